From an optimization exercise on the open Yosys and OpenROAD flow, aimed at small area; shortcuts taken in it are not production practice. At most, simulation tests tie the RTL to the original design; equivalence was not proved. Runs are listed by start time; runs that overlapped did not see each other's results, and the first one shown may already differ from the original design. Some runs may be left out. An edit can pass the tests and still lose a function that they never use. Function not checked in runs 4 to 6, 14, 15 and 21 to 24: the RTL went through the layout flow alone. In runs 7 to 10 and 12 to 25 the design's own scripts or RTL, not TritonCTS, make the clock network. The clock input has no modelled driver; a real chip could not lean on it and would need a root buffer or a full tree. No activity file was given, so power comes from the tool's default toggle rates.

$ cat run.sh
#!/bin/bash
# synth_recipe.tcl (not shown) runs the flow's synth.tcl, then flattens the netlist and writes it again
# the make line also repeats each setting of config.mk as NAME=value (left out here)
make -C /OpenROAD-flow-scripts/flow DESIGN_CONFIG=/design/flow/config.mk WORK_HOME=/design/flow/orfs CLKGATE_MAP_FILE= SYNTH_SCRIPT=/design/flow/synth_recipe.tcl finish
$ cat config.mk
export PLATFORM = sky130hd
export DESIGN_NAME = top
export DESIGN_NICKNAME = top
export VERILOG_FILES = /design/flow/design.v
export SDC_FILE = /design/flow/constraint.sdc
export NUM_CORES = 4
export LEC_CHECK = 0
export CAP_MARGIN = 20
export CORE_MARGIN = 2
export CORE_UTILIZATION = 40
export SLEW_MARGIN = 20
$ cat constraint.sdc
create_clock -name core_clock -period 10.0 [get_ports {clk}]
set_input_delay 2.0000 -clock core_clock [delete_from_list [all_inputs] [get_ports {clk}]]
set_output_delay 2.0000 -clock core_clock [all_outputs]
set_load 0.01 [all_outputs]
$ cat design.v
`timescale 1ns / 1ps
module readinput(
    input clk, rst,
    input [15:0] SW,
    output wire [3:0] car_nb,
    output wire enter, exit
    );
    reg [3:0] car_nb_in;
    reg diff2;
    reg [15:0] present;
    reg [15:0] past;
    reg enter_in, exit_in;
    wire diff;
    always @(posedge clk) begin 
        if(!rst) begin
            present <=0;
            past<=0;
        end
        else begin
            present <= SW;
            past <= present;  
            end    
    end
    assign diff = (past==present)? 0:1;  
    always @(posedge clk) begin
        if(!rst) diff2<=0;
        else diff2<=diff;
    end
    always @(posedge clk) begin
        if(!rst) begin
            exit_in<=1'b0;
            enter_in<=1'b0;
        end
        else if(diff2) begin
            if(present[car_nb_in]) begin
                 enter_in<=1'b1;
                 exit_in<=1'b0;
            end
            else begin
                exit_in<=1'b1;
                enter_in<=1'b0;
            end 
        end   
        else begin
            exit_in<=1'b0;
            enter_in<=1'b0;
        end
    end
    always@(posedge clk) begin
        if(!rst) begin 
        car_nb_in <=0;
        end
        else if(diff) begin
            case(past^present)
                16'b0000000000000001: car_nb_in <= 'b0000;  
                16'b0000000000000010: car_nb_in <= 'b0001;
                16'b0000000000000100: car_nb_in <= 'b0010;
                16'b0000000000001000: car_nb_in <= 'b0011;
                16'b0000000000010000: car_nb_in <= 'b0100;
                16'b0000000000100000: car_nb_in <= 'b0101;
                16'b0000000001000000: car_nb_in <= 'b0110;
                16'b0000000010000000: car_nb_in <= 'b0111;
                16'b0000000100000000: car_nb_in <= 'b1000;
                16'b0000001000000000: car_nb_in <= 'b1001;        
                16'b0000010000000000: car_nb_in <= 'b1010;
                16'b0000100000000000: car_nb_in <= 'b1011;        
                16'b0001000000000000: car_nb_in <= 'b1100;
                16'b0010000000000000: car_nb_in <= 'b1101;
                16'b0100000000000000: car_nb_in <= 'b1110;
                16'b1000000000000000: car_nb_in <= 'b1111;
                default: car_nb_in <='b0000;
            endcase
      end
      end
assign car_nb = car_nb_in; 
assign enter = enter_in;
assign exit = exit_in;
endmodule
`timescale 1ns / 1ps
module parking_controller(
    input clk, rst, exit, enter, pw_correct, pwdone,
    input [15:0] SW,
    input [3:0] car_nb, output wire [2:0] TriLED1,
    output wire [15:0] LED, 
    output wire [1:0] segstate, output wire pwstart,  
    output wire full
    );
    reg [3:0] parked_car;  
    reg [15:0] LED_in;
    reg [1:0] segstate_in;
    reg pwstart_in;
    parameter [2:0] s0 =3'b000, s1=3'b001, s2=3'b010, s3=3'b011, s4=3'b100, s5=3'b101;
    parameter [1:0] seg_full=2'b00, seg_enter=2'b01, seg_error=2'b10, seg_off=3'b11;
    reg [1:0] preState, nextState;
always @ (posedge clk) begin  
        if (!rst)  
           begin preState <= s0; 
                 LED_in <=16'b0;
           end 
        else begin 
        preState <= nextState; 
        if (preState == s2) begin  LED_in[car_nb] <= 1'b1; end
        else if (preState == s3) begin  LED_in[car_nb] <= 1'b0; end 
        else begin  LED_in <= LED_in; end 
        end     
    end
    always @(posedge clk) begin
        if (!rst) segstate_in <= seg_off;
        else begin 
            if(full & !(preState==s3)) segstate_in <= seg_full;
            else if(enter|(preState==s3)) segstate_in <= seg_off;
            else if(pw_correct && pwdone) segstate_in <= seg_enter;
            else if(!pw_correct && pwdone) segstate_in <= seg_error;
        else segstate_in<=segstate_in; end 
    end
    always @(*) begin          
             if (!rst) begin             
             pwstart_in = 1'b0;
             nextState=s0;
             end 
             else begin 
             case(preState)
                s0:  begin 
                     pwstart_in = 0;
                     if(exit) nextState=s3;
                     else if(enter & !full) nextState=s1;
                     else nextState=s0;
                     end
                s1: begin
                    if(!pwdone) nextState = s1;  
                    else if(pwdone & pw_correct) nextState = s2;  
                    else nextState = s0;
                    pwstart_in = 1'b1;
                    end
                s2: begin   
                    nextState = s0;
                    pwstart_in = 1'b0;  
                    end
                 s3: begin 
                     nextState = s0;  
                     pwstart_in = 1'b0;
                    end    
                default:  begin
                          nextState = s0; 
                          pwstart_in = 1'b0; 
                          end
            endcase  
            end             
         end
         assign full = (LED == 16'b1111_1111_1111_1111)? 1'b1:1'b0; 
         assign LED = LED_in; 
         assign segstate = segstate_in; 
         assign pwstart = pwstart_in;
         assign TriLED1[1] = (pwstart)? 1:0; assign TriLED1[0] = 0; assign TriLED1[2] = 0;
endmodule
`timescale 1ns / 1ps
module pwread(
    input clk, BTNL, BTNR, BTNU, BTND, BTNC, 
    output wire [2:0] pwinput,
    output wire pw_entered, output wire [2:0] TriLED2
);
    assign pwinput = (BTNL)? 3'b001: (BTNR)? 3'b010: (BTNU)? 3'b011: (BTND)? 3'b100: (BTNC)? 3'b101: 3'b000;
    assign pw_entered = (pwinput != 3'b000)? 1: 0; 
    assign TriLED2[0] = (pw_entered == 1'b1)? 1: 0; assign TriLED2[1] = 0; assign TriLED2[2] = 0;
endmodule 
`timescale 1ns / 1ps
`timescale 1ns/1ps
module pwcheck(
    input rst, clk, pwstart, pw_entered, 
    input [2:0] pwinput,
    output wire pw_correct, pwdone
    );
reg [3:0] ps, ns;  
reg pw_correct_in, pwdone_in;
parameter [3:0] 
            S0 = 4'b0000, S1 = 4'b0001, S2 = 4'b0010, S3= 4'b0011, S4 = 4'b0100, 
            S5 = 4'b0101, S6 = 4'b0110, S7 = 4'b0111, S8 = 4'b1000, 
            E9 = 4'b1001, E10 = 4'b1010, E11 = 4'b1011, E12 = 4'b1100, E13 = 4'b1101, E14 = 4'b1110, E15 = 4'b1111;
parameter [2:0]
		    left = 3'b001, right = 3'b010, up= 3'b011, down = 3'b100, center = 3'b101;  
always @(posedge clk) begin
    if (!rst) begin ps <= S0; end
    else begin ps <= ns; end 
end
always @(*) begin
    if (!rst) begin ns = S0; pw_correct_in = 0; pwdone_in = 0; end
    else if (rst & pwstart) begin
        case (ps)
            S0: begin if (pw_entered != 1) ns = S0;
                      else ns = S1; 
                      pw_correct_in = 0; pwdone_in = 0; 
                end
            S1: begin if ((pw_entered == 1) & (pwinput == left)) ns = S2;
                      else if ((pw_entered == 1) & (pwinput != left)) ns = E9; 
                      else ns = S1;  
                      pw_correct_in = 0; pwdone_in = 0;
                end
            S2: begin if (pw_entered == 1) ns = S2;
                      else ns = S3;         
                      pw_correct_in = 0; pwdone_in = 0; 
                end
            S3: begin if ((pw_entered == 1) & (pwinput == right)) ns = S4;
                      else if ((pw_entered == 1) & (pwinput != right)) ns = E11; 
                      else ns = S3;
                      pw_correct_in = 0; pwdone_in = 0;
                end          
            S4: begin if (pw_entered == 1) ns = S4;
                       else ns = S5; 
                       pw_correct_in = 0; pwdone_in = 0;         
                end          
            S5: begin if ((pw_entered == 1) & (pwinput == up)) ns = S6;
                      else if ((pw_entered == 1) & (pwinput != up)) ns = E13;
                      else ns = S5; 
                      pw_correct_in = 0; pwdone_in = 0;
                end   
            S6: begin if (pw_entered == 1) ns = S6;
                      else ns = S7;            
                      pw_correct_in = 0; pwdone_in = 0; 
                end                    
            S7: begin if ((pw_entered == 1) & (pwinput == center)) ns = S8;
                      else if ((pw_entered == 1) & (pwinput != center)) ns = E15; 
                      else ns = S7;
                      pw_correct_in = 0; pwdone_in = 0;
                end    
            S8: begin if (pw_entered == 1) ns = S8;  
                      else ns = S0;
                      pw_correct_in = 1; pwdone_in = 1;
                end
            E9: begin if (pw_entered == 1) ns = E9; 
                      else ns = E10;       
                      pw_correct_in = 0; pwdone_in = 0;
                end    
            E10: begin if (pw_entered == 1) ns = E11;  
                      else ns = E10;     
                      pw_correct_in = 0; pwdone_in = 0;       
                end    
            E11: begin if (pw_entered == 1) ns = E11;  
                      else ns = E12;     
                      pw_correct_in = 0; pwdone_in = 0;   
                end                                         
            E12: begin if (pw_entered == 1) ns = E13;  
                      else ns = E12;     
                pw_correct_in = 0; pwdone_in = 0;     
                end         
            E13: begin if (pw_entered == 1) ns = E13;  
                          else ns = E14;     
                 pw_correct_in = 0; pwdone_in = 0;  
                end              
            E14: begin if (pw_entered == 1) ns = E15;  
                          else ns = E14;     
                 pw_correct_in = 0; pwdone_in = 0;    
                end       
            E15: begin if (pw_entered == 1) ns = E15;  
                      else ns = S0;     
                 pw_correct_in = 0; pwdone_in = 1;     
                end         
            default: begin ns = S0; pw_correct_in = 0; pwdone_in = 0; end
            endcase
            end
      else begin ns = S0; pw_correct_in = 0; pwdone_in = 0; end 
end 
assign pw_correct = pw_correct_in; 
assign pwdone = pwdone_in;
endmodule
`timescale 1ns / 1ps
module sevensegment(
    input clk, rst,
    input [1:0] segstate,
    output reg [7:0] digit,
    output reg [6:0] seg
    );
reg [55:0] seg1;  
reg [31:0] count;  
reg clk_10000;
always @(posedge clk)begin   
   if (!rst) begin
       count <= 32'd0;
       clk_10000 <= 0;
   end
   else begin
       if(count=='d10000) begin
            count<=32'd0;
            clk_10000<=~clk_10000;
        end
        else begin
        count<=count+1;
        end
    end
end
always@(posedge clk) begin  
   if(!rst) begin
      digit <= 8'b11111110;
   end
   else if(count=='d10000 && !clk_10000) begin
       digit <= {digit[6:0], digit[7]};
   end
end
always@(segstate) begin
   case(segstate)
        2'b00: seg1 = 56'b1111111_1111111_1111111_1111111_0111000_1000001_1110001_1110001;  
        2'b01: seg1 = 56'b1111111_1111111_1111111_0110000_1101010_1110000_0110000_1111010;  
        2'b10: seg1 = 56'b1111111_1111111_1111111_0110000_1111010_1111010_1100010_1111010;  
        2'b11: seg1 = 56'b1111111_1111111_1111111_1111111_1111111_1111111_1111111_1111111;  
      default : seg1 = 56'b0000000_0000000_0000000_0000000_0000000_0000000_0000000_0000000;
    endcase
end
always @(digit or seg1) begin
    case(digit)
        8'b11111110: seg = seg1[6:0];
        8'b11111101: seg = seg1[13:7];
        8'b11111011: seg = seg1[20:14];
        8'b11110111: seg = seg1[27:21];
        8'b11101111: seg = seg1[34:28];
        8'b11011111: seg = seg1[41:35];
        8'b10111111: seg = seg1[48:42];
        8'b01111111: seg = seg1[55:49];
        default : seg = 7'b0;
    endcase
end
endmodule
`timescale 1ns / 1ps
module top(
clk, 
rst, 
BTNL, 
BTNR,
BTNU,
BTND,
BTNC,
SW, 
LED, TriLED1, TriLED2,
seg,
digit
);
input clk;  
input rst;
input BTNL, BTNR, BTNU, BTND, BTNC;
input [15:0] SW;
output [15:0] LED;  
output [6:0] seg;
output [7:0] digit;
output [2:0] TriLED1, TriLED2;
wire enter, exit, full, pw_correct, pwdone, pw_entered, pwstart;
wire [3:0] enter_car_nb, exit_car_nb, car_nb; 
wire [2:0] pwinput; 
wire [1:0] segstate;
readinput RI(clk, rst, SW, car_nb, enter, exit);      
parking_controller PC(clk, rst, exit, enter, pw_correct, pwdone, SW, car_nb, TriLED1, LED, segstate, pwstart, full);
pwread PWR(clk, BTNL, BTNR, BTNU, BTND, BTNC, pwinput, pw_entered, TriLED2);          
pwcheck PWC(rst, clk, pwstart, pw_entered, pwinput, pw_correct, pwdone);   
sevensegment SS(clk, rst, segstate, digit, seg);       
endmodule
==> results of run 1 <==
==> worst max-delay path, cell delays in order <==
cell             delay, ns
clkdlybuf4s50_1       0.42
nor4_1                0.54
nand2b_1              0.28
clkdlybuf4s50_1       0.55
==> final cells by class <==
class,instances,area [sq um]
multi-input cells,453,2989
well taps,176,220.2
clock buffers,12,266.5
fillers,1249,6869
repair buffers,56,553.0
inverters,21,78.83
flip-flops and latches,104,2082
clock inverters,4,26.28
==> synthesized netlist by cell type (3+ instances only) <==
| library cell | n |
|---|---|
| mux2i_1 | 20 |
| nand2_1 | 55 |
| a21oi_1 | 20 |
| nand4_1 | 11 |
| buf_2 | 6 |
| nand3_1 | 27 |
| nand3b_1 | 5 |
| mux4_2 | 5 |
| a211oi_1 | 4 |
| inv_1 | 21 |
| o21a_1 | 4 |
| a221oi_1 | 3 |
| o211ai_1 | 5 |
| and2_1 | 35 |
| nor4_1 | 11 |
| nor2b_1 | 3 |
| xnor2_1 | 44 |
| o21ai_0 | 17 |
| buf_4 | 6 |
| and4_1 | 8 |
| nor3b_1 | 6 |
| a311oi_1 | 5 |
| nand2b_1 | 7 |
| nor3_1 | 23 |
| xor2_1 | 16 |
| ha_1 | 10 |
| nor2_1 | 61 |
| clkbuf_1 | 20 |
| dfxtp_1 | 104 |
| and3_1 | 5 |
| nand4b_1 | 3 |
==> report_power, final <==
part,switching [mW],internal (mW)
clock,0.151,0.189
combinational,0.0348,0.0315
sequential,0.00950,0.423
total,0.196,0.644
==> metal layers <==
metal  vias up  GRT usage, %  part of all wire [%]
met5         -             0                     0
met4         0         5.878                   1.7
li1       2183             -                     -
met3        17         2.874                   3.3
met2        63         26.54                    47
met1      2054         20.68                    48
==> cells by family (layout without fill, tap and decap cells) <==
group	Yosys count	after routing	share of synthesized area, %
AO/OA/AOI/OAI	76	76	9.519
AND/OR/NAND/NOR	275	275	27.80
flip-flops	104	104	39.30
XOR/XNOR	60	60	9.920
buffers and inverters	54	93	4.535
adder cells (fa/ha/maj)	12	12	2.740
other	1	4	0.07079
multiplexers	26	26	6.117
==> per-stage QoR <==
step	setup slack, ns	hold slack (ns)
floorplan	5.149	0.4148
global placement	4.273	0.4263
detailed placement	4.229	0.4322
CTS	4.215	0.4472
global route	4.076	0.4718
finish	4.218	0.4438
==> path summary, 6_finish.rpt <==
check | slack (ns) | to
min | 0.44 | RI.exit_in
max | 4.22 | TriLED2[0]
max reg2reg | 7.70 | SS.count[6]
min reg2reg | 0.44 | RI.exit_in
==> run notes, run 1 <==
- Status: complete, no violations
- Min-delay src: RI.diff2
- Starting Density: 40.49%
- Worst r2r src: SS.count[0]
- H-tree depth: 3
- Setup crit start kind: input port
- TritonRoute pass-1 iters: 4
- Tightest Pin Transition: 0.8568 ns
- 1st-iter DRT viols: 293
- Commonest non-fill, non-tap cell in the layout: dfxtp_1
- CTS Buf Count: 9
- Synth Register Bits: ~100
- Post-Synthesis Cells: 608
- # hold bufs at CTS: 0
- Cell area after layout: around 6200 sq um
- Row cnt: 42
- Ys Warns: 4
- Clock root cell: clkbuf_16
- Antenna Nets Post-Route: 0
- CTS Buffer Depth: 2
- CP arrival: 3.78 ns
- Post-cts resize count: 0
- Final setup fails: 0
- Die width: 119.1 um
- CTS clk-pin slew, worst paths: about 0.06 ns
- Slew Limit Fails: 0
- Post-layout util: 47.50%
- Crit share post-route: just under 60%
- Crit path kind: input port to output port
- Pwr/cell area: 135.0 nW/um^2
- Maximum vdd drop: ~0.000092 V
- Hold Path Class: flop to flop
- Hold Violations, Final: 0
- CTS tree: yes
- CP Capture Type: output port
- First-pass GRT wire length: 18.77 mm
- Vias per Instance: approximately 5.2
- Finished Layout Cells: 826
- Req. time, crit path: 8.00 ns
- Tot GR Track Use: 15.96%
- GPL Wtd Cong: about 0.80
- DP Area: around 6000 sq um
- GRT overflow: 0
- Leak Pwr: 2.244 nW
- Worst-path maximum fanout: 7
- Most frequent cells in the layout: dfxtp_1 (104), nor2_1 (61), nand2_1 (55)
- Sequential area share after synthesis: around two fifths
- Placed Instances: 810
- Hold path depth: 2
- Async set-reset flop share out of synthesis: 0%
- WL per Instance: around 13 um
- Initial antenna violation count: 0
- Worst Clk Skew: between 0.008 and 0.009 ns
- Synth top area share: 39.30%
- Antenna Cells: 0
- Clock sinks: 104
- RSZ-0062 raised after global routing: false
- Largest net degree at the start of global routing: 63
- Final HPWL DP: ~8 mm
- # port buffers: 55
- Setup TNS: 0 ns
- Fraction of layout cells with a size suffix above 1: about 4.9%
- Vias in the first global route: between 4,000 and 5,000
- Min Tclk post-route: 5.782 ns
- Clk Latency, worst-skew pair: 0.35 ns
- Vias: 4,317
- Post-synth EDFFs: 0
- Mapped Area: 5298 sq um
- Final net count: 678
- Die area: ~14,000 sq um
- I/O pins: 60
- R2R cell count: 7
- Core box area: 13,090 sq um
- Crit path from: BTNU
- DRC violations left: 0
- Synth top area cells: dfxtp_1 (39%), xnor2_1 (7.3%), nor2_1 (4.3%)
- Yosys cell types: 60
- Max Cap Violations: 0
- Layout area overhead: 17.34%
- Top_reg_cell synth: dfxtp_1
- Slew headroom: 41.40%
- Post-synth top area cell: dfxtp_1
- Syn avg cell area: 8.713 sq um
- Fmax: between 0.15 and 0.2 GHz
- Wirelength, routed: 11.03 mm
- Overall Power: approximately 840 uW
- Chip height: approximately 120 um
- Post-CTS Setup Repair Bufs: 0
==> run 2, diff against run 1 <==
==> design.v (replaced) <==
module readinput(
    input clk, rst,
    input [15:0] SW,
    output reg [3:0] car_nb,
    output reg enter, exit
    );
    reg [15:0] present;
    reg diffr, diff2;
    reg [3:0] code;
    wire [15:0] d = SW ^ present;
    reg [3:0] enc;
    integer i;
    always @(*) begin
        enc = 4'd0;
        for (i = 0; i < 16; i = i + 1)
            if (d == (16'd1 << i)) enc = i;
    end
    always @(posedge clk) begin
        code <= enc;
        if (!rst) begin
            present <= 16'd0;
            diffr <= 1'b0;
            diff2 <= 1'b0;
            enter <= 1'b0;
            exit <= 1'b0;
            car_nb <= 4'd0;
        end else begin
            present <= SW;
            diffr <= |d;
            diff2 <= diffr;
            enter <= diff2 & present[car_nb];
            exit <= diff2 & ~present[car_nb];
            if (diffr) car_nb <= code;
        end
    end
endmodule
module parking_controller(
    input clk, rst, exit, enter, pw_correct, pwdone,
    input [3:0] car_nb,
    output wire [2:0] TriLED1,
    output reg [15:0] LED,
    output reg [1:0] segstate,
    output wire pwstart
    );
    reg we, v;
    wire full = &LED;
    assign pwstart = rst & ~we & v;
    assign TriLED1 = {1'b0, pwstart, 1'b0};
    always @(posedge clk) begin
        if (!rst) begin
            we <= 1'b0;
            v <= 1'b0;
            LED <= 16'd0;
            segstate <= 2'b11;
        end else begin
            if (we) LED[car_nb] <= v;
            case ({we, v})
                2'b00: begin we <= exit; v <= ~exit & enter & ~full; end
                2'b01: begin we <= pwdone & pw_correct; v <= ~pwdone | pw_correct; end
                default: begin we <= 1'b0; v <= 1'b0; end
            endcase
            if (full & ~(we & ~v)) segstate <= 2'b00;
            else if (enter | (we & ~v)) segstate <= 2'b11;
            else if (pwdone) segstate <= pw_correct ? 2'b01 : 2'b10;
        end
    end
endmodule
module pwread(
    input BTNL, BTNR, BTNU, BTND, BTNC,
    output wire pw_entered,
    output wire [2:0] TriLED2
    );
    assign pw_entered = BTNL | BTNR | BTNU | BTND | BTNC;
    assign TriLED2 = {2'b00, pw_entered};
endmodule
module pwcheck(
    input rst, clk, pwstart,
    input BTNL, BTNR, BTNU, BTND, BTNC,
    output wire pw_correct, pwdone
    );
    reg err, h;
    reg [1:0] k;
    wire e = BTNL | BTNR | BTNU | BTND | BTNC;
    wire nl = ~BTNL, nr = nl & ~BTNR, nu = nr & ~BTNU;
    reg match;
    always @(*) begin
        case (k)
            2'd0: match = BTNL;
            2'd1: match = nl & BTNR;
            2'd2: match = nr & BTNU;
            default: match = nu & ~BTND & BTNC;
        endcase
    end
    wire last = k == 2'd3;
    wire idle = err & ~h & (k == 2'd0);
    assign pwdone = pwstart & h & last;
    assign pw_correct = pwdone & ~err;
    always @(posedge clk) begin
        if (!pwstart) begin
            err <= 1'b1;
            h <= 1'b0;
            k <= 2'd0;
        end else begin
            h <= e & (h | ~idle);
            if (h & ~e) k <= k + 2'd1;
            if (h) err <= err | (~e & last);
            else if (idle) err <= ~e;
            else err <= err | (e & ~match);
        end
    end
endmodule
module sevensegment(
    input clk, rst,
    input [1:0] segstate,
    output wire [7:0] digit,
    output reg [6:0] seg
    );
    reg [13:0] count;
    reg tgl;
    reg [2:0] idx;
    wire tc = count[13] & count[10] & count[9] & count[8] & count[4];
    always @(posedge clk) begin
        if (!rst | tc) count <= 14'd0;
        else count <= count + 14'd1;
        if (!rst) begin
            tgl <= 1'b0;
            idx <= 3'd0;
        end else begin
            tgl <= tgl ^ tc;
            if (tc & ~tgl) idx <= idx + 3'd1;
        end
    end
    assign digit = ~(8'd1 << idx);
    always @(*) begin
        case ({segstate, idx})
            5'b00_000: seg = 7'b1110001;
            5'b00_001: seg = 7'b1110001;
            5'b00_010: seg = 7'b1000001;
            5'b00_011: seg = 7'b0111000;
            5'b01_000: seg = 7'b1111010;
            5'b01_001: seg = 7'b0110000;
            5'b01_010: seg = 7'b1110000;
            5'b01_011: seg = 7'b1101010;
            5'b01_100: seg = 7'b0110000;
            5'b10_000: seg = 7'b1111010;
            5'b10_001: seg = 7'b1100010;
            5'b10_010: seg = 7'b1111010;
            5'b10_011: seg = 7'b1111010;
            5'b10_100: seg = 7'b0110000;
            default: seg = 7'b1111111;
        endcase
    end
endmodule
module top(
    clk, rst, BTNL, BTNR, BTNU, BTND, BTNC, SW,
    LED, TriLED1, TriLED2, seg, digit
    );
    input clk;
    input rst;
    input BTNL, BTNR, BTNU, BTND, BTNC;
    input [15:0] SW;
    output [15:0] LED;
    output [6:0] seg;
    output [7:0] digit;
    output [2:0] TriLED1, TriLED2;
    wire enter, exit, pw_correct, pwdone, pw_entered, pwstart;
    wire [3:0] car_nb;
    wire [1:0] segstate;
    readinput RI(.clk(clk), .rst(rst), .SW(SW), .car_nb(car_nb), .enter(enter), .exit(exit));
    parking_controller PC(.clk(clk), .rst(rst), .exit(exit), .enter(enter),
        .pw_correct(pw_correct), .pwdone(pwdone), .car_nb(car_nb), .TriLED1(TriLED1),
        .LED(LED), .segstate(segstate), .pwstart(pwstart));
    pwread PWR(.BTNL(BTNL), .BTNR(BTNR), .BTNU(BTNU), .BTND(BTND), .BTNC(BTNC),
        .pw_entered(pw_entered), .TriLED2(TriLED2));
    pwcheck PWC(.rst(rst), .clk(clk), .pwstart(pwstart), .BTNL(BTNL), .BTNR(BTNR),
        .BTNU(BTNU), .BTND(BTND), .BTNC(BTNC), .pw_correct(pw_correct), .pwdone(pwdone));
    sevensegment SS(.clk(clk), .rst(rst), .segstate(segstate), .digit(digit), .seg(seg));
endmodule
==> run 2 against run 1 <==
Against the previous run: still clean on timing, DRC and antenna; combinational power is 6.3% lower; wire length decreased by 28%; power fell by 28%; fmax shrank 0.29%; register-to-register slack worse by 0.22 ns; clock power decreased by 26%; highest routed layer unchanged.
==> run notes, run 2 <==
- GRT overflow: 0 (unchanged)
- TritonRoute pass-1 iters: 4 (unchanged)
- Ys Warns: 4 (unchanged)
- Most frequent cells in the layout: dfxtp_1 (70), clkdlybuf4s50_1 (55), nand2_1 (47) (was dfxtp_1 (104), nor2_1 (61), nand2_1 (55))
- Hold Path End: RI.exit (was RI.exit_in)
- Layout area overhead: 21.78% (was 17.34%)
- Slew headroom: 34.79% (was 41.40%)
- Hold Violations, Final: 0 (unchanged)
- Worst Clk Skew: 0.008647 ns (was 0.008453 ns)
- Max Cap Violations: 0 (unchanged)
- Synth top area cells: dfxtp_1 (36%), ha_1 (6.2%), nand2_1 (4.6%) (was dfxtp_1 (39%), xnor2_1 (7.3%), nor2_1 (4.3%))
- CTS clk-pin slew, worst paths: 0.07 ns (was 0.06 ns)
- # port buffers: 55 (unchanged)
- Tightest Pin Transition: 0.9692 ns (was 0.8568 ns)
- Core box area: 9284 sq um (was 13,090 sq um)
- Wirelength, routed: 7.918 mm (was 11.03 mm)
- Hold Path Class: flop to flop (unchanged)
- Req. time, crit path: 8.00 ns (about the same)
- Largest regs: PC.LED (16), RI.present (16), SS.count (14)
- First-pass GRT wire length: 13.52 mm (was 18.77 mm)
- Clock root cell: clkbuf_8 (was clkbuf_16)
- Post-cts resize count: 0 (unchanged)
- RSZ-0062 raised after global routing: false (unchanged)
- Clk Latency, worst-skew pair: 0.34 ns (was 0.35 ns)
- Synth Register Bits: 70 (was 104)
- Crit path kind: input port to output port (unchanged)
- CP arrival: 3.80 ns (was 3.78 ns)
- Sequential area share after synthesis: 36.29% (was 39.30%)
- Fraction of layout cells with a size suffix above 1: 7.010% (was 4.923%)
- Sequential cell area: 1401 sq um (was 2082 sq um)
- Die area: 10,460 sq um (was 14,180 sq um)
- Pwr/cell area: 128.8 nW/um^2 (was 135.0 nW/um^2)
- Async set-reset flop share out of synthesis: 0% (unchanged)
- R2r setup slk: 7.48 ns (was 7.70 ns)
- Fillers: 907 (was 1,249)
- Yosys cell types: 57 (was 60)
- Worst r2r src: RI.car_nb[0] (was SS.count[0])
- I/O pins: 60 (unchanged)
- Min Tclk post-route: 5.798 ns (was 5.782 ns)
- Most common cell in the netlist: dfxtp_1 (unchanged)
- Overall Power: 605.8 uW (was 839.3 uW)
- Crit share post-route: 57.98% (was 57.82%)
- 1st-iter DRT viols: 156 (was 293)
- Post-synth EDFFs: 0 (unchanged)
- Post-synth top area cell: dfxtp_1 (unchanged)
- Vias per Instance: 5.166 (was 5.226)
- Final setup fails: 0 (unchanged)
- Antenna Cells: 0 (unchanged)
- Maximum vdd drop: 0.00006731 V (was 0.00009194 V)
- CTS tree: yes (unchanged)
- GPL Wtd Cong: 0.8435 (was 0.7962)
- Setup TNS: 0 ns (unchanged)
- Leak Pwr: 1.730 nW (was 2.244 nW)
- Post-CTS Setup Repair Bufs: 0 (unchanged)
- Syn avg cell area: 8.917 sq um (was 8.713 sq um)
- Min-delay src: RI.diff2 (unchanged)
- Synth top area share: 36.29% (was 39.30%)
- Final HPWL DP: 5.790 mm (was 7.870 mm)
- CTS Buf Count: 9 (unchanged)
- Setup crit start kind: input port (unchanged)
- Status: complete, no violations (unchanged)
- Worst-path maximum fanout: 51 (was 7)
- Commonest non-fill, non-tap cell in the layout: dfxtp_1 (unchanged)
- H-tree depth: 3 (unchanged)
- Clock sinks: 70 (was 104)
- Final net count: 522 (was 678)
- Post-layout util: 50.65% (was 47.50%)
- Commonest cells post-synth: dfxtp_1 (70), nand2_1 (47), inv_1 (27) (was dfxtp_1 (104), nor2_1 (61), nand2_1 (55))
- Hold path depth: 2 (unchanged)
- Mapped Area: 3861 sq um (was 5298 sq um)
- Post-Synthesis Cells: 433 (was 608)
- WL per Instance: 12.90 um (was 13.36 um)
- Fmax: 0.1725 GHz (was 0.1730 GHz)
- Tot GR Track Use: 16.10% (was 15.96%)
- Largest net degree at the start of global routing: 52 (was 63)
- Slew Limit Fails: 0 (unchanged)
- Top_reg_cell synth: dfxtp_1 (unchanged)
- Chip height: 102.3 um (was 119.1 um)
- R2R cell count: 7 (unchanged)
- Initial antenna violation count: 0 (unchanged)
- # hold bufs at CTS: 0 (unchanged)
- Row cnt: 35 (was 42)
- Multi-input gate area: 2255 sq um (was 2989 sq um)
- Die width: 102.3 um (was 119.1 um)
- Vias: 3,172 (was 4,317)
- Worst R2R End: PC.LED[5] (was SS.count[6])
- CP Capture Type: output port (unchanged)
- CTS Buffer Depth: 2 (unchanged)
- Antenna Nets Post-Route: 0 (unchanged)
- DRC violations left: 0 (unchanged)
- Vias in the first global route: 3,006 (was 4,113)
- Starting Density: 41.59% (was 40.49%)
## run 2: cell types whose count changed after synthesis, sizes merged, moves of 8 or more
cell   delta
nor2b    +12
nor3     -12
nor4      -9
xnor2    -21
a21oi     -8
a32o      +9
nand2     -8
nor2     -41
mux2i     -8
dfxtp    -34
and2     -16
and4      -8
ha        +9
## run 2: worst max-delay path: stages
cell             delay [ns]
clkdlybuf4s50_1        0.46
buf_4                  0.39
nand3b_1               0.23
inv_1                  0.14
clkdlybuf4s50_1        0.54
## run 2: through the flow
| step | hold WS (ns) | instances | setup slack (ns) | area (sq um) |
|---|---|---|---|---|
| floorplan | 0.4267 | 436 | 5.201 | 3872 |
| CTS | 0.4600 | 614 | 4.168 | 4702 |
| global placement | 0.4453 | 598 | 4.244 | 4481 |
| global route | 0.4867 | 614 | 4.057 | 4702 |
| detailed placement | 0.4491 | 598 | 4.178 | 4481 |
| finish | 0.4559 | 614 | 4.202 | 4702 |
## run 2: layout make-up
type	instances	share of cell area (%)
multi-input cells	315	47.95
flip-flops and latches	70	29.80
repair buffers	56	11.87
well taps	129	3.433
clock buffers	9	2.634
inverters	28	2.235
clock inverters	7	2.076
## run 2: worst max-delay path by stage
stage	endpoint	startpoint
finish	TriLED1[1]	rst
CTS	TriLED1[1]	rst
global placement	TriLED1[1]	rst
detailed placement	TriLED1[1]	rst
global route	TriLED1[1]	rst
floorplan	TriLED2[0]	BTNR
## run 2: report_power, final
| part | total (mW) | internal (mW) | switching [mW] |
|---|---|---|---|
| Sequential | 0.291 | 0.284 | 0.00655 |
| Combinational | 0.0621 | 0.0305 | 0.0316 |
| Clock | 0.253 | 0.141 | 0.112 |
| Total | 0.606 | 0.456 | 0.150 |
## run 2: cells by family (layout without fill, tap and decap cells)
kind of cell / after synthesis / in the layout / share of synthesized area [%]
XOR/XNOR: 39 / 39 / 10.50
adder cells (fa/ha/maj): 19 / 19 / 6.157
other: 1 / 4 / 0.09712
multiplexers: 18 / 18 / 6.319
AND/OR/NAND/NOR: 169 / 169 / 22.94
flip-flops: 70 / 70 / 36.29
buffers and inverters: 51 / 100 / 5.606
AO/OA/AOI/OAI: 66 / 66 / 12.09
## run 2: metal layers
layer	global-route usage, %	wire length [um]	up-vias
met5	0	0	-
met2	27.68	3719	68
li1	-	-	1592
met1	20.31	3821	1502
met3	2.873	280	10
met4	5.641	95	0
==> run 3, diff against run 2 <==
--- a/design.v
+++ b/design.v
@@ -2,21 +2,20 @@
     input clk, rst,
     input [15:0] SW,
     output reg [3:0] car_nb,
+    output wire [15:0] sel,
     output reg enter, exit
     );
     reg [15:0] present;
     reg diffr, diff2;
     reg [3:0] code;
     wire [15:0] d = SW ^ present;
-    reg [3:0] enc;
-    integer i;
-    always @(*) begin
-        enc = 4'd0;
-        for (i = 0; i < 16; i = i + 1)
-            if (d == (16'd1 << i)) enc = i;
-    end
+    wire [3:0] hi = {|(d & 16'hff00), |(d & 16'hf0f0), |(d & 16'hcccc), |(d & 16'haaaa)};
+    wire [3:0] lo = {|(d & 16'h00ff), |(d & 16'h0f0f), |(d & 16'h3333), |(d & 16'h5555)};
+    wire multi = |(hi & lo);
+    assign sel = 16'd1 << car_nb;
+    wire b = |(sel & present);
     always @(posedge clk) begin
-        code <= enc;
+        code <= multi ? 4'd0 : hi;
         if (!rst) begin
             present <= 16'd0;
             diffr <= 1'b0;
@@ -26,17 +25,17 @@
             car_nb <= 4'd0;
         end else begin
             present <= SW;
-            diffr <= |d;
+            diffr <= hi[0] | lo[0];
             diff2 <= diffr;
-            enter <= diff2 & present[car_nb];
-            exit <= diff2 & ~present[car_nb];
+            enter <= diff2 & b;
+            exit <= diff2 & ~b;
             if (diffr) car_nb <= code;
         end
     end
 endmodule
 module parking_controller(
     input clk, rst, exit, enter, pw_correct, pwdone,
-    input [3:0] car_nb,
+    input [15:0] sel,
     output wire [2:0] TriLED1,
     output reg [15:0] LED,
     output reg [1:0] segstate,
@@ -46,6 +45,7 @@
     wire full = &LED;
     assign pwstart = rst & ~we & v;
     assign TriLED1 = {1'b0, pwstart, 1'b0};
+    integer i;
     always @(posedge clk) begin
         if (!rst) begin
             we <= 1'b0;
@@ -53,7 +53,8 @@
             LED <= 16'd0;
             segstate <= 2'b11;
         end else begin
-            if (we) LED[car_nb] <= v;
+            for (i = 0; i < 16; i = i + 1)
+                if (we & sel[i]) LED[i] <= v;
             case ({we, v})
                 2'b00: begin we <= exit; v <= ~exit & enter & ~full; end
                 2'b01: begin we <= pwdone & pw_correct; v <= ~pwdone | pw_correct; end
@@ -115,13 +116,14 @@
     output wire [7:0] digit,
     output reg [6:0] seg
     );
-    reg [13:0] count;
+    localparam [13:0] SEED = 14'd8100, TERM = 14'd11967, TMASK = 14'b10101010111111;
+    reg [13:0] lfsr;
     reg tgl;
     reg [2:0] idx;
-    wire tc = count[13] & count[10] & count[9] & count[8] & count[4];
+    wire tc = ((lfsr ^ TERM) & TMASK) == 14'd0;
     always @(posedge clk) begin
-        if (!rst | tc) count <= 14'd0;
-        else count <= count + 14'd1;
+        if (!rst | tc) lfsr <= SEED;
+        else lfsr <= {lfsr[12:0], ~(lfsr[13] ^ lfsr[12])};
         if (!rst) begin
             tgl <= 1'b0;
             idx <= 3'd0;
@@ -165,10 +167,11 @@
     output [2:0] TriLED1, TriLED2;
     wire enter, exit, pw_correct, pwdone, pw_entered, pwstart;
     wire [3:0] car_nb;
+    wire [15:0] sel;
     wire [1:0] segstate;
-    readinput RI(.clk(clk), .rst(rst), .SW(SW), .car_nb(car_nb), .enter(enter), .exit(exit));
+    readinput RI(.clk(clk), .rst(rst), .SW(SW), .car_nb(car_nb), .sel(sel), .enter(enter), .exit(exit));
     parking_controller PC(.clk(clk), .rst(rst), .exit(exit), .enter(enter),
-        .pw_correct(pw_correct), .pwdone(pwdone), .car_nb(car_nb), .TriLED1(TriLED1),
+        .pw_correct(pw_correct), .pwdone(pwdone), .sel(sel), .TriLED1(TriLED1),
         .LED(LED), .segstate(segstate), .pwstart(pwstart));
     pwread PWR(.BTNL(BTNL), .BTNR(BTNR), .BTNU(BTNU), .BTND(BTND), .BTNC(BTNC),
         .pw_entered(pw_entered), .TriLED2(TriLED2));
==> flow/run.sh (new file) <==
#!/bin/bash
set -euo pipefail
bash standard.sh \
  "BUFFER_PORTS_ARGS=-buffer_cell sky130_fd_sc_hd__buf_1" \
  "CTS_ARGS=-sink_clustering_enable -repair_clock_nets -dont_use_dummy_load -buf_list sky130_fd_sc_hd__clkbuf_4 -root_buf sky130_fd_sc_hd__clkbuf_4 -sink_clustering_size 30 -sink_clustering_max_diameter 100" \
  finish > standard.log 2>&1
==> standard.sh (new file) <==
#!/bin/bash
# synth_recipe.tcl (not shown) runs the flow's synth.tcl, then flattens the netlist and writes it again
# the make line also repeats each setting of config.mk as NAME=value (left out here)
make -C /OpenROAD-flow-scripts/flow DESIGN_CONFIG=/design/flow/config.mk WORK_HOME=/design/flow/orfs CLKGATE_MAP_FILE= SYNTH_SCRIPT=/design/flow/synth_recipe.tcl "${@:-finish}"
removed: run.sh
==> run 3 against run 2 <==
Against the previous run: combinational power is 42% lower; synthesized cell count is 14% lower; cell count is 15% lower; register-to-register slack better by 0.60 ns; sequential power hardly changed; still clean on timing, DRC and antenna; largest power group unchanged; flip-flop and latch count stayed put; non-clock buffer count stayed put; first-iteration DRC count is 7.1% higher; synthesized area is 11% lower; fmax is 16% higher; highest routed layer unchanged; clock skew is 0.013 ns higher.
==> run notes, run 3 <==
- Status: complete, no violations (unchanged)
- Yosys cell types: 50 (was 57)
- Mapped Area: 3420 sq um (was 3861 sq um)
- TritonRoute pass-1 iters: 4 (unchanged)
- CP arrival: 3.00 ns (was 3.80 ns)
- Clock sinks: 70 (unchanged)
- CTS Buf Count: 9 (unchanged)
- Hold Violations, Final: 0 (unchanged)
- Min-delay src: SS.lfsr[8] (was RI.diff2)
- H-tree depth: 3 (unchanged)
- GRT overflow: 0 (unchanged)
- Slew headroom: 51.37% (was 34.79%)
- Hold Path Class: flop to flop (unchanged)
- Starting Density: 41.41% (was 41.59%)
- Commonest non-fill, non-tap cell in the layout: dfxtp_1 (unchanged)
- Vias in the first global route: 2,344 (was 3,006)
- Crit share post-route: 49.99% (was 57.98%)
- Top_reg_cell synth: dfxtp_1 (unchanged)
- Die width: 96.46 um (was 102.3 um)
- CP Capture Type: output port (unchanged)
- Final HPWL DP: 4.772 mm (was 5.790 mm)
- Req. time, crit path: 8.00 ns (about the same)
- CTS Buffer Depth: 2 (unchanged)
- Post-CTS Setup Repair Bufs: 0 (unchanged)
- Clk Latency, worst-skew pair: 0.38 ns (was 0.34 ns)
- Overall Power: 451.4 uW (was 605.8 uW)
- Async set-reset flop share out of synthesis: 0% (unchanged)
- Synth top area cells: dfxtp_1 (41%), ha_1 (5.1%), mux2i_1 (5.0%) (was dfxtp_1 (36%), ha_1 (6.2%), nand2_1 (4.6%))
- # hold bufs at CTS: 0 (unchanged)
- Max Cap Violations: 0 (unchanged)
- Worst-path maximum fanout: 53 (was 51)
- GRT met2 Usage: 22.86% (was 27.68%)
- RSZ-0062 raised after global routing: false (unchanged)
- Met3 Use GR: 2.793% (was 2.873%)
- Fraction of layout cells with a size suffix above 1: 4.296% (was 7.010%)
- Synth Register Bits: 70 (unchanged)
- DRC violations left: 0 (unchanged)
- Fmax: 0.2000 GHz (was 0.1725 GHz)
- Post-cts resize count: 0 (unchanged)
- Slew Limit Fails: 0 (unchanged)
- Layout area overhead: 9.038% (was 21.78%)
- Antenna Cells: 0 (unchanged)
- Setup crit start kind: input port (unchanged)
- Tot GR Track Use: 14.97% (was 16.10%)
- Tightest Pin Transition: 0.7228 ns (was 0.9692 ns)
- Maximum vdd drop: 0.00005075 V (was 0.00006731 V)
- Final net count: 458 (was 522)
- Antenna Nets Post-Route: 0 (unchanged)
- Worst Clk Skew: 0.02118 ns (was 0.008647 ns)
- I/O pins: 60 (unchanged)
- 1st-iter DRT viols: 167 (was 156)
- Most common cell in the netlist: dfxtp_1 (unchanged)
- Syn avg cell area: 9.143 sq um (was 8.917 sq um)
- Largest regs: PC.LED (16), RI.present (16), SS.lfsr (14) (was PC.LED (16), RI.present (16), SS.count (14))
- Fillers: 844 (was 907)
- Largest net degree at the start of global routing: 54 (was 52)
- Met1 GRT Util: 20.57% (was 20.31%)
- WL per Instance: 12.56 um (was 12.90 um)
- Die area: 9305 sq um (was 10,460 sq um)
- Initial antenna violation count: 0 (unchanged)
- Most frequent cells in the layout: dfxtp_1 (70), buf_1 (55), nand2_1 (35) (was dfxtp_1 (70), clkdlybuf4s50_1 (55), nand2_1 (47))
- CTS tree: yes (unchanged)
- Vias per Instance: 5.074 (was 5.166)
- Leak Pwr: 1.336 nW (was 1.730 nW)
- Pwr/cell area: 121.1 nW/um^2 (was 128.8 nW/um^2)
- First-pass GRT wire length: 10.82 mm (was 13.52 mm)
- Crit path kind: input port to output port (unchanged)
- Min Tclk post-route: 4.999 ns (was 5.798 ns)
- Gr busiest metal: met2 (unchanged)
- Final setup fails: 0 (unchanged)
- Setup TNS: 0 ns (unchanged)
- Row cnt: 33 (was 35)
- Synth top area share: 40.98% (was 36.29%)
- Crit path from: rst (unchanged)
- Worst r2r src: RI.car_nb[1] (was RI.car_nb[0])
- Post-synth top area cell: dfxtp_1 (unchanged)
- Sequential area share after synthesis: 40.98% (was 36.29%)
- Chip height: 96.46 um (was 102.3 um)
- Clock root cell: clkbuf_4 (was clkbuf_8)
- Vias: 2,659 (was 3,172)
- GPL Wtd Cong: 0.7949 (was 0.8435)
- Ys Warns: 4 (unchanged)
- # port buffers: 55 (unchanged)
- Wirelength, routed: 6.579 mm (was 7.918 mm)
- Post-Synthesis Cells: 374 (was 433)
- CTS clk-pin slew, worst paths: 0.11 ns (was 0.07 ns)
- Commonest cells post-synth: dfxtp_1 (70), nand2_1 (35), and2_1 (24) (was dfxtp_1 (70), nand2_1 (47), inv_1 (27))
- Core box area: 8258 sq um (was 9284 sq um)
- Post-synth EDFFs: 0 (unchanged)
run 3: worst max-delay path: stages:
cell	delay (ns)
buf_1	0.07
buf_4	0.36
nand3b_1	0.27
inv_1	0.13
buf_1	0.15
run 3: cell families after synthesis:
| family | count (synthesis) | synth area share, % |
|---|---|---|
| xor gates and xnor gates | 19 | 4.866 |
| and+or+nand+nor | 160 | 27.37 |
| other | 1 | 0.1097 |
| adders and majority gates | 14 | 5.123 |
| DFF | 70 | 40.98 |
| buffers and inverters | 37 | 4.903 |
| AOI/OAI and AO/OA | 54 | 10.57 |
| muxes | 19 | 6.074 |
run 3: metrics by stage:
step	setup WS (ns)	instances	instance area [sq um]	utilization (%)	hold slack [ns]
final	5.001	524	3729	45.15	0.3947
after global placement	4.960	515	3661	44.33	0.3888
after floorplan	5.290	377	3431	-	0.3863
after global routing	4.792	524	3729	45.15	0.4364
after CTS	4.965	524	3729	45.15	0.4005
after detailed placement	4.959	515	3661	44.33	0.3928
run 3: worst paths after layout:
check	to	slack, ns	cells after the start
worst min register to register	SS.lfsr[9]	0.39	1
worst max-delay path	TriLED1[1]	5.00	5
worst min-delay path	SS.lfsr[9]	0.39	1
worst max register to register	RI.enter	8.08	4
run 3: area by class of cell:
cell class | count | area [sq um] | share of cell area [%]
multi-input combinational | 270 | 1862 | 49.93
sequential | 70 | 1401 | 37.58
timing repair buffer | 56 | 214.0 | 5.738
tap | 105 | 131.4 | 3.523
clock buffer | 9 | 67.56 | 1.812
inverter | 14 | 52.55 | 1.409
run 3: metal layers:
layer / up-vias / part of all wire (%)
li1: 1375 / -
met1: 1210 / 51
met2: 68 / 43
met3: 6 / 4.5
met4: 0 / 1.2
met5: - / 0
run 3: power by group:
part	internal, mW	total [mW]	leakage [nW]	switching, mW
registers	0.286	0.291	0.573	0.00518
clock network	0.0419	0.124	0.0414	0.0823
logic	0.0160	0.0361	0.721	0.0201
==> run 4, diff against run 3 <==
--- a/design.v
+++ b/design.v
@@ -5,7 +5,8 @@
     output wire [15:0] sel,
     output reg enter, exit
     );
-    reg [15:0] present;
+    reg [15:0] presentn;   
+    wire [15:0] present = ~presentn;
     reg diffr, diff2;
     reg [3:0] code;
     wire [15:0] d = SW ^ present;
@@ -16,20 +17,19 @@
     wire b = |(sel & present);
     always @(posedge clk) begin
         code <= multi ? 4'd0 : hi;
+        if (diffr) car_nb <= code;
         if (!rst) begin
-            present <= 16'd0;
+            presentn <= 16'hffff;
             diffr <= 1'b0;
             diff2 <= 1'b0;
             enter <= 1'b0;
             exit <= 1'b0;
-            car_nb <= 4'd0;
         end else begin
-            present <= SW;
+            presentn <= ~SW;
             diffr <= hi[0] | lo[0];
             diff2 <= diffr;
             enter <= diff2 & b;
             exit <= diff2 & ~b;
-            if (diffr) car_nb <= code;
         end
     end
 endmodule
==> flow/run.sh (replaced) <==
#!/bin/bash
# The standard layout (standard.sh) with:
#  - synthesis: the standard script, area-oriented ABC mapping, no half-adder cells
#  - port buffers: buf_1 instead of the default
#  - clock tree: clkbuf_4 only, no dummy loads
set -euo pipefail
F=$PWD/flow
export ABC_SCRIPT=$F/abc_area.script
bash standard.sh \
  "SYNTH_SCRIPT=$F/synth.tcl" \
  "ADDER_MAP_FILE=" \
  "BUFFER_PORTS_ARGS=-buffer_cell sky130_fd_sc_hd__buf_1" \
  "CTS_ARGS=-sink_clustering_enable -repair_clock_nets -dont_use_dummy_load -buf_list sky130_fd_sc_hd__clkbuf_4 -root_buf sky130_fd_sc_hd__clkbuf_4 -sink_clustering_size 30 -sink_clustering_max_diameter 100" \
  finish > standard.log 2>&1
==> flow/abc_area.script (new file) <==
&get -n
&st
&syn2
&dch
&nf -R 1000 -p -a
&put
topo
dnsize -c
==> flow/synth.tcl (new file) <==
# synth_recipe.tcl (the standard synthesis) with one change: the ABC pass
# that maps the logic runs the area-oriented script in ABC_SCRIPT.
proc synth {args} { yosys synth -nofsm -noshare {*}$args }
set f [open $::env(SCRIPTS_DIR)/synth.tcl]; set s [read $f]; close $f
set n [regsub {log_cmd abc \{\*\}\$abc_args} $s {log_cmd abc {*}[lreplace $abc_args 1 1 $::env(ABC_SCRIPT)]} s]
if { $n != 1 } { error "abc call not found in synth.tcl" }
uplevel #0 $s
# left out here: clear keep_hierarchy, flatten, clean up, hide names made inside functions, write 1_2_yosys.v
==> run 4 against run 3 <==
Against the previous run: largest cell class is now flip-flops and latches; critical endpoint is now TriLED2[0]; flip-flop and latch count unchanged; synthesized area down 14%; clock-buffer cell count unchanged.
==> run notes, run 4 <==
- Status: complete, no violations (unchanged)
- Post-synth top area cell: dfxtp_1 (unchanged)
- CTS Buffer Depth: 2 (unchanged)
- H-tree depth: 3 (unchanged)
- Leak Pwr: 1.170 nW (was 1.336 nW)
- 1st-iter DRT viols: 126 (was 167)
- Async set-reset flop share out of synthesis: 0% (unchanged)
- Post-cts resize count: 0 (unchanged)
- Die area: 8052 sq um (was 9305 sq um)
- Final net count: 423 (was 458)
- Maximum vdd drop: 0.00005350 V (was 0.00005075 V)
- Synth top area cells: dfxtp_1 (45%), nor2_1 (5.1%), nand2_1 (4.5%) (was dfxtp_1 (41%), ha_1 (5.1%), mux2i_1 (5.0%))
- # port buffers: 55 (unchanged)
- Top_reg_cell synth: dfxtp_1 (unchanged)
- Commonest cells post-synth: dfxtp_1 (66), nor2_1 (40), nand2_1 (35) (was dfxtp_1 (70), nand2_1 (35), and2_1 (24))
- Min-delay src: RI.code[1] (was SS.lfsr[8])
- Antenna Nets Post-Route: 0 (unchanged)
- DP Worst Slack: 4.808 ns (was 4.959 ns)
- Pwr/cell area: 135.3 nW/um^2 (was 121.1 nW/um^2)
- Syn avg cell area: 8.751 sq um (was 9.143 sq um)
- Row cnt: 31 (was 33)
- CTS clk-pin slew, worst paths: 0.06 ns (was 0.11 ns)
- Setup crit start kind: input port (unchanged)
- Fmax: 0.1924 GHz (was 0.2000 GHz)
- Vias: 2,521 (was 2,659)
- Synth top area share: 44.94% (was 40.98%)
- Antenna Cells: 0 (unchanged)
- Crit path kind: input port to output port (unchanged)
- Starting Density: 40.98% (was 41.41%)
- Slew Limit Fails: 0 (unchanged)
- GRT overflow: 0 (unchanged)
- Post-CTS Setup Repair Bufs: 0 (unchanged)
- RSZ-0062 raised after global routing: false (unchanged)
- Fillers: 736 (was 844)
- Worst-path maximum fanout: 5 (was 53)
- Layout area overhead: 12.68% (was 9.038%)
- Sequential area share after synthesis: 49.02% (was 40.98%)
- CP Capture Type: output port (unchanged)
- Crit share post-route: 51.98% (was 49.99%)
- GPL Wtd Cong: 0.8368 (was 0.7949)
- Mapped Area: 2940 sq um (was 3420 sq um)
- DRC violations left: 0 (unchanged)
- Post-Synthesis Cells: 336 (was 374)
- Final HPWL DP: 4.317 mm (was 4.772 mm)
- First-pass GRT wire length: 10.36 mm (was 10.82 mm)
- Worst Clk Skew: 0.04193 ns (was 0.02118 ns)
- Tightest Pin Transition: 0.4867 ns (was 0.7228 ns)
- Synth Register Bits: 70 (unchanged)
- Core box area: 7176 sq um (was 8258 sq um)
- Vias per Instance: 5.072 (was 5.074)
- Initial antenna violation count: 0 (unchanged)
- Wirelength, routed: 6.162 mm (was 6.579 mm)
- Max Cap Violations: 0 (unchanged)
- Hold Violations, Final: 0 (unchanged)
- Hold Path Class: flop to flop (unchanged)
- Most common cell in the netlist: dfxtp_1 (unchanged)
- Sequential cell area: 1441 sq um (was 1401 sq um)
- # hold bufs at CTS: 0 (unchanged)
- Multi-input gate area: 1439 sq um (was 1862 sq um)
- Clk Latency, worst-skew pair: 0.41 ns (was 0.38 ns)
- Yosys cell types: 41 (was 50)
- Slew headroom: 67.26% (was 51.37%)
- CTS Buf Count: 9 (unchanged)
- Commonest non-fill, non-tap cell in the layout: dfxtp_1 (unchanged)
- Die width: 89.74 um (was 96.46 um)
- Req. time, crit path: 8.00 ns (about the same)
- Largest regs: PC.LED (16), RI.presentn (16), SS.lfsr (14) (was PC.LED (16), RI.present (16), SS.lfsr (14))
- Post-synth EDFFs: 4 (was 0)
- Most frequent cells in the layout: dfxtp_1 (66), buf_1 (54), nor2_1 (40) (was dfxtp_1 (70), buf_1 (55), nand2_1 (35))
- TritonRoute pass-1 iters: 6 (was 4)
- Setup TNS: 0 ns (unchanged)
- Tot GR Track Use: 15.62% (was 14.97%)
- Clock sinks: 70 (unchanged)
- Clock root cell: clkbuf_4 (unchanged)
- CTS tree: yes (unchanged)
- Largest net degree at the start of global routing: 50 (was 54)
- Min Tclk post-route: 5.198 ns (was 4.999 ns)
- WL per Instance: 12.40 um (was 12.56 um)
- Final setup fails: 0 (unchanged)
- Crit path from: BTNL (was rst)
- Vias in the first global route: 2,327 (was 2,344)
- I/O pins: 60 (unchanged)
- Final WS setup: 4.802 ns (was 5.001 ns)
- CP arrival: 3.20 ns (was 3.00 ns)
- Worst r2r src: PC.we (was RI.car_nb[1])
- Ys Warns: 4 (unchanged)
- Fraction of layout cells with a size suffix above 1: 3.015% (was 4.296%)
- Chip height: 89.74 um (was 96.46 um)
==> run 4: area by class of cell <==
type                    instances  area share (%)
repair buffers                 56           6.495
flip-flops and latches         70           43.50
clock buffers                   9           2.039
multi-input cells             256           43.43
inverters                       7          0.7931
well taps                      99           3.739
==> run 4: worst paths after layout <==
| path | end | slack [ns] | cells past startpoint |
|---|---|---|---|
| max | TriLED2[0] | 4.80 | 5 |
| min reg2reg | RI.car_nb[1] | 0.40 | 0 |
| min | RI.car_nb[1] | 0.40 | 0 |
| max reg2reg | PC.segstate[1] | 8.14 | 7 |
==> run 4: layer usage <==
layer  vias up  track usage (%)  part of all wire, %
met3        15            3.269                  4.2
met2        64            24.62                   44
met5         -                0                    0
met1      1137            20.06                   49
li1       1305                -                    -
met4         0            8.590                  2.8
==> run 4: cells by family after synthesis <==
| logic type | count (synthesis) | synth area share [%] |
|---|---|---|
| simple gates | 165 | 28.60 |
| other cells | 1 | 0.1275 |
| buf+inv | 13 | 2.426 |
| flops | 70 | 49.02 |
| xor+xnor | 18 | 5.362 |
| mux | 1 | 0.7659 |
| compound gates | 68 | 13.70 |
==> run 4: where the power goes <==
part           internal (mW)  switching (mW)  total (mW)
Sequential             0.289         0.00579       0.295
Clock                 0.0418          0.0804       0.122
Combinational         0.0129          0.0187      0.0316
==> run 4: worst max-delay path: stages <==
cell and delay [ns]:
buf_1 0.10, or4_1 0.53, nor2_1 0.27, clkinv_1 0.14, buf_1 0.15
==> run 4: stage by stage <==
step | area, sq um | hold WS (ns) | util [%] | power [mW] | cells
6_report | 3313 | 0.4034 | 46.17 | 0.4484 | 497
3_5_place_dp | 3246 | 0.3887 | 45.23 | 0.3326 | 488
2_1_floorplan | 2952 | 0.3855 | - | 0.3205 | 339
5_1_grt | 3313 | 0.4181 | 46.17 | 0.4722 | 497
3_3_place_gp | 3246 | 0.3856 | 45.23 | 0.3320 | 488
4_1_cts | 3313 | 0.4048 | 46.17 | 0.4549 | 497
==> run 5, diff against run 4 <==
--- a/flow/run.sh
+++ b/flow/run.sh
@@ -10,5 +10,5 @@
   "SYNTH_SCRIPT=$F/synth.tcl" \
   "ADDER_MAP_FILE=" \
   "BUFFER_PORTS_ARGS=-buffer_cell sky130_fd_sc_hd__buf_1" \
-  "CTS_ARGS=-sink_clustering_enable -repair_clock_nets -dont_use_dummy_load -buf_list sky130_fd_sc_hd__clkbuf_4 -root_buf sky130_fd_sc_hd__clkbuf_4 -sink_clustering_size 30 -sink_clustering_max_diameter 100" \
+  "CTS_ARGS=-sink_clustering_enable -repair_clock_nets -dont_use_dummy_load -buf_list sky130_fd_sc_hd__clkbuf_8 -root_buf sky130_fd_sc_hd__clkbuf_8 -sink_clustering_size 80 -sink_clustering_max_diameter 500" \
   finish > standard.log 2>&1
==> run 5 against run 4 <==
Against the previous run: still clean; cell count is the same; power grew 9.7%; wire length shrank 0.31%; clock skew shrank 0.015 ns; register-to-register slack is essentially flat; critical path type unchanged; critical endpoint unchanged; largest power group unchanged.
==> run notes, run 5 <==
- WL per Instance: 12.36 um (was 12.40 um)
- Top_reg_cell synth: dfxtp_1 (unchanged)
- Crit path kind: input port to output port (unchanged)
- CTS Buffer Depth: 2 (unchanged)
- DRC violations left: 0 (unchanged)
- Die width: 89.74 um (unchanged)
- Hold Path Class: flop to flop (unchanged)
- Hold Violations, Final: 0 (unchanged)
- Post-synth top area cell: dfxtp_1 (unchanged)
- Combinational Power Share: 6.4% (was 7.0%)
- Commonest non-fill, non-tap cell in the layout: dfxtp_1 (unchanged)
- Most common cell in the netlist: dfxtp_1 (unchanged)
- CTS clk-pin slew, worst paths: 0.05 ns (was 0.06 ns)
- # port buffers: 55 (unchanged)
- Req. time, crit path: 8.00 ns (about the same)
- Status: complete, no violations (unchanged)
- Post-synth EDFFs: 4 (unchanged)
- Crit-path slowest cell: or4_1 (unchanged)
- Post-CTS Setup Repair Bufs: 0 (unchanged)
- CP arrival: 3.20 ns (about the same)
- Ys Warns: 4 (unchanged)
- GPL Wtd Cong: 0.8368 (unchanged)
- Worst path cell trace: buf_1 -> or4_1 -> nor2_1 -> clkinv_1 -> buf_1 (unchanged)
- Chip height: 89.74 um (unchanged)
- Crit share post-route: 51.97% (was 51.98%)
- Sequential area share after synthesis: 49.02% (unchanged)
- Row cnt: 31 (unchanged)
- Max Cap Violations: 0 (unchanged)
- Tot GR Track Use: 15.54% (was 15.62%)
- Cell area after layout: 3369 sq um (was 3313 sq um)
- DP Area: 3246 sq um (unchanged)
- Clk Latency, worst-skew pair: 0.34 ns (was 0.41 ns)
- Post-Synthesis Cells: 336 (unchanged)
- Final HPWL DP: 4.317 mm (unchanged)
- Pwr/cell area: 146.0 nW/um^2 (was 135.3 nW/um^2)
- GRT overflow: 0 (unchanged)
- # hold bufs at CTS: 0 (unchanged)
- CP Capture Type: output port (unchanged)
- Mapped Area: 2940 sq um (unchanged)
- Sw Share: 22.34% (was 23.39%)
- Post-cts resize count: 0 (unchanged)
- CP most frequent cell: buf_1 (unchanged)
- Core box area: 7176 sq um (unchanged)
- Most frequent cells in the layout: dfxtp_1 (66), buf_1 (54), nor2_1 (40) (unchanged)
- Leak Pwr: 1.194 nW (was 1.170 nW)
- Initial antenna violation count: 0 (unchanged)
- Wirelength, routed: 6.143 mm (was 6.162 mm)
- Syn avg cell area: 8.751 sq um (unchanged)
- Clock sinks: 70 (unchanged)
- Synth Register Bits: 70 (unchanged)
- Worst Clk Skew: 0.02725 ns (was 0.04193 ns)
- Fraction of layout cells with a size suffix above 1: 3.015% (unchanged)
- TritonRoute pass-1 iters: 7 (was 6)
- Vias in the first global route: 2,347 (was 2,327)
- Net Switching: 109.9 uW (was 104.9 uW)
- Maximum vdd drop: 0.00007003 V (was 0.00005350 V)
- Seq pwr share: 60.0% (was 65.7%)
- Hold path depth: 0 (unchanged)
- Yosys cell types: 41 (unchanged)
- Fmax: 0.1924 GHz (about the same)
- CTS tree: yes (unchanged)
- Largest stage delay on the critical path: 0.53 ns (about the same)
- Vias per Instance: 5.087 (was 5.072)
- Int Power: 382.1 uW (was 343.5 uW)
- Die area: 8052 sq um (unchanged)
- Largest regs: PC.LED (16), RI.presentn (16), SS.lfsr (14) (unchanged)
- Layout area overhead: 14.60% (was 12.68%)
- Async set-reset flop share out of synthesis: 0% (unchanged)
- Final net count: 423 (unchanged)
- Vias: 2,528 (was 2,521)
- Starting Density: 40.98% (unchanged)
- Commonest cells post-synth: dfxtp_1 (66), nor2_1 (40), nand2_1 (35) (unchanged)
- Clk pwr share: 33.6% (was 27.2%)
- RSZ-0062 raised after global routing: false (unchanged)
- Final setup fails: 0 (unchanged)
- H-tree depth: 3 (unchanged)
- Worst-path maximum fanout: 5 (unchanged)
- I/O pins: 60 (unchanged)
- R2R cell count: 5 (was 7)
- CTS Buf Count: 9 (unchanged)
- 1st-iter DRT viols: 175 (was 126)
- Slew Limit Fails: 0 (unchanged)
- Largest net degree at the start of global routing: 50 (unchanged)
- Antenna Nets Post-Route: 0 (unchanged)
- Antenna Cells: 0 (unchanged)
- Min Tclk post-route: 5.197 ns (was 5.198 ns)
- Setup crit start kind: input port (unchanged)
- Synth top area cells: dfxtp_1 (45%), nor2_1 (5.1%), nand2_1 (4.5%) (unchanged)
- Setup TNS: 0 ns (unchanged)
- Synth top area share: 44.94% (unchanged)
- Post-layout util: 46.96% (was 46.17%)
- First-pass GRT wire length: 10.43 mm (was 10.36 mm)
- Clock root cell: clkbuf_8 (was clkbuf_4)
==> run 5: stage by stage <==
stage / hold WS [ns] / setup slack, ns / instances / power [mW]
finish: 0.3992 / 4.803 / 497 / 0.4920
global route: 0.4127 / 4.684 / 497 / 0.5160
CTS: 0.4000 / 4.802 / 497 / 0.4990
detailed placement: 0.3887 / 4.808 / 488 / 0.3326
global placement: 0.3856 / 4.839 / 488 / 0.3320
floorplan: 0.3855 / 4.977 / 339 / 0.3205
==> run 5: area by class of cell <==
cell class	instances	area [sq um]
clock buffer	9	123.9
fill	736	3806
inverter	7	26.28
multi-input combinational	256	1439
sequential	70	1441
tap	99	123.9
timing repair buffer	56	215.2
==> run 5: metal layers <==
| metal | vias up | part of all wire, % | GRT usage, % | wire [um] |
|---|---|---|---|---|
| met2 | 60 | 45 | 24.94 | 2741 |
| met1 | 1152 | 49 | 20.22 | 2996 |
| met5 | - | 0 | 0 | 0 |
| li1 | 1301 | - | - | - |
| met4 | 0 | 2.7 | 7.821 | 164 |
| met3 | 15 | 3.9 | 2.766 | 241 |
==> run 5: worst paths after layout <==
kind / start / end / slack, ns
worst min register to register: RI.code[0] / RI.car_nb[0] / 0.40
worst min-delay path: RI.code[0] / RI.car_nb[0] / 0.40
worst max register to register: RI.presentn[3] / RI.code[2] / 8.15
worst max-delay path: BTNL / TriLED2[0] / 4.80
==> run 5: cells by family (layout without fill, tap and decap cells) <==
logic type	count (synthesis)	count (layout)	share of synthesized area, %
simple gates	165	165	28.60
flops	70	70	49.02
compound gates	68	68	13.70
xor+xnor	18	18	5.362
buf+inv	13	72	2.426
other cells	1	4	0.1275
mux	1	1	0.7659
==> run 5: critical path: cells and delay by family <==
kind	cells	cell delay [ns]
AND/OR/NAND/NOR	2	0.80
buffers and inverters	3	0.39
==> run 5: power groups by stage <==
stage	Combinational (mW)	Clock [mW]	Sequential [mW]
floorplan	0.0211	0	0.299
global placement	0.0310	0	0.301
detailed placement	0.0314	0	0.301
CTS	0.0316	0.172	0.295
global route	0.0354	0.185	0.296
finish	0.0315	0.166	0.295
==> run 6, diff against run 5 <==
--- a/flow/run.sh
+++ b/flow/run.sh
@@ -10,5 +10,5 @@
   "SYNTH_SCRIPT=$F/synth.tcl" \
   "ADDER_MAP_FILE=" \
   "BUFFER_PORTS_ARGS=-buffer_cell sky130_fd_sc_hd__buf_1" \
-  "CTS_ARGS=-sink_clustering_enable -repair_clock_nets -dont_use_dummy_load -buf_list sky130_fd_sc_hd__clkbuf_8 -root_buf sky130_fd_sc_hd__clkbuf_8 -sink_clustering_size 80 -sink_clustering_max_diameter 500" \
+  "CTS_ARGS=-repair_clock_nets -dont_use_dummy_load -buf_list sky130_fd_sc_hd__clkbuf_16 -root_buf sky130_fd_sc_hd__clkbuf_16" \
   finish > standard.log 2>&1
==> run 6 against run 5 <==
Against the previous run: register-to-register slack is essentially flat; worst hold slack got worse by 0.0016 ns; utilization is 1.4 points higher; wire length unchanged; combinational power is essentially flat; final area is 3.0% higher; synthesized area did not move; clock-buffer cell count stayed put; sequential power about the same; setup slack unchanged; synthesized cell count stayed put; highest routed layer unchanged.
==> run notes, run 6 <==
- DP Worst Slack: 4.808 ns (unchanged)
- Setup TNS: 0 ns (unchanged)
- Worst-path maximum fanout: 5 (unchanged)
- TritonRoute pass-1 iters: 4 (was 7)
- DRC violations left: 0 (unchanged)
- Layout area overhead: 18.04% (was 14.60%)
- Most common cell in the netlist: dfxtp_1 (unchanged)
- Clock sinks: 70 (unchanged)
- Fmax: 0.1924 GHz (unchanged)
- Pwr/cell area: 167.0 nW/um^2 (was 146.0 nW/um^2)
- Commonest non-fill, non-tap cell in the layout: dfxtp_1 (unchanged)
- Final HPWL DP: 4.317 mm (unchanged)
- Largest stage delay on the critical path: 0.53 ns (about the same)
- Clock root cell: clkbuf_16 (was clkbuf_8)
- Crit-path slowest cell: or4_1 (unchanged)
- Final setup fails: 0 (unchanged)
- Post-cts resize count: 0 (unchanged)
- Post-synth top area cell: dfxtp_1 (unchanged)
- Min-delay src: RI.code[1] (was RI.code[0])
- R2R cell count: 5 (unchanged)
- Maximum vdd drop: 0.00009222 V (was 0.00007003 V)
- 1st-iter DRT viols: 116 (was 175)
- Post-Synthesis Cells: 336 (unchanged)
- Synth top area cells: dfxtp_1 (45%), nor2_1 (5.1%), nand2_1 (4.5%) (unchanged)
- Vias per Instance: 5.085 (was 5.087)
- Final net count: 423 (unchanged)
- CTS Buf Count: 9 (unchanged)
- GRT overflow: 0 (unchanged)
- Min Tclk post-route: 5.197 ns (unchanged)
- Hold path depth: 0 (unchanged)
- Clk Latency, worst-skew pair: 0.33 ns (was 0.34 ns)
- I/O pins: 60 (unchanged)
- Chip height: 89.74 um (unchanged)
- Ys Warns: 4 (unchanged)
- Crit path kind: input port to output port (unchanged)
- Post-synth EDFFs: 4 (unchanged)
- Final WS setup: 4.803 ns (unchanged)
- Vias: 2,527 (was 2,528)
- Crit share post-route: 51.97% (unchanged)
- Sequential area share after synthesis: 49.02% (unchanged)
- Status: complete, no violations (unchanged)
- Wirelength, routed: 6.143 mm (unchanged)
- CTS Buffer Depth: 2 (unchanged)
- Async set-reset flop share out of synthesis: 0% (unchanged)
- Antenna Cells: 0 (unchanged)
- WL per Instance: 12.36 um (unchanged)
- Tot GR Track Use: 15.70% (was 15.54%)
- Worst R2R End: RI.code[2] (unchanged)
- Worst path cell trace: buf_1 -> or4_1 -> nor2_1 -> clkinv_1 -> buf_1 (unchanged)
- CP Capture Type: output port (unchanged)
- # port buffers: 55 (unchanged)
- Yosys cell types: 41 (unchanged)
- R2r setup slk: 8.15 ns (about the same)
- CTS tree: yes (unchanged)
- Initial antenna violation count: 0 (unchanged)
- CTS clk-pin slew, worst paths: 0.04 ns (was 0.05 ns)
- Req. time, crit path: 8.00 ns (about the same)
- Row cnt: 31 (unchanged)
- Largest net degree at the start of global routing: 50 (unchanged)
- Setup crit start kind: input port (unchanged)
- Fraction of layout cells with a size suffix above 1: 3.015% (unchanged)
- Most frequent cells in the layout: dfxtp_1 (66), buf_1 (54), nor2_1 (40) (unchanged)
- Commonest cells post-synth: dfxtp_1 (66), nor2_1 (40), nand2_1 (35) (unchanged)
- Slew Limit Fails: 0 (unchanged)
- Vias in the first global route: 2,354 (was 2,347)
- Hold Violations, Final: 0 (unchanged)
- # hold bufs at CTS: 0 (unchanged)
- Post-CTS Setup Repair Bufs: 0 (unchanged)
- Hold Path End: RI.car_nb[1] (was RI.car_nb[0])
- Max Cap Violations: 0 (unchanged)
- Worst Clk Skew: 0.01907 ns (was 0.02725 ns)
- Leak Pwr: 1.240 nW (was 1.194 nW)
- Top_reg_cell synth: dfxtp_1 (unchanged)
- CP arrival: 3.20 ns (about the same)
- RSZ-0062 raised after global routing: false (unchanged)
- First-pass GRT wire length: 10.44 mm (was 10.43 mm)
- CP most frequent cell: buf_1 (unchanged)
- Core box area: 7176 sq um (unchanged)
- Die area: 8052 sq um (unchanged)
- Synth Register Bits: 70 (unchanged)
- GPL Wtd Cong: 0.8368 (unchanged)
- Die width: 89.74 um (unchanged)
- Hold Path Class: flop to flop (unchanged)
- Antenna Nets Post-Route: 0 (unchanged)
- H-tree depth: 3 (unchanged)
- Syn avg cell area: 8.751 sq um (unchanged)
- Starting Density: 40.98% (unchanged)
- Synth top area share: 44.94% (unchanged)
- Worst r2r src: RI.presentn[3] (unchanged)
- Mapped Area: 2940 sq um (unchanged)
- Largest regs: PC.LED (16), RI.presentn (16), SS.lfsr (14) (unchanged)
==> run 6: cell counts after synthesis <==
No cell type changed its count.
==> run 6: metal layers <==
layer	share of wire (%)	track usage, %	vias up	wire length, um
li1	-	-	1306	-
met1	48	20.12	1141	2960
met2	45	25.00	68	2762
met4	2.4	8.590	0	148
met5	0	0	-	0
met3	4.4	3.101	12	272
==> run 6: cell families after synthesis <==
group                  count (synthesis)  synth area share [%]
AND/OR/NAND/NOR                      165                 28.60
buffers and inverters                 13                 2.426
AO/OA/AOI/OAI                         68                 13.70
multiplexers                           1                0.7659
XOR/XNOR                              18                 5.362
other                                  1                0.1275
flip-flops                            70                 49.02
==> run 6: worst max-delay path: cells and delay by family <==
family	cells	cell delay, ns
AND/OR/NAND/NOR	2	0.80
buffers and inverters	3	0.39
==> run 6: cell type report <==
class	count	area [sq um]
fill	722	3705
multi-input combinational	256	1439
clock buffer	9	225.2
timing repair buffer	56	215.2
tap	99	123.9
sequential	70	1441
inverter	7	26.28
==> run 6: worst max-delay path by stage <==
stage,slack [ns],depth (start not counted),endpoint,from
6_report,4.80,5,TriLED2[0],BTNL
5_1_grt,4.68,5,TriLED2[0],BTNL
4_1_cts,4.80,5,TriLED2[0],BTNL
3_5_place_dp,4.81,5,TriLED2[0],BTNL
3_3_place_gp,4.84,5,TriLED2[0],BTNL
2_1_floorplan,4.98,4,TriLED2[0],BTNR
==> run 6: power breakdown <==
group / leakage, nW / internal (mW) / switching, mW / total [mW]
registers: 0.584 / 0.290 / 0.00578 / 0.296
logic: 0.545 / 0.0129 / 0.0186 / 0.0315
clock network: 0.111 / 0.157 / 0.0959 / 0.253
==> run 6: through the flow <==
step | area [sq um] | instances | power, mW | hold slack (ns) | util, %
2_1_floorplan | 2952 | 339 | 0.3205 | 0.3855 | -
3_3_place_gp | 3246 | 488 | 0.3320 | 0.3856 | 45.23
3_5_place_dp | 3246 | 488 | 0.3326 | 0.3887 | 45.23
4_1_cts | 3471 | 497 | 0.5875 | 0.3981 | 48.37
5_1_grt | 3471 | 497 | 0.6061 | 0.4104 | 48.37
6_report | 3471 | 497 | 0.5797 | 0.3977 | 48.37
==> run 7, diff against run 6 <==
--- a/design.v
+++ b/design.v
@@ -34,34 +34,23 @@
     end
 endmodule
 module parking_controller(
-    input clk, rst, exit, enter, pw_correct, pwdone,
+    input clk, rst, enter, we, v, leave, pw_correct, pwdone,
     input [15:0] sel,
-    output wire [2:0] TriLED1,
+    output wire full,
     output reg [15:0] LED,
-    output reg [1:0] segstate,
-    output wire pwstart
+    output reg [1:0] segstate
     );
-    reg we, v;
-    wire full = &LED;
-    assign pwstart = rst & ~we & v;
-    assign TriLED1 = {1'b0, pwstart, 1'b0};
+    assign full = &LED;
     integer i;
     always @(posedge clk) begin
         if (!rst) begin
-            we <= 1'b0;
-            v <= 1'b0;
             LED <= 16'd0;
             segstate <= 2'b11;
         end else begin
             for (i = 0; i < 16; i = i + 1)
                 if (we & sel[i]) LED[i] <= v;
-            case ({we, v})
-                2'b00: begin we <= exit; v <= ~exit & enter & ~full; end
-                2'b01: begin we <= pwdone & pw_correct; v <= ~pwdone | pw_correct; end
-                default: begin we <= 1'b0; v <= 1'b0; end
-            endcase
-            if (full & ~(we & ~v)) segstate <= 2'b00;
-            else if (enter | (we & ~v)) segstate <= 2'b11;
+            if (full & ~leave) segstate <= 2'b00;
+            else if (enter | leave) segstate <= 2'b11;
             else if (pwdone) segstate <= pw_correct ? 2'b01 : 2'b10;
         end
     end
@@ -75,11 +64,11 @@
     assign TriLED2 = {2'b00, pw_entered};
 endmodule
 module pwcheck(
-    input rst, clk, pwstart,
+    input clk, rst, exit, enter, full,
     input BTNL, BTNR, BTNU, BTND, BTNC,
-    output wire pw_correct, pwdone
+    output wire we, v, leave, pwstart, pwdone, pw_correct
     );
-    reg err, h;
+    reg x, err, h;
     reg [1:0] k;
     wire e = BTNL | BTNR | BTNU | BTND | BTNC;
     wire nl = ~BTNL, nr = nl & ~BTNR, nu = nr & ~BTNU;
@@ -92,21 +81,31 @@
             default: match = nu & ~BTND & BTNC;
         endcase
     end
-    wire last = k == 2'd3;
+    wire last = h & (k == 2'd3);
     wire idle = err & ~h & (k == 2'd0);
-    assign pwdone = pwstart & h & last;
+    assign we = x & ~err;
+    assign v = h;
+    assign leave = x & ~err & ~h;
+    assign pwstart = rst & ~x;
+    assign pwdone = pwstart & last;
     assign pw_correct = pwdone & ~err;
     always @(posedge clk) begin
-        if (!pwstart) begin
-            err <= 1'b1;
+        if (!rst) begin
+            x <= 1'b1; err <= 1'b1; h <= 1'b0; k <= 2'd0;
+        end else if (x) begin
+            x <= ~(err & ~exit & enter & ~full);
+            err <= ~(err & exit);
             h <= 1'b0;
+            k <= 2'd0;
+        end else if (last) begin
+            x <= 1'b1;
+            h <= ~err;
             k <= 2'd0;
         end else begin
             h <= e & (h | ~idle);
             if (h & ~e) k <= k + 2'd1;
-            if (h) err <= err | (~e & last);
-            else if (idle) err <= ~e;
-            else err <= err | (e & ~match);
+            if (idle) err <= ~e;
+            else if (~h) err <= err | (e & ~match);
         end
     end
 endmodule
@@ -116,21 +115,16 @@
     output wire [7:0] digit,
     output reg [6:0] seg
     );
-    localparam [13:0] SEED = 14'd8100, TERM = 14'd11967, TMASK = 14'b10101010111111;
-    reg [13:0] lfsr;
-    reg tgl;
+    localparam [13:0] SEEDQ = 14'd13582, TERMQ = 14'd1045, TMASK = 14'b10101010111111;
+    reg [13:0] q;
+    reg t;
     reg [2:0] idx;
-    wire tc = ((lfsr ^ TERM) & TMASK) == 14'd0;
+    wire tc = ((q ^ TERMQ) & TMASK) == 14'd0;
     always @(posedge clk) begin
-        if (!rst | tc) lfsr <= SEED;
-        else lfsr <= {lfsr[12:0], ~(lfsr[13] ^ lfsr[12])};
-        if (!rst) begin
-            tgl <= 1'b0;
-            idx <= 3'd0;
-        end else begin
-            tgl <= tgl ^ tc;
-            if (tc & ~tgl) idx <= idx + 3'd1;
-        end
+        if (!rst | tc) q <= SEEDQ;
+        else q <= {~q[12:0], q[13] ^ q[12]};
+        if (!rst) {idx, t} <= 4'b0001;
+        else if (tc) {idx, t} <= {idx, t} + 4'd1;
     end
     assign digit = ~(8'd1 << idx);
     always @(*) begin
@@ -165,17 +159,18 @@
     output [6:0] seg;
     output [7:0] digit;
     output [2:0] TriLED1, TriLED2;
-    wire enter, exit, pw_correct, pwdone, pw_entered, pwstart;
+    wire enter, exit, full, pw_correct, pwdone, pw_entered, pwstart, we, v, leave;
     wire [3:0] car_nb;
     wire [15:0] sel;
     wire [1:0] segstate;
+    assign TriLED1 = {1'b0, pwstart, 1'b0};
     readinput RI(.clk(clk), .rst(rst), .SW(SW), .car_nb(car_nb), .sel(sel), .enter(enter), .exit(exit));
-    parking_controller PC(.clk(clk), .rst(rst), .exit(exit), .enter(enter),
-        .pw_correct(pw_correct), .pwdone(pwdone), .sel(sel), .TriLED1(TriLED1),
-        .LED(LED), .segstate(segstate), .pwstart(pwstart));
+    pwcheck PWC(.clk(clk), .rst(rst), .exit(exit), .enter(enter), .full(full),
+        .BTNL(BTNL), .BTNR(BTNR), .BTNU(BTNU), .BTND(BTND), .BTNC(BTNC),
+        .we(we), .v(v), .leave(leave), .pwstart(pwstart), .pwdone(pwdone), .pw_correct(pw_correct));
+    parking_controller PC(.clk(clk), .rst(rst), .enter(enter), .we(we), .v(v), .leave(leave),
+        .pw_correct(pw_correct), .pwdone(pwdone), .sel(sel), .full(full), .LED(LED), .segstate(segstate));
     pwread PWR(.BTNL(BTNL), .BTNR(BTNR), .BTNU(BTNU), .BTND(BTND), .BTNC(BTNC),
         .pw_entered(pw_entered), .TriLED2(TriLED2));
-    pwcheck PWC(.rst(rst), .clk(clk), .pwstart(pwstart), .BTNL(BTNL), .BTNR(BTNR),
-        .BTNU(BTNU), .BTND(BTND), .BTNC(BTNC), .pw_correct(pw_correct), .pwdone(pwdone));
     sevensegment SS(.clk(clk), .rst(rst), .segstate(segstate), .digit(digit), .seg(seg));
 endmodule
==> flow/run.sh (replaced) <==
#!/bin/bash
# The standard layout (standard.sh) with:
#  - synthesis: the standard script, area-oriented ABC mapping, no half-adder cells
#  - port buffers: buf_1 instead of the default
#  - clock: the clock port drives 4 clock buffers, each driving a group of registers (cts.tcl)
set -euo pipefail
F=$PWD/flow
export ABC_SCRIPT=$F/abc_area.script
export CLOCK_BUF_CELL=${CLOCK_BUF_CELL:-sky130_fd_sc_hd__clkbuf_8}
export CLOCK_GROUPS=${CLOCK_GROUPS:-4}
bash standard.sh \
  "SYNTH_SCRIPT=$F/synth.tcl" \
  "ADDER_MAP_FILE=" \
  "BUFFER_PORTS_ARGS=-buffer_cell sky130_fd_sc_hd__buf_1" \
  "PRE_CTS_TCL=$F/cts.tcl" \
  finish > standard.log 2>&1
==> flow/cts.tcl (new file) <==
rename clock_tree_synthesis _ctsorig_clock_tree_synthesis
proc clock_tree_synthesis {args} {
  set block [ord::get_db_block]
  set dbu [$block getDefUnits]
  set regs {}
  foreach inst [$block getInsts] {
    if { [[$inst getMaster] isSequential] } {
      set bb [$inst getBBox]
      lappend regs [list [expr {([$bb xMin] + [$bb xMax]) / 2}] \
                         [expr {([$bb yMin] + [$bb yMax]) / 2}] [$inst getName]]
    }
  }
  set groups [list [lsort -integer -index 0 $regs]]
  # split the largest group in two, along its wider side, until there are enough
  while { [llength $groups] < $::env(CLOCK_GROUPS) } {
    set groups [lsort -command {apply {{a b} {expr {[llength $b] - [llength $a]}}}} $groups]
    set g [lindex $groups 0]
    set xs [lsort -integer [lmap r $g {lindex $r 0}]]
    set ys [lsort -integer [lmap r $g {lindex $r 1}]]
    set idx [expr {([lindex $xs end] - [lindex $xs 0]) >= ([lindex $ys end] - [lindex $ys 0]) ? 0 : 1}]
    set g [lsort -integer -index $idx $g]
    set h [expr {[llength $g] / 2}]
    set groups [lreplace $groups 0 0 [lrange $g 0 [expr {$h - 1}]] [lrange $g $h end]]
  }
  set i 0
  foreach g $groups {
    set sx 0; set sy 0; set pins {}
    foreach r $g {
      set sx [expr {$sx + [lindex $r 0]}]
      set sy [expr {$sy + [lindex $r 1]}]
      lappend pins [get_pins [lindex $r 2]/CLK]
    }
    set x [expr {double($sx) / [llength $g] / $dbu}]
    set y [expr {double($sy) / [llength $g] / $dbu}]
    puts "clock buffer $i at $x $y for [llength $g] registers"
    insert_buffer -buffer_cell $::env(CLOCK_BUF_CELL) -net clk -load_pins $pins \
      -location [list $x $y] -buffer_name clkbuf_$i -net_name clknet_$i
    incr i
  }
  set_propagated_clock [all_clocks]
}
==> run 7 against run 6 <==
Against the previous run: still clean on timing, DRC and antenna; wire length fell by 2.2%; sequential power shrank 2%; register-to-register slack worse by 0.20 ns; final area fell by 5.8%; global-route usage fell by 0.67 points; critical path depth unchanged; die area fell by 1.0%; fmax increased by 5.9%; largest power group unchanged.
==> run notes, run 7 <==
- Status: complete, no violations (unchanged)
- Adder-cell share of the synthesized area: 0% (unchanged)
- Async set-reset flop share out of synthesis: 0% (unchanged)
- Most frequent cells in the layout: dfxtp_1 (65), buf_1 (55), nor2_1 (43) (was dfxtp_1 (66), buf_1 (54), nor2_1 (40))
- Setup crit start kind: input port (unchanged)
- GRT overflow: 0 (unchanged)
- Syn avg cell area: 8.581 sq um (was 8.751 sq um)
- R2R cell count: 6 (was 5)
- Worst R2R End: SS.idx[1] (was RI.code[2])
- Final WS setup: 5.091 ns (was 4.803 ns)
- Layout area overhead: 12.34% (was 18.04%)
- Vias: 2,466 (was 2,527)
- Post-layout util: 45.79% (was 48.37%)
- Die width: 89.28 um (was 89.74 um)
- Die area: 7971 sq um (was 8052 sq um)
- Vias in the first global route: 2,202 (was 2,354)
- Synth top area share: 44.73% (was 44.94%)
- Mux contribution to synthesized area: 0.7742% (was 0.7660%)
- Synth top area cells: dfxtp_1 (45%), nor2_1 (5.5%), nand2_1 (5.4%) (was dfxtp_1 (45%), nor2_1 (5.1%), nand2_1 (4.5%))
- Sequential cell area: 1421 sq um (was 1441 sq um)
- Worst-path maximum fanout: 48 (was 5)
- Final setup fails: 0 (unchanged)
- Maximum vdd drop: 0.00006706 V (was 0.00009222 V)
- Post-synth EDFFs: 4 (unchanged)
- Crit share post-route: 49.09% (was 51.97%)
- # port buffers: 55 (unchanged)
- Post-Synthesis Cells: 339 (was 336)
- DRC violations left: 0 (unchanged)
- Wirelength, routed: 6.006 mm (was 6.143 mm)
- Hold path depth: 1 (was 0)
- Post-cts resize count: 0 (unchanged)
- Most common cell in the netlist: dfxtp_1 (unchanged)
- Chip height: 89.28 um (was 89.74 um)
- WL per Instance: 12.13 um (was 12.36 um)
- Commonest cells post-synth: dfxtp_1 (65), nor2_1 (43), nand2_1 (42) (was dfxtp_1 (66), nor2_1 (40), nand2_1 (35))
- RSZ-0062 raised after global routing: false (unchanged)
- Starting Density: 40.76% (was 40.98%)
- Antenna Nets Post-Route: 0 (unchanged)
- Row cnt: 31 (unchanged)
- GPL Wtd Cong: 0.8921 (was 0.8368)
- Leak Pwr: 1.128 nW (was 1.240 nW)
- Hold Violations, Final: 0 (unchanged)
- Initial antenna violation count: 0 (unchanged)
- Fillers: 749 (was 722)
- Hold Path End: SS.q[11] (was RI.car_nb[1])
- Tightest Pin Transition: around 0.50 ns
- Slew headroom: 66.42%
- Synth Area in XOR/XNOR: 5.720% (was 5.362%)
- 1st-iter DRT viols: 150 (was 116)
- # hold bufs at CTS: 0 (unchanged)
- Post-CTS Setup Repair Bufs: 0 (unchanged)
- First-pass GRT wire length: 9.970 mm (was 10.44 mm)
- Yosys cell types: 40 (was 41)
- Min-delay src: SS.q[10] (was RI.code[1])
- Largest family of logic cells by synthesized area: simple AND/OR/NAND/NOR gates (unchanged)
- Core box area: 7137 sq um (was 7176 sq um)
- Worst Clk Skew: 0.007944 ns (was 0.01907 ns)
- Clk Latency, worst-skew pair: 0.16 ns (was 0.33 ns)
- CP arrival: 2.91 ns (was 3.20 ns)
- Largest regs: PC.LED (16), RI.presentn (16), SS.q (14) (was PC.LED (16), RI.presentn (16), SS.lfsr (14))
- Synth Register Bits: 69 (was 70)
- Req. time, crit path: 8.00 ns (about the same)
- Min Tclk post-route: 4.909 ns (was 5.197 ns)
- Largest net degree at the start of global routing: 49 (was 50)
- Commonest non-fill, non-tap cell in the layout: dfxtp_1 (unchanged)
- Final HPWL DP: 4.427 mm (was 4.317 mm)
- CTS clk-pin slew, worst paths: 0.10 ns (was 0.04 ns)
- DP Worst Slack: 5.081 ns (was 4.808 ns)
- Antenna Cells: 0 (unchanged)
- Pwr/cell area: 130.5 nW/um^2 (was 167.0 nW/um^2)
- Fraction of layout cells with a size suffix above 1: 1.515% (was 3.015%)
- Top_reg_cell synth: dfxtp_1 (unchanged)
- Sequential area share after synthesis: 48.86% (was 49.02%)
- Final net count: 421 (was 423)
- Synth Area in Simple Gates: 27.83% (was 28.60%)
- I/O pins: 60 (unchanged)
- Mapped Area: 2909 sq um (was 2940 sq um)
- Tot GR Track Use: 15.03% (was 15.70%)
- Post-synth top area cell: dfxtp_1 (unchanged)
- Max Cap Violations: 0 (unchanged)
- Hold Path Class: flop to flop (unchanged)
- Slew Limit Fails: 0 (unchanged)
- Multi-input gate area: 1424 sq um (was 1439 sq um)
- R2r setup slk: 7.95 ns (was 8.15 ns)
- Post-synthesis compound-gate area fraction: 14.11% (was 13.70%)
- TritonRoute pass-1 iters: 4 (unchanged)
- Ys Warns: 4 (unchanged)
- Setup TNS: 0 ns (unchanged)
- Worst r2r src: SS.q[5] (was RI.presentn[3])
- Fmax: 0.2037 GHz (was 0.1924 GHz)
- Vias per Instance: 4.982 (was 5.085)
- CP Capture Type: output port (unchanged)
- Crit path kind: input port to output port (unchanged)
## run 7: changes by cell type after synthesis, moves of 3 or more
cell      delta
and2_0       +3
nand2_1      +7
nor2_1       +3
or2_0        -8
nor2b_1      +4
o21ai_0      +3
nand3_1      -6
nand4b_1     +3
a21oi_1      +5
and3b_1      -3
xor2_1       +3
## run 7: power breakdown
part	switching, mW	internal [mW]
combinational	0.0185	0.0127
sequential	0.00628	0.285
clock	0.0668	0.0372
## run 7: worst max-delay path: stages
cell,delay (ns)
buf_1,0.06
buf_4,0.36
nand2b_1,0.18
clkinv_1,0.12
buf_1,0.16
## run 7: metal layers
layer	GRT usage, %	routed length (um)	vias to the layer above
met5	0	0	-
li1	-	-	1294
met1	21.66	2873	1093
met4	1.900	93	0
met3	1.385	336	7
met2	25.32	2702	72
## run 7: final cells by class, clock buffers not listed
class                   count  area share [%]
multi-input cells         259           43.57
flip-flops and latches     69           43.49
repair buffers             56           6.547
well taps                  99           3.790
inverters                   8          0.9188
## run 7: worst max path at each step
stage | startpoint | endpoint | slack (ns) | cells past startpoint
after CTS | rst | TriLED1[1] | 5.07 | 5
after detailed placement | rst | TriLED1[1] | 5.08 | 5
final | rst | TriLED1[1] | 5.09 | 5
after floorplan | BTNR | TriLED2[0] | 5.42 | 5
after global placement | rst | TriLED1[1] | 5.09 | 5
after global routing | rst | TriLED1[1] | 4.95 | 5
## run 7: kinds of logic after synthesis
kind of cell,after synthesis
simple gates,162
other cells,1
mux,1
flops,69
compound gates,73
xor+xnor,19
buf+inv,14
## run 7: through the flow
stage	cell area, sq um	hold slack, ns	power, mW	std cells
floorplan	2920	0.3527	0.3169	342
global placement	3213	0.3689	0.3285	491
detailed placement	3213	0.3702	0.3291	491
CTS	3268	0.3921	0.4321	495
global route	3268	0.4017	0.4499	495
finish	3268	0.3898	0.4265	495
==> run 8, diff against run 7 <==
==> flow/run.sh (replaced) <==
#!/bin/bash
# The standard layout (standard.sh) with:
#  - synthesis: the standard script, but the logic is mapped by the smallest
#    of several area-oriented ABC scripts (synth.tcl), and no half-adder cells
#  - port buffers: buf_1 instead of the default
#  - clock: the clock port drives a few clock buffers, each driving a group
#    of registers (cts.tcl)
set -euo pipefail
F=$PWD/flow
export ABC_SCRIPTS="$(ls $F/abc_*.script | tr '\n' ' ')"
export CLOCK_BUF_CELL=${CLOCK_BUF_CELL:-sky130_fd_sc_hd__clkbuf_8}
export CLOCK_GROUPS=${CLOCK_GROUPS:-4}
bash standard.sh \
  "SYNTH_SCRIPT=$F/synth.tcl" \
  "ADDER_MAP_FILE=" \
  "BUFFER_PORTS_ARGS=-buffer_cell sky130_fd_sc_hd__buf_1" \
  "PRE_CTS_TCL=$F/cts.tcl" \
  finish > standard.log 2>&1
==> flow/abc_a3.script (new file) <==
&get -n
&st
&syn2
&dch
&nf -R 1000 -p -a
&put
topo
dnsize -c
==> flow/abc_b7.script (new file) <==
strash
&get -n
&fraig -x
&put
scorr
dc2
dretime
strash
&get -n
&dch -f
&nf -R 1000 -p -a
&put
topo
dnsize -c
==> flow/abc_b8.script (new file) <==
&get -n
&st
&syn2
&dch
&nf -R 1000 -p -a
&put
amap
topo
dnsize -c
==> flow/abc_c2.script (new file) <==
strash
dch -f
amap -m
topo
dnsize -c
==> flow/abc_c3.script (new file) <==
&get -n
&st
&syn2
&dch
&put
amap
topo
dnsize -c
==> flow/abc_c5.script (new file) <==
strash
dc2
dch
amap
topo
dnsize -c
==> flow/abc_c6.script (new file) <==
&get -n
&st
&syn2
&dch
&nf -R 1000 -p -a
&put
mfs
amap
topo
dnsize -c
==> flow/abc_c8.script (new file) <==
&get -n
&st
&syn2
&dch
&nf -R 1000 -p -a
&put
strash
dch
amap
topo
dnsize -c
==> flow/synth.tcl (replaced) <==
# synth_recipe.tcl (the standard synthesis) with one change: the ABC pass that
# maps the logic is run with each area-oriented script in ABC_SCRIPTS (and
# the standard one), and the smallest result is kept. Registers are mapped
# before ABC, so they are the standard synthesis's.
proc synth {args} { yosys synth -nofsm -noshare {*}$args }

proc mapped_area {} {
  global lib_args
  set s [tee -q -s result.string stat {*}$lib_args]
  set area {}
  foreach line [split $s "\n"] {
    if { [regexp {Chip area for (top )?module '[^']*': ([0-9.]+)} $line -> _ a] } { set area $a }
  }
  return $area
}

proc best_abc {abc_args} {
  design -save pre_abc
  set best {}
  set best_area {}
  foreach script [concat [list [lindex $abc_args 1]] $::env(ABC_SCRIPTS)] {
    design -load pre_abc
    abc {*}[lreplace $abc_args 1 1 $script]
    opt_clean -purge
    set area [mapped_area]
    puts "ABC script $script: area $area"
    if { $area ne {} && ($best_area eq {} || $area < $best_area) } {
      set best $script
      set best_area $area
    }
  }
  puts "ABC script chosen: $best (area $best_area)"
  design -load pre_abc
  log_cmd abc {*}[lreplace $abc_args 1 1 $best]
}

set f [open $::env(SCRIPTS_DIR)/synth.tcl]; set s [read $f]; close $f
set n [regsub {log_cmd abc \{\*\}\$abc_args} $s {best_abc $abc_args} s]
if { $n != 1 } { error "abc call not found in synth.tcl" }
uplevel #0 $s
# left out here: clear keep_hierarchy, flatten, clean up, hide names made inside functions, write 1_2_yosys.v
removed: flow/abc_area.script
==> run 8 against run 7 <==
Against the previous run: still clean on timing, DRC and antenna; global-route usage grew 1.0 points; combinational power shrank 5%; cell count grew 2.8%; worst hold slack lost 0.0027 ns; utilization grew 1.1 points; final area shrank 1.9%; via count grew 5.3%; critical path type unchanged; largest cell class is now flip-flops and latches; largest power group unchanged.
==> run notes, run 8 <==
- Layout area overhead: 12.46% (was 12.34%)
- Post-synth EDFFs: 4 (unchanged)
- # hold bufs at CTS: 0 (unchanged)
- Wl on met1: 3.108 mm (was 2.873 mm)
- Worst path cell trace: buf_1 -> buf_4 -> clkinv_1 -> nor2_1 -> buf_1 (was buf_1 -> buf_4 -> nand2b_1 -> clkinv_1 -> buf_1)
- Pwr/cell area: 132.7 nW/um^2 (was 130.5 nW/um^2)
- Synth Register Bits: 69 (unchanged)
- Largest regs: PC.LED (16), RI.presentn (16), SS.q (14) (unchanged)
- Tot GR Track Use: 16.04% (was 15.03%)
- Clk Latency, worst-skew pair: 0.16 ns (about the same)
- Row cnt: 30 (was 31)
- Vias: 2,596 (was 2,466)
- Die width: 88.43 um (was 89.28 um)
- Finished Layout Cells: 509 (was 495)
- Final HPWL DP: 4.714 mm (was 4.427 mm)
- Die area: 7820 sq um (was 7971 sq um)
- Commonest non-fill, non-tap cell in the layout: nor2_1 (was dfxtp_1)
- Post-CTS Setup Repair Bufs: 0 (unchanged)
- Largest net degree at the start of global routing: 26 (was 49)
- Worst r2r src: RI.presentn[7] (was SS.q[5])
- Antenna Cells: 0 (unchanged)
- Top layer used by detailed routing: met4 (unchanged)
- Final net count: 438 (was 421)
- Hold path depth: 1 (unchanged)
- Starting Density: 41.74% (was 40.76%)
- Vias per Instance: 5.100 (was 4.982)
- Crit path kind: input port to output port (unchanged)
- Most frequent cells in the layout: nor2_1 (66), dfxtp_1 (65), nand2_1 (59) (was dfxtp_1 (65), buf_1 (55), nor2_1 (43))
- Leak Pwr: 1.076 nW (was 1.128 nW)
- Largest stage delay on the critical path: 0.56 ns (was 0.36 ns)
- Final setup fails: 0 (unchanged)
- WL per Instance: 12.16 um (was 12.13 um)
- I/O pins: 60 (unchanged)
- Placed Instances: 505 (was 491)
- Met2 wire len: 2.757 mm (was 2.702 mm)
- Antenna Nets Post-Route: 0 (unchanged)
- Crit share post-route: 56.30% (was 49.09%)
- # port buffers: 55 (unchanged)
- DRC violations left: 0 (unchanged)
- Synth top area cells: dfxtp_1 (46%), nor2_1 (8.7%), nand2_1 (7.8%) (was dfxtp_1 (45%), nor2_1 (5.5%), nand2_1 (5.4%))
- Status: complete, no violations (unchanged)
- Hold Path Class: flop to flop (unchanged)
- Max Cap Violations: 0 (unchanged)
- Wirelength, routed: 6.189 mm (was 6.006 mm)
- Chip height: 88.43 um (was 89.28 um)
- Min Tclk post-route: 5.630 ns (was 4.909 ns)
- Setup crit start kind: input port (unchanged)
- CP Capture Type: output port (unchanged)
- Worst R2R End: RI.code[3] (was SS.idx[1])
- Setup TNS: 0 ns (unchanged)
- Vias in the first global route: 2,318 (was 2,202)
- Req. time, crit path: 8.00 ns (about the same)
- Final WS setup: 4.370 ns (was 5.091 ns)
- Slew headroom: 58.40% (was 66.42%)
- Crit path to: TriLED1[1] (unchanged)
- Tightest Pin Transition: 0.6202 ns (was 0.5036 ns)
- Fraction of layout cells with a size suffix above 1: 1.211% (was 1.515%)
- Worst-path maximum fanout: 25 (was 48)
- R2R cell count: 8 (was 6)
- CTS clk-pin slew, worst paths: 0.10 ns (about the same)
- Maximum vdd drop: 0.00008321 V (was 0.00006706 V)
- CP arrival: 3.63 ns (was 2.91 ns)
- Sequential area share after synthesis: 49.85% (was 48.86%)
- Most common cell in the netlist: nor2_1 (was dfxtp_1)
- Mapped Area: 2851 sq um (was 2909 sq um)
- Overall Power: 425.4 uW (was 426.5 uW)
- Top_reg_cell synth: dfxtp_1 (unchanged)
- Post-synth top area cell: dfxtp_1 (unchanged)
- Post-cts resize count: 0 (unchanged)
- Initial antenna violation count: 0 (unchanged)
- Worst Clk Skew: 0.01134 ns (was 0.007944 ns)
- Crit path from: rst (unchanged)
- DR WL met3: 252 um (was 336 um)
- Async set-reset flop share out of synthesis: 0% (unchanged)
- Hold Violations, Final: 0 (unchanged)
- First-pass GRT wire length: 10.49 mm (was 9.970 mm)
- Fmax: 0.1776 GHz (was 0.2037 GHz)
- Cell area after layout: 3207 sq um (was 3268 sq um)
- TritonRoute pass-1 iters: 4 (unchanged)
- R2r setup slk: 7.91 ns (was 7.95 ns)
- Commonest cells post-synth: nor2_1 (66), dfxtp_1 (65), nand2_1 (59) (was dfxtp_1 (65), nor2_1 (43), nand2_1 (42))
- GPL Wtd Cong: 0.8355 (was 0.8921)
- CP most frequent cell: buf_1 (unchanged)
- Ys Warns: 4 (unchanged)
- Yosys cell types: 33 (was 40)
- GRT overflow: 0 (unchanged)
- DP Worst Slack: 4.326 ns (was 5.081 ns)
- RSZ-0062 raised after global routing: false (unchanged)
- Post-Synthesis Cells: 356 (was 339)
- Synth top area share: 45.63% (was 44.73%)
- Syn avg cell area: 8.010 sq um (was 8.581 sq um)
- 1st-iter DRT viols: 168 (was 150)
- DP Area: 3152 sq um (was 3213 sq um)
- Min-delay src: SS.q[10] (unchanged)
- Crit-path slowest cell: clkinv_1 (was buf_4)
- Slew Limit Fails: 0 (unchanged)
- Core box area: 6832 sq um (was 7137 sq um)
==> run 8: cell types whose count changed in the layout (fill, tap and decap cells not counted), sizes merged, moves of 8 or more <==
cell    change
nand2b     -15
xor2       -11
xnor2       -8
a21oi      -21
nor2b       -8
a211oi     +18
nand2      +17
nor2       +23
clkinv     +12
==> run 8: report_power, final <==
part	total (mW)	switching, mW	internal, mW
Combinational	0.0297	0.0195	0.0102
Sequential	0.291	0.00556	0.285
Clock	0.105	0.0679	0.0372
Total	0.425	0.0930	0.332
==> run 8: metal layers <==
metal / vias to the layer above / GRT usage, %
met4: 0 / 1.653
met1: 1170 / 23.89
li1: 1363 / -
met2: 57 / 26.79
met3: 6 / 0.7463
met5: - / 0
==> run 8: how the worst min path moves through the flow <==
stage	end	slack [ns]
2_1_floorplan	SS.q[8]	0.35
3_3_place_gp	SS.q[2]	0.36
3_5_place_dp	SS.q[1]	0.37
4_1_cts	SS.q[7]	0.39
5_1_grt	SS.q[9]	0.41
6_report	SS.q[11]	0.39
==> run 8: critical path, delay by kind of cell <==
kind,cells,cell delay (ns)
buffers and inverters,4,1.07
and+or+nand+nor,1,0.54
==> run 8: layout make-up, clock buffers not listed <==
type,instances,area (sq um)
inverters,20,75.07
multi-input cells,264,1321
well taps,96,120.1
flip-flops and latches,69,1421
fillers,712,3625
repair buffers,56,214.0
==> run 8: logic make-up (layout without fill, tap and decap cells) <==
kind of cell           count (synthesis)  after routing  share of synthesized area [%]
AND/OR/NAND/NOR                      185            185                          28.48
flip-flops                            69             69                          49.85
other                                  1              4                         0.1315
AO/OA/AOI/OAI                         75             75                          17.33
buffers and inverters                 26             80                          4.212
==> run 8: through the flow <==
step | hold slack (ns) | utilization (%)
2_1_floorplan | 0.3529 | -
3_3_place_gp | 0.3601 | 46.14
3_5_place_dp | 0.3655 | 46.14
4_1_cts | 0.3877 | 46.94
5_1_grt | 0.4051 | 46.94
6_report | 0.3871 | 46.94
==> run 9, diff against run 8 <==
--- a/design.v
+++ b/design.v
@@ -42,16 +42,16 @@
     );
     assign full = &LED;
     integer i;
+    always @(posedge clk)
+        for (i = 0; i < 16; i = i + 1)
+            if (~rst | (we & sel[i])) LED[i] <= v & rst;
     always @(posedge clk) begin
         if (!rst) begin
-            LED <= 16'd0;
-            segstate <= 2'b11;
+            segstate <= 2'b01;
         end else begin
-            for (i = 0; i < 16; i = i + 1)
-                if (we & sel[i]) LED[i] <= v;
             if (full & ~leave) segstate <= 2'b00;
-            else if (enter | leave) segstate <= 2'b11;
-            else if (pwdone) segstate <= pw_correct ? 2'b01 : 2'b10;
+            else if (enter | leave) segstate <= 2'b01;
+            else if (pwdone) segstate <= pw_correct ? 2'b10 : 2'b11;
         end
     end
 endmodule
@@ -133,16 +133,16 @@
             5'b00_001: seg = 7'b1110001;
             5'b00_010: seg = 7'b1000001;
             5'b00_011: seg = 7'b0111000;
-            5'b01_000: seg = 7'b1111010;
-            5'b01_001: seg = 7'b0110000;
-            5'b01_010: seg = 7'b1110000;
-            5'b01_011: seg = 7'b1101010;
-            5'b01_100: seg = 7'b0110000;
             5'b10_000: seg = 7'b1111010;
-            5'b10_001: seg = 7'b1100010;
-            5'b10_010: seg = 7'b1111010;
-            5'b10_011: seg = 7'b1111010;
+            5'b10_001: seg = 7'b0110000;
+            5'b10_010: seg = 7'b1110000;
+            5'b10_011: seg = 7'b1101010;
             5'b10_100: seg = 7'b0110000;
+            5'b11_000: seg = 7'b1111010;
+            5'b11_001: seg = 7'b1100010;
+            5'b11_010: seg = 7'b1111010;
+            5'b11_011: seg = 7'b1111010;
+            5'b11_100: seg = 7'b0110000;
             default: seg = 7'b1111111;
         endcase
     end
==> run 9 against run 8 <==
Against the previous run: fmax rose by 9.1%; still clean; highest routed layer unchanged; worst hold slack got worse by 0.0023 ns; die area fell by 1.9%; critical path type unchanged; power rose by 2.5%; cell count fell by 7.5%; sequential power rose by 4%; flip-flop and latch count did not move; sequential share of layout area rose by 5.9 points; wire length fell by 13%.
==> run notes, run 9 <==
- Commonest cells post-synth: nand2_1 (58), dfxtp_1 (49), nor2_1 (46) (was nor2_1 (66), dfxtp_1 (65), nand2_1 (59))
- Hold Violations, Final: 0 (unchanged)
- Hold Path Class: flop to flop (unchanged)
- Antenna Cells: 0 (unchanged)
- Worst R2R End: RI.exit (was RI.code[3])
- Post-synth EDFFs: 20 (was 4)
- Commonest non-fill, non-tap cell in the layout: nand2_1 (was nor2_1)
- Final WS setup: 4.841 ns (was 4.370 ns)
- 1st-iter DRT viols: 109 (was 168)
- WL per Instance: 11.43 um (was 12.16 um)
- GRT overflow: 0 (unchanged)
- Req. time, crit path: 8.00 ns (about the same)
- Min-delay src: SS.q[1] (was SS.q[10])
- I/O pins: 60 (unchanged)
- Die area: 7669 sq um (was 7820 sq um)
- Final HPWL DP: 4.194 mm (was 4.714 mm)
- Fmax: 0.1938 GHz (was 0.1776 GHz)
- RSZ-0062 raised after global routing: false (unchanged)
- Worst Clk Skew: 0.007187 ns (was 0.01134 ns)
- Sequential cell area: 1582 sq um (was 1421 sq um)
- Net Switching: 91.52 uW (was 92.97 uW)
- Placed Instances: 467 (was 505)
- Worst-path maximum fanout: 41 (was 25)
- First-pass GRT wire length: 8.825 mm (was 10.49 mm)
- Sw Share: 20.98% (was 21.85%)
- Worst path cell trace: buf_1 -> buf_4 -> clkinv_1 -> nor2_1 -> buf_1 (unchanged)
- Starting Density: 41.12% (was 41.74%)
- Max Cap Violations: 0 (unchanged)
- Die width: 87.58 um (was 88.43 um)
- TritonRoute pass-1 iters: 4 (unchanged)
- Post-CTS Setup Repair Bufs: 0 (unchanged)
- Setup TNS: 0 ns (unchanged)
- Hold path depth: 1 (unchanged)
- CTS clk-pin slew, worst paths: 0.10 ns (about the same)
- Yosys cell types: 28 (was 33)
- Hold Path End: SS.q[2] (was SS.q[11])
- CP most frequent cell: buf_1 (unchanged)
- Antenna Nets Post-Route: 0 (unchanged)
- CP arrival: 3.16 ns (was 3.63 ns)
- Slew Limit Fails: 0 (unchanged)
- Ys Warns: 4 (unchanged)
- Wirelength, routed: 5.384 mm (was 6.189 mm)
- Pwr/cell area: 138.5 nW/um^2 (was 132.7 nW/um^2)
- Largest stage delay on the critical path: 0.33 ns (was 0.56 ns)
- Final setup fails: 0 (unchanged)
- Clk pwr share: 23.5% (was 24.7%)
- Vias in the first global route: 2,035 (was 2,318)
- DP Worst Slack: 4.830 ns (was 4.326 ns)
- Async set-reset flop share out of synthesis: 0% (unchanged)
- Finished Layout Cells: 471 (was 509)
- Row cnt: 30 (unchanged)
- Layout area overhead: 12.72% (was 12.46%)
- Crit-path slowest cell: clkinv_1 (unchanged)
- Int Power: 344.6 uW (was 332.5 uW)
- Tot GR Track Use: 13.48% (was 16.04%)
- Crit share post-route: 51.59% (was 56.30%)
- Slew headroom: 48.30% (was 58.40%)
- Core box area: 6794 sq um (was 6832 sq um)
- # hold bufs at CTS: 0 (unchanged)
- Multi-input gate area: 1104 sq um (was 1321 sq um)
- Post-cts resize count: 0 (unchanged)
- Synth top area cells: dfxtp_1 (35%), edfxtp_1 (21%), nand2_1 (7.8%) (was dfxtp_1 (46%), nor2_1 (8.7%), nand2_1 (7.8%))
- R2r setup slk: 8.03 ns (was 7.91 ns)
- Largest regs: PC.LED (16), RI.presentn (16), SS.q (14) (unchanged)
- Vias per Instance: 4.964 (was 5.100)
- Chip height: 87.58 um (was 88.43 um)
- Hold slack: 0.3848 ns (was 0.3871 ns)
- DRC violations left: 0 (unchanged)
- Synth top area share: 35.11% (was 45.63%)
- Setup crit start kind: input port (unchanged)
- Worst r2r src: RI.car_nb[2] (was RI.presentn[7])
- Status: complete, no violations (unchanged)
- # port buffers: 55 (unchanged)
- Top_reg_cell synth: dfxtp_1 (unchanged)
- Fillers: 691 (was 712)
- Final net count: 400 (was 438)
- Post-Synthesis Cells: 318 (was 356)
- Initial antenna violation count: 0 (unchanged)
- Post-synth top area cell: dfxtp_1 (unchanged)
- Seq pwr share: 69.7% (was 68.3%)
- Maximum vdd drop: 0.00007367 V (was 0.00008321 V)
- Most frequent cells in the layout: nand2_1 (58), buf_1 (55), dfxtp_1 (49) (was nor2_1 (66), dfxtp_1 (65), nand2_1 (59))
- Min Tclk post-route: 5.159 ns (was 5.630 ns)
- DP Area: 3094 sq um (was 3152 sq um)
- Fraction of layout cells with a size suffix above 1: 1.333% (was 1.211%)
- R2R cell count: 6 (was 8)
- Largest net degree at the start of global routing: 42 (was 26)
- CP Capture Type: output port (unchanged)
- Most common cell in the netlist: nand2_1 (was nor2_1)
- Synth Register Bits: 69 (unchanged)
- Clk Latency, worst-skew pair: 0.16 ns (about the same)
- Tightest Pin Transition: 0.7726 ns (was 0.6202 ns)
- Sequential area share after synthesis: 56.61% (was 49.85%)
- Mapped Area: 2794 sq um (was 2851 sq um)
- Combinational Power Share: 6.9% (was 7.0%)
- Leak Pwr: 1.103 nW (was 1.076 nW)
- Syn avg cell area: 8.786 sq um (was 8.010 sq um)
- GPL Wtd Cong: 0.8088 (was 0.8355)
- Vias: 2,338 (was 2,596)
- Cell area after layout: 3149 sq um (was 3207 sq um)
- Crit path kind: input port to output port (unchanged)
run 9: cell types whose count changed in the layout (fill, tap and decap cells not counted), moves of 6 or more:
| cell | before | now |
|---|---|---|
| nor2_1 | 66 | 46 |
| dfxtp_1 | 65 | 49 |
| or4_1 | 1 | 11 |
| nor4_1 | 9 | 3 |
| a211oi_1 | 19 | 4 |
| o21ai_0 | 23 | 42 |
| nor3_1 | 18 | 12 |
| edfxtp_1 | 4 | 20 |
run 9: area by class of cell, clock buffers not listed:
class                   count  share of cell area (%)
inverters                  20                   2.384
multi-input cells         226                   35.04
repair buffers             56                   6.794
well taps                  96                   3.814
flip-flops and latches     69                   50.22
run 9: kinds of logic (layout without fill, tap and decap cells):
| kind of cell | after synthesis | after routing | share of synthesized area (%) |
|---|---|---|---|
| other | 1 | 4 | 0.1342 |
| AOI/OAI and AO/OA | 69 | 69 | 14.55 |
| buffers and inverters | 26 | 80 | 4.299 |
| DFF | 69 | 69 | 56.61 |
| and+or+nand+nor | 153 | 153 | 24.41 |
run 9: power groups by stage:
stage	logic (mW)	clock network, mW	registers [mW]
after global routing	0.0350	0.116	0.305
after global placement	0.0296	0	0.310
after CTS	0.0302	0.107	0.304
after detailed placement	0.0301	0	0.310
final	0.0300	0.102	0.304
after floorplan	0.0176	0	0.310
run 9: stage by stage:
stage | utilization [%] | power (mW)
2_1_floorplan | - | 0.3275
3_3_place_gp | 45.54 | 0.3396
3_5_place_dp | 45.54 | 0.3405
4_1_cts | 46.35 | 0.4408
5_1_grt | 46.35 | 0.4563
6_report | 46.35 | 0.4361
run 9: layer usage:
metal  part of all wire (%)  GRT usage, %  up-vias
li1                       -             -     1248
met1                     49         19.36     1039
met2                     46         23.35       46
met3                    3.5        0.7540        5
met4                    1.1         1.399        0
met5                      0             0        -
run 9: how the worst max path moves through the flow:
stage	from	end	slack (ns)	cells past startpoint
global placement	rst	TriLED1[1]	4.85	5
floorplan	BTNR	TriLED2[0]	5.05	3
finish	rst	TriLED1[1]	4.84	5
global route	rst	TriLED1[1]	4.65	5
CTS	rst	TriLED1[1]	4.82	5
detailed placement	rst	TriLED1[1]	4.83	5
run 9: worst max-delay path, delay by kind of cell:
family	cells	cell delay, ns
AND/OR/NAND/NOR	1	0.26
buffers and inverters	4	0.89
==> run 10, diff against run 9 <==
==> flow/abc_d1.script (new file) <==
&get -n
&st
&syn2
&dch -f
&nf -R 1000 -p -a
&put
strash
dch -f
amap
topo
dnsize -c
==> flow/abc_d2.script (new file) <==
&get -n
&st
&syn2
&dch
&nf -R 1000 -p -a
&put
strash
dch
amap -m
topo
dnsize -c
==> flow/abc_d3.script (new file) <==
&get -n
&st
&syn3
&dch
&nf -R 1000 -p -a
&put
strash
dch
amap
topo
dnsize -c
==> flow/abc_d4.script (new file) <==
&get -n
&st
&synch2
&dch
&nf -R 1000 -p -a
&put
strash
dch
amap
topo
dnsize -c
==> flow/abc_d5.script (new file) <==
strash
dc2
dch
amap
topo
dnsize -c
==> flow/abc_d6.script (new file) <==
strash
&get -n
&fraig -x
&put
scorr
dc2
strash
&get -n
&dch -f
&nf -R 1000 -p -a
&put
strash
dch
amap
topo
dnsize -c
==> flow/abc_d7.script (new file) <==
&get -n
&st
&syn2
&dch
&nf -R 1000 -p
&put
amap
topo
dnsize -c
==> flow/abc_d8.script (new file) <==
strash
dch
amap
strash
dch
amap
topo
dnsize -c
==> flow/abc_d9.script (new file) <==
&get -n
&st
&dc2
&dch
&nf -R 1000 -p -a
&put
amap
topo
dnsize -c
==> flow/abc_e1.script (new file) <==
strash
ifraig
dc2
dch -f
amap
topo
dnsize -c
==> flow/abc_e2.script (new file) <==
strash
drw
drf
dch
amap
topo
dnsize -c
==> flow/abc_e3.script (new file) <==
&get -n
&st
&syn2
&dch
&nf -R 1000 -p -a -C 32 -F 8 -A 8
&put
amap
topo
dnsize -c
==> run 10 against run 9 <==
Against the previous run: worst hold slack barely moved; die area shrank 0.34%; utilization is 0.19 points lower; setup slack got worse by 0.099 ns; wire length grew 1.1%; fmax shrank 1.9%; clock power is essentially flat.
==> run notes, run 10 <==
- Status: complete, no violations (unchanged)
- Post-synth top area cell: dfxtp_1 (unchanged)
- Placed Instances: 441 (was 467)
- Overall Power: 437.0 uW (was 436.1 uW)
- Most common cell in the netlist: nand2_1 (unchanged)
- Vias: 2,321 (was 2,338)
- Post-cts resize count: 0 (unchanged)
- Maximum vdd drop: 0.00008055 V (was 0.00007367 V)
- Tot GR Track Use: 13.75% (was 13.48%)
- Finished Layout Cells: 445 (was 471)
- CP most frequent cell: buf_1 (unchanged)
- Antenna Nets Post-Route: 0 (unchanged)
- Vias per Instance: 5.216 (was 4.964)
- Die width: 87.43 um (was 87.58 um)
- Wirelength, routed: 5.445 mm (was 5.384 mm)
- CP arrival: 3.26 ns (was 3.16 ns)
- Crit share post-route: 52.59% (was 51.59%)
- Vias in the first global route: 1,972 (was 2,035)
- DRC violations left: 0 (unchanged)
- Slew headroom: 48.35% (was 48.30%)
- Commonest cells post-synth: nand2_1 (60), dfxtp_1 (49), nor2_1 (39) (was nand2_1 (58), dfxtp_1 (49), nor2_1 (46))
- # hold bufs at CTS: 0 (unchanged)
- GRT overflow: 0 (unchanged)
- Largest stage delay on the critical path: 0.36 ns (was 0.33 ns)
- Die area: 7643 sq um (was 7669 sq um)
- Crit-path slowest cell: clkinv_1 (unchanged)
- Slew Limit Fails: 0 (unchanged)
- Post-CTS Setup Repair Bufs: 0 (unchanged)
- WL per Instance: 12.24 um (was 11.43 um)
- Final net count: 390 (was 400)
- Final setup fails: 0 (unchanged)
- Synth top area share: 35.24% (was 35.11%)
- CP Capture Type: output port (unchanged)
- Fraction of layout cells with a size suffix above 1: 1.370% (was 1.333%)
- Syn avg cell area: 9.039 sq um (was 8.786 sq um)
- Cell family with most CP delay: buffers and inverters (unchanged)
- Initial antenna violation count: 0 (unchanged)
- Min Tclk post-route: 5.259 ns (was 5.159 ns)
- I/O pins: 60 (unchanged)
- Commonest non-fill, non-tap cell in the layout: nand2_1 (unchanged)
- Setup crit start kind: input port (unchanged)
- Largest net degree at the start of global routing: 41 (was 42)
- RSZ-0062 raised after global routing: false (unchanged)
- Worst path cell trace: buf_1 -> buf_4 -> clkinv_1 -> nor2_1 -> buf_1 (unchanged)
- Mapped Area: 2784 sq um (was 2794 sq um)
- Max Cap Violations: 0 (unchanged)
- Tightest Pin Transition: 0.7719 ns (was 0.7726 ns)
- TritonRoute pass-1 iters: 4 (unchanged)
- First-pass GRT wire length: 8.942 mm (was 8.825 mm)
- Starting Density: 41.20% (was 41.12%)
- Crit path kind: input port to output port (unchanged)
- Largest regs: PC.LED (16), RI.presentn (16), SS.q (14) (unchanged)
- Post-layout util: 46.17% (was 46.35%)
- Setup TNS: 0 ns (unchanged)
- Post-synth EDFFs: 20 (unchanged)
- Worst Clk Skew: 0.006382 ns (was 0.007187 ns)
- Req. time, crit path: 8.00 ns (about the same)
- # port buffers: 55 (unchanged)
- Hold Violations, Final: 0 (unchanged)
- Layout area overhead: 12.04% (was 12.72%)
- Crit path buf inv count: 4 (unchanged)
- Final HPWL DP: 4.186 mm (was 4.194 mm)
- Hold slack: 0.3852 ns (was 0.3848 ns)
- Top_reg_cell synth: dfxtp_1 (unchanged)
- Ys Warns: 4 (unchanged)
- Core box area: 6756 sq um (was 6794 sq um)
- Fmax: 0.1902 GHz (was 0.1938 GHz)
- Synth top area cells: dfxtp_1 (35%), edfxtp_1 (22%), nand2_1 (8.1%) (was dfxtp_1 (35%), edfxtp_1 (21%), nand2_1 (7.8%))
- GPL Wtd Cong: 0.8503 (was 0.8088)
- Clk Latency, worst-skew pair: 0.16 ns (about the same)
- Row cnt: 30 (unchanged)
- Hold Path Class: flop to flop (unchanged)
- Leak Pwr: 1.106 nW (was 1.103 nW)
- Yosys cell types: 31 (was 28)
- 1st-iter DRT viols: 130 (was 109)
- Worst-path maximum fanout: 40 (was 41)
- Async set-reset flop share out of synthesis: 0% (unchanged)
- Post-Synthesis Cells: 308 (was 318)
- Sequential area share after synthesis: 56.81% (was 56.61%)
- Chip height: 87.43 um (was 87.58 um)
- Fillers: 657 (was 691)
- Most frequent cells in the layout: nand2_1 (60), buf_1 (55), dfxtp_1 (49) (was nand2_1 (58), buf_1 (55), dfxtp_1 (49))
- Antenna Cells: 0 (unchanged)
- Synth Register Bits: 69 (unchanged)
- Pwr/cell area: 140.1 nW/um^2 (was 138.5 nW/um^2)
- CTS clk-pin slew, worst paths: 0.09 ns (was 0.10 ns)
run 10: cell types whose count changed in the layout (fill, tap and decap cells not counted), sizes merged, moves of 4 or more:
cell	before	now
o21ai	42	37
nor2	46	39
a221oi	0	4
nor3	12	8
run 10: power by group:
| part | total [mW] | switching (mW) | internal, mW |
|---|---|---|---|
| Clock | 0.103 | 0.0657 | 0.0372 |
| Combinational | 0.0304 | 0.0197 | 0.0107 |
| Sequential | 0.304 | 0.00672 | 0.297 |
run 10: final timing paths:
kind,endpoint,startpoint,depth (start not counted),slack [ns]
worst max-delay path,TriLED1[1],rst,5,4.74
worst max register to register,RI.exit,RI.car_nb[2],6,8.01
worst min-delay path,SS.q[1],SS.q[0],1,0.39
worst min register to register,SS.q[1],SS.q[0],1,0.39
run 10: routing by layer:
metal  vias up  part of all wire (%)  global-route usage [%]
li1       1216                     -                       -
met3         6                   4.4                   1.043
met1      1046                    49                   19.94
met2        53                    45                   23.07
met4         0                   1.1                   1.818
met5         -                     0                       0
run 10: kinds of logic after synthesis:
| group | synth area share, % |
|---|---|
| AND/OR/NAND/NOR | 22.79 |
| AO/OA/AOI/OAI | 16.22 |
| flip-flops | 56.81 |
| other | 0.1347 |
| buffers and inverters | 4.045 |
run 10: layout make-up, clock buffers not listed:
| class | instances | area [sq um] | area share [%] |
|---|---|---|---|
| timing repair buffer | 56 | 214.0 | 6.859 |
| inverter | 18 | 67.56 | 2.166 |
| tap | 80 | 100.1 | 3.209 |
| sequential | 69 | 1582 | 50.70 |
| multi-input combinational | 218 | 1101 | 35.30 |
run 10: through the flow:
stage	area, sq um	worst slack, ns
2_1_floorplan	2795	5.043
3_3_place_gp	3064	4.761
3_5_place_dp	3064	4.729
4_1_cts	3119	4.722
5_1_grt	3119	4.585
6_report	3119	4.741
==> run 11, diff against run 10 <==
--- a/flow/run.sh
+++ b/flow/run.sh
@@ -8,8 +8,9 @@
 set -euo pipefail
 F=$PWD/flow
 export ABC_SCRIPTS="$(ls $F/abc_*.script | tr '\n' ' ')"
-export CLOCK_BUF_CELL=${CLOCK_BUF_CELL:-sky130_fd_sc_hd__clkbuf_8}
+export CLOCK_BUF_CELL=${CLOCK_BUF_CELL:-sky130_fd_sc_hd__clkbuf_4}
 export CLOCK_GROUPS=${CLOCK_GROUPS:-4}
+export CLOCK_ROOT_CELL=${CLOCK_ROOT_CELL:-sky130_fd_sc_hd__clkbuf_4}
 bash standard.sh \
   "SYNTH_SCRIPT=$F/synth.tcl" \
   "ADDER_MAP_FILE=" \
--- a/flow/cts.tcl
+++ b/flow/cts.tcl
@@ -37,5 +37,20 @@
       -location [list $x $y] -buffer_name clkbuf_$i -net_name clknet_$i
     incr i
   }
+  if { [info exists ::env(CLOCK_ROOT_CELL)] && $::env(CLOCK_ROOT_CELL) ne "" } {
+    # one root buffer, at the centre of the group buffers, drives them
+    set sx 0; set sy 0; set pins {}
+    for {set j 0} {$j < $i} {incr j} {
+      set bb [[[ord::get_db_block] findInst clkbuf_$j] getBBox]
+      set sx [expr {$sx + ([$bb xMin] + [$bb xMax]) / 2}]
+      set sy [expr {$sy + ([$bb yMin] + [$bb yMax]) / 2}]
+      lappend pins [get_pins clkbuf_$j/A]
+    }
+    set x [expr {double($sx) / $i / $dbu}]
+    set y [expr {double($sy) / $i / $dbu}]
+    puts "clock root buffer at $x $y"
+    insert_buffer -buffer_cell $::env(CLOCK_ROOT_CELL) -net clk -load_pins $pins \
+      -location [list $x $y] -buffer_name clkbuf_root -net_name clknet_root
+  }
   set_propagated_clock [all_clocks]
 }
==> run 11 against run 10 <==
Against the previous run: synthesized cell count stayed put; synthesized area did not move; the run now fails in clock tree synthesis.
==> run notes, run 11 <==
- Chip height: 87.43 um (unchanged)
- Mapped Area: 2784 sq um (unchanged)
- Top_reg_cell synth: dfxtp_1 (unchanged)
- GPL Wtd Cong: 0.8503 (unchanged)
- Post-synth top area cell: dfxtp_1 (unchanged)
- Final HPWL DP: 4.186 mm (unchanged)
- Post-synth EDFFs: 20 (unchanged)
- Synth Register Bits: 69 (unchanged)
- Sequential area share after synthesis: 56.81% (unchanged)
- Syn avg cell area: 9.039 sq um (unchanged)
- Synth top area cells: dfxtp_1 (35%), edfxtp_1 (22%), nand2_1 (8.1%) (unchanged)
- Most common cell in the netlist: nand2_1 (unchanged)
- Async set-reset flop share out of synthesis: 0% (unchanged)
- Error: Error: cts.tcl, 36 invalid command name "NULL"
- Post-Synthesis Cells: 308 (unchanged)
- Exit stage: clock tree synthesis
- Yosys cell types: 31 (unchanged)
- Ys Warns: 4 (unchanged)
- # port buffers: 55 (unchanged)
- I/O pins: 60 (unchanged)
- Die width: 87.43 um (unchanged)
- Commonest cells post-synth: nand2_1 (60), dfxtp_1 (49), nor2_1 (39) (unchanged)
- Synth top area share: 35.24% (unchanged)
- Status: stopped before the end (was complete, no violations)
- Starting Density: 41.20% (unchanged)
- Row cnt: 30 (unchanged)
-- run 11: cell counts after synthesis --
No cell type changed its count.
-- run 11: logic make-up after synthesis --
family                 synth area share [%]
buffers and inverters                 4.045
other                                0.1347
DFF                                   56.81
AOI/OAI and AO/OA                     16.22
and+or+nand+nor                       22.79
-- run 11: how the worst max path moves through the flow --
stage	from	to	slack (ns)
floorplan	BTNR	TriLED2[0]	5.04
global placement	rst	TriLED1[1]	4.76
detailed placement	rst	TriLED1[1]	4.73
-- run 11: power by group through the flow --
stage          Combinational, mW  Sequential (mW)  Clock [mW]
3_3_place_gp              0.0300            0.310           0
3_5_place_dp              0.0304            0.310           0
2_1_floorplan             0.0179            0.310           0
-- run 11: metrics by stage --
step	cells	power [mW]	cell area, sq um	utilization (%)	setup slack, ns
floorplan	311	0.3276	2795	-	5.043
global placement	441	0.3400	3064	45.35	4.761
detailed placement	441	0.3407	3064	45.35	4.729
==> run 12, diff against run 11 <==
==> flow/run.sh (replaced) <==
#!/bin/bash
# The standard layout (standard.sh) with:
#  - synthesis: the standard script, but the logic is mapped by the smallest
#    of several area-oriented ABC scripts (synth.tcl), and no half-adder cells
#  - port buffers: buf_1 instead of the default
#  - one tie cell drives all the constant outputs
#  - clock: the clock port drives a few clock buffers, each driving a group
#    of registers (cts.tcl)
set -euo pipefail
F=$PWD/flow
export ABC_SCRIPTS="$(ls $F/abc_*.script | tr '\n' ' ')"
export CLOCK_BUF_CELL=${CLOCK_BUF_CELL:-sky130_fd_sc_hd__clkbuf_8}
export CLOCK_GROUPS=${CLOCK_GROUPS:-4}
export CLOCK_ROOT_CELL=${CLOCK_ROOT_CELL:-}
bash standard.sh \
  "SYNTH_SCRIPT=$F/synth.tcl" \
  "ADDER_MAP_FILE=" \
  "BUFFER_PORTS_ARGS=-buffer_cell sky130_fd_sc_hd__buf_1" \
  "PRE_CTS_TCL=$F/cts.tcl" \
  "SKIP_REPAIR_TIE_FANOUT=1" \
  finish > standard.log 2>&1
--- a/flow/cts.tcl
+++ b/flow/cts.tcl
@@ -40,14 +40,14 @@
   if { [info exists ::env(CLOCK_ROOT_CELL)] && $::env(CLOCK_ROOT_CELL) ne "" } {
     # one root buffer, at the centre of the group buffers, drives them
     set sx 0; set sy 0; set pins {}
-    for {set j 0} {$j < $i} {incr j} {
-      set bb [[[ord::get_db_block] findInst clkbuf_$j] getBBox]
+    foreach it [[$block findNet clk] getITerms] {
+      set bb [[$it getInst] getBBox]
       set sx [expr {$sx + ([$bb xMin] + [$bb xMax]) / 2}]
       set sy [expr {$sy + ([$bb yMin] + [$bb yMax]) / 2}]
-      lappend pins [get_pins clkbuf_$j/A]
+      lappend pins [get_pins [[$it getInst] getName]/[[$it getMTerm] getName]]
     }
-    set x [expr {double($sx) / $i / $dbu}]
-    set y [expr {double($sy) / $i / $dbu}]
+    set x [expr {double($sx) / [llength $pins] / $dbu}]
+    set y [expr {double($sy) / [llength $pins] / $dbu}]
     puts "clock root buffer at $x $y"
     insert_buffer -buffer_cell $::env(CLOCK_ROOT_CELL) -net clk -load_pins $pins \
       -location [list $x $y] -buffer_name clkbuf_root -net_name clknet_root
==> run 12 against run 11 <==
Against the previous run: synthesized area did not move; now clean on timing, DRC and antenna; synthesized cell count is the same.
==> run notes, run 12 <==
- Die width: 87.43 um (unchanged)
- # port buffers: 55 (unchanged)
- Max Cap Violations: 0
- CP arrival: 3.27 ns
- Fraction of layout cells with a size suffix above 1: under 10%
- CP Capture Type: output port
- DP Area: 3053 sq um (was 3064 sq um)
- Overall Power: 441.0 uW
- Final WS setup: around 4.7 ns
- CP most frequent cell: buf_1
- DRC violations left: 0
- RSZ-0062 raised after global routing: false
- Vias in the first global route: 1,938
- Async set-reset flop share out of synthesis: 0% (unchanged)
- Yosys cell types: 31 (unchanged)
- Ys Warns: 4 (unchanged)
- TritonRoute pass-1 iters: 4
- Adder-cell share of the synthesized area: 0% (unchanged)
- Mapped Area: 2784 sq um (unchanged)
- Wirelength, routed: 5.673 mm
- Slew headroom: 47.08%
- Pwr/cell area: 141.9 nW/um^2
- Row cnt: 30 (unchanged)
- Largest stage delay on the critical path: about 0.36 ns
- Post-cts resize count: 0
- Synth top area cells: dfxtp_1 (35%), edfxtp_1 (22%), nand2_1 (8.1%) (unchanged)
- Largest family of logic cells by synthesized area: simple AND/OR/NAND/NOR gates (unchanged)
- Sequential area share after synthesis: 56.81% (unchanged)
- Synth Area in Simple Gates: 22.79% (unchanged)
- Crit share post-route: 52.70%
- Cell family with most CP delay: buffers and inverters
- Crit path buf inv count: 4
- Crit path kind: input port to output port
- Commonest cells post-synth: nand2_1 (60), dfxtp_1 (49), nor2_1 (39) (unchanged)
- Chip height: 87.43 um (unchanged)
- Tightest Pin Transition: 0.7909 ns
- Top_reg_cell synth: dfxtp_1 (unchanged)
- Synth Area in XOR/XNOR: 0% (unchanged)
- Commonest non-fill, non-tap cell in the layout: nand2_1
- Cell area after layout: 3108 sq um
- Post-synthesis compound-gate area fraction: 16.22% (unchanged)
- GPL Wtd Cong: 0.8559 (was 0.8503)
- GRT overflow: 0
- Gr busiest metal: met2
- Largest net degree at the start of global routing: 41
- Slew Limit Fails: 0
- Synth top area share: 35.24% (unchanged)
- Layout area overhead: 11.64%
- Vias: 2,365
- Post-synth EDFFs: 20 (unchanged)
- DP Worst Slack: 4.718 ns (was 4.729 ns)
- Status: complete, no violations (was stopped before the end)
- Min Tclk post-route: 5.270 ns
- Most common cell in the netlist: nand2_1 (unchanged)
- Crit-path slowest cell: clkinv_1
- Synth Register Bits: 69 (unchanged)
- Final setup fails: 0
- Syn avg cell area: 9.039 sq um (unchanged)
- Tot GR Track Use: between 10 and 15%
- Setup TNS: 0 ns
- Antenna Nets Post-Route: 0
- Hold Violations, Final: 0
- Hold Path Class: flop to flop
- Largest regs: PC.LED (16), RI.presentn (16), SS.q (14)
- Met3 Use GR: 1.422%
- Hold slack: around 0.38 ns
- GRT met2 Usage: between 20% and 30%
- Initial antenna violation count: 0
- Post-CTS Setup Repair Bufs: 0
- Worst-path maximum fanout: 40
- Maximum vdd drop: 0.00006651 V
- Final net count: 387
- Met1 GRT Util: 20.71%
- Starting Density: 41.20% (unchanged)
- WL per Instance: 12.83 um
- Fmax: 0.1898 GHz
- Die area: 7643 sq um
- Worst path cell trace: buf_1 -> buf_4 -> clkinv_1 -> nor2_1 -> buf_1
- Req. time, crit path: ~8.0 ns
- # hold bufs at CTS: 0
- Antenna Cells: 0
- Worst Clk Skew: 0.01375 ns
- Final HPWL DP: 4.266 mm (was 4.186 mm)
- 1st-iter DRT viols: roughly 120
- Mux contribution to synthesized area: 0% (unchanged)
- First-pass GRT wire length: 8.990 mm
- Setup crit start kind: input port
- Most frequent cells in the layout: nand2_1 (60), buf_1 (55), dfxtp_1 (49)
- Core box area: 6756 sq um
- CTS clk-pin slew, worst paths: 0.10 ns
- Clk Latency, worst-skew pair: 0.17 ns
- Vias per Instance: 5.351
- Post-Synthesis Cells: 308 (unchanged)
- I/O pins: 60 (unchanged)
- Leak Pwr: 1.096 nW
- Post-synth top area cell: dfxtp_1 (unchanged)
## run 12: cell counts after synthesis
Identical to the previous run, type by type.
## run 12: final cells by class, clock buffers not listed
cell class | instances | area, sq um
well taps | 80 | 100.1
inverters | 18 | 67.56
multi-input cells | 215 | 1090
repair buffers | 56 | 214.0
fillers | 688 | 3649
flip-flops and latches | 69 | 1582
## run 12: through the flow
step / cells / utilization [%]
2_1_floorplan: 308 / -
3_3_place_gp: 438 / 45.19
3_5_place_dp: 438 / 45.19
4_1_cts: 442 / 46.00
5_1_grt: 442 / 46.00
6_report: 442 / 46.00
## run 12: logic make-up after synthesis
family                 after synthesis
and+or+nand+nor                    142
AOI/OAI and AO/OA                   72
other                                1
DFF                                 69
buffers and inverters               24
## run 12: path summary, 6_finish.rpt
path | from | endpoint | slack (ns) | depth (start not counted)
min | SS.q[1] | SS.q[2] | 0.38 | 1
max | rst | TriLED1[1] | 4.73 | 5
max reg2reg | RI.car_nb[2] | RI.exit | 8.04 | 6
min reg2reg | SS.q[1] | SS.q[2] | 0.38 | 1
## run 12: power breakdown
| part | internal (mW) | total (mW) | switching, mW |
|---|---|---|---|
| registers | 0.297 | 0.304 | 0.00679 |
| clock network | 0.0373 | 0.106 | 0.0692 |
| logic | 0.0107 | 0.0308 | 0.0200 |
## run 12: metal layers
| layer | share of wire, % | routed length [um] | vias up |
|---|---|---|---|
| li1 | - | - | 1217 |
| met1 | 49 | 2779 | 1084 |
| met2 | 45 | 2564 | 60 |
| met3 | 4.8 | 273 | 4 |
| met4 | 0.99 | 56 | 0 |
| met5 | 0 | 0 | - |
==> run 13, diff against run 12 <==
--- a/config.mk
+++ b/config.mk
@@ -7,5 +7,6 @@
 export LEC_CHECK = 0
 export CAP_MARGIN = 20
 export CORE_MARGIN = 2
-export CORE_UTILIZATION = 40
+export CORE_UTILIZATION = 65
+export PLACE_DENSITY = 0.75
 export SLEW_MARGIN = 20
==> run 13 against run 12 <==
Against the previous run: highest routed layer unchanged; register-to-register slack is essentially flat; combinational power about the same; flip-flop and latch count is the same; fmax hardly changed; via count up 1.6%; still clean on timing, DRC and antenna; synthesized cell count unchanged.
==> run notes, run 13 <==
- Worst-path maximum fanout: 40 (unchanged)
- Wirelength, routed: 5.399 mm (was 5.673 mm)
- Hold Violations, Final: 0 (unchanged)
- Final net count: 387 (unchanged)
- RSZ-0062 raised after global routing: false (unchanged)
- Yosys cell types: 31 (unchanged)
- Worst Clk Skew: 0.007335 ns (was 0.01375 ns)
- TritonRoute pass-1 iters: 4 (unchanged)
- Post-synth top area cell: dfxtp_1 (unchanged)
- Starting Density: 68.61% (was 41.20%)
- Hold slack: 0.3868 ns (was 0.3831 ns)
- Maximum vdd drop: 0.0001445 V (was 0.00006651 V)
- # hold bufs at CTS: 0 (unchanged)
- CP most frequent cell: buf_1 (unchanged)
- Most frequent cells in the layout: nand2_1 (60), buf_1 (55), dfxtp_1 (49) (unchanged)
- Fillers: 307 (was 688)
- Worst path cell trace: buf_1 -> buf_4 -> clkinv_1 -> nor2_1 -> buf_1 (unchanged)
- Row cnt: 23 (was 30)
- Post-synth EDFFs: 20 (unchanged)
- Status: complete, no violations (unchanged)
- Synth top area cells: dfxtp_1 (35%), edfxtp_1 (22%), nand2_1 (8.1%) (unchanged)
- Antenna Cells: 0 (unchanged)
- Slew headroom: 49.18% (was 47.08%)
- Final setup fails: 0 (unchanged)
- Layout area overhead: 10.29% (was 11.64%)
- Largest net degree at the start of global routing: 41 (unchanged)
- DRC violations left: 0 (unchanged)
- Hold Path Class: flop to flop (unchanged)
- Die area: 4823 sq um (was 7643 sq um)
- Req. time, crit path: 8.00 ns (about the same)
- Core box area: 4058 sq um (was 6756 sq um)
- Final HPWL DP: 4.071 mm (was 4.266 mm)
- GPL Wtd Cong: 0.8634 (was 0.8559)
- Initial antenna violation count: 0 (unchanged)
- Syn avg cell area: 9.039 sq um (unchanged)
- Tightest Pin Transition: 0.7595 ns (was 0.7909 ns)
- Max Cap Violations: 0 (unchanged)
- Tot GR Track Use: 22.86% (was 14.03%)
- Post-CTS Setup Repair Bufs: 0 (unchanged)
- Crit share post-route: 52.65% (was 52.70%)
- Slew Limit Fails: 0 (unchanged)
- Setup TNS: 0 ns (unchanged)
- Cell family with most CP delay: buffers and inverters (unchanged)
- Crit path kind: input port to output port (unchanged)
- Synth Register Bits: 69 (unchanged)
- Top_reg_cell synth: dfxtp_1 (unchanged)
- First-pass GRT wire length: 9.528 mm (was 8.990 mm)
- WL per Instance: 13.10 um (was 12.83 um)
- Leak Pwr: 1.096 nW (unchanged)
- Crit path buf inv count: 4 (unchanged)
- Sequential area share after synthesis: 56.81% (unchanged)
- Antenna Nets Post-Route: 0 (unchanged)
- CP Capture Type: output port (unchanged)
- I/O pins: 60 (unchanged)
- Most common cell in the netlist: nand2_1 (unchanged)
- Post-Synthesis Cells: 308 (unchanged)
- Ys Warns: 4 (unchanged)
- Vias per Instance: 5.833 (was 5.351)
- Synth top area share: 35.24% (unchanged)
- Fraction of layout cells with a size suffix above 1: 1.381% (unchanged)
- Vias: 2,403 (was 2,365)
- Die width: 69.45 um (was 87.43 um)
- Vias in the first global route: 2,177 (was 1,938)
- CTS clk-pin slew, worst paths: 0.09 ns (was 0.10 ns)
- Pwr/cell area: 141.5 nW/um^2 (was 141.9 nW/um^2)
- # port buffers: 55 (unchanged)
- Largest regs: PC.LED (16), RI.presentn (16), SS.q (14) (unchanged)
- Largest stage delay on the critical path: 0.35 ns (was 0.36 ns)
- 1st-iter DRT viols: 297 (was 123)
- Clk Latency, worst-skew pair: 0.16 ns (was 0.17 ns)
- Chip height: 69.45 um (was 87.43 um)
- Mapped Area: 2784 sq um (unchanged)
- Fmax: 0.1899 GHz (was 0.1898 GHz)
- Overall Power: 434.4 uW (was 441.0 uW)
- GRT overflow: 0 (unchanged)
- Commonest cells post-synth: nand2_1 (60), dfxtp_1 (49), nor2_1 (39) (unchanged)
- Crit-path slowest cell: clkinv_1 (unchanged)
- Post-cts resize count: 0 (unchanged)
- CP arrival: 3.26 ns (was 3.27 ns)
- Commonest non-fill, non-tap cell in the layout: nand2_1 (unchanged)
- Async set-reset flop share out of synthesis: 0% (unchanged)
- Min Tclk post-route: 5.265 ns (was 5.270 ns)
- Setup crit start kind: input port (unchanged)
-- run 13: cell counts after synthesis --
No cell type changed its count.
-- run 13: power breakdown --
part / internal, mW / switching (mW)
sequential: 0.297 / 0.00681
clock: 0.0371 / 0.0628
combinational: 0.0107 / 0.0200
total: 0.345 / 0.0897
-- run 13: final timing paths --
check                                   from          to  slack (ns)  cells past startpoint
worst max-delay path                     rst  TriLED1[1]        4.74                      5
worst min-delay path                SS.q[10]    SS.q[11]        0.39                      1
worst max register to register  RI.car_nb[2]     RI.exit        8.03                      6
worst min register to register      SS.q[10]    SS.q[11]        0.39                      1
-- run 13: area by class of cell, clock buffers not listed --
type / count / area, sq um / share of cell area (%)
flip-flops and latches: 69 / 1582 / 51.51
multi-input cells: 215 / 1090 / 35.49
repair buffers: 56 / 214.0 / 6.968
inverters: 18 / 67.56 / 2.200
well taps: 50 / 62.56 / 2.037
-- run 13: cells by family after synthesis --
logic type / Yosys count / share of synthesized area, %
AND/OR/NAND/NOR: 142 / 22.79
AO/OA/AOI/OAI: 72 / 16.22
flip-flops: 69 / 56.81
buffers and inverters: 24 / 4.045
other: 1 / 0.1347
-- run 13: metal layers --
| layer | global-route usage (%) | wire length (um) | vias up |
|---|---|---|---|
| met4 | 4.357 | 72 | 0 |
| met3 | 1.890 | 284 | 6 |
| met5 | 0 | 0 | - |
| li1 | - | - | 1217 |
| met1 | 32.18 | 2374 | 1100 |
| met2 | 39.21 | 2668 | 80 |
-- run 13: through the flow --
step                util (%)  worst slack (ns)  area (sq um)  cells
floorplan                  -             5.043          2784    308
global placement       74.31             4.817          3015    408
detailed placement     74.31             4.760          3015    408
CTS                    75.67             4.763          3070    412
global route           75.67             4.602          3070    412
finish                 75.67             4.735          3070    412
==> run 14, diff against run 13 <==
--- a/design.v
+++ b/design.v
@@ -3,11 +3,13 @@
     input [15:0] SW,
     output reg [3:0] car_nb,
     output wire [15:0] sel,
-    output reg enter, exit
+    output wire enter, exit
     );
     reg [15:0] presentn;   
     wire [15:0] present = ~presentn;
-    reg diffr, diff2;
+    reg diffr, diff2, ev, bq;
+    assign enter = ev & bq;
+    assign exit = ev & ~bq;
     reg [3:0] code;
     wire [15:0] d = SW ^ present;
     wire [3:0] hi = {|(d & 16'hff00), |(d & 16'hf0f0), |(d & 16'hcccc), |(d & 16'haaaa)};
@@ -17,19 +19,18 @@
     wire b = |(sel & present);
     always @(posedge clk) begin
         code <= multi ? 4'd0 : hi;
+        bq <= b;
         if (diffr) car_nb <= code;
         if (!rst) begin
             presentn <= 16'hffff;
             diffr <= 1'b0;
             diff2 <= 1'b0;
-            enter <= 1'b0;
-            exit <= 1'b0;
+            ev <= 1'b0;
         end else begin
             presentn <= ~SW;
             diffr <= hi[0] | lo[0];
             diff2 <= diffr;
-            enter <= diff2 & b;
-            exit <= diff2 & ~b;
+            ev <= diff2;
         end
     end
 endmodule
--- a/config.mk
+++ b/config.mk
@@ -7,6 +7,5 @@
 export LEC_CHECK = 0
 export CAP_MARGIN = 20
 export CORE_MARGIN = 2
-export CORE_UTILIZATION = 65
-export PLACE_DENSITY = 0.75
+export CORE_UTILIZATION = 40
 export SLEW_MARGIN = 20
==> run 14 against run 13 <==
Against the previous run: cell count rose by 14%; sequential share of layout area fell by 1.5 points; flip-flop and latch count did not move; final area rose by 3.0%; clock skew rose by 0.0024 ns; setup slack improved by 0.075 ns; power rose by 1.0%.
==> run notes, run 14 <==
- Worst Clk Skew: 0.009739 ns (was 0.007335 ns)
- Antenna Cells: 0 (unchanged)
- Max Cap Violations: 0 (unchanged)
- Status: complete, no violations (unchanged)
- Req. time, crit path: 8.00 ns (about the same)
- R2R cell count: 8 (was 6)
- DRC violations left: 0 (unchanged)
- Async set-reset flop share out of synthesis: 0% (unchanged)
- Initial antenna violation count: 0 (unchanged)
- Sequential area share after synthesis: 56.10% (was 56.81%)
- Tightest Pin Transition: 0.8426 ns (was 0.7595 ns)
- Fraction of layout cells with a size suffix above 1: 1.340% (was 1.381%)
- I/O pins: 60 (unchanged)
- Chip height: 87.95 um (was 69.45 um)
- Overall Power: 438.9 uW (was 434.4 uW)
- CP arrival: 3.19 ns (was 3.26 ns)
- Post-CTS Setup Repair Bufs: 0 (unchanged)
- Synth Register Bits: 69 (unchanged)
- Synth top area cells: dfxtp_1 (35%), edfxtp_1 (21%), o21ai_0 (6.6%) (was dfxtp_1 (35%), edfxtp_1 (22%), nand2_1 (8.1%))
- Ys Warns: 4 (unchanged)
- Vias in the first global route: 2,080 (was 2,177)
- Hold path depth: 1 (unchanged)
- Crit path kind: input port to output port (unchanged)
- Post-synth EDFFs: 20 (unchanged)
- Vias: 2,389 (was 2,403)
- Yosys cell types: 36 (was 31)
- Wirelength, routed: 5.782 mm (was 5.399 mm)
- Min Tclk post-route: 5.190 ns (was 5.265 ns)
- CP Capture Type: output port (unchanged)
- # hold bufs at CTS: 0 (unchanged)
- Largest regs: PC.LED (16), RI.presentn (16), SS.q (14) (unchanged)
- Post-Synthesis Cells: 319 (was 308)
- Vias per Instance: 5.094 (was 5.833)
- CTS clk-pin slew, worst paths: 0.10 ns (was 0.09 ns)
- Min-delay src: SS.q[10] (unchanged)
- Fillers: 680 (was 307)
- Setup crit start kind: input port (unchanged)
- Core box area: 6794 sq um (was 4058 sq um)
- Largest net degree at the start of global routing: 41 (unchanged)
- Crit share post-route: 51.90% (was 52.65%)
- Fmax: 0.1927 GHz (was 0.1899 GHz)
- Hold Violations, Final: 0 (unchanged)
- Die width: 87.95 um (was 69.45 um)
- GPL Wtd Cong: 0.9195 (was 0.8634)
- # port buffers: 55 (unchanged)
- Post-cts resize count: 0 (unchanged)
- TritonRoute pass-1 iters: 6 (was 4)
- Commonest non-fill, non-tap cell in the layout: buf_1 (was nand2_1)
- Mapped Area: 2819 sq um (was 2784 sq um)
- Most frequent cells in the layout: buf_1 (55), dfxtp_1 (49), nand2_1 (49) (was nand2_1 (60), buf_1 (55), dfxtp_1 (49))
- Top_reg_cell synth: dfxtp_1 (unchanged)
- WL per Instance: 12.33 um (was 13.10 um)
- Starting Density: 41.49% (was 68.61%)
- Pwr/cell area: 138.8 nW/um^2 (was 141.5 nW/um^2)
- Hold Path End: SS.q[11] (unchanged)
- Commonest cells post-synth: dfxtp_1 (49), nand2_1 (49), nor2_1 (47) (was nand2_1 (60), dfxtp_1 (49), nor2_1 (39))
- Synth top area share: 34.80% (was 35.24%)
- Antenna Nets Post-Route: 0 (unchanged)
- Post-synth top area cell: dfxtp_1 (unchanged)
- Syn avg cell area: 8.837 sq um (was 9.039 sq um)
- Hold slack: 0.3871 ns (was 0.3868 ns)
- GRT overflow: 0 (unchanged)
- Worst r2r src: RI.presentn[3] (was RI.car_nb[2])
- First-pass GRT wire length: 9.197 mm (was 9.528 mm)
- Slew headroom: 43.62% (was 49.18%)
- Finished Layout Cells: 469 (was 412)
- Die area: 7735 sq um (was 4823 sq um)
- Worst-path maximum fanout: 40 (unchanged)
- 1st-iter DRT viols: 143 (was 297)
- Row cnt: 30 (was 23)
- Final setup fails: 0 (unchanged)
- R2r setup slk: 8.04 ns (was 8.03 ns)
- Placed Instances: 465 (was 408)
- Clk Latency, worst-skew pair: 0.16 ns (about the same)
- Hold Path Class: flop to flop (unchanged)
- Layout area overhead: 12.21% (was 10.29%)
- Final net count: 398 (was 387)
- Maximum vdd drop: 0.00007926 V (was 0.0001445 V)
- Slew Limit Fails: 0 (unchanged)
- Final HPWL DP: 4.403 mm (was 4.071 mm)
- RSZ-0062 raised after global routing: false (unchanged)
- Setup TNS: 0 ns (unchanged)
- Leak Pwr: 1.094 nW (was 1.096 nW)
- Worst R2R End: RI.code[1] (was RI.exit)
- Tot GR Track Use: 14.31% (was 22.86%)
==> run 14: cell types whose count changed in the layout (fill, tap and decap cells not counted), sizes merged, moves of 5 or more <==
| cell | previous run | this run |
|---|---|---|
| nand2 | 60 | 49 |
| or4 | 10 | 2 |
| a21oi | 3 | 8 |
| nor2 | 39 | 47 |
| nor4 | 3 | 8 |
| or2 | 1 | 7 |
==> run 14: cell families (layout without fill, tap and decap cells) <==
logic type,count (synthesis),after routing,share of synthesized area (%)
AO/OA/AOI/OAI,68,68,14.25
buffers and inverters,25,79,4.128
flip-flops,69,69,56.10
other,1,1,0.1330
AND/OR/NAND/NOR,156,156,25.39
==> run 14: report_power, final <==
group	internal [mW]	leakage (nW)	switching (mW)
logic	0.0114	0.453	0.0210
registers	0.297	0.612	0.00673
clock network	0.0372	0.0288	0.0656
total	0.346	1.09	0.0932
==> run 14: metal layers <==
layer  routed length [um]  track usage (%)
met1                 2778            20.24
met2                 2654            24.10
met3                  293            1.979
met4                   56            1.818
met5                    0                0
==> run 14: layout make-up, clock buffers not listed <==
cell class | count | area, sq um | area share, %
Sequential cell | 69 | 1582 | 50.00
Timing Repair Buffer | 56 | 214.0 | 6.764
Multi-Input combinational cell | 225 | 1121 | 35.44
Inverter | 19 | 71.32 | 2.255
Tap cell | 96 | 120.1 | 3.797
==> run 14: critical path, stage by stage <==
cell and delay [ns]:
buf_1 0.07, buf_4 0.34, clkinv_1 0.31, nor2_1 0.28
buf_1 0.18
==> run 14: how the worst max path moves through the flow <==
stage	start	endpoint	slack (ns)	cells after the start
after floorplan	BTNU	TriLED2[0]	5.03	4
after global placement	rst	TriLED1[1]	4.86	5
after global routing	rst	TriLED1[1]	4.67	5
final	rst	TriLED1[1]	4.81	5
after CTS	rst	TriLED1[1]	4.79	5
after detailed placement	rst	TriLED1[1]	4.80	5
==> run 14: stage by stage <==
step	setup slack (ns)	area, sq um	utilization [%]
floorplan	5.033	2819	-
global placement	4.861	3108	45.75
detailed placement	4.796	3108	45.75
CTS	4.789	3163	46.56
global route	4.666	3163	46.56
finish	4.810	3163	46.56
==> run 15, diff against run 14 <==
--- a/design.v
+++ b/design.v
@@ -69,46 +69,55 @@
     input BTNL, BTNR, BTNU, BTND, BTNC,
     output wire we, v, leave, pwstart, pwdone, pw_correct
     );
-    reg x, err, h;
-    reg [1:0] k;
+    localparam [4:0] POL = 5'b10100;
+    localparam [1:0] K0 = 2'd0, K1 = 2'd1, K2 = 2'd3, K3 = 2'd2;
+    reg [4:0] st;
+    wire [4:0] cur = st ^ POL;
+    wire x = cur[4], err = cur[3], h = cur[2];
+    wire [1:0] k = cur[1:0];
+    reg nx, nerr, nh; reg [1:0] nk;
     wire e = BTNL | BTNR | BTNU | BTND | BTNC;
     wire nl = ~BTNL, nr = nl & ~BTNR, nu = nr & ~BTNU;
     reg match;
     always @(*) begin
         case (k)
-            2'd0: match = BTNL;
-            2'd1: match = nl & BTNR;
-            2'd2: match = nr & BTNU;
+            K0: match = BTNL;
+            K1: match = nl & BTNR;
+            K2: match = nr & BTNU;
             default: match = nu & ~BTND & BTNC;
         endcase
     end
-    wire last = h & (k == 2'd3);
-    wire idle = err & ~h & (k == 2'd0);
+    wire last = h & (k == K3);
+    wire idle = err & ~h & (k == K0);
+    reg [1:0] kinc;
+    always @(*) case (k) K0: kinc = K1; K1: kinc = K2; K2: kinc = K3; default: kinc = K0; endcase
     assign we = x & ~err;
     assign v = h;
     assign leave = x & ~err & ~h;
     assign pwstart = rst & ~x;
     assign pwdone = pwstart & last;
     assign pw_correct = pwdone & ~err;
-    always @(posedge clk) begin
+    always @(*) begin
+        nx = x; nerr = err; nh = h; nk = k;
         if (!rst) begin
-            x <= 1'b1; err <= 1'b1; h <= 1'b0; k <= 2'd0;
+            nx = 1'b1; nerr = 1'b1; nh = 1'b0; nk = K0;
         end else if (x) begin
-            x <= ~(err & ~exit & enter & ~full);
-            err <= ~(err & exit);
-            h <= 1'b0;
-            k <= 2'd0;
+            nx = ~(err & ~exit & enter & ~full);
+            nerr = ~(err & exit);
+            nh = 1'b0;
+            nk = K0;
         end else if (last) begin
-            x <= 1'b1;
-            h <= ~err;
-            k <= 2'd0;
+            nx = 1'b1;
+            nh = ~err;
+            nk = K0;
         end else begin
-            h <= e & (h | ~idle);
-            if (h & ~e) k <= k + 2'd1;
-            if (idle) err <= ~e;
-            else if (~h) err <= err | (e & ~match);
+            nh = e & (h | ~idle);
+            if (h & ~e) nk = kinc;
+            if (idle) nerr = ~e;
+            else if (~h) nerr = err | (e & ~match);
         end
     end
+    always @(posedge clk) st <= {nx, nerr, nh, nk} ^ POL;
 endmodule
 module sevensegment(
     input clk, rst,
==> run 15 against run 14 <==
Against the previous run: largest cell class unchanged; worst hold slack got worse by 0.0040 ns; power grew 0.50%; sequential share of layout area is 0.059 points lower; fmax shrank 1.6%; flip-flop and latch count did not move; setup slack got worse by 0.082 ns; die area rose by 0.13%; synthesized cell count shrank 0.94%; via count shrank 1.1%.
==> run notes, run 15 <==
- Post-synth top area cell: dfxtp_1 (unchanged)
- Clk Latency, worst-skew pair: 0.16 ns (about the same)
- Maximum vdd drop: 0.00009374 V (was 0.00007926 V)
- Worst path cell trace: buf_1 -> buf_4 -> clkinv_1 -> nor2_1 -> buf_1 (unchanged)
- Crit share post-route: 52.72% (was 51.90%)
- Largest regs: PC.LED (16), RI.presentn (16), SS.q (14) (unchanged)
- Hold Path End: SS.q[2] (was SS.q[11])
- Slew Limit Fails: 0 (unchanged)
- 1st-iter DRT viols: 106 (was 143)
- Post-cts resize count: 0 (unchanged)
- Vias: 2,363 (was 2,389)
- Req. time, crit path: 8.00 ns (about the same)
- Sequential area share after synthesis: 56.03% (was 56.10%)
- Die width: 88.01 um (was 87.95 um)
- R2R cell count: 7 (was 8)
- Crit path from: rst (unchanged)
- DRC violations left: 0 (unchanged)
- CTS clk-pin slew, worst paths: 0.09 ns (was 0.10 ns)
- Largest net degree at the start of global routing: 38 (was 41)
- Largest family of logic cells by synthesized area: simple AND/OR/NAND/NOR gates (unchanged)
- Vias in the first global route: 2,083 (was 2,080)
- # port buffers: 55 (unchanged)
- GPL Wtd Cong: 0.8287 (was 0.9195)
- Commonest cells post-synth: nand2_1 (59), dfxtp_1 (49), nor2_1 (39) (was dfxtp_1 (49), nand2_1 (49), nor2_1 (47))
- Hold Violations, Final: 0 (unchanged)
- Adder-cell share of the synthesized area: 0% (unchanged)
- Final net count: 395 (was 398)
- Mux contribution to synthesized area: 0% (unchanged)
- Synth top area cells: dfxtp_1 (35%), edfxtp_1 (21%), nand2_1 (7.8%) (was dfxtp_1 (35%), edfxtp_1 (21%), o21ai_0 (6.6%))
- Fillers: 696 (was 680)
- Overall Power: 441.1 uW (was 438.9 uW)
- CP arrival: 3.27 ns (was 3.19 ns)
- R2r setup slk: 7.89 ns (was 8.04 ns)
- CP Capture Type: output port (unchanged)
- Row cnt: 30 (unchanged)
- I/O pins: 60 (unchanged)
- Ys Warns: 4 (unchanged)
- Hold Path Class: flop to flop (unchanged)
- Most frequent cells in the layout: nand2_1 (59), buf_1 (55), dfxtp_1 (49) (was buf_1 (55), dfxtp_1 (49), nand2_1 (49))
- Tot GR Track Use: 14.29% (was 14.31%)
- GRT overflow: 0 (unchanged)
- Min Tclk post-route: 5.272 ns (was 5.190 ns)
- Layout area overhead: 12.19% (was 12.21%)
- Setup TNS: 0 ns (unchanged)
- WL per Instance: 12.01 um (was 12.33 um)
- First-pass GRT wire length: 9.246 mm (was 9.197 mm)
- Top_reg_cell synth: dfxtp_1 (unchanged)
- Mapped Area: 2823 sq um (was 2819 sq um)
- Post-Synthesis Cells: 316 (was 319)
- Post-synth EDFFs: 20 (unchanged)
- Final setup fails: 0 (unchanged)
- Commonest non-fill, non-tap cell in the layout: nand2_1 (was buf_1)
- Vias per Instance: 5.071 (was 5.094)
- Pwr/cell area: 139.3 nW/um^2 (was 138.8 nW/um^2)
- Worst r2r src: RI.presentn[14] (was RI.presentn[3])
- Chip height: 88.01 um (was 87.95 um)
- Min-delay src: SS.q[1] (was SS.q[10])
- Hold path depth: 1 (unchanged)
- Tightest Pin Transition: 0.8060 ns (was 0.8426 ns)
- Crit path kind: input port to output port (unchanged)
- Wirelength, routed: 5.598 mm (was 5.782 mm)
- Starting Density: 41.55% (was 41.49%)
- TritonRoute pass-1 iters: 4 (was 6)
- Status: complete, no violations (unchanged)
- Post-CTS Setup Repair Bufs: 0 (unchanged)
- Final HPWL DP: 4.312 mm (was 4.403 mm)
- Synth top area share: 34.75% (was 34.80%)
- Initial antenna violation count: 0 (unchanged)
- Largest stage delay on the critical path: 0.37 ns (was 0.34 ns)
- Yosys cell types: 32 (was 36)
- Worst R2R End: RI.code[1] (unchanged)
- CP most frequent cell: buf_1 (unchanged)
- Antenna Nets Post-Route: 0 (unchanged)
- Post-synthesis compound-gate area fraction: 15.25% (was 14.25%)
- Fmax: 0.1897 GHz (was 0.1927 GHz)
- Most common cell in the netlist: nand2_1
- Slew headroom: 46.07% (was 43.62%)
- Die area: 7745 sq um (was 7735 sq um)
- Setup crit start kind: input port (unchanged)
- Max Cap Violations: 0 (unchanged)
- Fraction of layout cells with a size suffix above 1: 1.351% (was 1.340%)
- Synth Area in XOR/XNOR: 0% (unchanged)
- Antenna Cells: 0 (unchanged)
- Crit-path slowest cell: clkinv_1 (was buf_4)
- Syn avg cell area: 8.933 sq um (was 8.837 sq um)
- Leak Pwr: 1.085 nW (was 1.094 nW)
- Worst-path maximum fanout: 37 (was 40)
- # hold bufs at CTS: 0 (unchanged)
- Async set-reset flop share out of synthesis: 0% (unchanged)
- Synth Register Bits: 69 (unchanged)
- RSZ-0062 raised after global routing: false (unchanged)
- Core box area: 6794 sq um (unchanged)
- Synth Area in Simple Gates: 24.20% (was 25.39%)
- Worst Clk Skew: 0.01307 ns (was 0.009739 ns)
-- run 15: where the power goes --
group          switching (mW)  internal, mW  total, mW
Sequential            0.00651         0.297      0.304
Combinational          0.0207        0.0113     0.0320
Clock                  0.0682        0.0372      0.105
Total                  0.0954         0.346      0.441
-- run 15: logic make-up after synthesis --
group	after synthesis
buf+inv	27
other cells	1
compound gates	70
simple gates	149
flops	69
-- run 15: layout make-up, clock buffers not listed --
class / instances / area (sq um) / area share, %
Timing Repair Buffer: 56 / 214.0 / 6.756
Sequential cell: 69 / 1582 / 49.94
Multi-Input combinational cell: 220 / 1117 / 35.28
Tap cell: 96 / 120.1 / 3.793
Inverter: 21 / 78.83 / 2.489
-- run 15: worst max-delay path: cells and delay by family --
| kind | cells | cell delay, ns |
|---|---|---|
| and+or+nand+nor | 1 | 0.34 |
| buffers and inverters | 4 | 0.92 |
-- run 15: routing by layer --
layer	vias to the layer above	global-route usage [%]	part of all wire, %	routed length (um)
met5	-	0	0	0
met4	0	1.538	1.3	71
met3	5	0.9425	4.3	240
met2	55	24.86	45	2534
met1	1069	20.26	49	2752
li1	1234	-	-	-
-- run 15: worst max path at each step --
stage                     slack, ns  cells after the start         end
after floorplan                5.04                      4  TriLED2[0]
after global placement         4.74                      5  TriLED1[1]
after detailed placement       4.69                      5  TriLED1[1]
after CTS                      4.70                      5  TriLED1[1]
after global routing           4.57                      5  TriLED1[1]
final                          4.73                      5  TriLED1[1]
-- run 15: stage by stage --
| stage | instances | instance area (sq um) | utilization [%] | worst slack (ns) | hold slack [ns] |
|---|---|---|---|---|---|
| 2_1_floorplan | 316 | 2823 | - | 5.045 | 0.3529 |
| 5_1_grt | 466 | 3167 | 46.61 | 4.568 | 0.3939 |
| 4_1_cts | 466 | 3167 | 46.61 | 4.695 | 0.3875 |
| 6_report | 466 | 3167 | 46.61 | 4.728 | 0.3831 |
| 3_5_place_dp | 462 | 3112 | 45.80 | 4.689 | 0.3645 |
| 3_3_place_gp | 462 | 3112 | 45.80 | 4.743 | 0.3575 |
==> run 16, diff against run 15 <==
==> design.v: back to that of run 9 <==
==> flow/abc_m1.script (new file) <==
&get -n
&st
&deepsyn -T 10
&put
strash
dch
amap
topo
dnsize -c
==> flow/abc_m2.script (new file) <==
&get -n
&st
&deepsyn -T 10 -S 1
&put
strash
dch
amap
topo
dnsize -c
==> flow/abc_m3.script (new file) <==
&get -n
&st
&deepsyn -T 10 -S 3
&put
strash
dch -f
amap
topo
dnsize -c
==> flow/abc_m4.script (new file) <==
&get -n
&st
&deepsyn -T 10
&dch
&nf -R 1000 -p -a
&put
amap
topo
dnsize -c
==> flow/abc_m5.script (new file) <==
&get -n
&st
&deepsyn -T 10 -S 5
&put
strash
dch
amap
topo
dnsize -c
==> flow/abc_m6.script (new file) <==
&get -n
&st
&syn2
&deepsyn -T 10 -S 7
&put
strash
dch
amap
topo
dnsize -c
==> run 16 against run 15 <==
Against the previous run: combinational power shrank 5%; synthesized area decreased by 3.1%; global-route usage shrank 0.19 points; cell count down 5.4%; power fell by 0.51%; sequential power about the same; flip-flop and latch count unchanged; critical path type unchanged; critical path depth stayed put.
==> run notes, run 16 <==
- Status: complete, no violations (unchanged)
- Adder-cell share of the synthesized area: 0% (unchanged)
- Async set-reset flop share out of synthesis: 0% (unchanged)
- Synth Area in XOR/XNOR: 0% (unchanged)
- Crit path from: rst (unchanged)
- Leak Pwr: 1.082 nW (was 1.085 nW)
- Commonest cells post-synth: nand2_1 (54), nor2_1 (50), dfxtp_1 (49) (was nand2_1 (59), dfxtp_1 (49), nor2_1 (39))
- Row cnt: 30 (unchanged)
- Hold Violations, Final: 0 (unchanged)
- Gr busiest metal: met2 (unchanged)
- Most common cell in the netlist: nand2_1 (unchanged)
- Die area: 7515 sq um (was 7745 sq um)
- Clk Latency, worst-skew pair: 0.16 ns (about the same)
- RSZ-0062 raised after global routing: false (unchanged)
- Synth Register Bits: 69 (unchanged)
- Starting Density: 40.71% (was 41.55%)
- Synth Area in Simple Gates: 24.84% (was 24.20%)
- CP arrival: 3.29 ns (was 3.27 ns)
- Syn avg cell area: 8.909 sq um (was 8.933 sq um)
- Crit share post-route: 52.89% (was 52.72%)
- Worst r2r src: PWC.h (was RI.presentn[14])
- Met1 GRT Util: 19.21% (was 20.26%)
- Maximum vdd drop: 0.00006742 V (was 0.00009374 V)
- GRT met2 Usage: 25.10% (was 24.86%)
- Wirelength, routed: 5.393 mm (was 5.598 mm)
- Hold slack: 0.3844 ns (was 0.3831 ns)
- Final HPWL DP: 4.173 mm (was 4.312 mm)
- Layout area overhead: 11.85% (was 12.19%)
- Tot GR Track Use: 14.09% (was 14.29%)
- DP Area: 3004 sq um (was 3112 sq um)
- Setup crit start kind: input port (unchanged)
- Fmax: 0.1891 GHz (was 0.1897 GHz)
- Synth top area share: 35.86% (was 34.75%)
- Post-CTS Setup Repair Bufs: 0 (unchanged)
- DRC violations left: 0 (unchanged)
- Worst Clk Skew: 0.01094 ns (was 0.01307 ns)
- Crit path kind: input port to output port (unchanged)
- Final net count: 386 (was 395)
- Hold Path End: SS.q[2] (unchanged)
- Vias per Instance: 5.116 (was 5.071)
- Setup TNS: 0 ns (unchanged)
- TritonRoute pass-1 iters: 4 (unchanged)
- Chip height: 86.69 um (was 88.01 um)
- Antenna Cells: 0 (unchanged)
- Largest regs: PC.LED (16), RI.presentn (16), SS.q (14) (unchanged)
- Vias: 2,256 (was 2,363)
- GPL Wtd Cong: 0.8800 (was 0.8287)
- Slew Limit Fails: 0 (unchanged)
- Mapped Area: 2735 sq um (was 2823 sq um)
- Mux contribution to synthesized area: 0% (unchanged)
- Commonest non-fill, non-tap cell in the layout: buf_1 (was nand2_1)
- Worst-path maximum fanout: 38 (was 37)
- Post-synth EDFFs: 20 (unchanged)
- Placed Instances: 437 (was 462)
- CP Capture Type: output port (unchanged)
- Finished Layout Cells: 441 (was 466)
- First-pass GRT wire length: 8.921 mm (was 9.246 mm)
- Fillers: 676 (was 696)
- 1st-iter DRT viols: 68 (was 106)
- GRT overflow: 0 (unchanged)
- Hold Path Class: flop to flop (unchanged)
- Worst R2R End: PC.segstate[1] (was RI.code[1])
- Sequential cell area: 1582 sq um (unchanged)
- Met3 Use GR: 1.238% (was 0.9425%)
- Largest net degree at the start of global routing: 39 (was 38)
- Slew headroom: 41.41% (was 46.07%)
- # hold bufs at CTS: 0 (unchanged)
- R2r setup slk: 8.13 ns (was 7.89 ns)
- Initial antenna violation count: 0 (unchanged)
- Vias in the first global route: 2,003 (was 2,083)
- Pwr/cell area: 143.4 nW/um^2 (was 139.3 nW/um^2)
- Min-delay src: SS.q[1] (unchanged)
- Hold path depth: 1 (unchanged)
- R2R cell count: 4 (was 7)
- Die width: 86.69 um (was 88.01 um)
- Post-synthesis compound-gate area fraction: 12.81% (was 15.25%)
- Post-cts resize count: 0 (unchanged)
- Post-Synthesis Cells: 307 (was 316)
- Req. time, crit path: 8.00 ns (about the same)
- Ys Warns: 4 (unchanged)
- Tightest Pin Transition: 0.8756 ns (was 0.8060 ns)
- Largest family of logic cells by synthesized area: simple AND/OR/NAND/NOR gates (unchanged)
- Cell area after layout: 3059 sq um (was 3167 sq um)
- Antenna Nets Post-Route: 0 (unchanged)
- I/O pins: 60 (unchanged)
- Max Cap Violations: 0 (unchanged)
- # port buffers: 55 (unchanged)
- CTS clk-pin slew, worst paths: 0.10 ns (was 0.09 ns)
- Yosys cell types: 31 (was 32)
- Post-synth top area cell: dfxtp_1 (unchanged)
- WL per Instance: 12.23 um (was 12.01 um)
- Top_reg_cell synth: dfxtp_1 (unchanged)
- Fraction of layout cells with a size suffix above 1: 1.385% (was 1.351%)
- Synth top area cells: dfxtp_1 (36%), edfxtp_1 (22%), nand2_1 (7.4%) (was dfxtp_1 (35%), edfxtp_1 (21%), nand2_1 (7.8%))
- Sequential area share after synthesis: 57.82% (was 56.03%)
- Multi-input gate area: 1033 sq um (was 1117 sq um)
- Final setup fails: 0 (unchanged)
- Core box area: 6719 sq um (was 6794 sq um)
- Most frequent cells in the layout: buf_1 (55), nand2_1 (54), nor2_1 (50) (was nand2_1 (59), buf_1 (55), dfxtp_1 (49))
- Min Tclk post-route: 5.289 ns (was 5.272 ns)
-- run 16: cell count changes after synthesis, sizes merged, moves of 3 or more --
cell,change
nor2,+11
o221ai,-5
or3,-6
or2,-6
nand3,+6
nand2,-5
or4,+4
a21oi,-3
nand4,-4
-- run 16: worst max path at each step --
stage                  to  slack [ns]
2_1_floorplan  TriLED2[0]        4.96
3_3_place_gp   TriLED2[0]        4.81
3_5_place_dp   TriLED2[0]        4.73
4_1_cts        TriLED1[1]        4.73
5_1_grt        TriLED2[0]        4.57
6_report       TriLED1[1]        4.71
-- run 16: area by class of cell, clock buffers not listed --
cell class | instances | area share (%)
multi-input combinational | 212 | 33.78
timing repair buffer | 56 | 6.994
inverter | 20 | 2.454
tap | 80 | 3.272
sequential | 69 | 51.70
-- run 16: where the power goes --
part | internal (mW) | switching [mW] | total, mW
clock network | 0.0372 | 0.0681 | 0.105
registers | 0.297 | 0.00622 | 0.303
logic | 0.0106 | 0.0198 | 0.0304
-- run 16: cell families (layout without fill, tap and decap cells) --
kind of cell | Yosys count | in the layout
AND/OR/NAND/NOR | 151 | 151
flip-flops | 69 | 69
AO/OA/AOI/OAI | 60 | 60
buffers and inverters | 26 | 80
other | 1 | 1
-- run 16: critical path: stages --
cell      delay, ns
buf_1          0.07
buf_4          0.32
clkinv_1       0.36
nor2_1         0.34
buf_1          0.18
-- run 16: metal layers --
layer | routed length (um) | share of wire [%]
met1 | 2555 | 47
met2 | 2544 | 47
met3 | 232 | 4.3
met4 | 60 | 1.1
met5 | 0 | 0
-- run 16: stage by stage --
step           setup WS (ns)  util, %  total power, mW
2_1_floorplan          4.963        -           0.3270
3_3_place_gp           4.812    44.71           0.3391
3_5_place_dp           4.734    44.71           0.3400
4_1_cts                4.730    45.53           0.4430
5_1_grt                4.571    45.53           0.4568
6_report               4.711    45.53           0.4388
==> run 17, diff against run 16 <==
--- a/design.v
+++ b/design.v
@@ -42,13 +42,13 @@
     );
     assign full = &LED;
     integer i;
-    always @(posedge clk)
-        for (i = 0; i < 16; i = i + 1)
-            if (~rst | (we & sel[i])) LED[i] <= v & rst;
     always @(posedge clk) begin
         if (!rst) begin
+            LED <= 16'd0;
             segstate <= 2'b01;
         end else begin
+            for (i = 0; i < 16; i = i + 1)
+                if (we & sel[i]) LED[i] <= v;
             if (full & ~leave) segstate <= 2'b00;
             else if (enter | leave) segstate <= 2'b01;
             else if (pwdone) segstate <= pw_correct ? 2'b10 : 2'b11;
==> run 17 against run 16 <==
Against the previous run: still clean on timing, DRC and antenna; synthesized area down 0.32%; power down 3.2%; clock power about the same; highest routed layer unchanged.
==> run notes, run 17 <==
- Crit path kind: input port to output port (unchanged)
- Post-synth EDFFs: 4 (was 20)
- Fraction of layout cells with a size suffix above 1: 1.020% (was 1.385%)
- Combinational Power Share: 6.9% (about the same)
- Largest regs: PC.LED (16), RI.presentn (16), SS.q (14) (unchanged)
- First-pass GRT wire length: 10.10 mm (was 8.921 mm)
- CP most frequent cell: buf_1 (unchanged)
- Tot GR Track Use: 16.02% (was 14.09%)
- Req. time, crit path: 8.00 ns (about the same)
- Die width: 86.56 um (was 86.69 um)
- Post-synth top area cell: dfxtp_1 (unchanged)
- CP arrival: 3.90 ns (was 3.29 ns)
- Maximum vdd drop: 0.00009885 V (was 0.00006742 V)
- Pwr/cell area: 139.6 nW/um^2 (was 143.4 nW/um^2)
- Status: complete, no violations (unchanged)
- Worst-path maximum fanout: 22 (was 38)
- Tightest Pin Transition: 0.9081 ns (was 0.8756 ns)
- Commonest non-fill, non-tap cell in the layout: dfxtp_1 (was buf_1)
- Vias per Instance: 5.157 (was 5.116)
- Starting Density: 40.81% (was 40.71%)
- Layout area overhead: 11.61% (was 11.85%)
- Cell area after layout: 3043 sq um (was 3059 sq um)
- DP Area: 2988 sq um (was 3004 sq um)
- Post-cts resize count: 0 (unchanged)
- Hold Path Class: flop to flop (unchanged)
- Max Cap Violations: 0 (unchanged)
- Fmax: 0.1694 GHz (was 0.1891 GHz)
- Setup TNS: 0 ns (unchanged)
- WL per Instance: 12.64 um (was 12.23 um)
- Core box area: 6681 sq um (was 6719 sq um)
- Sequential cell area: 1421 sq um (was 1582 sq um)
- Net Switching: 93.16 uW (was 94.11 uW)
- GRT overflow: 0 (unchanged)
- Worst Clk Skew: 0.008090 ns (was 0.01094 ns)
- Synth top area cells: dfxtp_1 (48%), o21ai_0 (9.4%), nor2_1 (7.7%) (was dfxtp_1 (36%), edfxtp_1 (22%), nand2_1 (7.4%))
- Sw Share: 21.94% (was 21.44%)
- Seq pwr share: 68.2% (was 69.1%)
- Crit path buf inv count: 3 (was 4)
- Final HPWL DP: 4.633 mm (was 4.173 mm)
- Die area: 7493 sq um (was 7515 sq um)
- Async set-reset flop share out of synthesis: 0% (unchanged)
- Fillers: 722 (was 676)
- Final setup fails: 0 (unchanged)
- I/O pins: 60 (unchanged)
- Antenna Nets Post-Route: 0 (unchanged)
- Mapped Area: 2726 sq um (was 2735 sq um)
- Synth top area share: 47.73% (was 35.86%)
- CTS clk-pin slew, worst paths: 0.10 ns (about the same)
- Clk pwr share: 24.9% (was 24.0%)
- Clk Latency, worst-skew pair: 0.16 ns (about the same)
- CP Capture Type: output port (unchanged)
- Setup crit start kind: input port (unchanged)
- Final net count: 417 (was 386)
- Post-Synthesis Cells: 339 (was 307)
- Slew Limit Fails: 0 (unchanged)
- Largest net degree at the start of global routing: 23 (was 39)
- Int Power: 331.5 uW (was 344.7 uW)
- # port buffers: 55 (unchanged)
- Min Tclk post-route: 5.902 ns (was 5.289 ns)
- Largest stage delay on the critical path: 0.68 ns (was 0.36 ns)
- Yosys cell types: 34 (was 31)
- Vias: 2,434 (was 2,256)
- Crit-path slowest cell: clkinv_1 (unchanged)
- Slew headroom: 39.46% (was 41.41%)
- Hold Violations, Final: 0 (unchanged)
- DRC violations left: 0 (unchanged)
- Syn avg cell area: 8.042 sq um (was 8.909 sq um)
- Most frequent cells in the layout: dfxtp_1 (65), nor2_1 (56), buf_1 (55) (was buf_1 (55), nand2_1 (54), nor2_1 (50))
- # hold bufs at CTS: 0 (unchanged)
- Crit share post-route: 59.02% (was 52.89%)
- Post-CTS Setup Repair Bufs: 0 (unchanged)
- Ys Warns: 4 (unchanged)
- Vias in the first global route: 2,205 (was 2,003)
- Multi-input gate area: 1147 sq um (was 1033 sq um)
- TritonRoute pass-1 iters: 4 (unchanged)
- RSZ-0062 raised after global routing: false (unchanged)
- Cell family with most CP delay: buffers and inverters (unchanged)
- Sequential area share after synthesis: 52.13% (was 57.82%)
- Row cnt: 30 (unchanged)
- Synth Register Bits: 69 (unchanged)
- Leak Pwr: 1.068 nW (was 1.082 nW)
- Antenna Cells: 0 (unchanged)
- Commonest cells post-synth: dfxtp_1 (65), nor2_1 (56), nand2_1 (54) (was nand2_1 (54), nor2_1 (50), dfxtp_1 (49))
- Worst path cell trace: buf_1 -> clkinv_1 -> nor2_1 -> buf_1 (was buf_1 -> buf_4 -> clkinv_1 -> nor2_1 -> buf_1)
- Overall Power: 424.7 uW (was 438.8 uW)
- Wirelength, routed: 5.968 mm (was 5.393 mm)
- 1st-iter DRT viols: 64 (was 68)
- Most common cell in the netlist: dfxtp_1 (was nand2_1)
- GPL Wtd Cong: 0.8229 (was 0.8800)
- Top_reg_cell synth: dfxtp_1 (unchanged)
- Initial antenna violation count: 0 (unchanged)
- R2r setup slk: 8.08 ns (was 8.13 ns)
- Chip height: 86.56 um (was 86.69 um)
## run 17: changes by cell type in the layout (fill, tap and decap cells not counted), sizes merged, moves of 7 or more
cell    previous run  this run
clkinv            20        30
o21ai             36        51
dfxtp             49        65
edfxtp            20         4
or4                9         2
## run 17: path summary, 6_finish.rpt
kind,start,end,cells after the start
worst max-delay path,rst,TriLED1[1],4
worst min-delay path,SS.q[1],SS.q[2],1
worst max register to register,SS.q[7],SS.idx[2],6
worst min register to register,SS.q[1],SS.q[2],1
## run 17: layout make-up, clock buffers not listed
| type | instances | area share, % |
|---|---|---|
| Inverter | 30 | 3.701 |
| Multi-Input combinational cell | 234 | 37.71 |
| Sequential cell | 69 | 46.71 |
| Tap cell | 80 | 3.289 |
| Timing Repair Buffer | 55 | 6.785 |
## run 17: cells by family after synthesis
group / after synthesis / share of synthesized area, %
other: 1 / 0.1375
buffers and inverters: 36 / 5.782
AND/OR/NAND/NOR: 148 / 23.45
flip-flops: 69 / 52.13
AO/OA/AOI/OAI: 85 / 18.49
## run 17: per-layer routing
layer	vias up	GRT usage [%]	part of all wire, %
met4	0	1.847	1.4
met2	53	27.76	46
met5	-	0	0
li1	1278	-	-
met3	5	0.9524	4.2
met1	1098	22.77	48
## run 17: power by group through the flow
stage | Combinational (mW) | Clock (mW) | Sequential (mW)
final | 0.0292 | 0.106 | 0.290
after global routing | 0.0342 | 0.119 | 0.291
after CTS | 0.0294 | 0.110 | 0.290
after detailed placement | 0.0293 | 0 | 0.296
after global placement | 0.0287 | 0 | 0.296
after floorplan | 0.0194 | 0 | 0.294
## run 17: per-stage QoR
stage	cells	utilization [%]	setup slack (ns)	hold slack, ns
global route	472	45.54	3.770	0.4038
detailed placement	468	44.72	4.086	0.3635
floorplan	339	-	5.096	0.3529
finish	472	45.54	4.098	0.3852
global placement	468	44.72	4.121	0.3598
CTS	472	45.54	4.083	0.3876
==> run 18, diff against run 17 <==
==> flow/abc_m1.script (replaced) <==
&get -n
&st
&deepsyn -T 30
&put
strash
dch
amap
topo
dnsize -c
==> flow/abc_m2.script (replaced) <==
&get -n
&st
&deepsyn -T 30 -S 1
&put
strash
dch
amap
topo
dnsize -c
==> flow/abc_m3.script (replaced) <==
&get -n
&st
&deepsyn -T 30 -S 3
&put
strash
dch -f
amap
topo
dnsize -c
==> flow/abc_m4.script (replaced) <==
&get -n
&st
&deepsyn -T 30
&dch
&nf -R 1000 -p -a
&put
amap
topo
dnsize -c
==> flow/abc_m5.script (replaced) <==
&get -n
&st
&deepsyn -T 30 -S 5
&put
strash
dch
amap
topo
dnsize -c
==> flow/abc_m6.script (replaced) <==
&get -n
&st
&syn2
&deepsyn -T 30 -S 7
&put
strash
dch
amap
topo
dnsize -c
==> run 18 against run 17 <==
Against the previous run: register-to-register slack hardly changed; critical path type unchanged; die area is 0.39% higher; first-iteration DRC count is 81% higher; critical endpoint unchanged; largest cell class unchanged; synthesized cell count is 0.59% lower; still clean; via count is 0.29% lower.
==> run notes, run 18 <==
- Critical path depth: 5 (was 4)
- Slew headroom: 59.23% (was 39.46%)
- Crit path from: rst (unchanged)
- DRC violations left: 0 (unchanged)
- Setup crit start kind: input port (unchanged)
- Fraction of layout cells with a size suffix above 1: 1.279% (was 1.020%)
- # port buffers: 55 (unchanged)
- Crit-path slowest cell: clkinv_1 (unchanged)
- Most frequent cells in the layout: dfxtp_1 (65), buf_1 (55), nor2_1 (53), o21ai_0 (53), nand2_1 (47) (was dfxtp_1 (65), nor2_1 (56), buf_1 (55))
- Yosys cell types: 39 (was 34)
- Finished Layout Cells: 471 (was 472)
- Post-layout util: 45.57% (was 45.54%)
- R2r setup slk: 8.07 ns (was 8.08 ns)
- Worst R2R End: SS.idx[2] (unchanged)
- Tightest Pin Transition: 0.6060 ns (was 0.9081 ns)
- Overall Power: 425.8 uW (was 424.7 uW)
- Req. time, crit path: 8.00 ns (about the same)
- GPL Wtd Cong: 0.8279 (was 0.8229)
- Seq pwr share: 68.1% (was 68.2%)
- Post-Synthesis Cells: 337 (was 339)
- WL per Instance: 12.50 um (was 12.64 um)
- Vias in the first global route: 2,270 (was 2,205)
- Core box area: 6719 sq um (was 6681 sq um)
- Cell area after layout: 3062 sq um (was 3043 sq um)
- CTS clk-pin slew, worst paths: 0.10 ns (about the same)
- Sw Share: 21.90% (was 21.94%)
- Crit path buf inv count: 4 (was 3)
- Row cnt: 30 (unchanged)
- Crit path kind: input port to output port (unchanged)
- Starting Density: 40.74% (was 40.81%)
- Final net count: 416 (was 417)
- Chip height: 86.73 um (was 86.56 um)
- Synth top area cells: dfxtp_1 (48%), o21ai_0 (9.7%), nor2_1 (7.3%) (was dfxtp_1 (48%), o21ai_0 (9.4%), nor2_1 (7.7%))
- Vias: 2,427 (was 2,434)
- Commonest cells post-synth: dfxtp_1 (65), nor2_1 (53), o21ai_0 (53) (was dfxtp_1 (65), nor2_1 (56), nand2_1 (54))
- Worst Clk Skew: 0.009807 ns (was 0.008090 ns)
- 1st-iter DRT viols: 116 (was 64)
- Most common cell in the netlist: dfxtp_1 (unchanged)
- Post-CTS Setup Repair Bufs: 0 (unchanged)
- Net Switching: 93.24 uW (was 93.16 uW)
- Synth top area share: 47.53% (was 47.73%)
- Antenna Cells: 0 (unchanged)
- I/O pins: 60 (unchanged)
- Hold Violations, Final: 0 (unchanged)
- Worst r2r src: SS.q[7] (unchanged)
- Cell family with most CP delay: buffers and inverters (unchanged)
- Final HPWL DP: 4.614 mm (was 4.633 mm)
- Syn avg cell area: 8.124 sq um (was 8.042 sq um)
- Worst path cell trace: buf_1 -> buf_4 -> clkinv_1 -> nor2_1 -> buf_1 (was buf_1 -> clkinv_1 -> nor2_1 -> buf_1)
- Final WS setup: 4.768 ns (was 4.098 ns)
- Hold slack: 0.3868 ns (was 0.3852 ns)
- Mapped Area: 2738 sq um (was 2726 sq um)
- Post-synth EDFFs: 4 (unchanged)
- Die width: 86.73 um (was 86.56 um)
- CP arrival: 3.23 ns (was 3.90 ns)
- DP Worst Slack: 4.740 ns (was 4.086 ns)
- Placed Instances: 467 (was 468)
- Wirelength, routed: 5.886 mm (was 5.968 mm)
- R2R cell count: 6 (unchanged)
- Largest stage delay on the critical path: 0.41 ns (was 0.68 ns)
- Status: complete, no violations (unchanged)
- Min Tclk post-route: 5.232 ns (was 5.902 ns)
- Layout area overhead: 11.84% (was 11.61%)
- Largest regs: PC.LED (16), RI.presentn (16), SS.q (14) (unchanged)
- Max Cap Violations: 0 (unchanged)
- Largest net degree at the start of global routing: 25 (was 23)
- Worst-path maximum fanout: 24 (was 22)
- Leak Pwr: 1.066 nW (was 1.068 nW)
- Int Power: 332.6 uW (was 331.5 uW)
- Tot GR Track Use: 15.95% (was 16.02%)
- RSZ-0062 raised after global routing: false (unchanged)
- Antenna Nets Post-Route: 0 (unchanged)
- TritonRoute pass-1 iters: 4 (unchanged)
- Slew Limit Fails: 0 (unchanged)
- Maximum vdd drop: 0.00006666 V (was 0.00009885 V)
- Crit share post-route: 52.32% (was 59.02%)
- GRT overflow: 0 (unchanged)
- DP Area: 3007 sq um (was 2988 sq um)
- Clk Latency, worst-skew pair: 0.16 ns (about the same)
- Post-cts resize count: 0 (unchanged)
- Sequential area share after synthesis: 51.92% (was 52.13%)
- CP Capture Type: output port (unchanged)
- CP most frequent cell: buf_1 (unchanged)
- Async set-reset flop share out of synthesis: 0% (unchanged)
- Hold Path Class: flop to flop (unchanged)
- Final setup fails: 0 (unchanged)
- Commonest non-fill, non-tap cell in the layout: dfxtp_1 (unchanged)
- Ys Warns: 4 (unchanged)
- Clk pwr share: 24.6% (was 24.9%)
- Die area: 7522 sq um (was 7493 sq um)
- Combinational Power Share: 7.3% (was 6.9%)
- Post-synth top area cell: dfxtp_1 (unchanged)
- Top_reg_cell synth: dfxtp_1 (unchanged)
- Fmax: 0.1911 GHz (was 0.1694 GHz)
- Setup TNS: 0 ns (unchanged)
- Vias per Instance: 5.153 (was 5.157)
- # hold bufs at CTS: 0 (unchanged)
- Synth Register Bits: 69 (unchanged)
- Crit path to: TriLED1[1] (unchanged)
- Initial antenna violation count: 0 (unchanged)
- Pwr/cell area: 139.1 nW/um^2 (was 139.6 nW/um^2)
- First-pass GRT wire length: 10.16 mm (was 10.10 mm)
[run 18: logic make-up (layout without fill, tap and decap cells)]
family / Yosys count / in the layout / share of synthesized area (%)
AO/OA/AOI/OAI: 91 / 91 / 19.20
buffers and inverters: 34 / 88 / 5.484
flip-flops: 69 / 69 / 51.92
other: 1 / 1 / 0.1370
AND/OR/NAND/NOR: 142 / 142 / 23.26
[run 18: layout make-up, clock buffers not listed]
| type | count | area (sq um) |
|---|---|---|
| well taps | 80 | 100.1 |
| flip-flops and latches | 69 | 1421 |
| inverters | 28 | 105.1 |
| repair buffers | 56 | 214.0 |
| multi-input cells | 234 | 1166 |
| fillers | 690 | 3657 |
[run 18: routing by layer]
| layer | wire [um] | track usage (%) |
|---|---|---|
| met1 | 2928 | 23.14 |
| met2 | 2683 | 26.64 |
| met3 | 200 | 1.429 |
| met4 | 73 | 1.989 |
| met5 | 0 | 0 |
[run 18: power by group through the flow]
stage	clock network [mW]	registers (mW)	logic (mW)
after floorplan	0	0.295	0.0202
after global placement	0	0.297	0.0305
after detailed placement	0	0.297	0.0312
after CTS	0.108	0.290	0.0313
after global routing	0.122	0.291	0.0362
final	0.105	0.290	0.0312
[run 18: worst min-delay path by stage]
stage	from	to	slack, ns	cells after the start
6_report	SS.q[8]	SS.q[9]	0.39	1
5_1_grt	SS.q[6]	SS.q[7]	0.39	1
4_1_cts	SS.q[6]	SS.q[7]	0.39	1
3_5_place_dp	SS.q[2]	SS.q[3]	0.37	1
3_3_place_gp	SS.q[1]	SS.q[2]	0.36	1
2_1_floorplan	SS.q[1]	SS.q[2]	0.35	1
==> run 19, diff against run 18 <==
==> flow/abc_ja_100_0.script (new file) <==
&get -n
&st
&deepsyn -J 100 -S 0
&put
strash
dch
amap
topo
dnsize -c
==> flow/abc_ja_20_0.script (new file) <==
&get -n
&st
&deepsyn -J 20 -S 0
&put
strash
dch
amap
topo
dnsize -c
==> flow/abc_jn_100_5.script (new file) <==
&get -n
&st
&deepsyn -J 100 -S 5
&dch
&nf -R 1000 -p -a
&put
amap
topo
dnsize -c
==> flow/abc_jn_20_0.script (new file) <==
&get -n
&st
&deepsyn -J 20 -S 0
&dch
&nf -R 1000 -p -a
&put
amap
topo
dnsize -c
==> flow/abc_jn_20_1.script (new file) <==
&get -n
&st
&deepsyn -J 20 -S 1
&dch
&nf -R 1000 -p -a
&put
amap
topo
dnsize -c
==> flow/abc_jn_20_5.script (new file) <==
&get -n
&st
&deepsyn -J 20 -S 5
&dch
&nf -R 1000 -p -a
&put
amap
topo
dnsize -c
removed: flow/abc_m1.script
removed: flow/abc_m2.script
removed: flow/abc_m3.script
removed: flow/abc_m4.script
removed: flow/abc_m5.script
removed: flow/abc_m6.script
==> run 19 against run 18 <==
Against the previous run: flip-flop and latch count stayed put; first-iteration DRC count rose by 27%; largest power group unchanged; still clean on timing, DRC and antenna; power is 0.33% higher; synthesized area is 1.1% higher; clock skew about the same; wire length increased by 3.3%; synthesized cell count is 2.4% lower; register-to-register slack hardly changed.
==> run notes, run 19 <==
- Top_reg_cell synth: dfxtp_1 (unchanged)
- Hold Violations, Final: 0 (unchanged)
- Crit path from: BTNL (was rst)
- Antenna Nets Post-Route: 0 (unchanged)
- DRC violations left: 0 (unchanged)
- First-pass GRT wire length: 9.998 mm (was 10.16 mm)
- Row cnt: 30 (unchanged)
- Post-Synthesis Cells: 329 (was 337)
- Post-layout util: 45.74% (was 45.57%)
- Finished Layout Cells: 463 (was 471)
- # port buffers: 55 (unchanged)
- Largest net degree at the start of global routing: 28 (was 25)
- Setup crit start kind: input port (unchanged)
- R2R cell count: 7 (was 6)
- Commonest cells post-synth: dfxtp_1 (65), nor2_1 (53), o21ai_0 (39) (was dfxtp_1 (65), nor2_1 (53), o21ai_0 (53))
- Yosys cell types: 34 (was 39)
- Leak Pwr: 1.048 nW (was 1.066 nW)
- Maximum vdd drop: 0.0001125 V (was 0.00006666 V)
- Post-cts resize count: 0 (unchanged)
- Clk Latency, worst-skew pair: 0.16 ns (about the same)
- Tightest Pin Transition: 0.9284 ns (was 0.6060 ns)
- Max Cap Violations: 0 (unchanged)
- GPL Wtd Cong: 0.8184 (was 0.8279)
- Post-synth EDFFs: 4 (unchanged)
- CTS clk-pin slew, worst paths: 0.10 ns (about the same)
- Most frequent cells in the layout: dfxtp_1 (65), buf_1 (55), nor2_1 (53) (was dfxtp_1 (65), buf_1 (55), nor2_1 (53), o21ai_0 (53), nand2_1 (47))
- Worst Clk Skew: 0.009600 ns (was 0.009807 ns)
- Slew Limit Fails: 0 (unchanged)
- Vias per Instance: 5.324 (was 5.153)
- TritonRoute pass-1 iters: 4 (unchanged)
- Slew headroom: 37.23% (was 59.23%)
- CP arrival: 3.35 ns (was 3.23 ns)
- Starting Density: 40.94% (was 40.74%)
- Crit path kind: input port to output port (unchanged)
- Synth top area cells: dfxtp_1 (47%), nor2_1 (7.2%), o21ai_0 (7.1%) (was dfxtp_1 (48%), o21ai_0 (9.7%), nor2_1 (7.3%))
- Worst R2R End: SS.idx[2] (unchanged)
- Layout area overhead: 11.71% (was 11.84%)
- Wirelength, routed: 6.078 mm (was 5.886 mm)
- Initial antenna violation count: 0 (unchanged)
- Setup TNS: 0 ns (unchanged)
- Final setup fails: 0 (unchanged)
- GRT overflow: 0 (unchanged)
- Min-delay src: SS.q[11] (was SS.q[8])
- Mapped Area: 2766 sq um (was 2738 sq um)
- Status: complete, no violations (unchanged)
- Overall Power: 427.2 uW (was 425.8 uW)
- Worst-path maximum fanout: 6 (was 24)
- Req. time, crit path: 8.00 ns (about the same)
- Post-synth top area cell: dfxtp_1 (unchanged)
- R2r setup slk: 8.06 ns (was 8.07 ns)
- 1st-iter DRT viols: 147 (was 116)
- RSZ-0062 raised after global routing: false (unchanged)
- Crit path to: TriLED2[0] (was TriLED1[1])
- Fraction of layout cells with a size suffix above 1: 1.305% (was 1.279%)
- Fillers: 692 (was 690)
- Vias: 2,465 (was 2,427)
- Antenna Cells: 0 (unchanged)
- Hold slack: 0.3876 ns (was 0.3868 ns)
- Final HPWL DP: 4.723 mm (was 4.614 mm)
- Syn avg cell area: 8.409 sq um (was 8.124 sq um)
- Async set-reset flop share out of synthesis: 0% (unchanged)
- Fmax: 0.1869 GHz (was 0.1911 GHz)
- Ys Warns: 4 (unchanged)
- # hold bufs at CTS: 0 (unchanged)
- Vias in the first global route: 2,099 (was 2,270)
- Hold Path Class: flop to flop (unchanged)
- WL per Instance: 13.13 um (was 12.50 um)
- Chip height: 87.16 um (was 86.73 um)
- Commonest non-fill, non-tap cell in the layout: dfxtp_1 (unchanged)
- Core box area: 6756 sq um (was 6719 sq um)
- Pwr/cell area: 138.2 nW/um^2 (was 139.1 nW/um^2)
- Min Tclk post-route: 5.350 ns (was 5.232 ns)
- Tot GR Track Use: 15.90% (was 15.95%)
- Most common cell in the netlist: dfxtp_1 (unchanged)
- Synth top area share: 47.04% (was 47.53%)
- Crit share post-route: 53.50% (was 52.32%)
- Die area: 7597 sq um (was 7522 sq um)
- Post-CTS Setup Repair Bufs: 0 (unchanged)
- Placed Instances: 459 (was 467)
- CP Capture Type: output port (unchanged)
- Die width: 87.16 um (was 86.73 um)
- Sequential area share after synthesis: 51.38% (was 51.92%)
- Largest regs: PC.LED (16), RI.presentn (16), SS.q (14) (unchanged)
- Worst r2r src: SS.q[7] (unchanged)
- Final net count: 408 (was 416)
- Synth Register Bits: 69 (unchanged)
- I/O pins: 60 (unchanged)
==> run 19: how the worst min path moves through the flow <==
stage / to / slack [ns] / depth (start not counted)
4_1_cts: SS.q[12] / 0.39 / 1
2_1_floorplan: SS.q[8] / 0.35 / 1
5_1_grt: SS.q[2] / 0.40 / 1
3_5_place_dp: SS.q[12] / 0.37 / 1
6_report: SS.q[12] / 0.39 / 1
3_3_place_gp: SS.q[12] / 0.36 / 1
==> run 19: critical path, cell delays in order <==
cell and delay, ns:
buf_1 0.09, nor2_1 0.16, nor4b_1 0.78, clkinv_1 0.15, buf_1 0.16
==> run 19: power by group <==
part	internal (mW)	total, mW	switching [mW]
Clock	0.0372	0.105	0.0678
Sequential	0.285	0.290	0.00511
Combinational	0.0116	0.0321	0.0204
Total	0.334	0.427	0.0933
==> run 19: area by class of cell, clock buffers not listed <==
class | count | area (sq um) | share of cell area, %
sequential | 69 | 1421 | 45.99
tap | 80 | 100.1 | 3.239
timing repair buffer | 56 | 214.0 | 6.923
multi-input combinational | 220 | 1172 | 37.94
inverter | 34 | 127.6 | 4.130
==> run 19: cells by family after synthesis <==
kind of cell | after synthesis | synth area share (%)
simple gates | 128 | 21.03
compound gates | 81 | 18.05
flops | 69 | 51.38
buf+inv | 40 | 6.241
xor+xnor | 10 | 3.166
other cells | 1 | 0.1356
==> run 19: metrics by stage <==
stage	cell area, sq um	worst slack (ns)
floorplan	2766	4.973
global placement	3035	4.715
detailed placement	3035	4.682
CTS	3090	4.656
global route	3090	4.494
finish	3090	4.650
==> run 19: per-layer routing <==
metal  global-route usage (%)  up-vias  part of all wire, %
met5                        0        -                    0
met4                    2.098        0                  1.2
met3                   0.7583        5                  4.3
met2                    24.77       63                   44
met1                    24.99     1131                   51
li1                         -     1266                    -
==> run 20, diff against run 19 <==
--- a/design.v
+++ b/design.v
@@ -42,13 +42,13 @@
     );
     assign full = &LED;
     integer i;
+    always @(posedge clk)
+        for (i = 0; i < 16; i = i + 1)
+            if (~rst | (we & sel[i])) LED[i] <= v & rst;
     always @(posedge clk) begin
         if (!rst) begin
-            LED <= 16'd0;
             segstate <= 2'b01;
         end else begin
-            for (i = 0; i < 16; i = i + 1)
-                if (we & sel[i]) LED[i] <= v;
             if (full & ~leave) segstate <= 2'b00;
             else if (enter | leave) segstate <= 2'b01;
             else if (pwdone) segstate <= pw_correct ? 2'b10 : 2'b11;
==> run 20 against run 19 <==
Against the previous run: largest power group unchanged; critical path depth stayed put; clock skew is 0.0011 ns higher; via count down 8.6%; sequential share of layout area grew 5.6 points; combinational power shrank 3%; power increased by 3.0%; flip-flop and latch count stayed put; critical path type unchanged; utilization fell by 0.080 points.
==> run notes, run 20 <==
- Status: complete, no violations (unchanged)
- Leak Pwr: 1.049 nW (was 1.048 nW)
- Synth top area share: 35.75% (was 47.04%)
- Tightest Pin Transition: 0.7749 ns (was 0.9284 ns)
- Cell family with most CP delay: buffers and inverters (was simple AND/OR/NAND/NOR gates)
- Worst-path maximum fanout: 39 (was 6)
- Largest regs: PC.LED (16), RI.presentn (16), SS.q (14) (unchanged)
- Hold Violations, Final: 0 (unchanged)
- Pwr/cell area: 143.5 nW/um^2 (was 138.2 nW/um^2)
- Layout area overhead: 11.81% (was 11.71%)
- Hold Path Class: flop to flop (unchanged)
- Maximum vdd drop: 0.00006045 V (was 0.0001125 V)
- CP Capture Type: output port (unchanged)
- Die area: 7539 sq um (was 7597 sq um)
- Post-CTS Setup Repair Bufs: 0 (unchanged)
- Async set-reset flop share out of synthesis: 0% (unchanged)
- Fraction of layout cells with a size suffix above 1: 1.385% (was 1.305%)
- Post-synth EDFFs: 20 (was 4)
- Post-layout util: 45.66% (was 45.74%)
- Fillers: 662 (was 692)
- DP Area: 3013 sq um (was 3035 sq um)
- GPL Wtd Cong: 0.8680 (was 0.8184)
- Placed Instances: 437 (was 459)
- Crit path buf inv count: 4 (was 3)
- Crit share post-route: 52.02% (was 53.50%)
- Antenna Nets Post-Route: 0 (unchanged)
- Row cnt: 30 (unchanged)
- # hold bufs at CTS: 0 (unchanged)
- Clk Latency, worst-skew pair: 0.16 ns (about the same)
- TritonRoute pass-1 iters: 4 (unchanged)
- First-pass GRT wire length: 8.942 mm (was 9.998 mm)
- Post-Synthesis Cells: 307 (was 329)
- Crit path kind: input port to output port (unchanged)
- 1st-iter DRT viols: 129 (was 147)
- Sequential cell area: 1582 sq um (was 1421 sq um)
- RSZ-0062 raised after global routing: false (unchanged)
- Ys Warns: 4 (unchanged)
- Commonest non-fill, non-tap cell in the layout: buf_1 (was dfxtp_1)
- Setup crit start kind: input port (unchanged)
- Top_reg_cell synth: dfxtp_1 (unchanged)
- Die width: 86.83 um (was 87.16 um)
- Vias: 2,254 (was 2,465)
- Worst Clk Skew: 0.01066 ns (was 0.009600 ns)
- Wirelength, routed: 5.404 mm (was 6.078 mm)
- WL per Instance: 12.25 um (was 13.13 um)
- Crit-path slowest cell: clkinv_1 (was nor4b_1)
- Chip height: 86.83 um (was 87.16 um)
- Req. time, crit path: 8.00 ns (about the same)
- Mapped Area: 2744 sq um (was 2766 sq um)
- Final HPWL DP: 4.200 mm (was 4.723 mm)
- DRC violations left: 0 (unchanged)
- Tot GR Track Use: 14.18% (was 15.90%)
- Antenna Cells: 0 (unchanged)
- Synth top area cells: dfxtp_1 (36%), edfxtp_1 (22%), nand2_1 (6.8%) (was dfxtp_1 (47%), nor2_1 (7.2%), o21ai_0 (7.1%))
- Post-cts resize count: 0 (unchanged)
- Final net count: 386 (was 408)
- Finished Layout Cells: 441 (was 463)
- Yosys cell types: 30 (was 34)
- Sequential area share after synthesis: 57.64% (was 51.38%)
- Synth Register Bits: 69 (unchanged)
- Most frequent cells in the layout: buf_1 (55), nand2_1 (50), dfxtp_1 (49) (was dfxtp_1 (65), buf_1 (55), nor2_1 (53))
- # port buffers: 55 (unchanged)
- Final setup fails: 0 (unchanged)
- Worst path cell trace: buf_1 -> buf_4 -> clkinv_1 -> nor2_1 -> buf_1 (was buf_1 -> nor2_1 -> nor4b_1 -> clkinv_1 -> buf_1)
- Vias in the first global route: 1,999 (was 2,099)
- Largest net degree at the start of global routing: 40 (was 28)
- CP most frequent cell: buf_1 (unchanged)
- Largest stage delay on the critical path: 0.34 ns (was 0.78 ns)
- Post-synth top area cell: dfxtp_1 (unchanged)
- Max Cap Violations: 0 (unchanged)
- CP arrival: 3.20 ns (was 3.35 ns)
- Slew headroom: 48.15% (was 37.23%)
- Multi-input gate area: 1023 sq um (was 1172 sq um)
- CTS clk-pin slew, worst paths: 0.10 ns (about the same)
- Initial antenna violation count: 0 (unchanged)
- Starting Density: 40.84% (was 40.94%)
- Setup TNS: 0 ns (unchanged)
- Fmax: 0.1922 GHz (was 0.1869 GHz)
- Commonest cells post-synth: nand2_1 (50), dfxtp_1 (49), nor2_1 (36), o21ai_0 (36), clkinv_1 (25) (was dfxtp_1 (65), nor2_1 (53), o21ai_0 (39))
- Min Tclk post-route: 5.202 ns (was 5.350 ns)
- Vias per Instance: 5.111 (was 5.324)
- GRT overflow: 0 (unchanged)
- Syn avg cell area: 8.938 sq um (was 8.409 sq um)
- I/O pins: 60 (unchanged)
- Core box area: 6719 sq um (was 6756 sq um)
- Most common cell in the netlist: nand2_1 (was dfxtp_1)
- Slew Limit Fails: 0 (unchanged)
- Cell area after layout: 3068 sq um (was 3090 sq um)
run 20: cell count changes in the layout (fill, tap and decap cells not counted), sizes merged, moves of 10 or more:
cell,before,now
dfxtp,65,49
nand2,36,50
edfxtp,4,20
xnor2,10,0
nor2,53,36
nor4,1,12
run 20: final cells by class, clock buffers not listed:
class                           instances  area share [%]
Multi-Input combinational cell        207           33.36
Sequential cell                        69           51.55
Timing Repair Buffer                   56           6.974
Inverter                               25           3.059
Tap cell                               80           3.263
run 20: where the power goes:
part | internal [mW] | switching (mW) | total, mW
clock | 0.0372 | 0.0685 | 0.106
sequential | 0.297 | 0.00633 | 0.303
combinational | 0.0106 | 0.0206 | 0.0312
run 20: cell families (layout without fill, tap and decap cells):
group | after synthesis | after routing | synth area share [%]
compound gates | 67 | 67 | 13.95
buf+inv | 31 | 85 | 5.061
flops | 69 | 69 | 57.64
other cells | 1 | 1 | 0.1367
simple gates | 139 | 139 | 23.21
run 20: path summary, 6_finish.rpt:
path	start	end	slack [ns]	cells past startpoint
max	rst	TriLED1[1]	4.80	5
min	SS.q[1]	SS.q[2]	0.39	1
max reg2reg	RI.presentn[15]	RI.code[3]	8.10	8
min reg2reg	SS.q[1]	SS.q[2]	0.39	1
run 20: per-layer routing:
layer	global-route usage [%]	wire, um	part of all wire [%]
met5	0	0	0
met4	1.705	46	0.85
met3	1.238	201	3.7
met2	24.36	2538	47
met1	20.05	2618	48
run 20: stage by stage:
step	hold slack (ns)	worst slack (ns)	power, mW
floorplan	0.3529	5.035	0.3278
global placement	0.3630	4.832	0.3403
detailed placement	0.3633	4.793	0.3410
CTS	0.3904	4.793	0.4421
global route	0.4025	4.656	0.4595
finish	0.3879	4.798	0.4401
==> run 21, diff against run 20 <==
--- a/design.v
+++ b/design.v
@@ -42,13 +42,13 @@
     );
     assign full = &LED;
     integer i;
-    always @(posedge clk)
-        for (i = 0; i < 16; i = i + 1)
-            if (~rst | (we & sel[i])) LED[i] <= v & rst;
     always @(posedge clk) begin
         if (!rst) begin
+            LED <= 16'd0;
             segstate <= 2'b01;
         end else begin
+            for (i = 0; i < 16; i = i + 1)
+                if (we & sel[i]) LED[i] <= v;
             if (full & ~leave) segstate <= 2'b00;
             else if (enter | leave) segstate <= 2'b01;
             else if (pwdone) segstate <= pw_correct ? 2'b10 : 2'b11;
@@ -68,46 +68,55 @@
     input BTNL, BTNR, BTNU, BTND, BTNC,
     output wire we, v, leave, pwstart, pwdone, pw_correct
     );
-    reg x, err, h;
-    reg [1:0] k;
+    localparam [4:0] POL = 5'b00000;
+    localparam [1:0] K0 = 2'd0, K1 = 2'd1, K2 = 2'd3, K3 = 2'd2;
+    reg [4:0] st;
+    wire [4:0] cur = st ^ POL;
+    wire x = cur[4], err = cur[3], h = cur[2];
+    wire [1:0] k = cur[1:0];
+    reg nx, nerr, nh; reg [1:0] nk;
     wire e = BTNL | BTNR | BTNU | BTND | BTNC;
     wire nl = ~BTNL, nr = nl & ~BTNR, nu = nr & ~BTNU;
     reg match;
     always @(*) begin
         case (k)
-            2'd0: match = BTNL;
-            2'd1: match = nl & BTNR;
-            2'd2: match = nr & BTNU;
+            K0: match = BTNL;
+            K1: match = nl & BTNR;
+            K2: match = nr & BTNU;
             default: match = nu & ~BTND & BTNC;
         endcase
     end
-    wire last = h & (k == 2'd3);
-    wire idle = err & ~h & (k == 2'd0);
+    wire last = h & (k == K3);
+    wire idle = err & ~h & (k == K0);
+    reg [1:0] kinc;
+    always @(*) case (k) K0: kinc = K1; K1: kinc = K2; K2: kinc = K3; default: kinc = K0; endcase
     assign we = x & ~err;
     assign v = h;
     assign leave = x & ~err & ~h;
     assign pwstart = rst & ~x;
     assign pwdone = pwstart & last;
     assign pw_correct = pwdone & ~err;
-    always @(posedge clk) begin
+    always @(*) begin
+        nx = x; nerr = err; nh = h; nk = k;
         if (!rst) begin
-            x <= 1'b1; err <= 1'b1; h <= 1'b0; k <= 2'd0;
+            nx = 1'b1; nerr = 1'b1; nh = 1'b0; nk = K0;
         end else if (x) begin
-            x <= ~(err & ~exit & enter & ~full);
-            err <= ~(err & exit);
-            h <= 1'b0;
-            k <= 2'd0;
+            nx = ~(err & ~exit & enter & ~full);
+            nerr = ~(err & exit);
+            nh = 1'b0;
+            nk = K0;
         end else if (last) begin
-            x <= 1'b1;
-            h <= ~err;
-            k <= 2'd0;
+            nx = 1'b1;
+            nh = ~err;
+            nk = K0;
         end else begin
-            h <= e & (h | ~idle);
-            if (h & ~e) k <= k + 2'd1;
-            if (idle) err <= ~e;
-            else if (~h) err <= err | (e & ~match);
+            nh = e & (h | ~idle);
+            if (h & ~e) nk = kinc;
+            if (idle) nerr = ~e;
+            else if (~h) nerr = err | (e & ~match);
         end
     end
+    always @(posedge clk) st <= {nx, nerr, nh, nk} ^ POL;
 endmodule
 module sevensegment(
     input clk, rst,
==> run 21 against run 20 <==
Against the previous run: via count grew 7.4%; still clean on timing, DRC and antenna; synthesized area about the same; highest routed layer unchanged; combinational power about the same.
==> run notes, run 21 <==
- Status: complete, no violations (unchanged)
- Row cnt: 30 (unchanged)
- Slew Limit Fails: 0 (unchanged)
- DP Area: 3014 sq um (was 3013 sq um)
- Hold Path Class: flop to flop (unchanged)
- Most frequent cells in the layout: dfxtp_1 (65), nor2_1 (57), buf_1 (55) (was buf_1 (55), nand2_1 (50), dfxtp_1 (49))
- Met3 Use GR: 1.238% (unchanged)
- Clk Latency, worst-skew pair: 0.17 ns (was 0.16 ns)
- R2r setup slk: 8.04 ns (was 8.10 ns)
- Crit-path slowest cell: clkinv_1 (unchanged)
- Fmax: 0.1845 GHz (was 0.1922 GHz)
- TritonRoute pass-1 iters: 4 (unchanged)
- Worst Clk Skew: 0.01183 ns (was 0.01066 ns)
- Synth top area share: 47.40% (was 35.75%)
- Layout area overhead: 11.80% (was 11.81%)
- CP Capture Type: output port (unchanged)
- Crit path kind: input port to output port (unchanged)
- Final HPWL DP: 4.712 mm (was 4.200 mm)
- Largest stage delay on the critical path: 0.49 ns (was 0.34 ns)
- CP arrival: 3.42 ns (was 3.20 ns)
- Core box area: 6719 sq um (unchanged)
- Vias per Instance: 5.218 (was 5.111)
- Leak Pwr: 1.032 nW (was 1.049 nW)
- Maximum vdd drop: 0.00006800 V (was 0.00006045 V)
- Min Tclk post-route: 5.419 ns (was 5.202 ns)
- Post-synth EDFFs: 4 (was 20)
- CTS clk-pin slew, worst paths: 0.10 ns (about the same)
- Final setup fails: 0 (unchanged)
- Mapped Area: 2745 sq um (was 2744 sq um)
- Synth top area cells: dfxtp_1 (47%), nor2_1 (7.8%), o21ai_0 (7.3%) (was dfxtp_1 (36%), edfxtp_1 (22%), nand2_1 (6.8%))
- Met1 GRT Util: 23.30% (was 20.05%)
- Vias in the first global route: 2,244 (was 1,999)
- Initial antenna violation count: 0 (unchanged)
- Crit share post-route: 54.19% (was 52.02%)
- Hold slack: 0.3897 ns (was 0.3879 ns)
- Yosys cell types: 33 (was 30)
- Wirelength, routed: 6.190 mm (was 5.404 mm)
- GPL Wtd Cong: 0.8333 (was 0.8680)
- Vias: 2,421 (was 2,254)
- WL per Instance: 13.34 um (was 12.25 um)
- Post-synth top area cell: dfxtp_1 (unchanged)
- Tightest Pin Transition: 0.6390 ns (was 0.7749 ns)
- Antenna Cells: 0 (unchanged)
- First-pass GRT wire length: 10.25 mm (was 8.942 mm)
- DRC violations left: 0 (unchanged)
- Pwr/cell area: 139.0 nW/um^2 (was 143.5 nW/um^2)
- Tot GR Track Use: 16.27% (was 14.18%)
- Fraction of layout cells with a size suffix above 1: 1.302% (was 1.385%)
- Post-cts resize count: 0 (unchanged)
- Final net count: 409 (was 386)
- Most common cell in the netlist: dfxtp_1 (was nand2_1)
- Antenna Nets Post-Route: 0 (unchanged)
- Overall Power: 426.5 uW (was 440.1 uW)
- Setup crit start kind: input port (unchanged)
- Req. time, crit path: 8.00 ns (about the same)
- CP most frequent cell: buf_1 (unchanged)
- 1st-iter DRT viols: 130 (was 129)
- Commonest cells post-synth: dfxtp_1 (65), nor2_1 (57), o21ai_0 (40) (was nand2_1 (50), dfxtp_1 (49), nor2_1 (36), o21ai_0 (36), clkinv_1 (25))
- Max Cap Violations: 0 (unchanged)
- GRT met2 Usage: 27.62% (was 24.36%)
- Setup TNS: 0 ns (unchanged)
- I/O pins: 60 (unchanged)
- Fillers: 692 (was 662)
- Commonest non-fill, non-tap cell in the layout: dfxtp_1 (was buf_1)
- Chip height: 86.84 um (was 86.83 um)
- Worst-path maximum fanout: 29 (was 39)
- Die width: 86.84 um (was 86.83 um)
- Largest regs: PC.LED (16), RI.presentn (16), SS.q (14) (unchanged)
- GRT overflow: 0 (unchanged)
- # hold bufs at CTS: 0 (unchanged)
- Gr busiest metal: met2 (unchanged)
- Ys Warns: 4 (unchanged)
- RSZ-0062 raised after global routing: false (unchanged)
- Post-layout util: 45.68% (was 45.66%)
- Cell family with most CP delay: buffers and inverters (unchanged)
- Syn avg cell area: 8.319 sq um (was 8.938 sq um)
- Top_reg_cell synth: dfxtp_1 (unchanged)
- Starting Density: 40.86% (was 40.84%)
- Cell area after layout: 3069 sq um (was 3068 sq um)
- Crit path buf inv count: 4 (unchanged)
- Hold Violations, Final: 0 (unchanged)
- Synth Register Bits: 69 (unchanged)
- Post-Synthesis Cells: 330 (was 307)
- Post-CTS Setup Repair Bufs: 0 (unchanged)
- Die area: 7541 sq um (was 7539 sq um)
- Sequential area share after synthesis: 51.78% (was 57.64%)
- Largest net degree at the start of global routing: 30 (was 40)
- Worst path cell trace: buf_1 -> buf_4 -> clkinv_1 -> nor2_1 -> buf_1 (unchanged)
- # port buffers: 55 (unchanged)
- Async set-reset flop share out of synthesis: 0% (unchanged)
- Slew headroom: 57.01% (was 48.15%)
## run 21: layout make-up, clock buffers not listed
| class | instances | area [sq um] | area share (%) |
|---|---|---|---|
| repair buffers | 56 | 214.0 | 6.971 |
| multi-input cells | 222 | 1155 | 37.63 |
| flip-flops and latches | 69 | 1421 | 46.31 |
| inverters | 33 | 123.9 | 4.036 |
| well taps | 80 | 100.1 | 3.261 |
## run 21: worst reg2reg max path, cell delays in order, from the launching register on
cell      delay, ns
edfxtp_1       0.49
clkinv_1       0.11
or2_0          0.31
o21ai_0        0.18
a222oi_1       0.37
o221ai_1       0.20
and3_1         0.21
## run 21: through the flow
step                worst slack, ns  cells
CTS                           4.604    464
detailed placement            4.608    460
floorplan                     5.337    330
finish                        4.581    464
global route                  4.438    464
global placement              4.669    460
## run 21: final timing paths
check | start | endpoint | cells past startpoint
hold / removal | SS.q[10] | SS.q[11] | 1
setup / recovery | rst | TriLED1[1] | 5
hold reg to reg | SS.q[10] | SS.q[11] | 1
setup reg to reg | RI.car_nb[1] | RI.enter | 6
## run 21: routing by layer
metal,vias to the layer above,routed length (um)
li1,1246,-
met1,1103,2981
met2,67,2814
met3,5,327
met4,0,66
met5,-,0
## run 21: cell families after synthesis
kind of cell	share of synthesized area, %
DFF	51.78
and+or+nand+nor	21.70
xor gates and xnor gates	3.509
buffers and inverters	6.153
AOI/OAI and AO/OA	16.73
other	0.1366
## run 21: power breakdown
group          internal, mW  switching [mW]  leakage, nW  total (mW)
Clock                0.0372          0.0685       0.0288       0.106
Sequential            0.285         0.00458        0.576       0.289
Combinational        0.0116          0.0199        0.427      0.0315
==> run 22, diff against run 21 <==
--- a/design.v
+++ b/design.v
@@ -40,18 +40,19 @@
     output reg [15:0] LED,
     output reg [1:0] segstate
     );
+    localparam [1:0] SFULL = 2'b01, SENTER = 2'b11, SERROR = 2'b10, SOFF = 2'b00;
     assign full = &LED;
     integer i;
     always @(posedge clk) begin
         if (!rst) begin
             LED <= 16'd0;
-            segstate <= 2'b01;
+            segstate <= SOFF;
         end else begin
             for (i = 0; i < 16; i = i + 1)
                 if (we & sel[i]) LED[i] <= v;
-            if (full & ~leave) segstate <= 2'b00;
-            else if (enter | leave) segstate <= 2'b01;
-            else if (pwdone) segstate <= pw_correct ? 2'b10 : 2'b11;
+            if (full & ~leave) segstate <= SFULL;
+            else if (enter | leave) segstate <= SOFF;
+            else if (pwdone) segstate <= pw_correct ? SENTER : SERROR;
         end
     end
 endmodule
@@ -68,55 +69,46 @@
     input BTNL, BTNR, BTNU, BTND, BTNC,
     output wire we, v, leave, pwstart, pwdone, pw_correct
     );
-    localparam [4:0] POL = 5'b00000;
-    localparam [1:0] K0 = 2'd0, K1 = 2'd1, K2 = 2'd3, K3 = 2'd2;
-    reg [4:0] st;
-    wire [4:0] cur = st ^ POL;
-    wire x = cur[4], err = cur[3], h = cur[2];
-    wire [1:0] k = cur[1:0];
-    reg nx, nerr, nh; reg [1:0] nk;
+    reg x, err, h;
+    reg [1:0] k;
     wire e = BTNL | BTNR | BTNU | BTND | BTNC;
     wire nl = ~BTNL, nr = nl & ~BTNR, nu = nr & ~BTNU;
     reg match;
     always @(*) begin
         case (k)
-            K0: match = BTNL;
-            K1: match = nl & BTNR;
-            K2: match = nr & BTNU;
+            2'd0: match = BTNL;
+            2'd1: match = nl & BTNR;
+            2'd2: match = nr & BTNU;
             default: match = nu & ~BTND & BTNC;
         endcase
     end
-    wire last = h & (k == K3);
-    wire idle = err & ~h & (k == K0);
-    reg [1:0] kinc;
-    always @(*) case (k) K0: kinc = K1; K1: kinc = K2; K2: kinc = K3; default: kinc = K0; endcase
+    wire last = h & (k == 2'd3);
+    wire idle = err & ~h & (k == 2'd0);
     assign we = x & ~err;
     assign v = h;
     assign leave = x & ~err & ~h;
     assign pwstart = rst & ~x;
     assign pwdone = pwstart & last;
     assign pw_correct = pwdone & ~err;
-    always @(*) begin
-        nx = x; nerr = err; nh = h; nk = k;
+    always @(posedge clk) begin
         if (!rst) begin
-            nx = 1'b1; nerr = 1'b1; nh = 1'b0; nk = K0;
+            x <= 1'b1; err <= 1'b1; h <= 1'b0; k <= 2'd0;
         end else if (x) begin
-            nx = ~(err & ~exit & enter & ~full);
-            nerr = ~(err & exit);
-            nh = 1'b0;
-            nk = K0;
+            x <= ~(err & ~exit & enter & ~full);
+            err <= ~(err & exit);
+            h <= 1'b0;
+            k <= 2'd0;
         end else if (last) begin
-            nx = 1'b1;
-            nh = ~err;
-            nk = K0;
+            x <= 1'b1;
+            h <= ~err;
+            k <= 2'd0;
         end else begin
-            nh = e & (h | ~idle);
-            if (h & ~e) nk = kinc;
-            if (idle) nerr = ~e;
-            else if (~h) nerr = err | (e & ~match);
+            h <= e & (h | ~idle);
+            if (h & ~e) k <= k + 2'd1;
+            if (idle) err <= ~e;
+            else if (~h) err <= err | (e & ~match);
         end
     end
-    always @(posedge clk) st <= {nx, nerr, nh, nk} ^ POL;
 endmodule
 module sevensegment(
     input clk, rst,
@@ -138,20 +130,20 @@
     assign digit = ~(8'd1 << idx);
     always @(*) begin
         case ({segstate, idx})
-            5'b00_000: seg = 7'b1110001;
-            5'b00_001: seg = 7'b1110001;
-            5'b00_010: seg = 7'b1000001;
-            5'b00_011: seg = 7'b0111000;
+            5'b01_000: seg = 7'b1110001;
+            5'b01_001: seg = 7'b1110001;
+            5'b01_010: seg = 7'b1000001;
+            5'b01_011: seg = 7'b0111000;
+            5'b11_000: seg = 7'b1111010;
+            5'b11_001: seg = 7'b0110000;
+            5'b11_010: seg = 7'b1110000;
+            5'b11_011: seg = 7'b1101010;
+            5'b11_100: seg = 7'b0110000;
             5'b10_000: seg = 7'b1111010;
-            5'b10_001: seg = 7'b0110000;
-            5'b10_010: seg = 7'b1110000;
-            5'b10_011: seg = 7'b1101010;
+            5'b10_001: seg = 7'b1100010;
+            5'b10_010: seg = 7'b1111010;
+            5'b10_011: seg = 7'b1111010;
             5'b10_100: seg = 7'b0110000;
-            5'b11_000: seg = 7'b1111010;
-            5'b11_001: seg = 7'b1100010;
-            5'b11_010: seg = 7'b1111010;
-            5'b11_011: seg = 7'b1111010;
-            5'b11_100: seg = 7'b0110000;
             default: seg = 7'b1111111;
         endcase
     end
==> run 22 against run 21 <==
Against the previous run: critical endpoint unchanged; critical path depth unchanged; sequential power about the same; combinational power is essentially flat; worst hold slack worse by 0.0059 ns; clock power about the same; power about the same; via count is 2.9% higher; sequential share of layout area increased by 0.15 points; utilization shrank 0.15 points; synthesized cell count grew 3.9%.
==> run notes, run 22 <==
- Status: complete, no violations (unchanged)
- Chip height: 86.69 um (was 86.84 um)
- Most common cell in the netlist: dfxtp_1 (unchanged)
- Starting Density: 40.71% (was 40.86%)
- Final net count: 422 (was 409)
- Layout area overhead: 11.85% (was 11.80%)
- Tot GR Track Use: 15.07% (was 16.27%)
- R2R cell count: 6 (unchanged)
- Crit path kind: input port to output port (unchanged)
- Synth top area cells: dfxtp_1 (48%), o21ai_0 (9.3%), nor2_1 (8.4%) (was dfxtp_1 (47%), nor2_1 (7.8%), o21ai_0 (7.3%))
- Antenna Nets Post-Route: 0 (unchanged)
- Tightest Pin Transition: 0.7415 ns (was 0.6390 ns)
- R2r setup slk: 7.70 ns (was 8.04 ns)
- 1st-iter DRT viols: 138 (was 130)
- Worst-path maximum fanout: 23 (was 29)
- RSZ-0062 raised after global routing: false (unchanged)
- CP Capture Type: output port (unchanged)
- Hold slack: 0.3838 ns (was 0.3897 ns)
- Met2 wire len: 2.714 mm (was 2.814 mm)
- Slew headroom: 49.29% (was 57.01%)
- GPL Wtd Cong: 0.8623 (was 0.8333)
- Hold Path Class: flop to flop (unchanged)
- Finished Layout Cells: 477 (was 464)
- Die width: 86.69 um (was 86.84 um)
- Final setup fails: 0 (unchanged)
- TritonRoute pass-1 iters: 4 (unchanged)
- DRC violations left: 0 (unchanged)
- Synth Register Bits: 69 (unchanged)
- Post-cts resize count: 0 (unchanged)
- Fraction of layout cells with a size suffix above 1: 1.259% (was 1.302%)
- WL per Instance: 12.40 um (was 13.34 um)
- Initial antenna violation count: 0 (unchanged)
- DR WL met3: 287 um (was 327 um)
- Hold Path End: SS.q[2] (was SS.q[11])
- Setup crit start kind: input port (unchanged)
- Crit share post-route: 51.92% (was 54.19%)
- # hold bufs at CTS: 0 (unchanged)
- Ys Warns: 4 (unchanged)
- # port buffers: 55 (unchanged)
- Hold path depth: 1 (unchanged)
- Vias in the first global route: 2,145 (was 2,244)
- Largest regs: PC.LED (16), RI.presentn (16), SS.q (14) (unchanged)
- Hold Violations, Final: 0 (unchanged)
- I/O pins: 60 (unchanged)
- GRT overflow: 0 (unchanged)
- Top_reg_cell synth: dfxtp_1 (unchanged)
- Synth top area share: 47.58% (was 47.40%)
- Async set-reset flop share out of synthesis: 0% (unchanged)
- Overall Power: 426.5 uW (about the same)
- CTS clk-pin slew, worst paths: 0.09 ns (was 0.10 ns)
- Final HPWL DP: 4.580 mm (was 4.712 mm)
- Core box area: 6719 sq um (unchanged)
- Placed Instances: 473 (was 460)
- Maximum vdd drop: 0.00006115 V (was 0.00006800 V)
- Worst R2R End: RI.enter (unchanged)
- Die area: 7515 sq um (was 7541 sq um)
- Clk Latency, worst-skew pair: 0.16 ns (was 0.17 ns)
- Req. time, crit path: 8.00 ns (about the same)
- Wirelength, routed: 5.916 mm (was 6.190 mm)
- Post-CTS Setup Repair Bufs: 0 (unchanged)
- Commonest non-fill, non-tap cell in the layout: dfxtp_1 (unchanged)
- Final WS setup: 4.808 ns (was 4.581 ns)
- Min Tclk post-route: 5.192 ns (was 5.419 ns)
- Post-synth top area cell: dfxtp_1 (unchanged)
- Crit path from: rst (unchanged)
- Max Cap Violations: 0 (unchanged)
- Syn avg cell area: 7.974 sq um (was 8.319 sq um)
- Pwr/cell area: 139.4 nW/um^2 (was 139.0 nW/um^2)
- Slew Limit Fails: 0 (unchanged)
- Post-synth EDFFs: 4 (unchanged)
- Mapped Area: 2735 sq um (was 2745 sq um)
- Largest net degree at the start of global routing: 24 (was 30)
- Worst Clk Skew: 0.01285 ns (was 0.01183 ns)
- Fmax: 0.1926 GHz (was 0.1845 GHz)
- Min-delay src: SS.q[1] (was SS.q[10])
- Post-Synthesis Cells: 343 (was 330)
- CP arrival: 3.19 ns (was 3.42 ns)
- Vias per Instance: 5.224 (was 5.218)
- Setup TNS: 0 ns (unchanged)
- Most frequent cells in the layout: dfxtp_1 (65), nor2_1 (61), buf_1 (55) (was dfxtp_1 (65), nor2_1 (57), buf_1 (55))
- Leak Pwr: 1.049 nW (was 1.032 nW)
- Worst r2r src: RI.car_nb[1] (unchanged)
- Commonest cells post-synth: dfxtp_1 (65), nor2_1 (61), o21ai_0 (51) (was dfxtp_1 (65), nor2_1 (57), o21ai_0 (40))
- Antenna Cells: 0 (unchanged)
- DP Worst Slack: 4.764 ns (was 4.608 ns)
- Top layer used by detailed routing: met4 (unchanged)
- Yosys cell types: 31 (was 33)
- Fillers: 704 (was 692)
- Row cnt: 30 (unchanged)
- First-pass GRT wire length: 9.604 mm (was 10.25 mm)
- Wl on met1: 2.797 mm (was 2.981 mm)
- Vias: 2,492 (was 2,421)
- Sequential area share after synthesis: 51.97% (was 51.78%)
[run 22: changes by cell type after synthesis, sizes merged, moves of 4 or more]
cell,previous run,this run
nor4,4,17
or4,9,1
clkinv,33,29
nand2,37,49
xnor2,11,0
o21ai,40,51
nand3,12,4
nor2,57,61
[run 22: logic make-up (layout without fill, tap and decap cells)]
kind of cell,after synthesis,count (layout),share of synthesized area [%]
other,1,1,0.1371
flip-flops,69,69,51.97
buffers and inverters,35,89,5.626
AND/OR/NAND/NOR,155,155,24.98
AO/OA/AOI/OAI,83,83,17.29
[run 22: report_power, final]
group / internal (mW) / switching (mW)
Clock: 0.0372 / 0.0677
Combinational: 0.0103 / 0.0211
Sequential: 0.285 / 0.00510
Total: 0.333 / 0.0938
[run 22: worst max-delay path, stage by stage]
cell	delay, ns
buf_1	0.07
buf_4	0.25
clkinv_1	0.42
nor2_1	0.28
buf_1	0.17
[run 22: routing by layer]
| layer | vias up | track usage, % |
|---|---|---|
| li1 | 1291 | - |
| met1 | 1113 | 21.28 |
| met2 | 76 | 26.22 |
| met3 | 12 | 0.7619 |
| met4 | 0 | 1.989 |
| met5 | - | 0 |
[run 22: worst max-delay path by stage]
stage          slack, ns    endpoint
6_report            4.81  TriLED1[1]
5_1_grt             4.65  TriLED1[1]
4_1_cts             4.77  TriLED1[1]
3_5_place_dp        4.76  TriLED1[1]
3_3_place_gp        4.80  TriLED1[1]
2_1_floorplan       5.01  TriLED2[0]
[run 22: metrics by stage]
stage | area [sq um] | utilization [%]
after detailed placement | 3004 | 44.71
final | 3059 | 45.53
after global placement | 3004 | 44.71
after floorplan | 2735 | -
after CTS | 3059 | 45.53
after global routing | 3059 | 45.53
[run 22: area by class of cell, clock buffers not listed]
class,instances,area (sq um),share of cell area (%)
flip-flops and latches,69,1421,46.46
multi-input cells,239,1160,37.91
repair buffers,56,214.0,6.994
inverters,29,108.9,3.558
well taps,80,100.1,3.272
==> run 23, diff against run 22 <==
==> design.v: back to that of run 15 <==
==> run 23 against run 22 <==
Against the previous run: flip-flop and latch count unchanged; via count decreased by 11%; synthesized area about the same; synthesized cell count decreased by 10%; cell count decreased by 7.5%; largest cell class unchanged; still clean on timing, DRC and antenna; clock power about the same; sequential power increased by 4%; combinational power decreased by 2%; utilization about the same; first-iteration DRC count decreased by 25%; die area about the same.
==> run notes, run 23 <==
- Status: complete, no violations (unchanged)
- Antenna Nets Post-Route: 0 (unchanged)
- # hold bufs at CTS: 0 (unchanged)
- Die area: 7522 sq um (was 7515 sq um)
- Hold Path Class: flop to flop (unchanged)
- Int Power: 345.1 uW (was 332.7 uW)
- Post-synthesis compound-gate area fraction: 14.40% (was 17.29%)
- Fmax: 0.2052 GHz (was 0.1926 GHz)
- Die width: 86.73 um (was 86.69 um)
- Post-CTS Setup Repair Bufs: 0 (unchanged)
- Wirelength, routed: 5.119 mm (was 5.916 mm)
- Most frequent cells in the layout: buf_1 (55), nand2_1 (54), dfxtp_1 (49) (was dfxtp_1 (65), nor2_1 (61), buf_1 (55))
- Min-delay src: SS.q[11] (was SS.q[1])
- Slew headroom: 47.49% (was 49.29%)
- Crit path kind: input port to output port (unchanged)
- R2R cell count: 6 (unchanged)
- Largest regs: PC.LED (16), RI.presentn (16), SS.q (14) (unchanged)
- Worst r2r src: RI.presentn[5] (was RI.car_nb[1])
- Commonest cells post-synth: nand2_1 (54), dfxtp_1 (49), nor2_1 (44) (was dfxtp_1 (65), nor2_1 (61), o21ai_0 (51))
- Largest family of logic cells by synthesized area: simple AND/OR/NAND/NOR gates (unchanged)
- Chip height: 86.73 um (was 86.69 um)
- Commonest non-fill, non-tap cell in the layout: buf_1 (was dfxtp_1)
- Sw Share: 21.21% (was 22.00%)
- 1st-iter DRT viols: 103 (was 138)
- Pwr/cell area: 143.0 nW/um^2 (was 139.4 nW/um^2)
- Fraction of layout cells with a size suffix above 1: 1.385% (was 1.259%)
- Max Cap Violations: 0 (unchanged)
- Seq pwr share: 69.2% (was 68.0%)
- Min Tclk post-route: 4.874 ns (was 5.192 ns)
- # port buffers: 55 (unchanged)
- Vias: 2,219 (was 2,492)
- Ys Warns: 4 (unchanged)
- WL per Instance: 11.61 um (was 12.40 um)
- Maximum vdd drop: 0.00005854 V (was 0.00006115 V)
- GPL Wtd Cong: 0.8823 (was 0.8623)
- Clk Latency, worst-skew pair: 0.16 ns (about the same)
- Final net count: 386 (was 422)
- Fillers: 682 (was 704)
- R2r setup slk: 7.93 ns (was 7.70 ns)
- Combinational Power Share: 7.1% (was 7.4%)
- Synth Register Bits: 69 (unchanged)
- CP Capture Type: output port (unchanged)
- Hold path depth: 1 (unchanged)
- Crit path from: BTNU (was rst)
- Final setup fails: 0 (unchanged)
- Post-cts resize count: 0 (unchanged)
- Row cnt: 30 (unchanged)
- Tot GR Track Use: 13.83% (was 15.07%)
- Tightest Pin Transition: 0.7848 ns (was 0.7415 ns)
- Setup crit start kind: input port (unchanged)
- I/O pins: 60 (unchanged)
- Layout area overhead: 11.84% (was 11.85%)
- Core box area: 6719 sq um (unchanged)
- DRC violations left: 0 (unchanged)
- Worst-path maximum fanout: 3 (was 23)
- Starting Density: 40.74% (was 40.71%)
- Req. time, crit path: 8.00 ns (about the same)
- Antenna Cells: 0 (unchanged)
- Post-synth EDFFs: 20 (was 4)
- Initial antenna violation count: 0 (unchanged)
- Synth Area in XOR/XNOR: 0% (unchanged)
- CTS clk-pin slew, worst paths: 0.10 ns (was 0.09 ns)
- Vias per Instance: 5.032 (was 5.224)
- RSZ-0062 raised after global routing: false (unchanged)
- Mapped Area: 2738 sq um (was 2735 sq um)
- Yosys cell types: 32 (was 31)
- Synth top area cells: dfxtp_1 (36%), edfxtp_1 (22%), o21ai_0 (7.7%) (was dfxtp_1 (48%), o21ai_0 (9.3%), nor2_1 (8.4%))
- Synth Area in Simple Gates: 23.17% (was 24.98%)
- Most common cell in the netlist: nand2_1 (was dfxtp_1)
- Post-synth top area cell: dfxtp_1 (unchanged)
- Hold Violations, Final: 0 (unchanged)
- Synth top area share: 35.83% (was 47.58%)
- TritonRoute pass-1 iters: 4 (unchanged)
- Syn avg cell area: 8.917 sq um (was 7.974 sq um)
- Net Switching: 92.89 uW (was 93.84 uW)
- Sequential area share after synthesis: 57.77% (was 51.97%)
- Final HPWL DP: 3.876 mm (was 4.580 mm)
- CP arrival: 2.87 ns (was 3.19 ns)
- Slew Limit Fails: 0 (unchanged)
- Adder-cell share of the synthesized area: 0% (unchanged)
- GRT overflow: 0 (unchanged)
- Crit share post-route: 48.74% (was 51.92%)
- Post-Synthesis Cells: 307 (was 343)
- Clk pwr share: 23.8% (was 24.6%)
- Vias in the first global route: 2,032 (was 2,145)
- Worst Clk Skew: 0.008577 ns (was 0.01285 ns)
- Post-layout util: 45.57% (was 45.53%)
- Leak Pwr: 1.063 nW (was 1.049 nW)
- Async set-reset flop share out of synthesis: 0% (unchanged)
- Largest net degree at the start of global routing: 39 (was 24)
- Mux contribution to synthesized area: 0% (unchanged)
- Setup TNS: 0 ns (unchanged)
- First-pass GRT wire length: 8.783 mm (was 9.604 mm)
- Top_reg_cell synth: dfxtp_1 (unchanged)
==> run 23: cell count changes in the layout (fill, tap and decap cells not counted), moves of 5 or more <==
cell,change
nor2_1,-17
dfxtp_1,-16
edfxtp_1,+16
nor4_1,-15
o21ai_0,-9
clkinv_1,-8
or4_1,+6
a21oi_1,-5
nand2_1,+5
or3_1,+5
==> run 23: final cells by class, clock buffers not listed <==
cell class                      count  area [sq um]  area share, %
Inverter                           21         78.83          2.575
Multi-Input combinational cell    211          1032          33.71
Sequential cell                    69          1582          51.66
Tap cell                           80         100.1          3.269
Timing Repair Buffer               56         214.0          6.988
==> run 23: stage by stage <==
stage / worst slack (ns) / power [mW] / cell area, sq um / instances / hold slack, ns
6_report: 5.126 / 0.4380 / 3062 / 441 / 0.3912
5_1_grt: 5.022 / 0.4566 / 3062 / 441 / 0.4100
4_1_cts: 5.122 / 0.4411 / 3062 / 441 / 0.3963
3_5_place_dp: 5.138 / 0.3404 / 3007 / 437 / 0.3728
3_3_place_gp: 5.182 / 0.3398 / 3007 / 437 / 0.3627
2_1_floorplan: 5.280 / 0.3277 / 2738 / 307 / 0.3530
==> run 23: kinds of logic after synthesis <==
family | count (synthesis)
AND/OR/NAND/NOR | 141
AO/OA/AOI/OAI | 69
flip-flops | 69
buffers and inverters | 27
other | 1
==> run 23: path summary, 6_finish.rpt <==
kind                                   end
worst max register to register  RI.code[0]
worst min-delay path              SS.q[12]
worst min register to register    SS.q[12]
worst max-delay path            TriLED2[0]
==> run 23: worst max-delay path, cell delays in order <==
cell	delay (ns)
buf_1	0.08
or2_0	0.24
nor3_1	0.26
clkinv_1	0.14
buf_1	0.15
==> run 23: power by group through the flow <==
| stage | Combinational [mW] | Sequential, mW | Clock (mW) |
|---|---|---|---|
| after floorplan | 0.0183 | 0.309 | 0 |
| after global placement | 0.0305 | 0.309 | 0 |
| after detailed placement | 0.0309 | 0.310 | 0 |
| after CTS | 0.0311 | 0.303 | 0.107 |
| after global routing | 0.0360 | 0.304 | 0.116 |
| final | 0.0309 | 0.303 | 0.104 |
==> run 23: layer usage <==
layer,up-vias,wire [um],track usage [%]
li1,1173,-,-
met2,47,2379,24.20
met1,993,2493,19.29
met4,0,46,1.847
met5,-,0,0
met3,6,200,1.048
==> run 24, diff against run 23 <==
==> design.v: back to that of run 14 <==
==> run 24 against run 23 <==
Against the previous run: still clean; sequential power is essentially flat; sequential share of layout area shrank 0.31 points; critical path depth is the same; utilization grew 0.28 points; via count grew 1.5%; cell count grew 0.68%; clock skew shrank 0.0020 ns; synthesized area grew 0.69%; global-route usage grew 1.1 points; clock power is essentially flat; critical path type unchanged; largest power group unchanged.
==> run notes, run 24 <==
- Status: complete, no violations (unchanged)
- Async set-reset flop share out of synthesis: 0% (unchanged)
- Post-synth EDFFs: 20 (unchanged)
- I/O pins: 60 (unchanged)
- GPL Wtd Cong: 0.8434 (was 0.8823)
- Final HPWL DP: 4.360 mm (was 3.876 mm)
- Pwr/cell area: 142.5 nW/um^2 (was 143.0 nW/um^2)
- Crit path kind: input port to output port (unchanged)
- Largest stage delay on the critical path: 0.38 ns (was 0.26 ns)
- CTS clk-pin slew, worst paths: 0.10 ns (about the same)
- CP most frequent cell: buf_1 (unchanged)
- Fmax: 0.1888 GHz (was 0.2052 GHz)
- Maximum vdd drop: 0.00006514 V (was 0.00005854 V)
- Commonest cells post-synth: dfxtp_1 (49), nand2_1 (48), nor2_1 (47) (was nand2_1 (54), dfxtp_1 (49), nor2_1 (44))
- Vias in the first global route: 2,079 (was 2,032)
- Hold Path Class: flop to flop (unchanged)
- Antenna Cells: 0 (unchanged)
- GRT overflow: 0 (unchanged)
- Tightest Pin Transition: 0.8113 ns (was 0.7848 ns)
- Adder-cell share of the synthesized area: 0% (unchanged)
- Min-delay src: SS.q[10] (was SS.q[11])
- CP arrival: 3.30 ns (was 2.87 ns)
- First-pass GRT wire length: 9.377 mm (was 8.783 mm)
- Slew Limit Fails: 0 (unchanged)
- Leak Pwr: 1.086 nW (was 1.063 nW)
- Ys Warns: 4 (unchanged)
- Largest family of logic cells by synthesized area: simple AND/OR/NAND/NOR gates (unchanged)
- # port buffers: 55 (unchanged)
- DP Worst Slack: 4.723 ns (was 5.138 ns)
- Hold Violations, Final: 0 (unchanged)
- Crit-path slowest cell: nor2_1 (was nor3_1)
- Post-synth top area cell: dfxtp_1 (unchanged)
- Setup TNS: 0 ns (unchanged)
- Hold slack: 0.3879 ns (was 0.3912 ns)
- Worst-path maximum fanout: 36 (was 3)
- Core box area: 6719 sq um (unchanged)
- Commonest non-fill, non-tap cell in the layout: buf_1 (unchanged)
- Initial antenna violation count: 0 (unchanged)
- Row cnt: 30 (unchanged)
- Clk Latency, worst-skew pair: 0.16 ns (about the same)
- R2r setup slk: 8.07 ns (was 7.93 ns)
- Mapped Area: 2756 sq um (was 2738 sq um)
- Largest net degree at the start of global routing: 37 (was 39)
- Crit path buf inv count: 4 (was 3)
- Setup crit start kind: input port (unchanged)
- Hold path depth: 1 (unchanged)
- Sequential area share after synthesis: 57.38% (was 57.77%)
- Most common cell in the netlist: dfxtp_1 (was nand2_1)
- Yosys cell types: 31 (was 32)
- Syn avg cell area: 8.892 sq um (was 8.917 sq um)
- RSZ-0062 raised after global routing: false (unchanged)
- Antenna Nets Post-Route: 0 (unchanged)
- Post-layout util: 45.85% (was 45.57%)
- Req. time, crit path: 8.00 ns (about the same)
- Worst R2R End: SS.idx[2] (was RI.code[0])
- Mux contribution to synthesized area: 0% (unchanged)
- Die width: 87.01 um (was 86.73 um)
- Slew headroom: 45.72% (was 47.49%)
- CP Capture Type: output port (unchanged)
- Worst path cell trace: buf_1 -> buf_4 -> clkinv_1 -> nor2_1 -> buf_1 (was buf_1 -> or2_0 -> nor3_1 -> clkinv_1 -> buf_1)
- Synth Register Bits: 69 (unchanged)
- Crit share post-route: 52.95% (was 48.74%)
- Worst Clk Skew: 0.006548 ns (was 0.008577 ns)
- Post-CTS Setup Repair Bufs: 0 (unchanged)
- Min Tclk post-route: 5.295 ns (was 4.874 ns)
- Synth top area share: 35.59% (was 35.83%)
- Die area: 7571 sq um (was 7522 sq um)
- DP Area: 3025 sq um (was 3007 sq um)
- WL per Instance: 12.64 um (was 11.61 um)
- Top_reg_cell synth: dfxtp_1 (unchanged)
- Tot GR Track Use: 14.89% (was 13.83%)
- DRC violations left: 0 (unchanged)
- Largest regs: PC.LED (16), RI.presentn (16), SS.q (14) (unchanged)
- Vias: 2,253 (was 2,219)
- Final WS setup: 4.705 ns (was 5.126 ns)
- Starting Density: 41.02% (was 40.74%)
- Max Cap Violations: 0 (unchanged)
- Layout area overhead: 11.76% (was 11.84%)
- Vias per Instance: 5.074 (was 5.032)
- Post-Synthesis Cells: 310 (was 307)
- Final setup fails: 0 (unchanged)
- Final net count: 389 (was 386)
- Cell family with most CP delay: buffers and inverters (was simple AND/OR/NAND/NOR gates)
- Post-synthesis compound-gate area fraction: 13.66% (was 14.40%)
- Chip height: 87.01 um (was 86.73 um)
- Synth top area cells: dfxtp_1 (36%), edfxtp_1 (22%), o21ai_0 (6.7%) (was dfxtp_1 (36%), edfxtp_1 (22%), o21ai_0 (7.7%))
- Post-cts resize count: 0 (unchanged)
- Most frequent cells in the layout: buf_1 (55), dfxtp_1 (49), nand2_1 (48) (was buf_1 (55), nand2_1 (54), dfxtp_1 (49))
- Worst r2r src: SS.q[7] (was RI.presentn[5])
- Fraction of layout cells with a size suffix above 1: 1.374% (was 1.385%)
- Synth Area in XOR/XNOR: 0% (unchanged)
- Wirelength, routed: 5.612 mm (was 5.119 mm)
- Synth Area in Simple Gates: 23.79% (was 23.17%)
- 1st-iter DRT viols: 85 (was 103)
- Hold Path End: SS.q[11] (was SS.q[12])
- R2R cell count: 6 (unchanged)
- # hold bufs at CTS: 0 (unchanged)
- Cell area after layout: 3080 sq um (was 3062 sq um)
- TritonRoute pass-1 iters: 4 (unchanged)
==> run 24: cell count changes after synthesis, moves of 3 or more <==
| cell | before | now |
|---|---|---|
| clkinv_1 | 21 | 25 |
| nand2_1 | 54 | 48 |
| nand3_1 | 7 | 14 |
| nor2_1 | 44 | 47 |
| o21ai_0 | 42 | 37 |
| or2_0 | 5 | 2 |
| or3_1 | 5 | 2 |
==> run 24: how the worst max path moves through the flow <==
| stage | startpoint | endpoint | cells after the start |
|---|---|---|---|
| after global routing | rst | TriLED1[1] | 5 |
| after global placement | rst | TriLED1[1] | 5 |
| final | rst | TriLED1[1] | 5 |
| after detailed placement | rst | TriLED1[1] | 5 |
| after CTS | rst | TriLED1[1] | 5 |
| after floorplan | rst | TriLED1[1] | 3 |
==> run 24: layout make-up, clock buffers not listed <==
cell class | count | area, sq um
Fill cell | 685 | 3638
Sequential cell | 69 | 1582
Multi-Input combinational cell | 210 | 1036
Timing Repair Buffer | 56 | 214.0
Tap cell | 80 | 100.1
Inverter | 25 | 93.84
==> run 24: where the power goes <==
group          switching [mW]  total (mW)  leakage [nW]  internal (mW)
Sequential            0.00644       0.304         0.612          0.297
Clock                  0.0674       0.105        0.0288         0.0372
Combinational          0.0201      0.0308         0.444         0.0107
==> run 24: cell families (layout without fill, tap and decap cells) <==
logic type	Yosys count	count (layout)
compound gates	64	64
buf+inv	31	85
flops	69	69
other cells	1	1
simple gates	145	145
==> run 24: per-layer routing <==
layer  GRT usage, %  part of all wire, %  vias to the layer above
li1               -                    -                     1190
met1          20.84                   49                     1020
met2          25.47                   46                       38
met3          1.611                  3.8                        5
met4          2.131                  1.1                        0
met5              0                    0                        -
==> run 24: per-stage QoR <==
stage / instances / total power [mW]
3_3_place_gp: 440 / 0.3402
6_report: 444 / 0.4390
5_1_grt: 444 / 0.4577
3_5_place_dp: 440 / 0.3409
2_1_floorplan: 310 / 0.3278
4_1_cts: 444 / 0.4410
==> run 25, diff against run 24 <==
--- a/design.v
+++ b/design.v
@@ -3,13 +3,11 @@
     input [15:0] SW,
     output reg [3:0] car_nb,
     output wire [15:0] sel,
-    output wire enter, exit
+    output reg enter, exit
     );
     reg [15:0] presentn;   
     wire [15:0] present = ~presentn;
-    reg diffr, diff2, ev, bq;
-    assign enter = ev & bq;
-    assign exit = ev & ~bq;
+    reg diffr, diff2;
     reg [3:0] code;
     wire [15:0] d = SW ^ present;
     wire [3:0] hi = {|(d & 16'hff00), |(d & 16'hf0f0), |(d & 16'hcccc), |(d & 16'haaaa)};
@@ -19,18 +17,19 @@
     wire b = |(sel & present);
     always @(posedge clk) begin
         code <= multi ? 4'd0 : hi;
-        bq <= b;
         if (diffr) car_nb <= code;
         if (!rst) begin
             presentn <= 16'hffff;
             diffr <= 1'b0;
             diff2 <= 1'b0;
-            ev <= 1'b0;
+            enter <= 1'b0;
+            exit <= 1'b0;
         end else begin
             presentn <= ~SW;
             diffr <= hi[0] | lo[0];
             diff2 <= diffr;
-            ev <= diff2;
+            enter <= diff2 & b;
+            exit <= diff2 & ~b;
         end
     end
 endmodule
@@ -43,13 +42,13 @@
     );
     assign full = &LED;
     integer i;
-    always @(posedge clk)
-        for (i = 0; i < 16; i = i + 1)
-            if (~rst | (we & sel[i])) LED[i] <= v & rst;
     always @(posedge clk) begin
         if (!rst) begin
+            LED <= 16'd0;
             segstate <= 2'b01;
         end else begin
+            for (i = 0; i < 16; i = i + 1)
+                if (we & sel[i]) LED[i] <= v;
             if (full & ~leave) segstate <= 2'b00;
             else if (enter | leave) segstate <= 2'b01;
             else if (pwdone) segstate <= pw_correct ? 2'b10 : 2'b11;
==> flow/abc_m1.script (new file) <==
&get -n
&st
&deepsyn -T 10
&put
strash
dch
amap
topo
dnsize -c
==> flow/abc_m2.script (new file) <==
&get -n
&st
&deepsyn -T 10 -S 1
&put
strash
dch
amap
topo
dnsize -c
==> flow/abc_m3.script (new file) <==
&get -n
&st
&deepsyn -T 10 -S 3
&put
strash
dch -f
amap
topo
dnsize -c
==> flow/abc_m4.script (new file) <==
&get -n
&st
&deepsyn -T 10
&dch
&nf -R 1000 -p -a
&put
amap
topo
dnsize -c
==> flow/abc_m5.script (new file) <==
&get -n
&st
&deepsyn -T 10 -S 5
&put
strash
dch
amap
topo
dnsize -c
==> flow/abc_m6.script (new file) <==
&get -n
&st
&syn2
&deepsyn -T 10 -S 7
&put
strash
dch
amap
topo
dnsize -c
removed: flow/abc_c2.script
removed: flow/abc_c5.script
removed: flow/abc_d5.script
removed: flow/abc_d6.script
removed: flow/abc_e1.script
removed: flow/abc_e2.script
==> run 25 against run 24 <==
Against the previous run: still clean; wire length up 8.6%; power down 3.5%; critical path type unchanged; largest power group unchanged; sequential share of layout area down 5.0 points; synthesized cell count up 11%; setup slack better by 0.017 ns.
==> run notes, run 25 <==
- Status: complete, no violations (unchanged)
- Initial antenna violation count: 0 (unchanged)
- Worst r2r src: RI.presentn[7] (was SS.q[7])
- Post-CTS Setup Repair Bufs: 0 (unchanged)
- Maximum vdd drop: 0.00007529 V (was 0.00006514 V)
- Most common cell in the netlist: dfxtp_1 (unchanged)
- CP arrival: 3.28 ns (was 3.30 ns)
- Hold Path End: SS.q[2] (was SS.q[11])
- GRT overflow: 0 (unchanged)
- GPL Wtd Cong: 0.8793 (was 0.8434)
- R2r setup slk: 7.97 ns (was 8.07 ns)
- Fillers: 693 (was 685)
- Row cnt: 30 (unchanged)
- Antenna Cells: 0 (unchanged)
- Most frequent cells in the layout: dfxtp_1 (65), nor2_1 (55), buf_1 (55) (was buf_1 (55), dfxtp_1 (49), nand2_1 (48))
- Max Cap Violations: 0 (unchanged)
- Synth top area cells: dfxtp_1 (47%), o21ai_0 (9.1%), nor2_1 (7.5%) (was dfxtp_1 (36%), edfxtp_1 (22%), o21ai_0 (6.7%))
- Post-Synthesis Cells: 343 (was 310)
- Synth Register Bits: 69 (unchanged)
- Hold Violations, Final: 0 (unchanged)
- Commonest cells post-synth: dfxtp_1 (65), nor2_1 (55), nand2_1 (50), o21ai_0 (50), clkinv_1 (31) (was dfxtp_1 (49), nand2_1 (48), nor2_1 (47))
- Die width: 86.81 um (was 87.01 um)
- Commonest non-fill, non-tap cell in the layout: dfxtp_1 (was buf_1)
- Antenna Nets Post-Route: 0 (unchanged)
- Leak Pwr: 1.084 nW (was 1.086 nW)
- Post-synth EDFFs: 4 (was 20)
- DRC violations left: 0 (unchanged)
- Fmax: 0.1895 GHz (was 0.1888 GHz)
- Cell area after layout: 3067 sq um (was 3080 sq um)
- # port buffers: 55 (unchanged)
- Synth top area share: 47.45% (was 35.59%)
- Top_reg_cell synth: dfxtp_1 (unchanged)
- Post-cts resize count: 0 (unchanged)
- Starting Density: 40.82% (was 41.02%)
- Mapped Area: 2743 sq um (was 2756 sq um)
- Fraction of layout cells with a size suffix above 1: 1.259% (was 1.374%)
- Layout area overhead: 11.82% (was 11.76%)
- Wirelength, routed: 6.093 mm (was 5.612 mm)
- Final net count: 422 (was 389)
- Vias per Instance: 5.136 (was 5.074)
- R2R cell count: 8 (was 6)
- WL per Instance: 12.77 um (was 12.64 um)
- Die area: 7535 sq um (was 7571 sq um)
- Min Tclk post-route: 5.278 ns (was 5.295 ns)
- 1st-iter DRT viols: 112 (was 85)
- Min-delay src: SS.q[1] (was SS.q[10])
- Final WS setup: 4.722 ns (was 4.705 ns)
- I/O pins: 60 (unchanged)
- Slew headroom: 55.86% (was 45.72%)
- Hold path depth: 1 (unchanged)
- Hold Path Class: flop to flop (unchanged)
- Ys Warns: 4 (unchanged)
- First-pass GRT wire length: 10.20 mm (was 9.377 mm)
- Setup crit start kind: input port (unchanged)
- DP Area: 3012 sq um (was 3025 sq um)
- Setup TNS: 0 ns (unchanged)
- Post-layout util: 45.64% (was 45.85%)
- Async set-reset flop share out of synthesis: 0% (unchanged)
- Crit path kind: input port to output port (unchanged)
- Vias in the first global route: 2,180 (was 2,079)
- # hold bufs at CTS: 0 (unchanged)
- Slew Limit Fails: 0 (unchanged)
- CP Capture Type: output port (unchanged)
- Largest net degree at the start of global routing: 27 (was 37)
- Worst R2R End: RI.code[1] (was SS.idx[2])
- TritonRoute pass-1 iters: 4 (unchanged)
- Tot GR Track Use: 16.25% (was 14.89%)
- Final setup fails: 0 (unchanged)
- Pwr/cell area: 138.2 nW/um^2 (was 142.5 nW/um^2)
- CTS clk-pin slew, worst paths: 0.09 ns (was 0.10 ns)
- Worst-path maximum fanout: 26 (was 36)
- RSZ-0062 raised after global routing: false (unchanged)
- Largest regs: PC.LED (16), RI.presentn (16), SS.q (14) (unchanged)
- Clk Latency, worst-skew pair: 0.16 ns (about the same)
- Post-synth top area cell: dfxtp_1 (unchanged)
- Vias: 2,450 (was 2,253)
- DP Worst Slack: 4.684 ns (was 4.723 ns)
- Req. time, crit path: 8.00 ns (about the same)
- Crit share post-route: 52.78% (was 52.95%)
- Sequential area share after synthesis: 51.82% (was 57.38%)
- Tightest Pin Transition: 0.6561 ns (was 0.8113 ns)
- Overall Power: 423.7 uW (was 439.0 uW)
- Yosys cell types: 33 (was 31)
- Syn avg cell area: 7.996 sq um (was 8.892 sq um)
- Chip height: 86.81 um (was 87.01 um)
- Final HPWL DP: 4.759 mm (was 4.360 mm)
- Worst Clk Skew: 0.009926 ns (was 0.006548 ns)
- Core box area: 6719 sq um (unchanged)
run 25: cell count changes after synthesis, sizes merged, moves of 4 or more:
| cell | previous run | this run |
|---|---|---|
| dfxtp | 49 | 65 |
| a21oi | 7 | 16 |
| nor2 | 47 | 55 |
| nand3 | 14 | 6 |
| clkinv | 25 | 31 |
| o21ai | 37 | 50 |
| nor4 | 4 | 8 |
| or4 | 9 | 5 |
| edfxtp | 20 | 4 |
run 25: layer usage:
| metal | track usage, % | wire (um) |
|---|---|---|
| met1 | 23.02 | 3050 |
| met5 | 0 | 0 |
| met3 | 1.429 | 314 |
| met4 | 2.415 | 114 |
| met2 | 27.55 | 2614 |
run 25: how the worst max path moves through the flow:
| stage | start | end | cells after the start | slack (ns) |
|---|---|---|---|---|
| 6_report | rst | TriLED1[1] | 5 | 4.72 |
| 2_1_floorplan | BTNU | TriLED2[0] | 4 | 5.22 |
| 3_5_place_dp | rst | TriLED1[1] | 5 | 4.68 |
| 4_1_cts | rst | TriLED1[1] | 5 | 4.68 |
| 3_3_place_gp | rst | TriLED1[1] | 5 | 4.74 |
| 5_1_grt | rst | TriLED1[1] | 5 | 4.54 |
run 25: area by class of cell, clock buffers not listed:
type,instances,area (sq um),share of cell area [%]
multi-input combinational,237,1160,37.82
tap,80,100.1,3.264
timing repair buffer,56,214.0,6.977
sequential,69,1421,46.35
inverter,31,116.4,3.794
run 25: metrics by stage:
stage	hold slack [ns]	cells
final	0.3835	477
after global routing	0.4041	477
after CTS	0.3901	477
after detailed placement	0.3652	473
after global placement	0.3645	473
after floorplan	0.3529	343
run 25: power breakdown:
group          internal (mW)  switching [mW]  leakage [nW]
Combinational         0.0101          0.0205         0.480
Clock                 0.0372          0.0665        0.0288
Sequential             0.285         0.00464         0.576
run 25: worst max-delay path: stages:
cell and delay (ns):
buf_1 0.06, buf_4 0.27, clkinv_1 0.48, nor2_1 0.28
buf_1 0.17
run 25: cell families (layout without fill, tap and decap cells):
kind of cell	Yosys count	in the layout	share of synthesized area, %
compound gates	86	86	17.88
flops	69	69	51.83
simple gates	150	150	24.27
other cells	1	1	0.1367
buf+inv	37	91	5.885

static timing again, ports no longer ideal:
Ports are ideal in the flow. The routed layouts listed here were re-timed in OpenROAD. Step 1 (the two cells are an assumption about what drives the block):
set clk [get_ports {clk}]
set_driving_cell -lib_cell sky130_fd_sc_hd__clkbuf_16 $clk
set_driving_cell -lib_cell sky130_fd_sc_hd__buf_2 [delete_from_list [all_inputs] $clk]
Step 2, shift: input delay + t, output delay - t, t = (earliest + latest rising clock arrival at the registers) / 2. This alone moves slack from input paths to output paths. a / b / c = ideal / step 1 / step 2; a / b = the first two.
| run | shift t [ns] | slack for setup (ns) | worst setup path at the end | clock arrival spread, ns | slew at the worst register clock pin (ns) |
|---|---|---|---|---|---|
| run 1 | 0.383 | 4.218 / 4.194 / 4.194 | input to output | 0.009 / 0.009 | 0.07 / 0.07 |
| run 2 | 0.367 | 4.202 / 4.173 / 4.173 | input to output | 0.010 / 0.009 | 0.08 / 0.08 |
| run 3 | 0.406 | 5.001 / 4.973 / 4.973 | input to output | 0.029 / 0.030 | 0.11 / 0.11 |
| run 4 | 0.416 | 4.802 / 4.781 / 4.781 | input to output | 0.042 / 0.042 | 0.12 / 0.12 |
| run 5 | 0.353 | 4.803 / 4.782 / 4.782 | input to output | 0.028 / 0.028 | 0.08 / 0.08 |
| run 6 | 0.352 | 4.803 / 4.782 / 4.782 | input to output | 0.019 / 0.019 | 0.06 / 0.06 |
| run 7 | 0.218 | 5.091 / 5.068 / 5.068 | input to output | 0.008 / 0.008 | 0.11 / 0.10 |
| run 8 | 0.214 | 4.370 / 4.349 / 4.349 | input to output | 0.011 / 0.011 | 0.11 / 0.11 |
| run 9 | 0.209 | 4.841 / 4.819 / 4.819 | input to output | 0.007 / 0.007 | 0.10 / 0.10 |
| run 10 | 0.212 | 4.741 / 4.720 / 4.720 | input to output | 0.007 / 0.006 | 0.10 / 0.10 |
| run 12 | 0.220 | 4.730 / 4.708 / 4.708 | input to output | 0.014 / 0.014 | 0.11 / 0.11 |
| run 13 | 0.211 | 4.735 / 4.713 / 4.713 | input to output | 0.013 / 0.013 | 0.10 / 0.10 |
| run 14 | 0.214 | 4.810 / 4.785 / 4.785 | input to output | 0.010 / 0.010 | 0.11 / 0.11 |
| run 15 | 0.214 | 4.728 / 4.705 / 4.705 | input to output | 0.013 / 0.013 | 0.11 / 0.11 |
| run 16 | 0.213 | 4.711 / 4.689 / 4.689 | input to output | 0.011 / 0.011 | 0.11 / 0.11 |
| run 17 | 0.217 | 4.098 / 4.069 / 4.069 | input to output | 0.009 / 0.009 | 0.11 / 0.11 |
| run 18 | 0.218 | 4.768 / 4.747 / 4.747 | input to output | 0.011 / 0.010 | 0.11 / 0.11 |
| run 19 | 0.214 | 4.650 / 4.629 / 4.629 | input to output | 0.009 / 0.010 | 0.11 / 0.11 |
| run 20 | 0.220 | 4.798 / 4.777 / 4.777 | input to output | 0.011 / 0.012 | 0.11 / 0.11 |
| run 21 | 0.218 | 4.581 / 4.560 / 4.560 | input to output | 0.013 / 0.012 | 0.11 / 0.11 |
| run 22 | 0.212 | 4.808 / 4.786 / 4.786 | input to output | 0.013 / 0.013 | 0.11 / 0.11 |
| run 23 | 0.210 | 5.126 / 5.102 / 5.102 | input to output | 0.008 / 0.008 | 0.10 / 0.10 |
| run 24 | 0.216 | 4.705 / 4.683 / 4.683 | input to output | 0.006 / 0.006 | 0.10 / 0.10 |
| run 25 | 0.214 | 4.722 / 4.698 / 4.698 | input to output | 0.010 / 0.009 | 0.10 / 0.10 |
After both steps setup and hold are still met in every run listed.
